Context: an optimization exercise on an open-source flow, tuned for small area, a short achievable clock period and few clock cycles. The choices shown serve that exercise and are no tape-out recipe.
RTL that was checked went through simulation tests only; none was proved equivalent to the original.
Runs are listed by start time; runs that overlapped did not see each other's results, and the first one shown may already differ from the original design.
Not every run is shown, and edits may drop behaviour that the tests do not exercise.
Only the layout flow was run in runs 2 to 4, 11, 16 and 19; the RTL was not checked for function there.
Power figures rest on the tool's default switching activity, not on a simulated workload.

File: flow/config.mk
export PLATFORM = sky130hd
export DESIGN_NAME = top_module
export DESIGN_NICKNAME = top_module
export VERILOG_FILES = /design/flow/design.v
export SDC_FILE = /design/flow/constraint.sdc
export NUM_CORES = 4
export LEC_CHECK = 0
export CAP_MARGIN = 20
export CORE_MARGIN = 2
export CORE_UTILIZATION = 35
export PLACE_DENSITY = 0.55
export SLEW_MARGIN = 20
File: flow/constraint.sdc
create_clock -name core_clock -period 7.0 [get_ports {clock}]
set_input_delay 1.4000 -clock core_clock [delete_from_list [all_inputs] [get_ports {clock}]]
set_output_delay 1.4000 -clock core_clock [all_outputs]
set_load 0.01 [all_outputs]
File: flow/run.sh
#!/bin/bash
# synth_recipe.tcl (not shown) runs the flow's synth.tcl, then flattens the netlist and writes it again
# the make line also repeats each setting of config.mk as NAME=value (left out here)
make -C /OpenROAD-flow-scripts/flow DESIGN_CONFIG=/design/flow/config.mk WORK_HOME=/design/flow/orfs CLKGATE_MAP_FILE= SYNTH_SCRIPT=/design/flow/synth_recipe.tcl finish
File: flow/design.v
module processing_element (clock , r , s1 ,s2
   ,s1s2_mux , new_dist, accumulate, r_pipe);
  input clock;
  input [7:0] r;      
  input [7:0] s1;     
  input [7:0] s2;     
  input  s1s2_mux;    
  input  new_dist;    
  output [7:0] accumulate;     
  output [7:0] r_pipe;         
  reg [7:0]  r_pipe, accumulate, accumulate_in, difference;
  reg carry, borrow;
  always @(posedge clock) r_pipe <= r;
  always @(posedge clock) accumulate <=  accumulate_in;
  always @(*)
    begin
      if (s1s2_mux)
        {borrow, difference} = {1'b0, r} - {1'b0, s1};    
      else
        {borrow, difference} = {1'b0, r} - {1'b0, s2};    
      if (borrow) difference = 0 - difference;
        {carry, accumulate_in} = difference + accumulate;
        if (carry == 1) accumulate_in = 8'hFF;     
        if (new_dist == 1) accumulate_in = difference;
    end
endmodule
module controller (clock, reset, start, s1s2_mux, new_dist, comp_start,
   pe_ready, vector_x, vector_y, address_r, address_s1, address_s2, done);
input clock;
input reset;  
input start;  
output [15:0] s1s2_mux;
output [15:0] new_dist;
output comp_start;
output [15:0] pe_ready;
output [3:0] vector_x, vector_y;
output [7:0] address_r;
output [9:0] address_s1, address_s2;
output done;
reg [15:0] s1s2_mux;
reg [15:0] new_dist;
reg comp_start;
reg [15:0] pe_ready;
reg [3:0] vector_x, vector_y;
reg [7:0] address_r;
reg [9:0] address_s1, address_s2;
reg [12:0] count;
reg completed;
reg [11:0] temp;
integer i;
always @(posedge clock)
   if (reset) count <= 16 * 257;
   else if (completed == 0) count <= count + 1'b1;
   else if (start == 0 ) count <= 13'b0;
always @(*)
   begin
      for (i = 0; i < 16; i = i + 1)
         begin
            new_dist[i] = (count[7:0] == i );
            pe_ready[i] = (new_dist[i] && !(count < 256));
            s1s2_mux[i] = (count[3:0] >= i);
            comp_start = (!(count < 256));
         end
      temp = count[11:0] - 16;
      address_r = count[7:0];
      address_s1 = (count[11:8] + count[7:4]) * 31 + count[3:0];
      address_s2 = (temp[11:8] + temp[7:4]) * 31 + temp[3:0] + 16;
      vector_x = count[3:0] - 8;
      vector_y = count[11:8] - 9;
      completed = (count[12:0] == (16 * 257));
   end
assign done = completed;
endmodule
module comparator (clock, comp_start, pe_out, pe_ready, vector_x,
  vector_y, best_dist, motion_x, motion_y);
input clock;
input comp_start;
input [127:0] pe_out;             
input [15:0] pe_ready;            
input [3:0] vector_x, vector_y;   
output [7:0] best_dist;           
output [3:0] motion_x, motion_y;
reg [7:0] best_dist;
reg [7:0] new_dist;
reg [3:0] motion_x, motion_y;
reg new_best;
always@(posedge clock)
  if(comp_start == 0) best_dist <= 8'hFF;    
  else if (new_best == 1) 
    begin
      best_dist <= new_dist;
      motion_x <= vector_x;
      motion_y <= vector_y;
    end 
always @(*)
  begin
    case(pe_ready)
      16'b0000000000000001 :new_dist = pe_out[7:0];       
      16'b0000000000000010 :new_dist = pe_out[15:8];      
      16'b0000000000000100 :new_dist = pe_out[23:16];
      16'b0000000000001000 :new_dist = pe_out[31:24];
      16'b0000000000010000 :new_dist = pe_out[39:32];
      16'b0000000000100000 :new_dist = pe_out[47:40];
      16'b0000000001000000 :new_dist = pe_out[55:48];
      16'b0000000010000000 :new_dist = pe_out[63:56];
      16'b0000000100000000 :new_dist = pe_out[71:64];
      16'b0000001000000000 :new_dist = pe_out[79:72];
      16'b0000010000000000 :new_dist = pe_out[87:80];
      16'b0000100000000000 :new_dist = pe_out[95:88];
      16'b0001000000000000 :new_dist = pe_out[103:96];
      16'b0010000000000000 :new_dist = pe_out[111:104];
      16'b0100000000000000 :new_dist = pe_out[119:112];
      16'b1000000000000000 :new_dist = pe_out[127:120];
      default              :new_dist = 8'hFF;           
    endcase
    if ((|pe_ready == 0) || (comp_start == 0)) new_best = 0;
    else if (new_dist < best_dist)   
      new_best = 1;
    else 
      new_best = 0;
  end
endmodule
module top_module (clock, reset, start, r, s1, s2, address_r, address_s1, address_s2,
   best_dist, motion_x, motion_y, done);
input clock, reset, start;
input [7:0] r;
input [7:0] s1, s2;
output [7:0] best_dist, address_r;
output [3:0] motion_x, motion_y;
output [9:0] address_s1, address_s2;
output done;
wire comp_start;
wire [127:0] pe_out;
wire [15:0] s1s2_mux, new_dist, pe_ready;
wire [9:0] address_s1, address_s2;
wire [7:0] best_dist, address_r;
wire [3:0] vector_x, vector_y;
wire [7:0] r, r_pipe0, r_pipe1, r_pipe2, r_pipe3, r_pipe4, r_pipe5, r_pipe6, r_pipe7, r_pipe8, r_pipe9, r_pipe10, r_pipe11, r_pipe12;
wire [7:0] r_pipe13, r_pipe14, r_pipe15;   
comparator comparador(.clock(clock), .comp_start(comp_start), .pe_out(pe_out),
   .pe_ready(pe_ready), .vector_x(vector_x), .vector_y(vector_y),
   .best_dist(best_dist), .motion_x(motion_x), .motion_y(motion_y));
controller controlador(.clock(clock), .reset(reset), .start(start), .s1s2_mux(s1s2_mux),
   .new_dist(new_dist), .comp_start(comp_start), .pe_ready(pe_ready),
   .vector_x(vector_x), .vector_y(vector_y), .address_r(address_r),
   .address_s1(address_s1), .address_s2(address_s2), .done(done));   
processing_element pe0(.clock(clock), .r(r), .s1(s1), .s2(s2), .s1s2_mux(s1s2_mux[0]), .new_dist(new_dist[0]), .accumulate(pe_out [7 : 0]) , .r_pipe(r_pipe0));
processing_element pe1(.clock(clock), .r(r_pipe0), .s1(s1), .s2(s2), .s1s2_mux(s1s2_mux[1]), .new_dist(new_dist[1]), .accumulate(pe_out [15 : 8]) , .r_pipe(r_pipe1));  
processing_element pe2(.clock(clock), .r(r_pipe1), .s1(s1), .s2(s2), .s1s2_mux(s1s2_mux[2]), .new_dist(new_dist[2]), .accumulate(pe_out [23 : 16]) , .r_pipe(r_pipe2));  
processing_element pe3(.clock(clock), .r(r_pipe2), .s1(s1), .s2(s2), .s1s2_mux(s1s2_mux[3]), .new_dist(new_dist[3]), .accumulate(pe_out [31 : 24]) , .r_pipe(r_pipe3));    
processing_element pe4(.clock(clock), .r(r_pipe3), .s1(s1), .s2(s2), .s1s2_mux(s1s2_mux[4]), .new_dist(new_dist[4]), .accumulate(pe_out [39 : 32]) , .r_pipe(r_pipe4));  
processing_element pe5(.clock(clock), .r(r_pipe4), .s1(s1), .s2(s2), .s1s2_mux(s1s2_mux[5]), .new_dist(new_dist[5]), .accumulate(pe_out [47 : 40]) , .r_pipe(r_pipe5));  
processing_element pe6(.clock(clock), .r(r_pipe5), .s1(s1), .s2(s2), .s1s2_mux(s1s2_mux[6]), .new_dist(new_dist[6]), .accumulate(pe_out [55 : 48]) , .r_pipe(r_pipe6));       
processing_element pe7(.clock(clock), .r(r_pipe6), .s1(s1), .s2(s2), .s1s2_mux(s1s2_mux[7]), .new_dist(new_dist[7]), .accumulate(pe_out [63 : 56]) , .r_pipe(r_pipe7));  
processing_element pe8(.clock(clock), .r(r_pipe7), .s1(s1), .s2(s2), .s1s2_mux(s1s2_mux[8]), .new_dist(new_dist[8]), .accumulate(pe_out [71 : 64]) , .r_pipe(r_pipe8));  
processing_element pe9(.clock(clock), .r(r_pipe8), .s1(s1), .s2(s2), .s1s2_mux(s1s2_mux[9]), .new_dist(new_dist[9]), .accumulate(pe_out [79 : 72]) , .r_pipe(r_pipe9));    
processing_element pe10(.clock(clock), .r(r_pipe9), .s1(s1), .s2(s2), .s1s2_mux(s1s2_mux[10]), .new_dist(new_dist[10]), .accumulate(pe_out [87 : 80]) , .r_pipe(r_pipe10));  
processing_element pe11(.clock(clock), .r(r_pipe10), .s1(s1), .s2(s2), .s1s2_mux(s1s2_mux[11]), .new_dist(new_dist[11]), .accumulate(pe_out [95 : 88]) , .r_pipe(r_pipe11));  
processing_element pe12(.clock(clock), .r(r_pipe11), .s1(s1), .s2(s2), .s1s2_mux(s1s2_mux[12]), .new_dist(new_dist[12]), .accumulate(pe_out [103 : 96]) , .r_pipe(r_pipe12));        
processing_element pe13(.clock(clock), .r(r_pipe12), .s1(s1), .s2(s2), .s1s2_mux(s1s2_mux[13]), .new_dist(new_dist[13]), .accumulate(pe_out [111 : 104]) , .r_pipe(r_pipe13));  
processing_element pe14(.clock(clock), .r(r_pipe13), .s1(s1), .s2(s2), .s1s2_mux(s1s2_mux[14]), .new_dist(new_dist[14]), .accumulate(pe_out [119 : 112]) , .r_pipe(r_pipe14));  
processing_element pe15(.clock(clock), .r(r_pipe14), .s1(s1), .s2(s2), .s1s2_mux(s1s2_mux[15]), .new_dist(new_dist[15]), .accumulate(pe_out [127 : 120]) , .r_pipe(r_pipe15));  
endmodule
==> results.cfg, run 1 <==
[power]
powerDensity_nw_per_um2 = 470.7
ir_drop_mv = 0.5658
leakage_nw = 11.83

[sta]
worst_pin_slew_ns = 1.139
rsz0062_at_grt = false
clock_skew_ns = 0.01851
max_freq_mhz = 148.0
slew_violations = 0
period_needed_ns = 6.755
fin_tns_setup_ns = 0
relSlewSlack_pct = 23.46
hold_viol = 0
fin_crit_sh_pct = 96.50
setup_viol = 0

[setup_path]
crit_start = controlador.count[4]
path_class = reg2out
worst_ep_required_time_ns = 5.60
cp_max_fo = 6
start_kind = register
r2r_start = controlador.count[1]
rr_worst_depth = 15
end_kind = primary output
path_depth = 22
crit_path_top_delay_cell = fa_1
critPathArrivalTime_ns = 5.36
path_delay_family = adder cells
cp_cell_sequence = buf_4 > nor3_1 > nor3b_2 > xnor2_1 > inv_1 > fa_1 > nor2b_1 > o21ai_0 > nand2b_1 > inv_2 > fa_1 > ha_1 > inv_1 > fa_1 > inv_1 > ha_1 > a21oi_1 > o21bai_1 > a21o_1 > a21oi_1 > xnor2_1 > buf_2
max_stage_delay_ns = 0.53
critPathBufInv = 6

[finish]
final_cells = 3750
nets = 3294
drive_gt1_share_pct = 7.267
largest_reg_flops = 13
fillers = 6625
top_register = controlador.count
layout-area-overhead-vs-synth_pct = 14.36

[route]
drtIter0Drc = 1340
drc_errors = 0
routed_wl_um = 81350
antenna_left = 0
firstDrtPassIters = 7
wl_per_cell_um = 21.69
via_per_inst = 5.611
num_vias = 21040

[global_routing]
antenna_found_initial = 3
grt_max_degree = 24
grt_pass1_vias = 20796
grt_util_all_layers_pct = 22.95
overflow = 0
grt_pass1_wl_um = 123900

[clocking]
cts_tree = done
htree_levels = 2
postCtsHoldBufs = 0
clkSlewWorstSetupHoldPaths_ns = 0.06
clock-root-buffer = clkbuf_16
cts_buffer_depth = 3
cts_buffers = 36
clk-insertion-delay-late_ns = 0.58
cts_sinks = 277

[logic_synthesis]
yosysSeqAreaShare_pct = 23.49
synth_cells = 2719
ys_types = 76
synth.most_common_cell = ha_1
synth_edf_count = 8
synth_top_area_share_pct = 22.49
synth_common_cells = ha_1 (358), dfxtp_1 (269), nor2_1 (266), xnor2_1 (202), inv_1 (182)
ys_warn_count = 3
synthArstFlopShare_pct = 0
syn-num-nets = 3162
synth-main-ff-cell = dfxtp_1
yosysTopAreaCell = dfxtp_1
avgSynthCellArea_um2 = 8.806
synth-seq-cells = 277
synth_area_leaders = dfxtp_1 (22%), ha_1 (19%), xnor2_1 (7.4%)
syn_area_um2 = 23940

[worst_hold_path]
hold_path_class = reg2reg
min_path_cells = 0
hold_start = pe6.r_pipe[0]

[floorplanning]
die_h_um = 265.6
fp.coreArea_um2 = 67400
start_util_pct = 35.53
die_area_um2 = 70520
pin_count = 72
die_w_um = 265.6
fp-row-count = 95

[place]
portBuffers = 71
dpl.cell_count = 3679
place.gp.congestion = 0.9773
hpwl_um = 64540

[outcome]
status = timing/DRC/antenna clean

[run]
drv_cap = 0
-- stage by stage --
stage	hold WS, ns	instance area, µm²	total power, mW	worst slack, ns	utilization, %
6_report	0.3512	27380	12.89	0.2448	40.63
5_1_grt	0.3584	27380	14.01	0.003916	40.63
4_1_cts	0.3533	27300	12.90	0.009450	40.50
3_5_place_dp	0.3394	26060	10.94	0.03403	38.67
3_3_place_gp	0.3369	26060	10.69	0.2523	38.66
2_1_floorplan	0.3308	23940	8.564	0.3891	-
-- cell type report --
class                           count  area (µm²)  area share (%)
Clock inverter                     14       167.7          0.6123
Timing Repair Buffer              159        1371           5.008
Sequential cell                   277        5632           20.57
Tap cell                          873        1092           3.989
Antenna cell                        1       2.502        0.009138
Inverter                          188       708.2           2.586
Multi-Input combinational cell   2189       17370           63.43
Clock buffer                       49        1040           3.797
-- kinds of logic after synthesis --
family / after synthesis / synth area share (%)
xor gates and xnor gates: 265 / 9.693
AOI/OAI and AO/OA: 785 / 23.09
buffers and inverters: 253 / 4.274
muxes: 66 / 2.848
and+or+nand+nor: 657 / 13.05
adders and majority gates: 416 / 23.56
DFF: 277 / 23.49
-- placed cells by master (no fill, tap or decap), types with 11 or more instances in the layout --
cell | Yosys | layout
nand3b_1 | 12 | 12
o21a_1 | 83 | 83
o31ai_1 | 40 | 40
buf_4 | 9 | 87
nand2_1 | 116 | 116
mux2i_1 | 49 | 49
clkbuf_16 | 0 | 36
o21ai_1 | 11 | 11
o21ai_0 | 111 | 111
nor3_1 | 52 | 51
a21o_1 | 47 | 47
a32oi_1 | 14 | 14
o21bai_1 | 19 | 19
dfxtp_1 | 269 | 266
o31a_1 | 19 | 19
nand2b_1 | 42 | 42
a2bb2oi_1 | 17 | 17
o22a_1 | 108 | 108
a211oi_1 | 22 | 22
a22oi_1 | 24 | 24
nor2b_1 | 69 | 69
fa_1 | 58 | 57
a21oi_1 | 170 | 165
clkdlybuf4s50_1 | 0 | 67
mux2_2 | 17 | 17
a21boi_0 | 17 | 17
xnor2_1 | 202 | 200
inv_1 | 182 | 177
nand4_1 | 19 | 19
nand3_1 | 28 | 28
and2_1 | 11 | 11
xor2_1 | 63 | 62
o41ai_1 | 16 | 16
nor2_1 | 266 | 266
ha_1 | 358 | 357
-- what timing repair did --
action / in CTS / in global routing
endpoints found under the hold margin: 0 / 0
gates resized for setup: 14 / 16
pin swaps: 0 / 6
buffers inserted: 1 / 6
endpoints found under the setup margin: 8 / 9
-- worst register-to-register path, stage by stage, from the launching register on --
cell and delay, ns:
dfxtp_1 0.72, ha_1 0.85, nor3_1 0.17, o211ai_1 0.29, nor2b_1 0.26, a222oi_1 0.60, nand3_1 0.25, nor3_1 0.42
nand3_1 0.22, ha_1 0.35, a21oi_1 0.15, nor2_1 0.06, a2111oi_0 0.60, o41ai_1 0.31, or2_1 0.41, inv_1 0.31
-- where the power goes --
part           internal (mW)  leakage [nW]  switching, mW  total [mW]
registers               2.01          2.31          0.429        2.44
logic                   4.07          8.93           4.45        8.52
clock network           1.12         0.587          0.799        1.92
total                   7.21          11.8           5.68        12.9
-- worst paths after layout --
| path | slack, ns | to |
|---|---|---|
| max | 0.24 | address_s2[8] |
| min | 0.35 | pe7.r_pipe[0] |
| max reg2reg | 0.67 | comparador.motion_x[1] |
| min reg2reg | 0.35 | pe7.r_pipe[0] |
-- routing by layer --
layer	track usage, %	wire length [µm]	up-vias
li1	-	-	10085
met1	29.10	35830	10160
met2	38.25	37000	625
met3	2.999	4276	166
met4	11.51	4223	4
met5	0	23	-
Testbench counts, summed over its fixed seeds: cycles 131,616.
==> run 2: changes to the inputs <==
==> flow/design.v (replaced) <==
module processing_element (clock, r, s1, s2, s1s2_mux, new_dist, accumulate, ovf, r_pipe);
  input clock;
  input [7:0] r;          
  input [7:0] s1, s2;     
  input s1s2_mux;         
  input new_dist;         
  output reg [7:0] accumulate;
  output reg ovf;
  output reg [7:0] r_pipe;
  reg [8:0] d;
  always @(posedge clock) begin
    r_pipe <= r;
    d <= {1'b0, r_pipe} - {1'b0, s1s2_mux ? s1 : s2};
  end
  wire b = d[8];
  wire [7:0] x = d[7:0] ^ {8{b}};             
  wire [7:0] a = new_dist ? 8'd0 : accumulate;
  wire [8:0] sum = {1'b0, a} + {1'b0, x} + {8'd0, b};
  always @(posedge clock) begin
    accumulate <= sum[7:0];
    ovf <= (ovf & ~new_dist) | sum[8];
  end
endmodule
module controller (clock, reset, start, n, address_s1, address_s2, done);
  input clock, reset, start;
  output reg [12:0] n;
  output reg [9:0] address_s1, address_s2;
  output reg done;
  wire c15 = (n[3:0] == 4'd15);
  wire w1 = c15 & (n[7:4] == 4'd15);    
  wire w2 = c15 & (n[7:4] == 4'd0);     
  wire [9:0] k1 = {w1, 3'b000, w1, w1 | c15, w1, w1, w1, w1 | ~c15};
  wire [9:0] k2 = {w2, 3'b000, w2, w2 | c15, w2, w2, w2, w2 | ~c15};
  always @(posedge clock) begin
    if (reset) done <= 1'b1;
    else if (done) done <= start;
    else done <= (n == 13'd4114);
    if (done) begin
      n <= 13'd0;
      address_s1 <= 10'd0;
      address_s2 <= 10'd450;    
    end else begin
      n <= n + 1'b1;
      address_s1 <= address_s1 + k1;
      address_s2 <= address_s2 + k2;
    end
  end
endmodule
module comparator (clock, done, start, n, pick, pe_out, pe_ovf, best_dist, motion_x, motion_y);
  input clock, done, start;
  input [12:0] n;
  input [15:0] pick;         
  input [127:0] pe_out;
  input [15:0] pe_ovf;
  output reg [7:0] best_dist;
  output reg [3:0] motion_x, motion_y;
  reg [7:0] cv;
  reg cval;
  reg [7:0] v;
  reg o;
  integer k;
  always @(*) begin
    v = 8'd0;
    o = 1'b0;
    for (k = 0; k < 16; k = k + 1) begin
      v = v | (pe_out[k*8 +: 8] & {8{pick[k]}});
      o = o | (pe_ovf[k] & pick[k]);
    end
  end
  wire ready = (|pick) & (n[12:8] != 5'd0);
  always @(posedge clock) begin
    cv <= v;
    cval <= ready & ~o;
    if (done) begin
      if (!start) best_dist <= 8'hFF;
    end else if (cval && (cv < best_dist)) begin
      best_dist <= cv;
      motion_x <= n[3:0] + 4'd5;     
      motion_y <= n[11:8] + 4'd7;    
    end
  end
endmodule
module top_module (clock, reset, start, r, s1, s2, address_r, address_s1, address_s2,
   best_dist, motion_x, motion_y, done);
input clock, reset, start;
input [7:0] r;
input [7:0] s1, s2;
output [7:0] best_dist, address_r;
output [3:0] motion_x, motion_y;
output [9:0] address_s1, address_s2;
output done;
wire [12:0] n;
wire [127:0] pe_out;
wire [15:0] pe_ovf;
wire [135:0] rp;
reg [7:0] s1q, s2q;
reg [15:0] therm;      
wire [15:0] pick;
always @(posedge clock) begin
  s1q <= s1;
  s2q <= s2;
end
always @(*)
  case (n[3:0])
    4'd0:  therm = 16'hFFFF;
    4'd1:  therm = 16'h0001;
    4'd2:  therm = 16'h0003;
    4'd3:  therm = 16'h0007;
    4'd4:  therm = 16'h000F;
    4'd5:  therm = 16'h001F;
    4'd6:  therm = 16'h003F;
    4'd7:  therm = 16'h007F;
    4'd8:  therm = 16'h00FF;
    4'd9:  therm = 16'h01FF;
    4'd10: therm = 16'h03FF;
    4'd11: therm = 16'h07FF;
    4'd12: therm = 16'h0FFF;
    4'd13: therm = 16'h1FFF;
    4'd14: therm = 16'h3FFF;
    default: therm = 16'h7FFF;
  endcase
assign address_r = n[7:0];
assign rp[7:0] = r;
controller ctl (.clock(clock), .reset(reset), .start(start), .n(n),
  .address_s1(address_s1), .address_s2(address_s2), .done(done));
comparator cmp (.clock(clock), .done(done), .start(start), .n(n), .pick(pick),
  .pe_out(pe_out), .pe_ovf(pe_ovf), .best_dist(best_dist), .motion_x(motion_x),
  .motion_y(motion_y));
genvar g;
generate
  for (g = 0; g < 16; g = g + 1) begin : pe
    assign pick[g] = (n[7:0] == g + 2);
    processing_element u (.clock(clock), .r(rp[g*8 +: 8]), .s1(s1q), .s2(s2q),
      .s1s2_mux(therm[g]), .new_dist(pick[g]),
      .accumulate(pe_out[g*8 +: 8]), .ovf(pe_ovf[g]), .r_pipe(rp[g*8+8 +: 8]));
  end
endgenerate
endmodule
==> run 2 against run 1 <==
Sequential power rose by 81%. Die area rose by 9.9%. Largest power group unchanged. First-iteration DRC count fell by 2.6%. Register-to-register slack improved by 2.0 ns. Still clean on timing, DRC and antenna. Final cell count fell by 0.19%. Synthesized area rose by 10%. Fmax rose by 56%. Sequential share of layout area rose by 14 points.
==> results.cfg, run 2 <==
[setup_path]
max_stage_delay_ns = 0.73
critPathMostFrequentCell = nand2_1
end_kind = register
path_class = reg2reg
r2r_slack_ns = 2.68
rr_worst_depth = 12
r2r_start = ctl.n[0]
cp-endpoint = pe[3].u.ovf
critPathArrivalTime_ns = 4.83
crit_start = ctl.n[0]
crit_path_top_delay_cell = ha_1
cp_max_fo = 24
cp_cell_sequence = ha_1 > inv_1 > nor2_4 > nand2_1 > and2_1 > fa_1 > a21o_1 > a21oi_1 > nor2b_1 > o31a_1 > o21ai_0 > nand2_1
worst_ep_required_time_ns = 7.51
rr_endpoint = pe[3].u.ovf
start_kind = register

[route]
drtIter0Drc = 1305
antenna_left = 0
wl_per_cell_um = 19.96
num_vias = 19140
via_per_inst = 5.114
firstDrtPassIters = 8
drc_errors = 0
routed_wl_um = 74730

[sta]
slew_violations = 0
max_freq_mhz = 231.3
hold_viol = 0
fin_tns_setup_ns = 0
rsz0062_at_grt = false
worst_pin_slew_ns = 1.120
fin_crit_sh_pct = 61.76
relSlewSlack_pct = 25.22
clock_skew_ns = 0.03494
period_needed_ns = 4.323
setup_viol = 0

[floorplanning]
pin_count = 72
die_area_um2 = 77520
die_w_um = 278.4
die_h_um = 278.4
start_util_pct = 35.41
fp.coreArea_um2 = 74450
fp-row-count = 100

[finish]
multi_input_area_um2 = 15050
largestRegisters = pe.u.d: 144 flops, pe.u.accumulate: 128 flops, pe.u.r_pipe: 128 flops
layout_common_cells = dfxtp_1 (490), ha_1 (269), xor2_1 (185)
drive_gt1_share_pct = 6.022
largest_reg_flops = 144
layout-area-overhead-vs-synth_pct = 13.63
regArea_um2 = 10290
fillers = 7163
top_register = pe.u.d
nets = 3058
layout_commonest_cell = dfxtp_1

[global_routing]
antenna_found_initial = 0
grt_pass1_vias = 19285
overflow = 0
grt_pass1_wl_um = 115000
grt_util_all_layers_pct = 19.12
grt_max_degree = 41

[logic_synthesis]
avgSynthCellArea_um2 = 9.865
synth.most_common_cell = dfxtp_1
syn_area_um2 = 26360
synth-main-ff-cell = dfxtp_1
synth_top_area_share_pct = 37.21
synth_edf_count = 16
synth_cells = 2672
yosysTopAreaCell = dfxtp_1
synth-seq-cells = 506
synth_common_cells = dfxtp_1 (490), ha_1 (269), xor2_1 (185), inv_1 (151), nand2_1 (143)
synth_area_leaders = dfxtp_1 (37%), ha_1 (13%), xor2_1 (6.1%)
yosysSeqAreaShare_pct = 39.04
synthArstFlopShare_pct = 0
ys_warn_count = 4
ys_types = 71
syn-num-nets = 3002

[clocking]
cts_tree = done
clock-root-buffer = clkbuf_16
cts_buffers = 56
clk-insertion-delay-late_ns = 0.62
cts_buffer_depth = 3
postCtsHoldBufs = 0
post-cts-setup-buffers = 0
clkSlewWorstSetupHoldPaths_ns = 0.07
htree_levels = 2
cts_sinks = 506
cts_resized = 0

[power]
p_sw_mw = 4.987
p_int_mw = 8.309
ir_drop_mv = 0.2108
seqPwrFrac_pct = 33.1
p_total_mw = 13.30
leakage_nw = 13.37
clkPwrFrac_pct = 23.4
powerDensity_nw_per_um2 = 443.9
combPwrFrac_pct = 43.5
switching_share_pct = 37.51

[place]
portBuffers = 71
hpwl_um = 57860
place.gp.congestion = 0.9039

[worst_hold_path]
hold_path_class = reg2reg
min_path_cells = 0

[run]
drv_cap = 0

[outcome]
status = timing/DRC/antenna clean
==> run 2: cell types whose count changed after synthesis, moves of 38 or more <==
cell	change
nor2_1	-145
o31ai_1	-38
and2_1	+106
xnor2_1	-82
a21o_1	+40
xor2_1	+122
dfxtp_1	+221
o21a_1	-61
mux2i_1	+74
o22a_1	-108
ha_1	-89
==> run 2: worst min-delay path by stage <==
stage | from | end | slack (ns)
after global placement | pe[10].u.r_pipe[0] | pe[11].u.r_pipe[0] | 0.34
after global routing | pe[13].u.r_pipe[3] | pe[14].u.r_pipe[3] | 0.35
after CTS | pe[13].u.r_pipe[3] | pe[14].u.r_pipe[3] | 0.32
after floorplan | pe[9].u.r_pipe[0] | pe[10].u.r_pipe[0] | 0.33
after detailed placement | pe[5].u.r_pipe[0] | pe[6].u.r_pipe[0] | 0.34
final | pe[13].u.r_pipe[3] | pe[14].u.r_pipe[3] | 0.33
==> run 2: area by class of cell <==
class	count	share of cell area, %
Antenna cell	1	0.008355
Clock buffer	78	5.472
Clock inverter	25	1.061
Inverter	153	1.917
Multi-Input combinational cell	1920	50.26
Sequential cell	506	34.36
Tap cell	969	4.048
Timing Repair Buffer	91	2.874
==> run 2: power groups by stage <==
| stage | combinational [mW] | sequential (mW) | clock (mW) |
|---|---|---|---|
| 2_1_floorplan | 4.66 | 4.03 | 0 |
| 3_3_place_gp | 5.55 | 4.46 | 0 |
| 3_5_place_dp | 5.70 | 4.45 | 0 |
| 4_1_cts | 5.75 | 4.40 | 3.19 |
| 5_1_grt | 6.47 | 4.48 | 3.31 |
| 6_report | 5.78 | 4.41 | 3.11 |
==> run 2: logic make-up (layout without fill, tap and decap cells) <==
kind of cell | count (synthesis) | after routing | synth area share, %
AOI/OAI and AO/OA | 553 | 553 | 14.10
muxes | 140 | 140 | 5.440
and+or+nand+nor | 619 | 619 | 12.09
buffers and inverters | 246 | 347 | 3.850
other | 0 | 1 | 0
DFF | 506 | 506 | 39.04
xor gates and xnor gates | 305 | 305 | 10.13
adders and majority gates | 303 | 303 | 15.35
==> run 2: worst max-delay path: cells and delay by family, from the launching register on <==
kind                     cells  cell delay (ns)
AO/OA/AOI/OAI                4             0.86
adder cells (fa/ha/maj)      2             1.19
flip-flops                   1             0.48
AND/OR/NAND/NOR              5             1.42
buffers and inverters        1             0.26
==> run 2: metrics by stage <==
stage | worst slack [ns] | hold WS, ns | cell area, µm² | utilization (%) | instances
floorplan | 3.834 | 0.3308 | 26360 | - | 2672
global placement | 2.934 | 0.3412 | 27990 | 37.60 | 3639
detailed placement | 2.788 | 0.3373 | 27990 | 37.60 | 3639
CTS | 2.742 | 0.3231 | 29950 | 40.23 | 3742
global route | 2.383 | 0.3463 | 29950 | 40.23 | 3742
finish | 2.677 | 0.3272 | 29950 | 40.23 | 3743
==> run 2: metal layers <==
metal | track usage [%] | wire (µm) | up-vias
met5 | 0 | 0 | -
met4 | 5.184 | 1925 | 0
met3 | 2.569 | 3059 | 126
met2 | 30.81 | 33250 | 438
met1 | 26.76 | 36490 | 9198
li1 | - | - | 9378
==> run 3: changes to the inputs <==
--- a/flow/design.v
+++ b/flow/design.v
@@ -9,14 +9,28 @@
   output reg [7:0] r_pipe;
-  reg [8:0] d;
+  reg [7:0] d;
+  reg b;
+  wire [7:0] sn = s1s2_mux ? ~s1 : ~s2;
+  wire [8:0] c1;
+  wire [7:0] d1;
+  assign c1[0] = 1'b1;
+  wire [7:0] x = d ^ {8{b}};
+  wire [7:0] a = accumulate & {8{~new_dist}};
+  wire [8:0] c2;
+  wire [7:0] s;
+  assign c2[0] = b;
+  genvar k;
+  generate
+    for (k = 0; k < 8; k = k + 1) begin : fa
+      assign d1[k] = r_pipe[k] ^ sn[k] ^ c1[k];
+      assign c1[k+1] = (r_pipe[k] & sn[k]) | (r_pipe[k] & c1[k]) | (sn[k] & c1[k]);
+      assign s[k] = a[k] ^ x[k] ^ c2[k];
+      assign c2[k+1] = (a[k] & x[k]) | (a[k] & c2[k]) | (x[k] & c2[k]);
+    end
+  endgenerate
   always @(posedge clock) begin
     r_pipe <= r;
-    d <= {1'b0, r_pipe} - {1'b0, s1s2_mux ? s1 : s2};
-  end
-  wire b = d[8];
-  wire [7:0] x = d[7:0] ^ {8{b}};             
-  wire [7:0] a = new_dist ? 8'd0 : accumulate;
-  wire [8:0] sum = {1'b0, a} + {1'b0, x} + {8'd0, b};
-  always @(posedge clock) begin
-    accumulate <= sum[7:0];
-    ovf <= (ovf & ~new_dist) | sum[8];
+    d <= d1;
+    b <= ~c1[8];
+    accumulate <= s;
+    ovf <= (ovf & ~new_dist) | c2[8];
   end
==> run 3 against run 2 <==
Still clean. Worst setup slack lost 0.92 ns. Combinational power shrank 46%. First-iteration DRC count shrank 24%. Final area fell by 11%. Final cell count is 19% lower. Largest power group is now sequential cells. Clock power barely moved. Critical path type unchanged. Fmax decreased by 18%. Global-route usage fell by 0.61 points.
==> results.cfg, run 3 <==
[sta]
worst_pin_slew_ns = 1.218
setup_viol = 0
fin_tns_setup_ns = 0
slew_violations = 0
clock_skew_ns = 0.02274
rsz0062_at_grt = false
relSlewSlack_pct = 18.69
max_freq_mhz = 190.6
fin_crit_sh_pct = 74.96
period_needed_ns = 5.248
hold_viol = 0

[logic_synthesis]
synth_cells = 2082
synthArstFlopShare_pct = 0
synth_area_leaders = dfxtp_1 (42%), fa_1 (20%), inv_1 (6.5%)
synth_edf_count = 16
synth_common_cells = dfxtp_1 (490), inv_1 (400), fa_1 (226), nand2_1 (148), mux2_2 (124)
synth-main-ff-cell = dfxtp_1
synth_top_area_share_pct = 42.38
avgSynthCellArea_um2 = 11.12
ys_types = 70
synth.most_common_cell = dfxtp_1
synth-seq-cells = 506
yosysTopAreaCell = dfxtp_1
yosysSeqAreaShare_pct = 44.46
syn-num-nets = 2381
ys_warn_count = 4
syn_area_um2 = 23150

[global_routing]
grtUsageMet2_pct = 29.39
grt_pass1_vias = 14629
overflow = 0
grt_util_all_layers_pct = 18.51
grt_max_degree = 51
use_met1_pct = 25.64
grt_pass1_wl_um = 92670
antenna_found_initial = 1
grtUsageMet3_pct = 3.000
grt_busiest_layer = met2

[setup_path]
path_class = reg2reg
r2r_slack_ns = 1.75
critPathMostFrequentCell = fa_1
critPathArrivalTime_ns = 5.74
end_kind = register
r2r_start = ctl.n[0]
start_kind = register
path_delay_family = adder cells
cp_max_fo = 11
critPathBufInv = 3
rr_endpoint = pe[0].u.accumulate[7]
cp_cell_sequence = inv_1 > ha_1 > and2_1 > buf_4 > nand2_4 > a31oi_1 > fa_1 > fa_1 > fa_1 > fa_1 > fa_1 > fa_1 > inv_1 > fa_1
crit_path_top_delay_cell = dfxtp_1
max_stage_delay_ns = 0.55
path_depth = 14
rr_worst_depth = 14
worst_ep_required_time_ns = 7.49

[clocking]
post-cts-setup-buffers = 0
clk-insertion-delay-late_ns = 0.62
cts_tree = done
cts_buffers = 56
clock-root-buffer = clkbuf_16
postCtsHoldBufs = 0
cts_buffer_depth = 3
clkSlewWorstSetupHoldPaths_ns = 0.06
cts_resized = 0
cts_sinks = 506
htree_levels = 2

[finish]
largestRegisters = pe.u.accumulate: 128 flops, pe.u.d: 128 flops, pe.u.r_pipe: 128 flops
antenna_cells = 0
drive_gt1_share_pct = 11.95
nets = 2429
layout-area-overhead-vs-synth_pct = 14.74
layout_commonest_cell = dfxtp_1
layout_common_cells = dfxtp_1 (488), inv_1 (400), fa_1 (226)

[place]
hpwl_um = 47890
portBuffers = 71
place.gp.congestion = 0.9261

[worst_hold_path]
min_path_cells = 0
hold_start = pe[7].u.r_pipe[2]
hold_path_class = reg2reg
min_to = pe[8].u.r_pipe[2]

[floorplanning]
fp-row-count = 94
die_w_um = 261.2
pin_count = 72
die_h_um = 261.2
start_util_pct = 35.27
die_area_um2 = 68200
fp.coreArea_um2 = 65630

[power]
ir_drop_mv = 0.2132
powerDensity_nw_per_um2 = 400.1
leakage_nw = 11.92
p_total_mw = 10.62

[route]
firstDrtPassIters = 8
drc_errors = 0
routed_wl_um = 61930
num_vias = 13841
wl_per_cell_um = 20.37
drtIter0Drc = 993
antenna_left = 0
via_per_inst = 4.553

[run]
drv_cap = 0

[outcome]
status = timing/DRC/antenna clean
==> run 3: worst max path at each step <==
| stage | startpoint | end |
|---|---|---|
| after floorplan | ctl.n[0] | pe[10].u.accumulate[7] |
| after global placement | ctl.n[0] | pe[12].u.accumulate[7] |
| after detailed placement | ctl.n[0] | pe[0].u.accumulate[7] |
| after CTS | ctl.n[0] | pe[4].u.accumulate[7] |
| after global routing | ctl.n[0] | pe[4].u.accumulate[7] |
| final | ctl.n[0] | pe[0].u.accumulate[7] |
==> run 3: worst reg2reg max path: stages, from the launching register on <==
cell and delay, ns:
dfxtp_1 0.55, inv_1 0.14, ha_1 0.38, and2_1 0.32
buf_4 0.25, nand2_4 0.14, a31oi_1 0.13, fa_1 0.46
fa_1 0.46, fa_1 0.46, fa_1 0.47, fa_1 0.47
fa_1 0.42, inv_1 0.09, fa_1 0.39
==> run 3: through the flow <==
step / worst slack [ns] / instances / hold slack, ns / util [%] / cell area [µm²]
after floorplan: 2.172 / 2082 / 0.3308 / - / 23150
after global placement: 1.928 / 2935 / 0.3353 / 37.47 / 24590
after detailed placement: 1.733 / 2936 / 0.3350 / 37.50 / 24610
after CTS: 1.718 / 3040 / 0.3489 / 40.47 / 26560
after global routing: 1.466 / 3040 / 0.3537 / 40.47 / 26560
final: 1.752 / 3040 / 0.3464 / 40.47 / 26560
==> run 3: cell families after synthesis <==
logic type	synth area share [%]
flip-flops	44.46
buffers and inverters	8.411
AND/OR/NAND/NOR	7.709
adder cells (fa/ha/maj)	22.03
AO/OA/AOI/OAI	5.427
XOR/XNOR	5.714
multiplexers	6.249
==> run 3: power by group <==
part / switching (mW) / total [mW] / internal [mW]
Sequential: 0.704 / 4.41 / 3.71
Combinational: 1.70 / 3.13 / 1.43
Clock: 1.22 / 3.08 / 1.87
Total: 3.62 / 10.6 / 7.00
==> run 3: metal layers <==
layer  share of wire, %  vias up
met5              0.019        -
met4                3.0        2
met3                5.2      110
met2                 46      355
met1                 46     6818
li1                   -     6556
==> run 3: cell type report <==
type | count | area (µm²)
Clock buffer | 81 | 1617
Clock inverter | 23 | 332.8
Fill cell | 6290 | 39070
Inverter | 400 | 1501
Multi-Input combinational cell | 1082 | 10920
Sequential cell | 506 | 10290
Tap cell | 864 | 1081
Timing Repair Buffer | 84 | 815.8
==> run 4: changes to the inputs <==
--- a/flow/design.v
+++ b/flow/design.v
@@ -9,28 +9,15 @@
   output reg [7:0] r_pipe;
-  reg [7:0] d;
+  reg [7:0] x;
   reg b;
-  wire [7:0] sn = s1s2_mux ? ~s1 : ~s2;
-  wire [8:0] c1;
-  wire [7:0] d1;
-  assign c1[0] = 1'b1;
-  wire [7:0] x = d ^ {8{b}};
-  wire [7:0] a = accumulate & {8{~new_dist}};
-  wire [8:0] c2;
-  wire [7:0] s;
-  assign c2[0] = b;
-  genvar k;
-  generate
-    for (k = 0; k < 8; k = k + 1) begin : fa
-      assign d1[k] = r_pipe[k] ^ sn[k] ^ c1[k];
-      assign c1[k+1] = (r_pipe[k] & sn[k]) | (r_pipe[k] & c1[k]) | (sn[k] & c1[k]);
-      assign s[k] = a[k] ^ x[k] ^ c2[k];
-      assign c2[k+1] = (a[k] & x[k]) | (a[k] & c2[k]) | (x[k] & c2[k]);
-    end
-  endgenerate
+  wire [8:0] d = {1'b0, r_pipe} - {1'b0, s1s2_mux ? s1 : s2};
   always @(posedge clock) begin
     r_pipe <= r;
-    d <= d1;
-    b <= ~c1[8];
-    accumulate <= s;
-    ovf <= (ovf & ~new_dist) | c2[8];
+    x <= d[7:0] ^ {8{d[8]}};
+    b <= d[8];
+  end
+  wire [7:0] a = new_dist ? 8'd0 : accumulate;
+  wire [8:0] sum = {1'b0, a} + {1'b0, x} + {8'd0, b};
+  always @(posedge clock) begin
+    accumulate <= sum[7:0];
+    ovf <= (ovf & ~new_dist) | sum[8];
   end
@@ -111,3 +98,3 @@
 reg [15:0] therm;      
-wire [15:0] pick;
+reg [15:0] pick;       
 always @(posedge clock) begin
@@ -115,22 +102,7 @@
   s2q <= s2;
+  pick <= {pick[14:0], (n[7:0] == 8'd1)};
+  if (done) therm <= 16'hFFFF;
+  else if (therm[15]) therm <= 16'h0001;
+  else therm <= {therm[14:0], 1'b1};
 end
-always @(*)
-  case (n[3:0])
-    4'd0:  therm = 16'hFFFF;
-    4'd1:  therm = 16'h0001;
-    4'd2:  therm = 16'h0003;
-    4'd3:  therm = 16'h0007;
-    4'd4:  therm = 16'h000F;
-    4'd5:  therm = 16'h001F;
-    4'd6:  therm = 16'h003F;
-    4'd7:  therm = 16'h007F;
-    4'd8:  therm = 16'h00FF;
-    4'd9:  therm = 16'h01FF;
-    4'd10: therm = 16'h03FF;
-    4'd11: therm = 16'h07FF;
-    4'd12: therm = 16'h0FFF;
-    4'd13: therm = 16'h1FFF;
-    4'd14: therm = 16'h3FFF;
-    default: therm = 16'h7FFF;
-  endcase
 assign address_r = n[7:0];
@@ -145,3 +117,2 @@
   for (g = 0; g < 16; g = g + 1) begin : pe
-    assign pick[g] = (n[7:0] == g + 2);
     processing_element u (.clock(clock), .r(rp[g*8 +: 8]), .s1(s1q), .s2(s2q),
==> run 4 against run 3 <==
Worst setup slack better by 1.6 ns. Flip-flop and latch count up 16. Worst hold slack better by 0.0070 ns. Global-route usage up 0.34 points. Critical endpoint is now done.
==> results.cfg, run 4 <==
[outcome]
status = timing/DRC/antenna clean

[floorplanning]
die_area_um2 = 82860
start_util_pct = 35.18
die_h_um = 287.9
die_w_um = 287.9
fp-row-count = 104
pin_count = 72
fp.coreArea_um2 = 80160

[clocking]
cts_sinks = 522
cts_buffer_depth = 3
clock-root-buffer = clkbuf_16
postCtsHoldBufs = 0
cts_resized = 0
htree_levels = 2
post-cts-setup-buffers = 0
clkSlewWorstSetupHoldPaths_ns = 0.06
clk-insertion-delay-late_ns = 0.64
cts_tree = done
cts_buffers = 58

[route]
drc_errors = 0
wl_per_cell_um = 19.66
via_per_inst = 5.067
drtIter0Drc = 1465
firstDrtPassIters = 5
antenna_left = 0
routed_wl_um = 79030
num_vias = 20365

[power]
ir_drop_mv = 0.2156
leakage_nw = 14.04
powerDensity_nw_per_um2 = 413.8
p_total_mw = 13.15

[setup_path]
path_class = reg2out
critPathArrivalTime_ns = 2.21
crit_path_top_delay_cell = clkdlybuf4s50_1
cp_cell_sequence = buf_4 > clkdlybuf4s50_1
worst_ep_required_time_ns = 5.60
max_stage_delay_ns = 0.67
critPathBufInv = 2
path_delay_family = buffers and inverters
start_kind = register
end_kind = primary output
cp_max_fo = 62

[finish]
drive_gt1_share_pct = 5.542
nets = 3258
layout-area-overhead-vs-synth_pct = 12.64
layout_common_cells = dfxtp_1 (504), ha_1 (265), inv_1 (218)
finish.utilization_pct = 39.63
layout_commonest_cell = dfxtp_1
antenna_cells = 0
largestRegisters = pe.u.accumulate: 128 flops, pe.u.r_pipe: 128 flops, pe.u.x: 128 flops

[place]
hpwl_um = 59780
portBuffers = 71
place.gp.congestion = 0.9178

[logic_synthesis]
synth_edf_count = 16
synth_cells = 2881
synth-main-ff-cell = dfxtp_1
yosysSeqAreaShare_pct = 37.62
ys_warn_count = 4
synth_common_cells = dfxtp_1 (506), ha_1 (265), inv_1 (218), nor2_1 (185), nor2b_1 (182)
ys_types = 57
synth.most_common_cell = dfxtp_1
syn_area_um2 = 28200
synthArstFlopShare_pct = 0
syn-num-nets = 3223
synth_area_leaders = dfxtp_1 (36%), ha_1 (12%), xnor2_1 (4.9%)
synth_top_area_share_pct = 35.92
yosysTopAreaCell = dfxtp_1
synth-seq-cells = 522
avgSynthCellArea_um2 = 9.789

[sta]
relSlewSlack_pct = 24.71
max_freq_mhz = 276.9
hold_viol = 0
slew_violations = 0
period_needed_ns = 3.611
clock_skew_ns = 0.03000
rsz0062_at_grt = false
fin_crit_sh_pct = 51.59
fin_tns_setup_ns = 0
worst_pin_slew_ns = 1.128
setup_viol = 0

[global_routing]
grt_pass1_wl_um = 118700
antenna_found_initial = 2
grt_max_degree = 63
grt_pass1_vias = 19308
grt_util_all_layers_pct = 18.86
overflow = 0

[run]
drv_cap = 0

[worst_hold_path]
hold_path_class = reg2reg
run 4: cell types whose count changed in the layout (fill, tap and decap cells not counted), sizes merged, moves of 48 or more:
cell / before / now
fa: 226 / 50
nor2: 46 / 185
inv: 403 / 220
o21a: 4 / 52
nor2b: 32 / 182
a21o: 20 / 72
a21oi: 16 / 95
ha: 46 / 265
xor2: 30 / 113
nand2: 159 / 107
mux2: 124 / 15
nor3: 15 / 87
mux2i: 5 / 133
run 4: worst register-to-register path, stage by stage (launching register included):
cell	delay, ns
dfxtp_1	0.61
mux2_2	0.44
ha_1	0.22
fa_1	0.41
nand2b_1	0.17
a21oi_2	0.27
a31oi_1	0.23
a211oi_4	0.50
xor2_1	0.14
run 4: through the flow:
stage	worst slack [ns]	hold WS, ns	instances	cell area, µm²
3_3_place_gp	3.919	0.3338	3916	29900
5_1_grt	3.294	0.3575	4019	31770
3_5_place_dp	3.923	0.3450	3916	29900
4_1_cts	3.339	0.3543	4019	31770
2_1_floorplan	4.074	0.3290	2881	28200
6_report	3.389	0.3534	4019	31770
run 4: path summary, 6_finish.rpt:
check                      from  slack [ns]  depth (start not counted)            endpoint
min reg2reg  pe[11].u.r_pipe[0]        0.35                          0  pe[12].u.r_pipe[0]
max                    ctl.done        3.39                          2                done
min          pe[11].u.r_pipe[0]        0.35                          0  pe[12].u.r_pipe[0]
max reg2reg              s1q[0]        3.87                          8       pe[14].u.x[0]
run 4: area by class of cell:
cell class | count | area [µm²]
Fill cell | 7967 | 48390
Timing Repair Buffer | 85 | 815.8
Sequential cell | 522 | 10610
Multi-Input combinational cell | 2031 | 16330
Tap cell | 1060 | 1326
Clock buffer | 80 | 1615
Inverter | 218 | 818.3
Clock inverter | 23 | 246.5
run 4: per-layer routing:
metal / vias up / routed length [µm] / track usage [%]
met4: 0 / 2779 / 6.684
met3: 138 / 4072 / 2.591
li1: 10185 / - / -
met2: 506 / 34330 / 29.24
met1: 9536 / 37850 / 26.69
met5: - / 0 / 0
run 4: logic make-up after synthesis:
family	after synthesis	share of synthesized area (%)
AND/OR/NAND/NOR	753	13.70
buffers and inverters	328	4.472
AO/OA/AOI/OAI	535	14.45
adder cells (fa/ha/maj)	315	15.31
multiplexers	148	5.319
XOR/XNOR	280	9.135
flip-flops	522	37.62
run 4: power by group:
part	switching (mW)	leakage, nW	internal, mW	total, mW
clock network	1.27	0.918	1.76	3.03
logic	2.73	8.74	2.54	5.27
registers	0.897	4.38	3.95	4.85
total	4.90	14.0	8.25	13.1
==> run 5: changes to the inputs <==
--- a/flow/design.v
+++ b/flow/design.v
@@ -24,3 +24,3 @@
 endmodule
-module controller (clock, reset, start, n, address_s1, address_s2, done);
+module controller (clock, reset, start, n, address_s1, address_s2, done, idle);
   input clock, reset, start;
@@ -28,21 +28,68 @@
   output reg [9:0] address_s1, address_s2;
-  output reg done;
-  wire c15 = (n[3:0] == 4'd15);
-  wire w1 = c15 & (n[7:4] == 4'd15);    
-  wire w2 = c15 & (n[7:4] == 4'd0);     
-  wire [9:0] k1 = {w1, 3'b000, w1, w1 | c15, w1, w1, w1, w1 | ~c15};
-  wire [9:0] k2 = {w2, 3'b000, w2, w2 | c15, w2, w2, w2, w2 | ~c15};
+  output reg done;       
+  output reg idle;              
+  function [9:0] rowstart(input [3:0] k);
+    case (k)
+      4'd0: rowstart = 10'd31;
+      4'd1: rowstart = 10'd62;
+      4'd2: rowstart = 10'd93;
+      4'd3: rowstart = 10'd124;
+      4'd4: rowstart = 10'd155;
+      4'd5: rowstart = 10'd186;
+      4'd6: rowstart = 10'd217;
+      4'd7: rowstart = 10'd248;
+      4'd8: rowstart = 10'd279;
+      4'd9: rowstart = 10'd310;
+      4'd10: rowstart = 10'd341;
+      4'd11: rowstart = 10'd372;
+      4'd12: rowstart = 10'd403;
+      4'd13: rowstart = 10'd434;
+      4'd14: rowstart = 10'd465;
+      4'd15: rowstart = 10'd496;
+    endcase
+  endfunction
+  function [9:0] rowstart2(input [3:0] k);
+    case (k)
+      4'd0: rowstart2 = 10'd16;
+      4'd1: rowstart2 = 10'd47;
+      4'd2: rowstart2 = 10'd78;
+      4'd3: rowstart2 = 10'd109;
+      4'd4: rowstart2 = 10'd140;
+      4'd5: rowstart2 = 10'd171;
+      4'd6: rowstart2 = 10'd202;
+      4'd7: rowstart2 = 10'd233;
+      4'd8: rowstart2 = 10'd264;
+      4'd9: rowstart2 = 10'd295;
+      4'd10: rowstart2 = 10'd326;
+      4'd11: rowstart2 = 10'd357;
+      4'd12: rowstart2 = 10'd388;
+      4'd13: rowstart2 = 10'd419;
+      4'd14: rowstart2 = 10'd450;
+      4'd15: rowstart2 = 10'd481;
+    endcase
+  endfunction
+  wire last = n[12] & n[4] & n[1];     
+  wire c15 = &n[3:0];
+  wire w1 = c15 & (&n[7:4]);           
+  wire w2 = c15 & (n[7:4] == 4'd0);    
+  wire [9:0] step1 = {address_s1[9:4] + (c15 | (&address_s1[3:0])),
+                      (c15 ? address_s1[3:0] : address_s1[3:0] + 4'd1)};
+  wire [9:0] step2 = {address_s2[9:4] + (c15 | (&address_s2[3:0])),
+                      (c15 ? address_s2[3:0] : address_s2[3:0] + 4'd1)};
   always @(posedge clock) begin
-    if (reset) done <= 1'b1;
-    else if (done) done <= start;
-    else done <= (n == 13'd4114);
-    if (done) begin
+    if (reset) begin
+      done <= 1'b1;
+      idle <= 1'b1;
+    end else begin
+      done <= idle ? start : last;
+      idle <= done ? start : last;
+    end
+    if (idle) begin
       n <= 13'd0;
       address_s1 <= 10'd0;
-      address_s2 <= 10'd450;    
     end else begin
       n <= n + 1'b1;
-      address_s1 <= address_s1 + k1;
-      address_s2 <= address_s2 + k2;
+      address_s1 <= w1 ? rowstart(n[11:8]) : step1;
     end
+    address_s2 <= w2 ? rowstart2(n[11:8]) : step2;
   end
@@ -93,2 +140,3 @@
 wire [12:0] n;
+wire idle;
 wire [127:0] pe_out;
@@ -103,3 +151,3 @@
   pick <= {pick[14:0], (n[7:0] == 8'd1)};
-  if (done) therm <= 16'hFFFF;
+  if (idle) therm <= 16'hFFFF;
   else if (therm[15]) therm <= 16'h0001;
@@ -110,4 +158,4 @@
 controller ctl (.clock(clock), .reset(reset), .start(start), .n(n),
-  .address_s1(address_s1), .address_s2(address_s2), .done(done));
-comparator cmp (.clock(clock), .done(done), .start(start), .n(n), .pick(pick),
+  .address_s1(address_s1), .address_s2(address_s2), .done(done), .idle(idle));
+comparator cmp (.clock(clock), .done(idle), .start(start), .n(n), .pick(pick),
   .pe_out(pe_out), .pe_ovf(pe_ovf), .best_dist(best_dist), .motion_x(motion_x),
==> run 5 against run 4 <==
Core utilization up 0.53 points. Critical path depth up 7. Clock power up 5%. Via count down 4.1%. Final cell count down 2.1%. Clock skew down 0.010 ns. Total power down 1.8%. Global-route usage down 0.35 points. Sequential share of layout area up 1.8 points. Clock-buffer cell count up 7. Worst setup slack better by 0.42 ns. Largest cell class unchanged. Highest routed layer unchanged.
==> results.cfg, run 5 <==
[outcome]
status = timing/DRC/antenna clean

[logic_synthesis]
ys_types = 71
syn-num-nets = 3115
ys_warn_count = 4
synth-main-ff-cell = dfxtp_1
synth_cells = 2781
synth_common_cells = dfxtp_1 (515), ha_1 (259), nor2b_1 (209), inv_1 (198), nor2_1 (189)
synth_top_area_share_pct = 37.89
syn_area_um2 = 27210
synth.most_common_cell = dfxtp_1
yosysSeqAreaShare_pct = 40.10
synth-seq-cells = 535
synth_edf_count = 20
avgSynthCellArea_um2 = 9.784
synthArstFlopShare_pct = 0
yosysTopAreaCell = dfxtp_1
synth_area_leaders = dfxtp_1 (38%), ha_1 (12%), xnor2_1 (5.9%)

[clocking]
clkSlewWorstSetupHoldPaths_ns = 0.06
clk-insertion-delay-late_ns = 0.62
cts_resized = 0
cts_tree = done
postCtsHoldBufs = 0
cts_buffer_depth = 3
htree_levels = 2
post-cts-setup-buffers = 0
cts_buffers = 59
clock-root-buffer = clkbuf_16
cts_sinks = 535

[sta]
hold_ws_ns = 0.3493
period_needed_ns = 3.195
fin_crit_sh_pct = 45.64
relSlewSlack_pct = 36.38
worst_pin_slew_ns = 0.9530
hold_viol = 0
rsz0062_at_grt = false
fin_tns_setup_ns = 0
clock_skew_ns = 0.01960
max_freq_mhz = 313.0
setup_viol = 0
slew_violations = 0

[setup_path]
end_kind = register
path_class = reg2reg
max_stage_delay_ns = 0.84
cp_max_fo = 16
critPathArrivalTime_ns = 3.66
start_kind = register
crit_path_top_delay_cell = dfxtp_1
worst_ep_required_time_ns = 7.46
cp_cell_sequence = mux2_2 > ha_1 > fa_1 > nor2b_1 > o21a_1 > a31o_2 > or2_1 > a21boi_1 > xnor2_1

[floorplanning]
fp.coreArea_um2 = 77210
die_area_um2 = 79980
start_util_pct = 35.24
fp-row-count = 102
die_w_um = 282.8
pin_count = 72
die_h_um = 282.8

[finish]
fillers = 7506
regArea_um2 = 10910
largestRegisters = pe.u.accumulate: 128 flops, pe.u.r_pipe: 128 flops, pe.u.x: 128 flops
final_area_um2 = 31000
nets = 3178
layout_commonest_cell = dfxtp_1
layout-area-overhead-vs-synth_pct = 13.95
multi_input_area_um2 = 15170
drive_gt1_share_pct = 6.189
layout_common_cells = dfxtp_1 (514), ha_1 (259), nor2b_1 (209)

[route]
drc_errors = 0
antenna_left = 0
routed_wl_um = 74570
firstDrtPassIters = 5
wl_per_cell_um = 18.96
drtIter0Drc = 1183
via_per_inst = 4.964
num_vias = 19525

[power]
powerDensity_nw_per_um2 = 416.5
seqPwrFrac_pct = 37.7
leakage_nw = 13.54
clkPwrFrac_pct = 24.7
p_sw_mw = 4.641
ir_drop_mv = 0.2143
p_int_mw = 8.271
p_total_mw = 12.91
combPwrFrac_pct = 37.5
switching_share_pct = 35.94

[global_routing]
grt_util_all_layers_pct = 18.51
antenna_found_initial = 0
grt_pass1_vias = 19023
grt_pass1_wl_um = 112300
overflow = 0
grt_max_degree = 52

[place]
place.gp.congestion = 0.8845
portBuffers = 71
hpwl_um = 56650
placed_area_um2 = 28990

[worst_hold_path]
hold_path_class = reg2reg

[run]
drv_cap = 0
==> run 5: cell types whose count changed after synthesis, moves of 19 or more <==
cell | previous run | this run
a21o_1 | 72 | 31
a21oi_1 | 85 | 123
a31oi_1 | 19 | 0
clkbuf_1 | 96 | 64
inv_1 | 218 | 198
nand3_1 | 57 | 17
nor2b_1 | 182 | 209
nor3_1 | 87 | 51
o211ai_1 | 47 | 9
o21ai_0 | 31 | 157
o21bai_1 | 8 | 28
xnor2_1 | 158 | 184
xor2_1 | 113 | 91
==> run 5: critical path: cells and delay by family (launching register included) <==
kind,cells,cell delay [ns]
and+or+nand+nor,2,0.31
xor gates and xnor gates,1,0.15
adders and majority gates,2,0.43
DFF,1,0.84
muxes,1,0.29
AOI/OAI and AO/OA,3,1.00
==> run 5: cells by family (layout without fill, tap and decap cells) <==
group                      after synthesis  count (layout)  synth area share (%)
AOI/OAI and AO/OA                      582             582                 14.00
xor gates and xnor gates               275             275                 8.852
adders and majority gates              307             307                 15.44
buffers and inverters                  287             398                 4.129
DFF                                    535             535                 40.10
muxes                                  131             131                 4.888
other                                    0               1                     0
and+or+nand+nor                        664             664                 12.59
==> run 5: power groups by stage <==
stage	clock (mW)	sequential, mW	combinational, mW
after global placement	0	4.94	4.66
final	3.19	4.87	4.85
after detailed placement	0	4.93	4.81
after global routing	3.38	4.93	5.50
after CTS	3.27	4.87	4.85
after floorplan	0	4.37	3.92
==> run 5: worst paths after layout <==
kind | end | from | depth (start not counted) | slack [ns]
setup / recovery | pe[10].u.x[1] | s1q[0] | 9 | 3.81
setup reg to reg | pe[10].u.x[1] | s1q[0] | 9 | 3.81
hold / removal | pe[9].u.r_pipe[0] | pe[8].u.r_pipe[0] | 0 | 0.35
hold reg to reg | pe[9].u.r_pipe[0] | pe[8].u.r_pipe[0] | 0 | 0.35
==> run 5: cell type report <==
class	instances	share of cell area, %
multi-input cells	1959	48.94
flip-flops and latches	535	35.19
clock buffers	87	5.654
well taps	1040	4.197
repair buffers	91	2.776
inverters	198	2.397
clock inverters	22	0.8313
diodes	1	0.008071
==> run 5: per-layer routing <==
layer / part of all wire, % / vias to the layer above / global-route usage (%)
met5: 0 / - / 0
met4: 3.2 / 0 / 6.132
met3: 4.5 / 128 / 2.462
met2: 45 / 448 / 30.22
met1: 47 / 9242 / 25.19
li1: - / 9707 / -
==> run 5: stage by stage <==
step / cells / setup slack, ns / utilization [%]
after floorplan: 2781 / 4.232 / -
after global placement: 3823 / 3.842 / 37.55
after detailed placement: 3823 / 3.769 / 37.55
after CTS: 3932 / 3.756 / 40.15
after global routing: 3932 / 3.625 / 40.15
final: 3933 / 3.805 / 40.16
Testbench counts for the RTL of run 5, summed over its fixed seeds: cycles 131,712.
==> run 6: changes to the inputs <==
--- a/flow/config.mk
+++ b/flow/config.mk
@@ -9,4 +9,5 @@
 export CORE_MARGIN = 2
-export CORE_UTILIZATION = 35
-export PLACE_DENSITY = 0.55
+export CORE_UTILIZATION = 55
+export PLACE_DENSITY = 0.7
+export SETUP_SLACK_MARGIN = 4.6
 export SLEW_MARGIN = 20
==> run 6 against run 5 <==
Largest cell class unchanged. Critical endpoint is now address_s2[2]. Wire length rose by 1.6%. First-iteration DRC count rose by 14%. Clock power fell by 4%. Sequential power fell by 0.8%. Synthesized cell count did not move.
==> results.cfg, run 6 <==
[route]
antenna_left = 0
drc_errors = 0
routed_wl_um = 75750
drtIter0Drc = 1353
num_vias = 20732
firstDrtPassIters = 6
dr.max_layer_used = met4
met1_length_um = 33740
wl_met3_um = 4251
wl_met2_um = 35030
wl_per_cell_um = 20.40
via_per_inst = 5.584

[finish]
largestRegisters = pe.u.accumulate: 128 flops, pe.u.r_pipe: 128 flops, pe.u.x: 128 flops
antenna_cells = 0
layout-area-overhead-vs-synth_pct = 22.34
layout_commonest_cell = dfxtp_1
fillers = 3700
nets = 3337
drive_gt1_share_pct = 19.88
final_area_um2 = 33290
layout_common_cells = dfxtp_1 (454), ha_1 (242), nor2b_1 (199)

[sta]
setup_viol = 0
period_needed_ns = 2.576
hold_ws_ns = 0.3514
hold_viol = 0
relSlewSlack_pct = 27.07
max_freq_mhz = 388.3
slew_violations = 0
clock_skew_ns = 0.02841
worst_pin_slew_ns = 1.094
rsz0062_at_grt = true
fin_tns_setup_ns = 0
fin_crit_sh_pct = 36.79

[clocking]
cts_tree = done
cts_buffer_depth = 3
clkSlewWorstSetupHoldPaths_ns = 0.06
cts_sinks = 535
postCtsHoldBufs = 0
clock-root-buffer = clkbuf_16
htree_levels = 2
cts_buffers = 55
clk-insertion-delay-late_ns = 0.63

[power]
clkPwrFrac_pct = 22.9
p_total_mw = 13.42
p_int_mw = 8.511
seqPwrFrac_pct = 36.0
powerDensity_nw_per_um2 = 403.0
p_sw_mw = 4.904
combPwrFrac_pct = 41.1
switching_share_pct = 36.55
ir_drop_mv = 0.2149
leakage_nw = 14.81

[setup_path]
worst_ep_required_time_ns = 5.60
path_delay_family = flip-flops
rr_endpoint = pe[6].u.x[2]
cp_cell_sequence = buf_2
r2r_start = s1q[0]
end_kind = primary output
critPathArrivalTime_ns = 1.18
max_stage_delay_ns = 0.41
start_kind = register
critPathBufInv = 1
r2r_slack_ns = 4.48
rr_worst_depth = 12
path_class = reg2out
crit_path_top_delay_cell = edfxtp_1
cp_max_fo = 2

[logic_synthesis]
synth_top_family_by_area = adder cells
synth-compound-area-share_pct = 14.00
synth-xor-area-share_pct = 8.852
yosys.area_share.adder_pct = 15.44
yosysSeqAreaShare_pct = 40.10
yosysTopAreaCell = dfxtp_1
synth_area_leaders = dfxtp_1 (38%), ha_1 (12%), xnor2_1 (5.9%)
synthArstFlopShare_pct = 0
synth_edf_count = 20
synth_cells = 2781
synth_common_cells = dfxtp_1 (515), ha_1 (259), nor2b_1 (209), inv_1 (198), nor2_1 (189)
ys_warn_count = 4
synthSimpleGateAreaFrac_pct = 12.59
synth-seq-cells = 535
ys_types = 71
avgSynthCellArea_um2 = 9.784
syn_area_um2 = 27210
synth.most_common_cell = dfxtp_1
synth-main-ff-cell = dfxtp_1
muxShareOfSynthArea_pct = 4.888
synth_top_area_share_pct = 37.89
syn-num-nets = 3115

[global_routing]
overflow = 0
antenna_found_initial = 0
grt_max_degree = 52
grt_util_all_layers_pct = 28.82
grt_pass1_vias = 20166
grt_pass1_wl_um = 112400

[floorplanning]
fp.coreArea_um2 = 48850
die_area_um2 = 51270
die_h_um = 226.4
fp-row-count = 81
start_util_pct = 55.70
die_w_um = 226.4
pin_count = 72

[place]
portBuffers = 71
hpwl_um = 54420
place.gp.congestion = 0.9501
placed_area_um2 = 28520

[worst_hold_path]
min_path_cells = 0
hold_path_class = reg2reg
hold_start = pe[13].u.r_pipe[3]
min_to = pe[14].u.r_pipe[3]

[run]
drv_cap = 0

[outcome]
status = timing/DRC/antenna clean
[run 6: cell counts after synthesis]
Identical to the previous run, type by type.
[run 6: power groups by stage]
stage	registers [mW]	clock network, mW	logic, mW
floorplan	4.37	0	3.94
global placement	4.91	0	4.65
detailed placement	4.91	0	4.84
CTS	4.82	3.11	5.12
global route	4.86	3.23	6.12
finish	4.83	3.07	5.51
[run 6: layout make-up]
type | instances | area [µm²] | area share, %
clock buffer | 73 | 1598 | 4.800
clock inverter | 30 | 330.3 | 0.9924
inverter | 198 | 745.7 | 2.240
multi-input combinational | 1959 | 16390 | 49.25
sequential | 535 | 11090 | 33.32
tap | 664 | 830.8 | 2.496
timing repair buffer | 254 | 2296 | 6.898
[run 6: through the flow]
| step | util [%] | cells | setup slack [ns] |
|---|---|---|---|
| detailed placement | 58.39 | 3440 | 3.898 |
| floorplan | - | 2781 | 4.600 |
| CTS | 65.26 | 3637 | 4.385 |
| finish | 68.14 | 3713 | 4.424 |
| global placement | 58.39 | 3440 | 4.019 |
| global route | 68.14 | 3713 | 4.389 |
[run 6: logic make-up after synthesis]
| family | Yosys count |
|---|---|
| xor+xnor | 275 |
| flops | 535 |
| compound gates | 582 |
| fa+ha+maj | 307 |
| simple gates | 664 |
| buf+inv | 287 |
| mux | 131 |
[run 6: repair_timing]
| item | in CTS | in global routing |
|---|---|---|
| pin swaps | 66 | 111 |
| gates resized for setup | 421 | 155 |
| endpoints found under the setup margin | 230 | 197 |
| buffers inserted | 94 | 76 |
[run 6: worst max-delay path by stage]
stage	from	slack [ns]	end	depth (start not counted)
detailed placement	s1q[2]	3.90	pe[6].u.x[4]	8
global placement	s1q[2]	4.02	pe[6].u.x[2]	8
global route	ctl.address_s2[2]	4.39	address_s2[2]	1
CTS	ctl.address_s2[2]	4.39	address_s2[2]	1
floorplan	therm[4]	4.60	pe[4].u.x[3]	11
finish	ctl.address_s2[2]	4.42	address_s2[2]	1
[run 6: routing by layer]
metal / global-route usage (%) / vias up
met4: 10.82 / 0
li1: - / 10037
met2: 47.33 / 615
met3: 3.538 / 149
met1: 38.92 / 9931
met5: 0 / -
==> run 7: changes to the inputs <==
--- a/flow/config.mk
+++ b/flow/config.mk
@@ -9,5 +9,5 @@
 export CORE_MARGIN = 2
-export CORE_UTILIZATION = 55
-export PLACE_DENSITY = 0.7
-export SETUP_SLACK_MARGIN = 4.6
+export CORE_UTILIZATION = 35
+export PLACE_DENSITY = 0.55
+export SETUP_SLACK_MARGIN = 4.4
 export SLEW_MARGIN = 20
==> run 7 against run 6 <==
Critical path depth is the same. Clock skew decreased by 0.0051 ns. Critical path type unchanged. Combinational power fell by 7.4%. Still clean. Synthesized area stayed put. Non-clock buffer count is 81 lower.
==> results.cfg, run 7 <==
[clocking]
clock-root-buffer = clkbuf_16
cts_sinks = 535
htree_levels = 2
cts_tree = done
cts_buffer_depth = 3
clkSlewWorstSetupHoldPaths_ns = 0.06
clk-insertion-delay-late_ns = 0.64
cts_buffers = 59

[logic_synthesis]
synth-compound-area-share_pct = 14.00
synth_area_leaders = dfxtp_1 (38%), ha_1 (12%), xnor2_1 (5.9%)
syn-num-nets = 3115
synth_edf_count = 20
yosys.area_share.adder_pct = 15.44
yosysSeqAreaShare_pct = 40.10
synthArstFlopShare_pct = 0
synth-xor-area-share_pct = 8.852
synth-main-ff-cell = dfxtp_1
syn_area_um2 = 27210
ys_warn_count = 4
synth_common_cells = dfxtp_1 (515), ha_1 (259), nor2b_1 (209), inv_1 (198), nor2_1 (189)
synth_top_area_share_pct = 37.89
avgSynthCellArea_um2 = 9.784
synth.most_common_cell = dfxtp_1
yosysTopAreaCell = dfxtp_1
synth-seq-cells = 535
ys_types = 71
muxShareOfSynthArea_pct = 4.888
synth_cells = 2781
synth_top_family_by_area = adder cells
synthSimpleGateAreaFrac_pct = 12.59

[power]
clkPwrFrac_pct = 24.6
combPwrFrac_pct = 38.6
leakage_nw = 14.12
switching_share_pct = 36.26
p_int_mw = 8.421
ir_drop_mv = 0.2262
p_total_mw = 13.21
seqPwrFrac_pct = 36.8
powerDensity_nw_per_um2 = 412.6
p_sw_mw = 4.791

[global_routing]
grt_max_degree = 52
grt_util_all_layers_pct = 18.83
grt_pass1_wl_um = 113800
antenna_found_initial = 0
overflow = 0
grt_pass1_vias = 19370

[route]
routed_wl_um = 76800
firstDrtPassIters = 5
antenna_left = 0
wl_per_cell_um = 19.14
via_per_inst = 4.990
num_vias = 20021
drtIter0Drc = 1189
drc_errors = 0

[setup_path]
critPathBufInv = 1
critPathArrivalTime_ns = 1.24
cp_cell_sequence = buf_2
start_kind = register
cp_max_fo = 2
end_kind = primary output
path_class = reg2out
path_delay_family = flip-flops
max_stage_delay_ns = 0.43
crit_path_top_delay_cell = edfxtp_1
worst_ep_required_time_ns = 5.60

[sta]
clock_skew_ns = 0.02335
fin_crit_sh_pct = 37.75
worst_pin_slew_ns = 0.8748
slew_violations = 0
hold_viol = 0
setup_viol = 0
relSlewSlack_pct = 41.68
fin_tns_setup_ns = 0
period_needed_ns = 2.642
max_freq_mhz = 378.5
rsz0062_at_grt = true

[outcome]
status = timing/DRC/antenna clean

[floorplanning]
fp.coreArea_um2 = 77210
pin_count = 72
die_h_um = 282.8
die_w_um = 282.8
die_area_um2 = 79980
fp-row-count = 102
start_util_pct = 35.24

[finish]
largestRegisters = pe.u.accumulate: 128 flops, pe.u.r_pipe: 128 flops, pe.u.x: 128 flops
final_area_um2 = 32020
layout_common_cells = dfxtp_1 (457), ha_1 (259), nor2b_1 (204)
regArea_um2 = 11080
multi_input_area_um2 = 15470
layout_commonest_cell = dfxtp_1
layout-area-overhead-vs-synth_pct = 17.69
drive_gt1_share_pct = 13.53
fillers = 7486
antenna_cells = 0
nets = 3260

[place]
placed_area_um2 = 28970
hpwl_um = 58120
place.gp.congestion = 0.8815
portBuffers = 71

[worst_hold_path]
hold_path_class = reg2reg

[run]
drv_cap = 0
==> run 7: cell type report <==
type | instances | share of cell area (%)
inverter | 198 | 2.321
sequential | 535 | 34.61
multi-input combinational | 1959 | 48.31
timing repair buffer | 173 | 4.345
clock buffer | 83 | 5.302
clock inverter | 24 | 1.051
tap | 1040 | 4.064
==> run 7: final timing paths <==
| kind | startpoint | to | slack, ns | cells after the start |
|---|---|---|---|---|
| min reg2reg | pe[8].u.r_pipe[0] | pe[9].u.r_pipe[0] | 0.35 | 0 |
| min | pe[8].u.r_pipe[0] | pe[9].u.r_pipe[0] | 0.35 | 0 |
| max reg2reg | therm[6] | pe[6].u.x[7] | 4.47 | 9 |
| max | cmp.best_dist[1] | best_dist[1] | 4.36 | 1 |
==> run 7: kinds of logic after synthesis <==
kind of cell	after synthesis
buffers and inverters	287
adder cells (fa/ha/maj)	307
AO/OA/AOI/OAI	582
flip-flops	535
XOR/XNOR	275
multiplexers	131
AND/OR/NAND/NOR	664
==> run 7: timing repair <==
action                     in CTS  in global routing
setup endpoints to repair     209                148
hold buffers                    0                  0
gates resized for setup       293                 61
buffers inserted               39                 46
pin swaps                      12                 15
==> run 7: through the flow <==
step / cells / utilization [%] / setup slack, ns / hold slack [ns]
after floorplan: 2781 / - / 4.404 / 0.3290
after global placement: 3820 / 37.52 / 3.878 / 0.3375
after detailed placement: 3820 / 37.52 / 3.800 / 0.3364
after CTS: 3966 / 40.69 / 4.316 / 0.3498
after global routing: 4012 / 41.47 / 4.311 / 0.3558
final: 4012 / 41.47 / 4.358 / 0.3488
==> run 7: power by group through the flow <==
stage | Clock, mW | Sequential (mW) | Combinational [mW]
4_1_cts | 3.33 | 4.87 | 4.96
5_1_grt | 3.46 | 4.91 | 5.74
3_5_place_dp | 0 | 4.94 | 4.85
6_report | 3.25 | 4.86 | 5.10
2_1_floorplan | 0 | 4.37 | 3.92
3_3_place_gp | 0 | 4.95 | 4.67
==> run 7: metal layers <==
layer / part of all wire, % / GRT usage [%] / routed length (µm) / vias to the layer above
li1: - / - / - / 9883
met1: 47 / 25.59 / 36180 / 9548
met2: 44 / 29.64 / 33900 / 454
met3: 4.7 / 3.186 / 3621 / 136
met4: 4.0 / 7.638 / 3102 / 0
met5: 0 / 0 / 0 / -
==> run 7: worst register-to-register path: stages, from the launching register on <==
cell	delay, ns
dfxtp_4	0.41
mux2_2	0.36
ha_1	0.21
fa_1	0.40
nor2b_1	0.13
o21a_1	0.14
a31o_2	0.18
nor2_1	0.06
a2111oi_1	0.38
o22ai_1	0.13
==> run 8: changes to the inputs <==
--- a/flow/design.v
+++ b/flow/design.v
@@ -1,2 +1,2 @@
-module processing_element (clock, r, s1, s2, s1s2_mux, new_dist, accumulate, ovf, r_pipe);
+module processing_element (clock, r, s1, s2, s1s2_mux, new_dist, lo, hi, c, ovf, r_pipe);
   input clock;
@@ -6,4 +6,4 @@
   input new_dist;         
-  output reg [7:0] accumulate;
-  output reg ovf;
+  output reg [3:0] lo, hi;
+  output reg c, ovf;
   output reg [7:0] r_pipe;
@@ -17,7 +17,22 @@
   end
-  wire [7:0] a = new_dist ? 8'd0 : accumulate;
-  wire [8:0] sum = {1'b0, a} + {1'b0, x} + {8'd0, b};
+  wire [3:0] al = lo & {4{~new_dist}};
+  wire [3:0] ah = hi & {4{~new_dist}};
+  wire [4:0] cl, ch;
+  wire [3:0] sl, sh;
+  assign cl[0] = b;
+  assign ch[0] = c & ~new_dist;
+  genvar k;
+  generate
+    for (k = 0; k < 4; k = k + 1) begin : fa
+      assign sl[k] = al[k] ^ x[k] ^ cl[k];
+      assign cl[k+1] = (al[k] & x[k]) | (al[k] & cl[k]) | (x[k] & cl[k]);
+      assign sh[k] = ah[k] ^ x[k+4] ^ ch[k];
+      assign ch[k+1] = (ah[k] & x[k+4]) | (ah[k] & ch[k]) | (x[k+4] & ch[k]);
+    end
+  endgenerate
   always @(posedge clock) begin
-    accumulate <= sum[7:0];
-    ovf <= (ovf & ~new_dist) | sum[8];
+    lo <= sl;
+    hi <= sh;
+    c <= cl[4];
+    ovf <= (ovf & ~new_dist) | ch[4];
   end
@@ -96,3 +111,4 @@
 endmodule
-module comparator (clock, done, start, n, pick, pe_out, pe_ovf, best_dist, motion_x, motion_y);
+module comparator (clock, done, start, n, pick, pe_lo, pe_hi, pe_c, pe_ovf,
+  best_dist, motion_x, motion_y);
   input clock, done, start;
@@ -100,17 +116,21 @@
   input [15:0] pick;         
-  input [127:0] pe_out;
-  input [15:0] pe_ovf;
+  input [63:0] pe_lo, pe_hi;
+  input [15:0] pe_c, pe_ovf;
   output reg [7:0] best_dist;
   output reg [3:0] motion_x, motion_y;
-  reg [7:0] cv;
-  reg cval;
-  reg [7:0] v;
-  reg o;
+  reg [3:0] cl, ch;
+  reg cc, co, cval;
+  reg [3:0] vl, vh;
+  reg vc, vo;
   integer k;
   always @(*) begin
-    v = 8'd0;
-    o = 1'b0;
+    vl = 4'd0;
+    vh = 4'd0;
+    vc = 1'b0;
+    vo = 1'b0;
     for (k = 0; k < 16; k = k + 1) begin
-      v = v | (pe_out[k*8 +: 8] & {8{pick[k]}});
-      o = o | (pe_ovf[k] & pick[k]);
+      vl = vl | (pe_lo[k*4 +: 4] & {4{pick[k]}});
+      vh = vh | (pe_hi[k*4 +: 4] & {4{pick[k]}});
+      vc = vc | (pe_c[k] & pick[k]);
+      vo = vo | (pe_ovf[k] & pick[k]);
     end
@@ -118,9 +138,13 @@
   wire ready = (|pick) & (n[12:8] != 5'd0);
+  wire [4:0] h = {1'b0, ch} + {4'd0, cc};
+  wire [7:0] sad = {h[3:0], cl};
   always @(posedge clock) begin
-    cv <= v;
-    cval <= ready & ~o;
+    cl <= vl;
+    ch <= vh;
+    cc <= vc;
+    cval <= ready & ~vo;
     if (done) begin
       if (!start) best_dist <= 8'hFF;
-    end else if (cval && (cv < best_dist)) begin
-      best_dist <= cv;
+    end else if (cval && !h[4] && (sad < best_dist)) begin
+      best_dist <= sad;
       motion_x <= n[3:0] + 4'd5;     
@@ -141,4 +165,4 @@
 wire idle;
-wire [127:0] pe_out;
-wire [15:0] pe_ovf;
+wire [63:0] pe_lo, pe_hi;
+wire [15:0] pe_c, pe_ovf;
 wire [135:0] rp;
@@ -160,3 +184,3 @@
 comparator cmp (.clock(clock), .done(idle), .start(start), .n(n), .pick(pick),
-  .pe_out(pe_out), .pe_ovf(pe_ovf), .best_dist(best_dist), .motion_x(motion_x),
+  .pe_lo(pe_lo), .pe_hi(pe_hi), .pe_c(pe_c), .pe_ovf(pe_ovf), .best_dist(best_dist), .motion_x(motion_x),
   .motion_y(motion_y));
@@ -167,3 +191,3 @@
       .s1s2_mux(therm[g]), .new_dist(pick[g]),
-      .accumulate(pe_out[g*8 +: 8]), .ovf(pe_ovf[g]), .r_pipe(rp[g*8+8 +: 8]));
+      .lo(pe_lo[g*4 +: 4]), .hi(pe_hi[g*4 +: 4]), .c(pe_c[g]), .ovf(pe_ovf[g]), .r_pipe(rp[g*8+8 +: 8]));
   end
--- a/flow/config.mk
+++ b/flow/config.mk
@@ -10,2 +10,3 @@
 export CORE_UTILIZATION = 35
+export CTS_BUF_LIST = sky130_fd_sc_hd__clkbuf_8
 export PLACE_DENSITY = 0.55
==> run 8 against run 7 <==
Still clean. Die area is 5.3% lower. First-iteration DRC count is 8.4% higher. Clock skew is 0.0047 ns higher. Final cell count is 9.9% lower. Fmax is 0.35% lower. Non-clock buffer count is 15 lower. Worst hold slack better by 0.00063 ns. Worst setup slack worse by 0.0092 ns. Flip-flop and latch count is 17 higher. Register-to-register slack worse by 0.03 ns. Wire length is 7.1% lower. Critical path type unchanged. Largest cell class unchanged.
==> results.cfg, run 8 <==
[clocking]
cts_buffer_depth = 3
cts_sinks = 552
clkSlewWorstSetupHoldPaths_ns = 0.06
htree_levels = 3
clock-root-buffer = clkbuf_8
cts_tree = done
cts_buffers = 93
clk-insertion-delay-late_ns = 0.70

[logic_synthesis]
synth_area_leaders = dfxtp_1 (41%), fa_1 (11%), ha_1 (7.2%)
synthArstFlopShare_pct = 0
synth_top_area_share_pct = 41.35
synth_cells = 2413
synth_common_cells = dfxtp_1 (532), inv_1 (234), ha_1 (149), fa_1 (144), nor2b_1 (144)
ys_warn_count = 4
yosysSeqAreaShare_pct = 43.69
syn-num-nets = 2733
synth-seq-cells = 552
synth-main-ff-cell = dfxtp_1
synth.most_common_cell = dfxtp_1
avgSynthCellArea_um2 = 10.67
synth_edf_count = 20
yosysTopAreaCell = dfxtp_1
ys_types = 62
syn_area_um2 = 25750

[setup_path]
critPathArrivalTime_ns = 1.25
cp_cell_sequence = buf_2
start_kind = register
cp-endpoint = address_s2[2]
max_stage_delay_ns = 0.42
critPathBufInv = 1
r2r_start = s1q[0]
crit_start = ctl.address_s2[2]
end_kind = primary output
r2r_slack_ns = 4.44
rr_worst_depth = 10
cp_max_fo = 2
crit_path_top_delay_cell = edfxtp_1
rr_endpoint = pe[2].u.x[6]
path_depth = 1
path_delay_family = flip-flops
worst_ep_required_time_ns = 5.60
path_class = reg2out

[global_routing]
grt_pass1_wl_um = 106300
grt_util_all_layers_pct = 18.64
grt_pass1_vias = 17957
grt_max_degree = 54
overflow = 0
antenna_found_initial = 6

[place]
place.gp.congestion = 0.9331
placed_area_um2 = 27410
portBuffers = 71
hpwl_um = 51040

[power]
powerDensity_nw_per_um2 = 375.3
p_total_mw = 11.39
leakage_nw = 13.50
ir_drop_mv = 0.1879

[finish]
final_area_um2 = 30340
layout-area-overhead-vs-synth_pct = 17.80
layout_commonest_cell = dfxtp_1
drive_gt1_share_pct = 15.98
nets = 2899
layout_common_cells = dfxtp_1 (472), inv_1 (257), ha_1 (149)
largestRegisters = pe.u.r_pipe: 128 flops, pe.u.x: 128 flops
finish.utilization_pct = 41.58
fillers = 6935

[sta]
period_needed_ns = 2.651
slew_violations = 0
fin_tns_setup_ns = 0
setup_viol = 0
clock_skew_ns = 0.02804
relSlewSlack_pct = 37.81
hold_viol = 0
fin_crit_sh_pct = 37.88
rsz0062_at_grt = true
max_freq_mhz = 377.2
worst_pin_slew_ns = 0.9328
hold_ws_ns = 0.3495

[route]
firstDrtPassIters = 5
drc_errors = 0
via_per_inst = 4.962
num_vias = 17939
drtIter0Drc = 1289
wl_per_cell_um = 19.74
antenna_left = 0
routed_wl_um = 71360

[worst_hold_path]
hold_path_class = reg2reg

[floorplanning]
fp.coreArea_um2 = 72960
die_h_um = 275.3
fp-row-count = 99
pin_count = 72
die_area_um2 = 75770
die_w_um = 275.3
start_util_pct = 35.30

[outcome]
status = timing/DRC/antenna clean

[run]
drv_cap = 0
-- run 8: cell count changes in the layout (fill, tap and decap cells not counted), sizes merged, moves of 27 or more --
cell | before | now
nor3 | 52 | 7
fa | 48 | 144
xnor2 | 184 | 101
nor2b | 209 | 144
ha | 259 | 149
inv | 201 | 260
clkbuf | 83 | 110
o21ai | 165 | 126
a21oi | 127 | 100
nand2b | 17 | 53
nor2 | 191 | 129
o21a | 59 | 29
-- run 8: what timing repair did --
item / in CTS / in global routing
cloned: 0 / 0
endpoints found under the setup margin: 255 / 191
pin swaps: 4 / 24
resized for setup: 309 / 56
hold buffers: 0 / 0
buffers inserted: 34 / 39
-- run 8: where the power goes --
| group | switching [mW] | internal (mW) |
|---|---|---|
| clock | 1.35 | 1.70 |
| combinational | 1.77 | 1.57 |
| sequential | 0.839 | 4.16 |
| total | 3.96 | 7.42 |
-- run 8: how the worst min path moves through the flow --
stage                            start  depth (start not counted)                  to  slack, ns
finish              pe[14].u.r_pipe[0]                          0  pe[15].u.r_pipe[0]       0.35
floorplan            pe[9].u.r_pipe[0]                          0  pe[10].u.r_pipe[0]       0.33
detailed placement  pe[14].u.r_pipe[0]                          0  pe[15].u.r_pipe[0]       0.34
CTS                 pe[14].u.r_pipe[0]                          0  pe[15].u.r_pipe[0]       0.35
global route        pe[14].u.r_pipe[0]                          0  pe[15].u.r_pipe[0]       0.36
global placement    pe[14].u.r_pipe[0]                          0  pe[15].u.r_pipe[0]       0.34
-- run 8: layout make-up --
type                    instances  area, µm²  area share [%]
multi-input cells            1538      13460           44.36
flip-flops and latches        552      11440           37.72
clock buffers                 110       1514           4.991
repair buffers                158       1363           4.491
well taps                     959       1200           3.955
inverters                     236      885.9           2.920
clock inverters                59      466.7           1.538
diodes                          3      7.507         0.02475
-- run 8: layer usage --
layer  vias up  global-route usage, %  wire length (µm)
li1       8502                      -                 -
met4         0                  5.349              1793
met2       539                  29.82             32420
met3       116                  3.776              4414
met5         -                      0                 0
met1      8782                  25.48             32730
-- run 8: metrics by stage --
stage	worst slack [ns]	std cells
global route	4.273	3613
detailed placement	3.738	3370
global placement	3.777	3370
floorplan	4.401	2413
CTS	4.275	3573
finish	4.349	3615
-- run 8: cells by family (layout without fill, tap and decap cells) --
logic type | count (synthesis) | count (layout) | synth area share, %
flops | 552 | 552 | 43.69
simple gates | 491 | 491 | 10.21
compound gates | 442 | 442 | 11.44
buf+inv | 323 | 563 | 4.858
fa+ha+maj | 293 | 293 | 18.43
xor+xnor | 173 | 173 | 5.883
mux | 139 | 139 | 5.495
other cells | 0 | 3 | 0
Testbench counts for the RTL of run 8, summed over its fixed seeds: cycles 131,712.
==> run 9: changes to the inputs <==
--- a/flow/config.mk
+++ b/flow/config.mk
@@ -10,3 +10,2 @@
 export CORE_UTILIZATION = 35
-export CTS_BUF_LIST = sky130_fd_sc_hd__clkbuf_8
 export PLACE_DENSITY = 0.55
==> run 9 against run 8 <==
Still clean. Clock-buffer cell count down 34. Clock skew down 0.0079 ns. Critical path depth unchanged. Non-clock buffer count down 6. Critical endpoint unchanged. Largest cell class unchanged.
==> results.cfg, run 9 <==
[sta]
clock_skew_ns = 0.02014
max_freq_mhz = 385.1
worst_pin_slew_ns = 0.9921
hold_viol = 0
fin_tns_setup_ns = 0
setup_viol = 0
relSlewSlack_pct = 33.86
rsz0062_at_grt = true
hold_ws_ns = 0.3523
slew_violations = 0
fin_crit_sh_pct = 37.10
period_needed_ns = 2.597

[run]
drv_cap = 0

[setup_path]
path_class = reg2out
path_delay_family = flip-flops
critPathArrivalTime_ns = 1.20
cp_cell_sequence = buf_2
end_kind = primary output
crit_path_top_delay_cell = edfxtp_1
max_stage_delay_ns = 0.41
cp_max_fo = 2
start_kind = register
critPathBufInv = 1
worst_ep_required_time_ns = 5.60

[route]
drtIter0Drc = 1185
routed_wl_um = 70550
via_per_inst = 4.957
num_vias = 17591
firstDrtPassIters = 5
wl_per_cell_um = 19.88
antenna_left = 0
drc_errors = 0

[logic_synthesis]
yosysSeqAreaShare_pct = 43.69
synthArstFlopShare_pct = 0
syn_area_um2 = 25750
synth_common_cells = dfxtp_1 (532), inv_1 (234), ha_1 (149), fa_1 (144), nor2b_1 (144)
synth_cells = 2413
ys_warn_count = 4
syn-num-nets = 2733
synth-seq-cells = 552
yosysTopAreaCell = dfxtp_1
synth_area_leaders = dfxtp_1 (41%), fa_1 (11%), ha_1 (7.2%)
synth_edf_count = 20
synth-main-ff-cell = dfxtp_1
ys_types = 62
avgSynthCellArea_um2 = 10.67
synth.most_common_cell = dfxtp_1
synth_top_area_share_pct = 41.35

[finish]
layout_common_cells = dfxtp_1 (473), inv_1 (234), ha_1 (149)
regArea_um2 = 11440
largestRegisters = pe.u.r_pipe: 128 flops, pe.u.x: 128 flops
fillers = 6933
layout_commonest_cell = dfxtp_1
layout-area-overhead-vs-synth_pct = 17.51
drive_gt1_share_pct = 14.26
multi_input_area_um2 = 13440
nets = 2858

[place]
place.gp.congestion = 0.9331
portBuffers = 71
hpwl_um = 51040

[global_routing]
grt_pass1_vias = 17727
grt_util_all_layers_pct = 18.35
grt_pass1_wl_um = 104700
grt_max_degree = 54
antenna_found_initial = 7
overflow = 0

[floorplanning]
die_h_um = 275.3
fp.coreArea_um2 = 72960
start_util_pct = 35.30
die_area_um2 = 75770
fp-row-count = 99
die_w_um = 275.3
pin_count = 72

[power]
leakage_nw = 13.37
powerDensity_nw_per_um2 = 385.0
ir_drop_mv = 0.2253

[clocking]
clock-root-buffer = clkbuf_16
postCtsHoldBufs = 0
cts_buffer_depth = 3
cts_tree = done
clk-insertion-delay-late_ns = 0.62
cts_sinks = 552
clkSlewWorstSetupHoldPaths_ns = 0.06
cts_buffers = 58
htree_levels = 2

[outcome]
status = timing/DRC/antenna clean

[worst_hold_path]
hold_path_class = reg2reg
run 9: cell counts after synthesis:
No cell type changed its count.
run 9: through the flow:
stage | power, mW | cell area [µm²] | worst slack, ns | utilization, % | cells
finish | 11.65 | 30260 | 4.403 | 41.48 | 3549
global route | 12.48 | 30260 | 4.332 | 41.47 | 3547
CTS | 11.69 | 29780 | 4.361 | 40.82 | 3511
detailed placement | 8.252 | 27410 | 3.738 | 37.57 | 3370
global placement | 8.105 | 27410 | 3.777 | 37.57 | 3370
floorplan | 7.002 | 25830 | 4.401 | - | 2413
run 9: cell type report:
class	instances	area share (%)
clock inverters	34	1.583
inverters	236	2.927
clock buffers	76	5.424
multi-input cells	1538	44.41
repair buffers	152	3.866
flip-flops and latches	552	37.81
diodes	2	0.01654
well taps	959	3.965
run 9: worst paths after layout:
check | start | endpoint | slack, ns | cells after the start
setup reg to reg | s1q[0] | pe[2].u.x[6] | 4.42 | 10
hold / removal | pe[14].u.r_pipe[0] | pe[15].u.r_pipe[0] | 0.35 | 0
setup / recovery | ctl.address_s2[2] | address_s2[2] | 4.40 | 1
hold reg to reg | pe[14].u.r_pipe[0] | pe[15].u.r_pipe[0] | 0.35 | 0
run 9: where the power goes:
part / internal [mW] / switching [mW] / total [mW]
combinational: 1.54 / 1.76 / 3.30
sequential: 4.16 / 0.836 / 4.99
clock: 2.03 / 1.33 / 3.36
run 9: cell families (layout without fill, tap and decap cells):
logic type / after synthesis / in the layout / share of synthesized area, %
buffers and inverters: 323 / 498 / 4.858
and+or+nand+nor: 491 / 491 / 10.21
xor gates and xnor gates: 173 / 173 / 5.883
other: 0 / 2 / 0
DFF: 552 / 552 / 43.69
AOI/OAI and AO/OA: 442 / 442 / 11.44
muxes: 139 / 139 / 5.495
adders and majority gates: 293 / 293 / 18.43
run 9: metal layers:
layer  vias up  share of wire, %  global-route usage, %
li1       8402                 -                      -
met1      8572                45                  24.51
met2       502                45                  29.33
met3       113               6.9                  4.080
met4         2               3.3                  6.017
met5         -              0.15                  1.003
run 9: timing repair:
item,4_1_cts,5_1_grt
setup endpoints to repair,255,170
gates resized for setup,286,51
pin swaps,5,26
buffers inserted,31,36
==> run 10: changes to the inputs <==
--- a/flow/config.mk
+++ b/flow/config.mk
@@ -11,3 +11,3 @@
 export PLACE_DENSITY = 0.55
-export SETUP_SLACK_MARGIN = 4.4
+export SETUP_SLACK_MARGIN = 4.7
 export SLEW_MARGIN = 20
==> run 10 against run 9 <==
Worst setup slack better by 0.024 ns. Combinational power is 18% higher. Fmax rose by 0.92%. Non-clock buffer count up 130. Clock power decreased by 9.8%. Register-to-register slack improved by 0.09 ns. Synthesized cell count unchanged. Worst hold slack got worse by 0.0017 ns. Still clean on timing, DRC and antenna.
==> results.cfg, run 10 <==
[route]
drtIter0Drc = 1254
via_per_inst = 5.025
drc_errors = 0
routed_wl_um = 75620
wl_per_cell_um = 20.58
firstDrtPassIters = 5
antenna_left = 0
num_vias = 18462

[logic_synthesis]
yosysTopAreaCell = dfxtp_1
synth_common_cells = dfxtp_1 (532), inv_1 (234), ha_1 (149), fa_1 (144), nor2b_1 (144)
syn_area_um2 = 25750
syn-num-nets = 2733
avgSynthCellArea_um2 = 10.67
synthArstFlopShare_pct = 0
synth_cells = 2413
ys_warn_count = 4
synth-main-ff-cell = dfxtp_1
ys_types = 62
synth_top_area_share_pct = 41.35
yosysSeqAreaShare_pct = 43.69
synth.most_common_cell = dfxtp_1
synth_area_leaders = dfxtp_1 (41%), fa_1 (11%), ha_1 (7.2%)
synth-seq-cells = 552
synth_edf_count = 20

[finish]
finish.utilization_pct = 45.28
layout_common_cells = dfxtp_1 (463), inv_1 (226), buf_4 (171)
drive_gt1_share_pct = 27.68
largestRegisters = pe.u.r_pipe: 128 flops, pe.u.x: 128 flops
nets = 2989
layout_commonest_cell = dfxtp_1
layout-area-overhead-vs-synth_pct = 28.28

[worst_hold_path]
hold_path_class = reg2reg
min_to = pe[10].u.r_pipe[0]
min_path_cells = 0
hold_start = pe[9].u.r_pipe[0]

[setup_path]
path_delay_family = flip-flops
r2r_start = s2q[0]
rr_worst_depth = 11
cp_cell_sequence = buf_6
crit_path_top_delay_cell = edfxtp_1
start_kind = register
rr_endpoint = pe[2].u.x[1]
critPathBufInv = 1
worst_ep_required_time_ns = 5.60
crit_start = ctl.address_s2[3]
critPathArrivalTime_ns = 1.17
end_kind = primary output
cp_max_fo = 2
r2r_slack_ns = 4.51
path_class = reg2out
max_stage_delay_ns = 0.41

[clocking]
clkSlewWorstSetupHoldPaths_ns = 0.06
cts_sinks = 552
clock-root-buffer = clkbuf_16
htree_levels = 2
cts_buffer_depth = 3
cts_tree = done
postCtsHoldBufs = 0
cts_buffers = 59
clk-insertion-delay-late_ns = 0.62

[floorplanning]
fp.coreArea_um2 = 72960
pin_count = 72
fp-row-count = 99
start_util_pct = 35.30
die_h_um = 275.3
die_area_um2 = 75770
die_w_um = 275.3

[sta]
fin_crit_sh_pct = 36.76
max_freq_mhz = 388.6
rsz0062_at_grt = true
clock_skew_ns = 0.01677
period_needed_ns = 2.573
hold_viol = 0
layout_setup_ws_ns = 4.427
slew_violations = 0
fin_tns_setup_ns = 0
relSlewSlack_pct = 28.96
setup_viol = 0
worst_pin_slew_ns = 1.064

[run]
drv_cap = 0

[place]
place.gp.congestion = 0.9563
portBuffers = 71
dpl_worst_slack_ns = 3.884
hpwl_um = 50790

[global_routing]
antenna_found_initial = 3
grt_pass1_vias = 18818
grt_pass1_wl_um = 112000
overflow = 0
grt_util_all_layers_pct = 19.63
grt_max_degree = 54

[outcome]
status = timing/DRC/antenna clean

[power]
powerDensity_nw_per_um2 = 360.6
p_total_mw = 11.91
leakage_nw = 14.41
ir_drop_mv = 0.1906
-- run 10: cell types whose count changed in the layout (fill, tap and decap cells not counted), sizes merged --
cell / delta
buf: +128
bufbuf: +1
clkbuf: +14
clkinv: -3
bufinv: -8
clkinvlp: -7
-- run 10: what timing repair did --
| action | CTS | global route |
|---|---|---|
| cloned | 2 | 0 |
| setup endpoints to repair | 257 | 231 |
| resized for setup | 494 | 152 |
| pin swaps | 128 | 138 |
| setup buffers | 133 | 64 |
| hold endpoints to repair | 0 | 0 |
-- run 10: through the flow --
step                area (µm²)  hold slack (ns)  cells
floorplan                26550           0.3308   2413
global placement         27700           0.3406   3368
detailed placement       27700           0.3430   3368
CTS                      31730           0.3523   3608
global route             33030           0.3562   3672
finish                   33040           0.3506   3674
-- run 10: power by group --
| group | internal [mW] | switching, mW |
|---|---|---|
| clock network | 1.75 | 1.27 |
| registers | 4.16 | 0.826 |
| logic | 1.90 | 2.00 |
-- run 10: how the worst max path moves through the flow --
stage | to | slack (ns) | cells after the start
3_3_place_gp | pe[2].u.x[0] | 3.94 | 9
4_1_cts | best_dist[7] | 4.39 | 1
3_5_place_dp | pe[2].u.x[1] | 3.88 | 9
6_report | address_s2[3] | 4.43 | 1
5_1_grt | best_dist[7] | 4.38 | 1
2_1_floorplan | pe[2].u.x[0] | 4.67 | 10
-- run 10: cells by family (layout without fill, tap and decap cells) --
kind of cell | count (synthesis) | count (layout) | share of synthesized area, %
buffers and inverters | 323 | 623 | 4.858
xor gates and xnor gates | 173 | 173 | 5.883
adders and majority gates | 293 | 293 | 18.43
and+or+nand+nor | 491 | 491 | 10.21
AOI/OAI and AO/OA | 442 | 442 | 11.44
muxes | 139 | 139 | 5.495
other | 0 | 2 | 0
DFF | 552 | 552 | 43.69
-- run 10: final cells by class --
| class | instances | area, µm² |
|---|---|---|
| sequential | 552 | 11450 |
| antenna | 2 | 5.005 |
| tap | 959 | 1200 |
| fill | 6632 | 39920 |
| timing repair buffer | 282 | 2542 |
| clock buffer | 89 | 1709 |
| clock inverter | 16 | 167.7 |
| multi-input combinational | 1538 | 15070 |
| inverter | 236 | 885.9 |
-- run 10: layer usage --
metal	up-vias	wire [µm]	GRT usage, %	part of all wire, %
met5	-	0	0	0
met3	134	4615	3.132	6.1
met2	486	34430	31.88	46
met1	9151	33920	26.68	45
met4	0	2654	6.401	3.5
li1	8691	-	-	-
==> run 11: changes to the inputs <==
--- a/flow/design.v
+++ b/flow/design.v
@@ -90,5 +90,5 @@
   wire [9:0] step1 = {address_s1[9:4] + (c15 | (&address_s1[3:0])),
-                      (c15 ? address_s1[3:0] : address_s1[3:0] + 4'd1)};
+                      address_s1[3:0] + {3'd0, ~c15}};
   wire [9:0] step2 = {address_s2[9:4] + (c15 | (&address_s2[3:0])),
-                      (c15 ? address_s2[3:0] : address_s2[3:0] + 4'd1)};
+                      address_s2[3:0] + {3'd0, ~c15}};
   always @(posedge clock) begin
@@ -140,2 +140,7 @@
   wire [7:0] sad = {h[3:0], cl};
+  reg [7:0] bd;
+  reg [3:0] mx, my;
+  wire upd = ~done & cval & ~h[4] & (sad < bd);
+  wire [3:0] mxn = n[3:0] + 4'd5;     
+  wire [3:0] myn = n[11:8] + 4'd7;    
   always @(posedge clock) begin
@@ -145,9 +150,8 @@
     cval <= ready & ~vo;
-    if (done) begin
-      if (!start) best_dist <= 8'hFF;
-    end else if (cval && !h[4] && (sad < best_dist)) begin
-      best_dist <= sad;
-      motion_x <= n[3:0] + 4'd5;     
-      motion_y <= n[11:8] + 4'd7;    
-    end
+    best_dist <= done ? (start ? bd : 8'hFF) : (upd ? sad : bd);
+    bd <= done ? (start ? best_dist : 8'hFF) : (upd ? sad : best_dist);
+    motion_x <= upd ? mxn : mx;
+    mx <= upd ? mxn : motion_x;
+    motion_y <= upd ? myn : my;
+    my <= upd ? myn : motion_y;
   end
--- a/flow/config.mk
+++ b/flow/config.mk
@@ -11,3 +11,3 @@
 export PLACE_DENSITY = 0.55
-export SETUP_SLACK_MARGIN = 4.7
+export SETUP_SLACK_MARGIN = 4.45
 export SLEW_MARGIN = 20
==> run 11 against run 10 <==
Fmax grew 1.0%. Clock power is 11% higher. Via count shrank 1.7%. First-iteration DRC count shrank 5.3%. Critical path type is now reg2reg. Critical endpoint is now pe[12].u.x[7]. Largest cell class unchanged. Largest power group unchanged. Highest routed layer unchanged.
==> results.cfg, run 11 <==
[outcome]
status = timing/DRC/antenna clean

[global_routing]
grt_pass1_wl_um = 111800
grt_max_degree = 46
grt_util_all_layers_pct = 19.13
antenna_found_initial = 1
overflow = 0
grt_pass1_vias = 18161

[route]
dr.max_layer_used = met4
firstDrtPassIters = 5
via_per_inst = 4.976
wl_per_cell_um = 20.37
drtIter0Drc = 1188
drc_errors = 0
num_vias = 18148
antenna_left = 0
wl_met3_um = 4182
met1_length_um = 34590
routed_wl_um = 74300
wl_met2_um = 33380

[place]
placed_area_um2 = 27880
place.gp.congestion = 0.9159
hpwl_um = 53360
portBuffers = 71
dpl_worst_slack_ns = 3.812

[sta]
rsz0062_at_grt = true
fin_tns_setup_ns = 0
worst_pin_slew_ns = 0.9545
hold_viol = 0
setup_viol = 0
max_freq_mhz = 392.6
layout_setup_ws_ns = 4.453
fin_crit_sh_pct = 36.39
clock_skew_ns = 0.02824
period_needed_ns = 2.547
slew_violations = 0
relSlewSlack_pct = 36.30

[setup_path]
crit_path_top_delay_cell = dfxtp_4
max_stage_delay_ns = 0.55
worst_ep_required_time_ns = 7.52
cp_max_fo = 15
path_depth = 8
path_class = reg2reg
rr_worst_depth = 8
path_delay_family = compound AO/OA/AOI/OAI gates
start_kind = register
cp_cell_sequence = mux2i_1 > ha_1 > nor2b_1 > o31a_1 > o21ai_1 > a21oi_1 > or4b_1 > o2111a_1
critPathArrivalTime_ns = 3.07
critPathBufInv = 0
end_kind = register

[logic_synthesis]
synthArstFlopShare_pct = 0
avgSynthCellArea_um2 = 10.48
ys_types = 59
synth_top_area_share_pct = 43.54
synth_edf_count = 0
synth_common_cells = dfxtp_1 (568), inv_1 (241), ha_1 (151), nor2_1 (145), nor2b_1 (145)
synth.most_common_cell = dfxtp_1
synth_area_leaders = dfxtp_1 (44%), fa_1 (11%), ha_1 (7.2%)
syn-num-nets = 2815
synth-seq-cells = 568
muxShareOfSynthArea_pct = 5.327
synth_top_family_by_area = adder cells
synth-compound-area-share_pct = 11.67
synthSimpleGateAreaFrac_pct = 10.48
yosysSeqAreaShare_pct = 43.54
syn_area_um2 = 26120
synth-xor-area-share_pct = 5.835
yosysTopAreaCell = dfxtp_1
yosys.area_share.adder_pct = 18.27
ys_warn_count = 4
synth-main-ff-cell = dfxtp_1
synth_cells = 2493

[floorplanning]
fp-row-count = 100
die_w_um = 277.2
fp.coreArea_um2 = 74200
pin_count = 72
start_util_pct = 35.20
die_h_um = 277.2
die_area_um2 = 76820

[finish]
nets = 2954
fillers = 7018
layout-area-overhead-vs-synth_pct = 19.22
regArea_um2 = 11550
final_area_um2 = 31140
layout_commonest_cell = dfxtp_1
multi_input_area_um2 = 13890
finish.utilization_pct = 41.97
drive_gt1_share_pct = 16.84
antenna_cells = 0
largestRegisters = pe.u.r_pipe: 128 flops, pe.u.x: 128 flops
layout_common_cells = dfxtp_1 (497), inv_1 (241), ha_1 (147)

[power]
leakage_nw = 13.81
powerDensity_nw_per_um2 = 380.3
p_total_mw = 11.84
ir_drop_mv = 0.2141

[run]
drv_cap = 0

[clocking]
clk-insertion-delay-late_ns = 0.64
cts_tree = done
cts_sinks = 568
cts_buffer_depth = 3
cts_buffers = 61
clkSlewWorstSetupHoldPaths_ns = 0.07
clock-root-buffer = clkbuf_16
htree_levels = 2

[worst_hold_path]
hold_path_class = reg2reg
min_path_cells = 0
## run 11: changes by cell type in the layout (fill, tap and decap cells not counted), moves of 34 or more
cell,change
fa_1,+56
fa_2,-56
o21ai_0,+40
xnor2_1,+44
nand2_1,+36
dfxtp_1,+34
buf_4,-101
xnor2_2,-47
buf_6,-36
a21oi_1,+42
## run 11: kinds of logic after synthesis
group                      Yosys count
DFF                                568
and+or+nand+nor                    527
AOI/OAI and AO/OA                  464
buffers and inverters              328
adders and majority gates          295
xor gates and xnor gates           174
muxes                              137
## run 11: worst paths after layout
| check | startpoint | end | slack [ns] |
|---|---|---|---|
| max | s2q[1] | pe[12].u.x[7] | 4.45 |
| min | pe[14].u.r_pipe[0] | pe[15].u.r_pipe[0] | 0.35 |
| max reg2reg | s2q[1] | pe[12].u.x[7] | 4.45 |
| min reg2reg | pe[14].u.r_pipe[0] | pe[15].u.r_pipe[0] | 0.35 |
## run 11: area by class of cell
class | instances | share of cell area [%]
timing repair buffer | 163 | 4.726
multi-input combinational | 1597 | 44.60
inverter | 241 | 2.905
clock buffer | 82 | 5.606
sequential | 568 | 37.11
clock inverter | 27 | 1.157
tap | 969 | 3.894
## run 11: stage by stage
stage | std cells | hold WS [ns]
3_3_place_gp | 3469 | 0.3395
2_1_floorplan | 2493 | 0.3308
3_5_place_dp | 3469 | 0.3367
6_report | 3647 | 0.3502
5_1_grt | 3647 | 0.3570
4_1_cts | 3615 | 0.3510
## run 11: power breakdown
| part | internal, mW | switching (mW) |
|---|---|---|
| sequential | 4.22 | 0.843 |
| combinational | 1.58 | 1.83 |
| clock | 2.00 | 1.36 |
## run 11: metal layers
| layer | vias up | global-route usage (%) |
|---|---|---|
| met4 | 0 | 5.895 |
| li1 | 8659 | - |
| met5 | - | 0 |
| met2 | 478 | 30.60 |
| met3 | 102 | 3.037 |
| met1 | 8909 | 26.50 |
## run 11: timing repair
| action | in CTS | in global routing |
|---|---|---|
| setup buffers | 37 | 30 |
| gates cloned | 0 | 2 |
| setup endpoints to repair | 238 | 189 |
| hold buffers | 0 | 0 |
| endpoints found under the hold margin | 0 | 0 |
| resized for setup | 339 | 101 |
| pin swaps | 20 | 42 |
==> run 12: changes to the inputs <==
--- a/flow/design.v
+++ b/flow/design.v
@@ -90,5 +90,5 @@
   wire [9:0] step1 = {address_s1[9:4] + (c15 | (&address_s1[3:0])),
-                      address_s1[3:0] + {3'd0, ~c15}};
+                      (c15 ? address_s1[3:0] : address_s1[3:0] + 4'd1)};
   wire [9:0] step2 = {address_s2[9:4] + (c15 | (&address_s2[3:0])),
-                      address_s2[3:0] + {3'd0, ~c15}};
+                      (c15 ? address_s2[3:0] : address_s2[3:0] + 4'd1)};
   always @(posedge clock) begin
@@ -140,7 +140,2 @@
   wire [7:0] sad = {h[3:0], cl};
-  reg [7:0] bd;
-  reg [3:0] mx, my;
-  wire upd = ~done & cval & ~h[4] & (sad < bd);
-  wire [3:0] mxn = n[3:0] + 4'd5;     
-  wire [3:0] myn = n[11:8] + 4'd7;    
   always @(posedge clock) begin
@@ -150,8 +145,9 @@
     cval <= ready & ~vo;
-    best_dist <= done ? (start ? bd : 8'hFF) : (upd ? sad : bd);
-    bd <= done ? (start ? best_dist : 8'hFF) : (upd ? sad : best_dist);
-    motion_x <= upd ? mxn : mx;
-    mx <= upd ? mxn : motion_x;
-    motion_y <= upd ? myn : my;
-    my <= upd ? myn : motion_y;
+    if (done) begin
+      if (!start) best_dist <= 8'hFF;
+    end else if (cval && !h[4] && (sad < best_dist)) begin
+      best_dist <= sad;
+      motion_x <= n[3:0] + 4'd5;     
+      motion_y <= n[11:8] + 4'd7;    
+    end
   end
--- a/flow/config.mk
+++ b/flow/config.mk
@@ -10,4 +10,6 @@
 export CORE_UTILIZATION = 35
+export CTS_BUF_LIST = sky130_fd_sc_hd__clkbuf_16
+export CTS_CLUSTER_SIZE = 24
 export PLACE_DENSITY = 0.55
-export SETUP_SLACK_MARGIN = 4.45
+export SETUP_SLACK_MARGIN = 4.4
 export SLEW_MARGIN = 20
==> run 12 against run 11 <==
Flip-flop and latch count is 16 lower. Sequential power fell by 2%. Critical path depth is 7 lower. Largest cell class unchanged. Still clean.
==> results.cfg, run 12 <==
[logic_synthesis]
synth-seq-cells = 552
ys_types = 62
synth-main-ff-cell = dfxtp_1
ys_warn_count = 4
syn-num-nets = 2733
synth_cells = 2413
yosysTopAreaCell = dfxtp_1
synthArstFlopShare_pct = 0
syn_area_um2 = 25750
avgSynthCellArea_um2 = 10.67
synth_common_cells = dfxtp_1 (532), inv_1 (234), ha_1 (149), fa_1 (144), nor2b_1 (144)
synth_edf_count = 20
synth_top_area_share_pct = 41.35
synth.most_common_cell = dfxtp_1
synth_area_leaders = dfxtp_1 (41%), fa_1 (11%), ha_1 (7.2%)
yosysSeqAreaShare_pct = 43.69

[setup_path]
path_delay_family = flip-flops
critPathArrivalTime_ns = 1.19
cp_max_fo = 2
cp_cell_sequence = buf_2
path_class = reg2out
end_kind = primary output
worst_ep_required_time_ns = 5.60
critPathBufInv = 1
start_kind = register
crit_path_top_delay_cell = edfxtp_1
max_stage_delay_ns = 0.41

[sta]
setup_viol = 0
max_freq_mhz = 385.7
rsz0062_at_grt = true
clock_skew_ns = 0.01925
hold_ws_ns = 0.3537
fin_tns_setup_ns = 0
worst_pin_slew_ns = 0.9788
hold_viol = 0
relSlewSlack_pct = 34.75
fin_crit_sh_pct = 37.04
period_needed_ns = 2.593
slew_violations = 0

[power]
leakage_nw = 13.36
powerDensity_nw_per_um2 = 382.6
ir_drop_mv = 0.2241

[route]
antenna_left = 0
drc_errors = 0
via_per_inst = 4.978
num_vias = 17656
routed_wl_um = 70610
wl_per_cell_um = 19.91
firstDrtPassIters = 5
drtIter0Drc = 1155

[clocking]
cts_tree = done
htree_levels = 2
clkSlewWorstSetupHoldPaths_ns = 0.06
cts_sinks = 552
cts_buffers = 58
clk-insertion-delay-late_ns = 0.62
clock-root-buffer = clkbuf_16
cts_buffer_depth = 3

[place]
dpl.cell_count = 3370
place.gp.congestion = 0.9331
portBuffers = 71
hpwl_um = 51040

[worst_hold_path]
hold_path_class = reg2reg

[floorplanning]
die_h_um = 275.3
fp.coreArea_um2 = 72960
pin_count = 72
die_area_um2 = 75770
die_w_um = 275.3
start_util_pct = 35.30
fp-row-count = 99

[finish]
final_cells = 3547
largestRegisters = pe.u.r_pipe: 128 flops, pe.u.x: 128 flops
layout_common_cells = dfxtp_1 (473), inv_1 (242), ha_1 (149)
drive_gt1_share_pct = 13.99
layout_commonest_cell = dfxtp_1
nets = 2858
finish.utilization_pct = 41.36
antenna_cells = 0
layout-area-overhead-vs-synth_pct = 17.18

[run]
drv_cap = 0

[global_routing]
grt_pass1_wl_um = 104600
overflow = 0
grt_pass1_vias = 17708
grt_util_all_layers_pct = 18.34
antenna_found_initial = 7
grt_max_degree = 54

[outcome]
status = timing/DRC/antenna clean
==> run 12: changes by cell type after synthesis, moves of 4 or more <==
cell and delta:
or2_2 +6, nand2_1 -37, dfxtp_1 -36, xor2_1 -4
nand3_1 +5, a21o_1 +5, edfxtp_1 +20, inv_1 -7
mux2_1 +4, a21oi_1 -19, o21ai_0 -38, nor2_1 -16
o21ai_1 +31
==> run 12: kinds of logic after synthesis <==
family,after synthesis,share of synthesized area (%)
AOI/OAI and AO/OA,442,11.44
and+or+nand+nor,491,10.21
buffers and inverters,323,4.858
xor gates and xnor gates,173,5.883
adders and majority gates,293,18.43
muxes,139,5.495
DFF,552,43.69
==> run 12: final cells by class <==
class                   instances  area (µm²)
clock buffers                  60        1501
well taps                     959        1200
clock inverters                50       539.3
fillers                      6941       42780
multi-input cells            1538       13440
flip-flops and latches        552       11440
repair buffers                152        1170
inverters                     236       885.9
==> run 12: path summary, 6_finish.rpt <==
kind	from	to	slack [ns]	cells after the start
worst min register to register	pe[14].u.r_pipe[0]	pe[15].u.r_pipe[0]	0.35	0
worst max register to register	s1q[0]	pe[2].u.x[6]	4.43	10
worst max-delay path	ctl.address_s2[2]	address_s2[2]	4.41	1
worst min-delay path	pe[14].u.r_pipe[0]	pe[15].u.r_pipe[0]	0.35	0
==> run 12: report_power, final <==
part	switching, mW	internal, mW	total [mW]
clock network	1.33	1.93	3.26
logic	1.76	1.54	3.30
registers	0.835	4.16	4.99
==> run 12: per-stage QoR <==
stage	setup slack [ns]	cell area, µm²	power, mW
after floorplan	4.401	25830	7.002
after global placement	3.777	27410	8.105
after detailed placement	3.738	27410	8.252
after CTS	4.363	29700	11.59
after global routing	4.332	30180	12.38
final	4.407	30180	11.55
==> run 12: per-layer routing <==
metal | routed length, µm | global-route usage [%] | part of all wire, %
met5 | 105 | 1.003 | 0.15
met1 | 31640 | 24.49 | 45
met2 | 31450 | 29.32 | 45
met4 | 2394 | 6.017 | 3.4
met3 | 5019 | 4.080 | 7.1
==> run 12: what timing repair did <==
| action | in CTS | in global routing |
|---|---|---|
| buffers inserted | 31 | 36 |
| pin swaps | 5 | 26 |
| setup endpoints to repair | 255 | 170 |
| hold buffers | 0 | 0 |
| gates resized for setup | 286 | 51 |
Testbench counts for the RTL of run 12, summed over its fixed seeds: cycles 131,712.
==> run 13: changes to the inputs <==
--- a/flow/design.v
+++ b/flow/design.v
@@ -9,3 +9,3 @@
   output reg [7:0] r_pipe;
-  reg [7:0] x;
+  reg [7:0] dq;
   reg b;
@@ -14,5 +14,6 @@
     r_pipe <= r;
-    x <= d[7:0] ^ {8{d[8]}};
+    dq <= d[7:0];
     b <= d[8];
   end
+  wire [7:0] x = dq ^ {8{b}};
   wire [3:0] al = lo & {4{~new_dist}};
@@ -90,5 +91,5 @@
   wire [9:0] step1 = {address_s1[9:4] + (c15 | (&address_s1[3:0])),
-                      (c15 ? address_s1[3:0] : address_s1[3:0] + 4'd1)};
+                      address_s1[3:0] + {3'd0, ~c15}};
   wire [9:0] step2 = {address_s2[9:4] + (c15 | (&address_s2[3:0])),
-                      (c15 ? address_s2[3:0] : address_s2[3:0] + 4'd1)};
+                      address_s2[3:0] + {3'd0, ~c15}};
   always @(posedge clock) begin
@@ -140,2 +141,7 @@
   wire [7:0] sad = {h[3:0], cl};
+  reg [7:0] bd;
+  reg [3:0] mx, my;
+  wire upd = ~done & cval & ~h[4] & (sad < bd);
+  wire [3:0] mxn = n[3:0] + 4'd5;     
+  wire [3:0] myn = n[11:8] + 4'd7;    
   always @(posedge clock) begin
@@ -145,9 +151,8 @@
     cval <= ready & ~vo;
-    if (done) begin
-      if (!start) best_dist <= 8'hFF;
-    end else if (cval && !h[4] && (sad < best_dist)) begin
-      best_dist <= sad;
-      motion_x <= n[3:0] + 4'd5;     
-      motion_y <= n[11:8] + 4'd7;    
-    end
+    best_dist <= done ? (start ? bd : 8'hFF) : (upd ? sad : bd);
+    bd <= done ? (start ? best_dist : 8'hFF) : (upd ? sad : best_dist);
+    motion_x <= upd ? mxn : mx;
+    mx <= upd ? mxn : motion_x;
+    motion_y <= upd ? myn : my;
+    my <= upd ? myn : motion_y;
   end
--- a/flow/config.mk
+++ b/flow/config.mk
@@ -10,6 +10,4 @@
 export CORE_UTILIZATION = 35
-export CTS_BUF_LIST = sky130_fd_sc_hd__clkbuf_16
-export CTS_CLUSTER_SIZE = 24
 export PLACE_DENSITY = 0.55
-export SETUP_SLACK_MARGIN = 4.4
+export SETUP_SLACK_MARGIN = 4.55
 export SLEW_MARGIN = 20
==> run 13 against run 12 <==
Largest power group unchanged. Core utilization rose by 0.59 points. Fmax increased by 4.0%. Sequential power shrank 1%. Flip-flop and latch count increased by 16. Largest cell class unchanged. Register-to-register slack better by 0.12 ns. Global-route usage up 0.34 points. Worst setup slack better by 0.099 ns. Final cell count decreased by 1.3%. Clock power grew 2%. Synthesized cell count is 0.79% lower. Synthesized area decreased by 1.0%. Wire length shrank 1.1%.
==> results.cfg, run 13 <==
[route]
drtIter0Drc = 1156
antenna_left = 0
num_vias = 16988
drc_errors = 0
wl_per_cell_um = 19.95
firstDrtPassIters = 5
routed_wl_um = 69840
via_per_inst = 4.852

[clocking]
cts_tree = done
htree_levels = 2
postCtsHoldBufs = 0
cts_buffers = 60
cts_sinks = 568
clock-root-buffer = clkbuf_16
clkSlewWorstSetupHoldPaths_ns = 0.06
clk-insertion-delay-late_ns = 0.63
cts_buffer_depth = 3

[global_routing]
grt_util_all_layers_pct = 18.69
grt_pass1_wl_um = 105300
antenna_found_initial = 1
overflow = 0
grt_pass1_vias = 17466
grt_max_degree = 44

[setup_path]
path_class = reg2out
worst_ep_required_time_ns = 5.60
path_delay_family = flip-flops
start_kind = register
critPathArrivalTime_ns = 1.09
rr_worst_depth = 8
crit_path_top_delay_cell = dfxtp_2
end_kind = primary output
cp_cell_sequence = buf_6
critPathBufInv = 1
max_stage_delay_ns = 0.36
path_depth = 1
cp_max_fo = 2

[logic_synthesis]
avgSynthCellArea_um2 = 10.65
synth_area_leaders = dfxtp_1 (45%), fa_1 (10%), ha_1 (7.4%)
synth.most_common_cell = dfxtp_1
synth_edf_count = 0
synthArstFlopShare_pct = 0
synth_top_area_share_pct = 44.61
syn_area_um2 = 25490
synth-seq-cells = 568
ys_types = 56
synth-main-ff-cell = dfxtp_1
syn-num-nets = 2700
yosysTopAreaCell = dfxtp_1
synth_common_cells = dfxtp_1 (568), inv_1 (239), ha_1 (151), nor2_1 (137), xnor2_1 (134)
synth_cells = 2394
yosysSeqAreaShare_pct = 44.61
ys_warn_count = 4

[finish]
layout_commonest_cell = dfxtp_1
drive_gt1_share_pct = 15.05
nets = 2811
layout-area-overhead-vs-synth_pct = 18.28
antenna_cells = 0
multi_input_area_um2 = 13040
layout_common_cells = dfxtp_1 (472), inv_1 (239), ha_1 (146)
fillers = 6866
regArea_um2 = 11560
largestRegisters = pe.u.dq: 128 flops, pe.u.r_pipe: 128 flops

[sta]
rsz0062_at_grt = true
setup_viol = 0
relSlewSlack_pct = 30.98
fin_tns_setup_ns = 0
hold_viol = 0
period_needed_ns = 2.494
clock_skew_ns = 0.02533
slew_violations = 0
hold_ws_ns = 0.3531
fin_crit_sh_pct = 35.63
max_freq_mhz = 401.0
worst_pin_slew_ns = 1.034

[power]
leakage_nw = 13.54
powerDensity_nw_per_um2 = 387.4
ir_drop_mv = 0.1873

[place]
portBuffers = 71
hpwl_um = 51140
place.gp.congestion = 0.8792

[floorplanning]
die_area_um2 = 75000
fp-row-count = 98
die_w_um = 273.9
die_h_um = 273.9
start_util_pct = 35.47
fp.coreArea_um2 = 71850
pin_count = 72

[worst_hold_path]
hold_path_class = reg2reg
min_path_cells = 0

[outcome]
status = timing/DRC/antenna clean

[run]
drv_cap = 0
==> run 13: changes by cell type in the layout (fill, tap and decap cells not counted), moves of 35 or more <==
cell | before | now
o21ai_0 | 81 | 33
nand2b_1 | 53 | 2
nand2_1 | 57 | 129
dfxtp_2 | 12 | 69
o21ai_1 | 44 | 7
buf_2 | 43 | 0
nor3_1 | 6 | 71
nor2b_1 | 140 | 105
a21oi_1 | 87 | 16
buf_6 | 5 | 45
==> run 13: worst reg2reg max path: cells and delay by family, from the launching register on <==
kind | cells | cell delay (ns)
muxes | 1 | 0.30
adders and majority gates | 2 | 0.66
DFF | 1 | 0.43
and+or+nand+nor | 1 | 0.13
AOI/OAI and AO/OA | 4 | 0.77
==> run 13: worst paths after layout <==
| check | startpoint | to | slack (ns) |
|---|---|---|---|
| setup / recovery | cmp.motion_y[1] | motion_y[1] | 4.51 |
| hold reg to reg | pe[2].u.r_pipe[3] | pe[3].u.r_pipe[3] | 0.35 |
| hold / removal | pe[2].u.r_pipe[3] | pe[3].u.r_pipe[3] | 0.35 |
| setup reg to reg | s2q[0] | pe[1].u.b | 4.55 |
==> run 13: per-layer routing <==
metal	up-vias	routed length (µm)	global-route usage (%)
li1	8193	-	-
met1	8253	31540	24.82
met2	425	31640	29.98
met3	117	4094	3.739
met4	0	2560	7.080
met5	-	0	0
==> run 13: cell type report <==
cell class / count / share of cell area (%)
timing repair buffer: 146 / 4.578
tap: 950 / 3.943
inverter: 241 / 3.009
clock buffer: 87 / 5.781
multi-input combinational: 1488 / 43.24
clock inverter: 21 / 1.108
sequential: 568 / 38.34
==> run 13: stage by stage <==
step / instance area [µm²] / cells / total power [mW] / utilization, % / setup slack, ns
after floorplan: 25510 / 2394 / 7.048 / - / 4.473
after global placement: 27080 / 3329 / 8.127 / 37.68 / 3.907
after detailed placement: 27080 / 3329 / 8.279 / 37.68 / 3.776
after CTS: 29770 / 3478 / 11.71 / 41.43 / 4.460
after global routing: 30150 / 3501 / 12.52 / 41.96 / 4.433
final: 30150 / 3501 / 11.68 / 41.96 / 4.506
==> run 13: kinds of logic (layout without fill, tap and decap cells) <==
kind of cell | after synthesis | after routing | synth area share, %
buffers and inverters | 341 | 495 | 5.194
muxes | 137 | 137 | 5.503
xor gates and xnor gates | 228 | 228 | 7.835
AOI/OAI and AO/OA | 304 | 307 | 9.298
adders and majority gates | 279 | 279 | 17.47
and+or+nand+nor | 537 | 537 | 10.09
DFF | 568 | 568 | 44.61
==> run 13: power breakdown <==
part           switching [mW]  internal [mW]
sequential              0.801           4.14
clock                    1.32           2.01
combinational            1.85           1.56
==> run 13: repair_timing <==
item / 4_1_cts / 5_1_grt
setup endpoints to repair: 148 / 115
gates cloned: 3 / 0
pin swaps: 2 / 19
resized for setup: 349 / 58
setup buffers: 38 / 23
Testbench counts for the RTL of run 13, summed over its fixed seeds: cycles 131,712.
==> run 14: changes to the inputs <==
--- a/flow/config.mk
+++ b/flow/config.mk
@@ -11,3 +11,3 @@
 export PLACE_DENSITY = 0.55
-export SETUP_SLACK_MARGIN = 4.55
+export SETUP_SLACK_MARGIN = 4.45
 export SLEW_MARGIN = 20
==> run 14 against run 13 <==
Worst setup slack worse by 0.011 ns. Synthesized cell count did not move. Largest power group unchanged. Clock power down 4%. First-iteration DRC count fell by 0.35%. Critical path depth did not move. Core utilization decreased by 1.0 points.
==> results.cfg, run 14 <==
[place]
dpl_worst_slack_ns = 3.873
hpwl_um = 50790
place.gp.congestion = 0.8817
placed_area_um2 = 27080
dpl.cell_count = 3330
portBuffers = 71

[floorplanning]
die_w_um = 273.9
fp-row-count = 98
die_h_um = 273.9
start_util_pct = 35.47
pin_count = 72
die_area_um2 = 75000
fp.coreArea_um2 = 71850

[sta]
setup_viol = 0
worst_pin_slew_ns = 0.8884
max_freq_mhz = 399.3
layout_setup_ws_ns = 4.495
fin_crit_sh_pct = 35.78
slew_violations = 0
fin_tns_setup_ns = 0
period_needed_ns = 2.505
relSlewSlack_pct = 40.78
hold_viol = 0
rsz0062_at_grt = true
clock_skew_ns = 0.01474

[setup_path]
path_delay_family = flip-flops
max_stage_delay_ns = 0.34
cp_max_fo = 2
critPathArrivalTime_ns = 1.10
end_kind = primary output
crit_path_top_delay_cell = dfxtp_4
path_class = reg2out
worst_ep_required_time_ns = 5.60
start_kind = register
critPathBufInv = 1
cp_cell_sequence = buf_2

[logic_synthesis]
syn-num-nets = 2700
avgSynthCellArea_um2 = 10.65
synth_edf_count = 0
synthArstFlopShare_pct = 0
synth_cells = 2394
syn_area_um2 = 25490
yosysSeqAreaShare_pct = 44.61
synth_common_cells = dfxtp_1 (568), inv_1 (239), ha_1 (151), nor2_1 (137), xnor2_1 (134)
ys_warn_count = 4
yosysTopAreaCell = dfxtp_1
synth-seq-cells = 568
synth.most_common_cell = dfxtp_1
synth_area_leaders = dfxtp_1 (45%), fa_1 (10%), ha_1 (7.4%)
synth-main-ff-cell = dfxtp_1
ys_types = 56
synth_top_area_share_pct = 44.61

[global_routing]
antenna_found_initial = 1
grt_util_all_layers_pct = 18.40
grt_pass1_wl_um = 104600
overflow = 0
grt_pass1_vias = 17297
grt_max_degree = 44

[power]
powerDensity_nw_per_um2 = 388.5
leakage_nw = 13.29
ir_drop_mv = 0.1717

[clocking]
clock-root-buffer = clkbuf_16
cts_buffers = 61
clkSlewWorstSetupHoldPaths_ns = 0.06
cts_sinks = 568
cts_buffer_depth = 3
htree_levels = 2
cts_tree = done
postCtsHoldBufs = 0
clk-insertion-delay-late_ns = 0.63

[finish]
regArea_um2 = 11540
largestRegisters = pe.u.dq: 128 flops, pe.u.r_pipe: 128 flops
multi_input_area_um2 = 12880
fillers = 6959
final_cells = 3475
drive_gt1_share_pct = 12.40
nets = 2782
layout_common_cells = dfxtp_1 (485), inv_1 (239), ha_1 (151)
layout_commonest_cell = dfxtp_1
final_area_um2 = 29420
layout-area-overhead-vs-synth_pct = 15.42

[route]
via_per_inst = 4.897
routed_wl_um = 68890
drc_errors = 0
firstDrtPassIters = 5
drtIter0Drc = 1152
wl_per_cell_um = 19.83
antenna_left = 0
num_vias = 17018

[outcome]
status = timing/DRC/antenna clean

[run]
drv_cap = 0

[worst_hold_path]
hold_path_class = reg2reg
[run 14: cell counts after synthesis]
Identical to the previous run, type by type.
[run 14: cell type report]
type / count / area share (%)
multi-input cells: 1487 / 43.79
clock inverters: 16 / 0.4721
inverters: 241 / 3.083
well taps: 950 / 4.040
repair buffers: 117 / 3.054
flip-flops and latches: 568 / 39.22
clock buffers: 95 / 6.337
diodes: 1 / 0.008506
[run 14: routing by layer]
| metal | part of all wire, % | track usage (%) | vias to the layer above |
|---|---|---|---|
| met5 | 0 | 0 | - |
| met4 | 2.6 | 5.635 | 0 |
| met3 | 4.8 | 2.750 | 99 |
| met2 | 46 | 30.24 | 396 |
| met1 | 46 | 24.94 | 8374 |
| li1 | - | - | 8149 |
[run 14: where the power goes]
part           total [mW]  switching, mW  internal [mW]  leakage (nW)
Combinational        3.32           1.81           1.50          7.53
Clock                3.19           1.33           1.86         0.987
Sequential           4.92          0.784           4.14          4.78
[run 14: metrics by stage]
| step | hold slack, ns | total power [mW] | utilization (%) |
|---|---|---|---|
| 5_1_grt | 0.3593 | 12.22 | 40.94 |
| 3_5_place_dp | 0.3426 | 8.269 | 37.69 |
| 4_1_cts | 0.3525 | 11.51 | 40.66 |
| 2_1_floorplan | 0.3290 | 7.047 | - |
| 6_report | 0.3534 | 11.43 | 40.94 |
| 3_3_place_gp | 0.3386 | 8.121 | 37.69 |
[run 14: cells by family after synthesis]
| group | Yosys count | share of synthesized area, % |
|---|---|---|
| adders and majority gates | 279 | 17.47 |
| buffers and inverters | 341 | 5.194 |
| xor gates and xnor gates | 228 | 7.835 |
| DFF | 568 | 44.61 |
| muxes | 137 | 5.503 |
| and+or+nand+nor | 537 | 10.09 |
| AOI/OAI and AO/OA | 304 | 9.298 |
[run 14: final timing paths]
| kind | start | endpoint | slack [ns] | cells after the start |
|---|---|---|---|---|
| min | pe[6].u.r_pipe[0] | pe[7].u.r_pipe[0] | 0.35 | 0 |
| min reg2reg | pe[6].u.r_pipe[0] | pe[7].u.r_pipe[0] | 0.35 | 0 |
| max reg2reg | s1q[0] | pe[15].u.b | 4.53 | 9 |
| max | ctl.address_s1[2] | address_s1[2] | 4.50 | 1 |
[run 14: timing repair]
item,4_1_cts,5_1_grt
endpoints found under the setup margin,124,68
cloned,1,1
endpoints found under the hold margin,0,0
pin swaps,2,3
resized for setup,270,41
setup buffers,20,11
==> run 15: changes to the inputs <==
--- a/flow/config.mk
+++ b/flow/config.mk
@@ -10,2 +10,5 @@
 export CORE_UTILIZATION = 35
+export CTS_BUF_LIST = sky130_fd_sc_hd__clkbuf_16
+export CTS_CLUSTER_DIAMETER = 120
+export CTS_CLUSTER_SIZE = 30
 export PLACE_DENSITY = 0.55
==> run 15 against run 14 <==
Flip-flop and latch count did not move. Non-clock buffer count rose by 19. Still clean on timing, DRC and antenna. Via count fell by 2.1%. Largest power group unchanged. Worst setup slack improved by 0.0027 ns.
==> results.cfg, run 15 <==
[outcome]
status = timing/DRC/antenna clean

[power]
powerDensity_nw_per_um2 = 350.0
p_total_mw = 9.836
ir_drop_mv = 0.1911
leakage_nw = 12.69

[route]
wl_per_cell_um = 19.88
drtIter0Drc = 1201
antenna_left = 0
drc_errors = 0
firstDrtPassIters = 5
via_per_inst = 4.889
routed_wl_um = 67740
num_vias = 16662

[finish]
layout_commonest_cell = dfxtp_1
finish.utilization_pct = 39.11
layout_common_cells = dfxtp_1 (477), inv_1 (241), ha_1 (151)
drive_gt1_share_pct = 10.70
nets = 2762
largestRegisters = pe.u.dq: 128 flops, pe.u.r_pipe: 128 flops
layout-area-overhead-vs-synth_pct = 10.25
final_cells = 3408

[clocking]
clock-root-buffer = clkbuf_16
cts_buffer_depth = 3
cts_tree = done
cts_sinks = 568
clk-insertion-delay-late_ns = 0.59
clkSlewWorstSetupHoldPaths_ns = 0.11
postCtsHoldBufs = 0
cts_buffers = 22
htree_levels = 1

[logic_synthesis]
synthSimpleGateAreaFrac_pct = 10.09
syn-num-nets = 2700
avgSynthCellArea_um2 = 10.65
yosys.area_share.adder_pct = 17.47
yosysTopAreaCell = dfxtp_1
ys_types = 56
synth-xor-area-share_pct = 7.835
synth.most_common_cell = dfxtp_1
syn_area_um2 = 25490
synth_edf_count = 0
synth-seq-cells = 568
yosysSeqAreaShare_pct = 44.61
synth_top_area_share_pct = 44.61
synth-main-ff-cell = dfxtp_1
synth-compound-area-share_pct = 9.298
muxShareOfSynthArea_pct = 5.503
synth_top_family_by_area = adder cells
synth_cells = 2394
synth_area_leaders = dfxtp_1 (45%), fa_1 (10%), ha_1 (7.4%)
synthArstFlopShare_pct = 0
ys_warn_count = 4
synth_common_cells = dfxtp_1 (568), inv_1 (239), ha_1 (151), nor2_1 (137), xnor2_1 (134)

[place]
hpwl_um = 50790
dpl_worst_slack_ns = 3.873
place.gp.congestion = 0.8817
dpl.cell_count = 3330
portBuffers = 71

[global_routing]
grt_util_all_layers_pct = 17.96
overflow = 0
grt_pass1_wl_um = 102400
grt_pass1_vias = 16835
grt_max_degree = 44
antenna_found_initial = 2

[floorplanning]
die_w_um = 273.9
fp-row-count = 98
pin_count = 72
die_area_um2 = 75000
die_h_um = 273.9
start_util_pct = 35.47
fp.coreArea_um2 = 71850

[setup_path]
rr_endpoint = pe[15].u.b
path_class = reg2reg
start_kind = register
critPathArrivalTime_ns = 2.98
r2r_start = s1q[0]
cp_max_fo = 13
r2r_slack_ns = 4.50
worst_ep_required_time_ns = 7.48
end_kind = register
rr_worst_depth = 9

[sta]
layout_setup_ws_ns = 4.498
setup_viol = 0
rsz0062_at_grt = true
fin_tns_setup_ns = 0
relSlewSlack_pct = 39.53
clock_skew_ns = 0.01728
period_needed_ns = 2.502
worst_pin_slew_ns = 0.9071
hold_viol = 0
fin_crit_sh_pct = 35.74
slew_violations = 0
max_freq_mhz = 399.7

[run]
drv_cap = 0

[worst_hold_path]
min_path_cells = 0
hold_start = pe[6].u.r_pipe[0]
min_to = pe[7].u.r_pipe[0]
hold_path_class = reg2reg
run 15: timing repair:
item,CTS,global route
resized for setup,267,39
pin swaps,2,2
gates cloned,1,1
buffers inserted,33,17
endpoints found under the setup margin,126,67
run 15: worst max-delay path: stages (launching register included):
cell and delay [ns]:
dfxtp_4 0.45, buf_12 0.16, mux2_2 0.27, ha_1 0.22, fa_1 0.44, nor2b_1 0.13, o21a_1 0.14, o211a_1 0.16
a211oi_1 0.05, or3_1 0.36
run 15: final cells by class:
class | count | area (µm²)
Antenna cell | 1 | 2.502
Clock inverter | 2 | 7.507
Clock buffer | 23 | 575.6
Sequential cell | 568 | 11540
Timing Repair Buffer | 136 | 998.5
Fill cell | 7054 | 43750
Multi-Input combinational cell | 1487 | 12880
Inverter | 241 | 907.1
Tap cell | 950 | 1189
run 15: power breakdown:
| part | internal [mW] | leakage [nW] | total, mW | switching [mW] |
|---|---|---|---|---|
| logic | 1.51 | 7.61 | 3.33 | 1.82 |
| clock network | 0.596 | 0.294 | 1.60 | 1.00 |
| registers | 4.13 | 4.78 | 4.91 | 0.779 |
run 15: cell families after synthesis:
| logic type | Yosys count |
|---|---|
| DFF | 568 |
| buffers and inverters | 341 |
| xor gates and xnor gates | 228 |
| and+or+nand+nor | 537 |
| adders and majority gates | 279 |
| AOI/OAI and AO/OA | 304 |
| muxes | 137 |
run 15: worst max path at each step:
| stage | start | endpoint | depth (start not counted) |
|---|---|---|---|
| global route | pe[7].u.b | pe[7].u.hi[3] | 7 |
| floorplan | therm[4] | pe[4].u.b | 9 |
| detailed placement | cmp.cc | cmp.best_dist[2] | 10 |
| CTS | ctl.n[0] | address_r[0] | 1 |
| finish | s1q[0] | pe[15].u.b | 9 |
| global placement | cmp.cc | cmp.bd[6] | 10 |
run 15: metal layers:
| layer | track usage [%] | wire length, µm | vias to the layer above |
|---|---|---|---|
| li1 | - | - | 8046 |
| met1 | 24.88 | 32000 | 8221 |
| met2 | 29.98 | 31300 | 333 |
| met3 | 2.329 | 3090 | 62 |
| met4 | 3.676 | 1350 | 0 |
| met5 | 0 | 0 | - |
run 15: metrics by stage:
stage | hold WS (ns) | cell area, µm²
global route | 0.3693 | 28100
global placement | 0.3386 | 27080
CTS | 0.3613 | 27850
floorplan | 0.3290 | 25490
detailed placement | 0.3426 | 27080
finish | 0.3623 | 28100
==> run 16: changes to the inputs <==
--- a/flow/design.v
+++ b/flow/design.v
@@ -175,2 +175,6 @@
 reg [15:0] therm;      
+integer j;
+always @(*)
+  for (j = 0; j < 16; j = j + 1)
+    therm[j] = (n[3:0] == 4'd0) || (n[3:0] > j);
 reg [15:0] pick;       
@@ -180,5 +184,2 @@
   pick <= {pick[14:0], (n[7:0] == 8'd1)};
-  if (idle) therm <= 16'hFFFF;
-  else if (therm[15]) therm <= 16'h0001;
-  else therm <= {therm[14:0], 1'b1};
 end
--- a/flow/config.mk
+++ b/flow/config.mk
@@ -11,4 +11,4 @@
 export CTS_BUF_LIST = sky130_fd_sc_hd__clkbuf_16
-export CTS_CLUSTER_DIAMETER = 120
-export CTS_CLUSTER_SIZE = 30
+export CTS_CLUSTER_DIAMETER = 100
+export CTS_CLUSTER_SIZE = 24
 export PLACE_DENSITY = 0.55
==> run 16 against run 15 <==
Via count up 3.6%. Wire length up 9.9%. Critical path type unchanged. First-iteration DRC count down 5.2%. Still clean. Critical endpoint is now pe[1].u.b. Worst hold slack worse by 0.0020 ns. Core utilization up 4.3 points. Flip-flop and latch count down 15. Largest cell class unchanged. Worst setup slack worse by 0.44 ns.
==> results.cfg, run 16 <==
[outcome]
status = timing/DRC/antenna clean

[place]
portBuffers = 71
dpl_worst_slack_ns = 3.362
place.gp.congestion = 0.8803
dpl.cell_count = 3273
hpwl_um = 53780
placed_area_um2 = 26690

[sta]
hold_viol = 0
period_needed_ns = 2.942
worst_pin_slew_ns = 1.134
setup_viol = 0
rsz0062_at_grt = true
relSlewSlack_pct = 24.31
layout_setup_ws_ns = 4.058
max_freq_mhz = 339.9
fin_tns_setup_ns = 0
slew_violations = 0
fin_crit_sh_pct = 42.02
clock_skew_ns = 0.04727
hold_ws_ns = 0.3603

[clocking]
clock-root-buffer = clkbuf_16
cts_tree = done
clk-insertion-delay-late_ns = 0.62
clkSlewWorstSetupHoldPaths_ns = 0.10
cts_sinks = 553
cts_buffer_depth = 3
cts_buffers = 27
htree_levels = 1
postCtsHoldBufs = 0

[global_routing]
overflow = 0
antenna_found_initial = 1
grt_pass1_vias = 17464
grt_util_all_layers_pct = 19.71
grt_max_degree = 31
grt_pass1_wl_um = 110100

[logic_synthesis]
synth.most_common_cell = dfxtp_1
syn-num-nets = 2648
yosysTopAreaCell = dfxtp_1
synth-main-ff-cell = dfxtp_1
synth_top_area_share_pct = 44.44
avgSynthCellArea_um2 = 10.65
synth_area_leaders = dfxtp_1 (44%), fa_1 (10%), ha_1 (7.7%)
synth-seq-cells = 553
synth_edf_count = 0
yosysSeqAreaShare_pct = 44.44
synth_common_cells = dfxtp_1 (553), inv_1 (206), nor2_1 (164), ha_1 (153), nand2_1 (147)
ys_warn_count = 4
ys_types = 55
syn_area_um2 = 24910
synth_cells = 2340
synthArstFlopShare_pct = 0

[floorplanning]
fp-row-count = 97
die_h_um = 270.8
die_area_um2 = 73330
start_util_pct = 35.45
pin_count = 72
fp.coreArea_um2 = 70270
die_w_um = 270.8

[setup_path]
r2r_slack_ns = 4.06
critPathArrivalTime_ns = 3.42
rr_worst_depth = 13
cp_cell_sequence = inv_4 > ha_4 > nor3_4 > buf_6 > and2_4 > mux2_4 > ha_4 > fa_2 > nand2b_4 > a21boi_2 > o211a_1 > a211oi_1 > or3_1
path_class = reg2reg
cp_max_fo = 5
r2r_start = ctl.n[1]
rr_endpoint = pe[1].u.b
crit_start = ctl.n[1]
crit_path_top_delay_cell = dfxtp_4
start_kind = register
critPathMostFrequentCell = ha_4
worst_ep_required_time_ns = 7.48
end_kind = register
max_stage_delay_ns = 0.38

[route]
wl_per_cell_um = 21.27
antenna_left = 0
drc_errors = 0
firstDrtPassIters = 6
num_vias = 17266
drtIter0Drc = 1139
routed_wl_um = 74450
via_per_inst = 4.933

[finish]
layout-area-overhead-vs-synth_pct = 22.36
final_area_um2 = 30490
layout_commonest_cell = dfxtp_1
drive_gt1_share_pct = 24.35
final_cells = 3500
finish.utilization_pct = 43.38
largestRegisters = pe.u.dq: 128 flops, pe.u.r_pipe: 128 flops
layout_common_cells = dfxtp_1 (476), inv_1 (193), buf_4 (146)
nets = 2862

[power]
powerDensity_nw_per_um2 = 352.1
p_total_mw = 10.73
ir_drop_mv = 0.2069
leakage_nw = 13.23

[worst_hold_path]
min_path_cells = 0
min_to = pe[1].u.r_pipe[0]
hold_path_class = reg2reg
hold_start = pe[0].u.r_pipe[0]

[run]
drv_cap = 0
-- run 16: changes by cell type after synthesis, moves of 15 or more --
cell,delta
a21oi_1,+38
dfxtp_1,-15
inv_1,-33
mux2i_1,-21
nand2_1,+17
nor2_1,+27
nor3_1,-37
o21a_1,-23
o21ai_0,-16
xor2_1,+15
-- run 16: timing repair --
item | 4_1_cts | 5_1_grt
setup buffers | 137 | 54
pin swaps | 101 | 147
resized for setup | 436 | 191
setup endpoints to repair | 190 | 136
gates cloned | 0 | 1
-- run 16: cell families (layout without fill, tap and decap cells) --
group	count (synthesis)	after routing	share of synthesized area, %
muxes	120	120	4.922
AOI/OAI and AO/OA	298	299	9.080
DFF	553	553	44.44
and+or+nand+nor	534	534	9.989
xor gates and xnor gates	252	252	8.859
adders and majority gates	281	281	17.97
buffers and inverters	302	520	4.746
other	0	1	0
-- run 16: where the power goes --
group	switching (mW)	internal, mW
Sequential	0.783	4.09
Combinational	2.14	1.91
Clock	1.04	0.774
Total	3.96	6.77
-- run 16: final cells by class --
type                       count  area, µm²
fill                        6506      39790
multi-input combinational   1486      14180
sequential                   553      11190
timing repair buffer         279       2379
tap                          940       1176
inverter                     207      788.3
clock buffer                  27      675.6
clock inverter                 7      93.84
antenna                        1      2.502
-- run 16: routing by layer --
metal	routed length (µm)	up-vias	share of wire, %	track usage, %
met2	35140	456	47	33.13
met4	2583	0	3.5	5.568
met1	32750	8520	44	26.60
li1	-	8176	-	-
met3	3984	114	5.4	2.388
met5	0	-	0	0
-- run 16: worst max path at each step --
stage            endpoint  slack [ns]
6_report        pe[1].u.b        4.06
5_1_grt         pe[1].u.b        4.00
4_1_cts        pe[11].u.b        4.13
3_5_place_dp   pe[10].u.b        3.36
3_3_place_gp   pe[10].u.b        3.55
2_1_floorplan   pe[1].u.b        4.12
-- run 16: critical path: cells and delay by family, from the launching register on --
| family | cells | cell delay [ns] |
|---|---|---|
| fa+ha+maj | 3 | 0.71 |
| simple gates | 4 | 0.78 |
| mux | 1 | 0.31 |
| compound gates | 3 | 0.41 |
| flops | 1 | 0.38 |
| buf+inv | 2 | 0.20 |
==> run 17: changes to the inputs <==
--- a/flow/design.v
+++ b/flow/design.v
@@ -175,6 +175,2 @@
 reg [15:0] therm;      
-integer j;
-always @(*)
-  for (j = 0; j < 16; j = j + 1)
-    therm[j] = (n[3:0] == 4'd0) || (n[3:0] > j);
 reg [15:0] pick;       
@@ -184,2 +180,5 @@
   pick <= {pick[14:0], (n[7:0] == 8'd1)};
+  if (idle) therm <= 16'hFFFF;
+  else if (therm[15]) therm <= 16'h0001;
+  else therm <= {therm[14:0], 1'b1};
 end
--- a/flow/config.mk
+++ b/flow/config.mk
@@ -11,4 +11,4 @@
 export CTS_BUF_LIST = sky130_fd_sc_hd__clkbuf_16
-export CTS_CLUSTER_DIAMETER = 100
-export CTS_CLUSTER_SIZE = 24
+export CTS_CLUSTER_DIAMETER = 90
+export CTS_CLUSTER_SIZE = 30
 export PLACE_DENSITY = 0.55
==> run 17 against run 16 <==
Via count fell by 2.7%. First-iteration DRC count fell by 6.3%. Still clean. Worst setup slack improved by 0.43 ns. Clock skew fell by 0.015 ns. Critical path depth fell by 5. Final cell count fell by 2.0%. Final area fell by 6.4%. Flip-flop and latch count rose by 15. Highest routed layer unchanged. Synthesized cell count rose by 2.3%. Sequential power rose by 0.8%. Clock-buffer cell count rose by 2.
==> results.cfg, run 17 <==
[finish]
drive_gt1_share_pct = 11.46
final_area_um2 = 28530
layout_commonest_cell = dfxtp_1
nets = 2765
layout-area-overhead-vs-synth_pct = 11.93
final_cells = 3429
layout_common_cells = dfxtp_1 (477), inv_1 (239), ha_1 (151)
finish.utilization_pct = 39.71
largestRegisters = pe.u.dq: 128 flops, pe.u.r_pipe: 128 flops

[clocking]
clkSlewWorstSetupHoldPaths_ns = 0.11
cts_tree = done
cts_sinks = 568
cts_buffer_depth = 3
clk-insertion-delay-late_ns = 0.62
postCtsHoldBufs = 0
cts_buffers = 29
clock-root-buffer = clkbuf_16
htree_levels = 1

[place]
hpwl_um = 50790
dpl_worst_slack_ns = 3.873
placed_area_um2 = 27080
dpl.cell_count = 3330
portBuffers = 71
place.gp.congestion = 0.8817

[floorplanning]
die_area_um2 = 75000
start_util_pct = 35.47
die_w_um = 273.9
die_h_um = 273.9
pin_count = 72
fp-row-count = 98
fp.coreArea_um2 = 71850

[logic_synthesis]
yosysTopAreaCell = dfxtp_1
synth-seq-cells = 568
synth_edf_count = 0
synth-xor-area-share_pct = 7.835
yosys.area_share.adder_pct = 17.47
ys_types = 56
synthArstFlopShare_pct = 0
syn_area_um2 = 25490
yosysSeqAreaShare_pct = 44.61
ys_warn_count = 4
synth.most_common_cell = dfxtp_1
synth_top_area_share_pct = 44.61
synth_area_leaders = dfxtp_1 (45%), fa_1 (10%), ha_1 (7.4%)
synthSimpleGateAreaFrac_pct = 10.09
avgSynthCellArea_um2 = 10.65
synth_common_cells = dfxtp_1 (568), inv_1 (239), ha_1 (151), nor2_1 (137), xnor2_1 (134)
synth_cells = 2394
synth_top_family_by_area = adder cells
synth-compound-area-share_pct = 9.298
synth-main-ff-cell = dfxtp_1
syn-num-nets = 2700
muxShareOfSynthArea_pct = 5.503

[setup_path]
rr_worst_depth = 8
r2r_start = s1q[0]
critPathArrivalTime_ns = 3.00
worst_ep_required_time_ns = 7.48
end_kind = register
rr_endpoint = pe[1].u.b
path_class = reg2reg
r2r_slack_ns = 4.48
start_kind = register
cp_max_fo = 16

[global_routing]
overflow = 0
grt_pass1_vias = 16938
antenna_found_initial = 1
grt_max_degree = 44
grt_pass1_wl_um = 102800
grt_util_all_layers_pct = 18.01

[outcome]
status = timing/DRC/antenna clean

[route]
via_per_inst = 4.900
firstDrtPassIters = 5
antenna_left = 0
num_vias = 16802
routed_wl_um = 67890
drc_errors = 0
wl_per_cell_um = 19.80
drtIter0Drc = 1067

[run]
drv_cap = 0

[sta]
setup_viol = 0
max_freq_mhz = 397.5
period_needed_ns = 2.516
fin_crit_sh_pct = 35.94
hold_ws_ns = 0.3414
hold_viol = 0
layout_setup_ws_ns = 4.484
fin_tns_setup_ns = 0
worst_pin_slew_ns = 0.9124
clock_skew_ns = 0.03192
slew_violations = 0
rsz0062_at_grt = true
relSlewSlack_pct = 39.18

[power]
powerDensity_nw_per_um2 = 361.6
leakage_nw = 12.87
p_total_mw = 10.32
ir_drop_mv = 0.2005

[worst_hold_path]
hold_start = pe[6].u.r_pipe[0]
hold_path_class = reg2reg
min_path_cells = 0
min_to = pe[7].u.r_pipe[0]
## run 17: cell count changes after synthesis, moves of 12 or more
| cell | before | now |
|---|---|---|
| a21oi_1 | 56 | 18 |
| nor2_1 | 164 | 137 |
| xor2_1 | 109 | 94 |
| mux2i_1 | 100 | 121 |
| inv_1 | 206 | 239 |
| o21ai_0 | 24 | 40 |
| o21a_1 | 18 | 41 |
| o41ai_1 | 14 | 0 |
| nor3_1 | 35 | 72 |
| nand2_1 | 147 | 130 |
| nor2b_1 | 97 | 110 |
| a211o_1 | 3 | 15 |
| dfxtp_1 | 553 | 568 |
## run 17: worst max path at each step
stage | slack, ns | cells past startpoint | startpoint | end
floorplan | 4.47 | 9 | therm[4] | pe[4].u.b
global placement | 3.92 | 10 | cmp.cc | cmp.bd[6]
detailed placement | 3.87 | 10 | cmp.cc | cmp.best_dist[2]
CTS | 4.32 | 1 | ctl.n[0] | address_r[0]
global route | 4.37 | 8 | s1q[0] | pe[1].u.b
finish | 4.48 | 8 | s1q[0] | pe[1].u.b
## run 17: critical path, cell delays in order, from the launching register on
cell,delay [ns]
dfxtp_4,0.46
mux2_2,0.30
ha_1,0.22
fa_1,0.43
nor2b_1,0.15
o21a_1,0.14
o21a_1,0.17
o21ai_0,0.14
a211o_1,0.36
## run 17: cell families (layout without fill, tap and decap cells)
| kind of cell | count (synthesis) | after routing |
|---|---|---|
| AO/OA/AOI/OAI | 304 | 306 |
| XOR/XNOR | 228 | 228 |
| adder cells (fa/ha/maj) | 279 | 279 |
| buffers and inverters | 341 | 423 |
| flip-flops | 568 | 568 |
| multiplexers | 137 | 137 |
| other | 0 | 1 |
| AND/OR/NAND/NOR | 537 | 537 |
## run 17: layout make-up
| type | count | area, µm² |
|---|---|---|
| antenna | 1 | 2.502 |
| clock buffer | 29 | 725.7 |
| clock inverter | 21 | 296.5 |
| fill | 7001 | 43320 |
| inverter | 241 | 907.1 |
| multi-input combinational | 1487 | 12880 |
| sequential | 568 | 11540 |
| tap | 950 | 1189 |
| timing repair buffer | 132 | 987.2 |
## run 17: routing by layer
layer,vias to the layer above,wire length [µm],track usage (%)
met5,-,0,0
met2,383,31410,29.94
met4,0,1615,4.205
met3,76,3302,2.111
met1,8272,31560,24.99
li1,8071,-,-
## run 17: report_power, final
group | switching [mW] | internal [mW] | total [mW]
Combinational | 1.82 | 1.51 | 3.33
Clock | 1.21 | 0.865 | 2.07
Sequential | 0.781 | 4.13 | 4.91
## run 17: what timing repair did
item                       CTS  global route
resized for setup          270            41
pin swaps                    2             3
gates cloned                 1             1
setup endpoints to repair  125            72
buffers inserted            29            17
Testbench counts for the RTL of run 17, summed over its fixed seeds: cycles 131,712.
==> run 18: changes to the inputs <==
--- a/flow/config.mk
+++ b/flow/config.mk
@@ -11,4 +11,4 @@
 export CTS_BUF_LIST = sky130_fd_sc_hd__clkbuf_16
-export CTS_CLUSTER_DIAMETER = 90
-export CTS_CLUSTER_SIZE = 30
+export CTS_CLUSTER_DIAMETER = 100
+export CTS_CLUSTER_SIZE = 24
 export PLACE_DENSITY = 0.55
==> run 18 against run 17 <==
Global-route usage barely moved. Clock power fell by 8%. Combinational power barely moved. Sequential share of layout area rose by 0.32 points. Synthesized cell count did not move. Flip-flop and latch count did not move. Die area did not move. Still clean. Non-clock buffer count fell by 3. Total power fell by 1.6%. First-iteration DRC count rose by 11%.
==> results.cfg, run 18 <==
[logic_synthesis]
synthArstFlopShare_pct = 0
synth.most_common_cell = dfxtp_1
syn_area_um2 = 25490
yosysSeqAreaShare_pct = 44.61
synth_top_area_share_pct = 44.61
synth-main-ff-cell = dfxtp_1
synth-seq-cells = 568
synth_edf_count = 0
ys_types = 56
synth_area_leaders = dfxtp_1 (45%), fa_1 (10%), ha_1 (7.4%)
syn-num-nets = 2700
avgSynthCellArea_um2 = 10.65
yosysTopAreaCell = dfxtp_1
ys_warn_count = 4
synth_common_cells = dfxtp_1 (568), inv_1 (239), ha_1 (151), nor2_1 (137), xnor2_1 (134)
synth_cells = 2394

[route]
num_vias = 16764
wl_per_cell_um = 19.90
routed_wl_um = 67930
antenna_left = 0
firstDrtPassIters = 5
drc_errors = 0
drtIter0Drc = 1188
via_per_inst = 4.910

[floorplanning]
die_w_um = 273.9
fp-row-count = 98
die_h_um = 273.9
start_util_pct = 35.47
die_area_um2 = 75000
fp.coreArea_um2 = 71850
pin_count = 72

[setup_path]
critPathBufInv = 0
max_stage_delay_ns = 0.46
worst_ep_required_time_ns = 7.47
path_class = reg2reg
start_kind = register
rr_endpoint = pe[1].u.b
r2r_slack_ns = 4.49
cp_max_fo = 16
end_kind = register
cp_cell_sequence = mux2_2 > ha_1 > fa_1 > nor2b_1 > o21a_1 > o21a_1 > o21ai_0 > a211o_1
r2r_start = s1q[0]
rr_worst_depth = 8
path_delay_family = compound AO/OA/AOI/OAI gates
critPathMostFrequentCell = o21a_1
critPathArrivalTime_ns = 2.97
crit_path_top_delay_cell = dfxtp_4

[global_routing]
grt_max_degree = 44
antenna_found_initial = 1
grt_util_all_layers_pct = 18.02
grt_pass1_vias = 16927
overflow = 0
grt_pass1_wl_um = 102800

[clocking]
clock-root-buffer = clkbuf_16
clkSlewWorstSetupHoldPaths_ns = 0.10
postCtsHoldBufs = 0
cts_buffer_depth = 3
cts_buffers = 29
cts_tree = done
clk-insertion-delay-late_ns = 0.61
htree_levels = 1
cts_sinks = 568

[worst_hold_path]
min_path_cells = 0
hold_path_class = reg2reg
min_to = pe[8].u.r_pipe[0]
hold_start = pe[7].u.r_pipe[0]

[sta]
fin_crit_sh_pct = 35.84
clock_skew_ns = 0.02072
fin_tns_setup_ns = 0
slew_violations = 0
hold_ws_ns = 0.3527
rsz0062_at_grt = true
period_needed_ns = 2.509
worst_pin_slew_ns = 0.9052
hold_viol = 0
max_freq_mhz = 398.6
setup_viol = 0
relSlewSlack_pct = 39.66

[power]
ir_drop_mv = 0.2122
leakage_nw = 12.78
p_total_mw = 10.16
powerDensity_nw_per_um2 = 358.8

[finish]
nets = 2762
layout_common_cells = dfxtp_1 (477), inv_1 (241), ha_1 (151)
final_cells = 3414
fillers = 7036
layout_commonest_cell = dfxtp_1
layout-area-overhead-vs-synth_pct = 11.05
multi_input_area_um2 = 12880
regArea_um2 = 11540
drive_gt1_share_pct = 10.92
largestRegisters = pe.u.dq: 128 flops, pe.u.r_pipe: 128 flops

[place]
dpl.cell_count = 3330
place.gp.congestion = 0.8817
hpwl_um = 50790
portBuffers = 71

[outcome]
status = timing/DRC/antenna clean

[run]
drv_cap = 0
-- run 18: power breakdown --
part | total, mW | internal [mW] | switching [mW]
logic | 3.33 | 1.51 | 1.82
clock network | 1.91 | 0.835 | 1.08
registers | 4.92 | 4.13 | 0.782
-- run 18: logic make-up (layout without fill, tap and decap cells) --
logic type / after synthesis / after routing / share of synthesized area, %
xor+xnor: 228 / 228 / 7.835
fa+ha+maj: 279 / 279 / 17.47
simple gates: 537 / 537 / 10.09
compound gates: 304 / 306 / 9.298
mux: 137 / 137 / 5.503
flops: 568 / 568 / 44.61
buf+inv: 341 / 408 / 5.194
other cells: 0 / 1 / 0
-- run 18: stage by stage --
step / area [µm²] / setup slack, ns / utilization (%)
2_1_floorplan: 25490 / 4.473 / -
3_3_place_gp: 27080 / 3.916 / 37.69
3_5_place_dp: 27080 / 3.873 / 37.69
4_1_cts: 28090 / 4.369 / 39.10
5_1_grt: 28300 / 4.378 / 39.39
6_report: 28310 / 4.491 / 39.39
-- run 18: worst max path at each step --
stage | startpoint | endpoint | slack [ns] | depth (start not counted)
2_1_floorplan | therm[4] | pe[4].u.b | 4.47 | 9
3_3_place_gp | cmp.cc | cmp.bd[6] | 3.92 | 10
3_5_place_dp | cmp.cc | cmp.best_dist[2] | 3.87 | 10
4_1_cts | ctl.n[0] | address_r[0] | 4.37 | 1
5_1_grt | s1q[0] | pe[1].u.b | 4.38 | 8
6_report | s1q[0] | pe[1].u.b | 4.49 | 8
-- run 18: final cells by class --
cell class | count | share of cell area [%]
multi-input combinational | 1487 | 45.49
sequential | 568 | 40.79
tap | 950 | 4.199
timing repair buffer | 129 | 3.298
inverter | 241 | 3.205
clock buffer | 29 | 2.564
clock inverter | 9 | 0.4464
antenna | 1 | 0.008841
-- run 18: what timing repair did --
action	4_1_cts	5_1_grt
buffers inserted	29	14
cloned	1	1
endpoints found under the setup margin	124	68
resized for setup	268	38
pin swaps	2	3
-- run 18: layer usage --
layer / vias up / track usage (%) / wire length [µm]
met3: 65 / 2.154 / 3235
met4: 0 / 3.676 / 1379
met1: 8258 / 25.14 / 31860
met5: - / 0 / 0
met2: 386 / 30.01 / 31460
li1: 8055 / - / -
==> run 19: changes to the inputs <==
--- a/flow/design.v
+++ b/flow/design.v
@@ -141,7 +141,2 @@
   wire [7:0] sad = {h[3:0], cl};
-  reg [7:0] bd;
-  reg [3:0] mx, my;
-  wire upd = ~done & cval & ~h[4] & (sad < bd);
-  wire [3:0] mxn = n[3:0] + 4'd5;     
-  wire [3:0] myn = n[11:8] + 4'd7;    
   always @(posedge clock) begin
@@ -151,8 +146,9 @@
     cval <= ready & ~vo;
-    best_dist <= done ? (start ? bd : 8'hFF) : (upd ? sad : bd);
-    bd <= done ? (start ? best_dist : 8'hFF) : (upd ? sad : best_dist);
-    motion_x <= upd ? mxn : mx;
-    mx <= upd ? mxn : motion_x;
-    motion_y <= upd ? myn : my;
-    my <= upd ? myn : motion_y;
+    if (done) begin
+      if (!start) best_dist <= 8'hFF;
+    end else if (cval && !h[4] && (sad < best_dist)) begin
+      best_dist <= sad;
+      motion_x <= n[3:0] + 4'd5;     
+      motion_y <= n[11:8] + 4'd7;    
+    end
   end
==> run 19 against run 18 <==
Clock-buffer cell count stayed put. Core utilization is 0.25 points lower. Wire length is 0.19% higher. Worst setup slack worse by 0.11 ns. Clock skew fell by 0.0031 ns. Combinational power is 3% higher. Critical path depth down 7. Fmax decreased by 4.3%. Register-to-register slack better by 0.05 ns. Flip-flop and latch count is 16 lower. Global-route usage increased by 0.44 points. Largest cell class unchanged.
==> results.cfg, run 19 <==
[outcome]
status = timing/DRC/antenna clean

[logic_synthesis]
syn-num-nets = 2637
ys_types = 56
syn_area_um2 = 25090
synth_cells = 2331
synth_area_leaders = dfxtp_1 (43%), fa_1 (10%), ha_1 (7.5%)
synth_common_cells = dfxtp_1 (536), inv_1 (241), ha_1 (151), xnor2_1 (133)
ys_warn_count = 4
synth-main-ff-cell = dfxtp_1
synth-seq-cells = 552
yosysSeqAreaShare_pct = 44.69
synth_edf_count = 16
yosysTopAreaCell = dfxtp_1
synthArstFlopShare_pct = 0
synth.most_common_cell = dfxtp_1
synth_top_area_share_pct = 42.78
avgSynthCellArea_um2 = 10.76

[clocking]
cts_tree = done
clkSlewWorstSetupHoldPaths_ns = 0.10
cts_sinks = 552
htree_levels = 1
cts_buffers = 28
postCtsHoldBufs = 0
clk-insertion-delay-late_ns = 0.62
clock-root-buffer = clkbuf_16
cts_buffer_depth = 3

[global_routing]
overflow = 0
antenna_found_initial = 1
grt_max_degree = 55
grt_pass1_vias = 16406
grt_pass1_wl_um = 103500
grt_util_all_layers_pct = 18.46

[sta]
period_needed_ns = 2.622
max_freq_mhz = 381.4
setup_viol = 0
hold_ws_ns = 0.3507
worst_pin_slew_ns = 0.8712
slew_violations = 0
hold_viol = 0
rsz0062_at_grt = true
fin_tns_setup_ns = 0
relSlewSlack_pct = 41.50
layout_setup_ws_ns = 4.378
clock_skew_ns = 0.01762
fin_crit_sh_pct = 37.46

[finish]
regArea_um2 = 11360
nets = 2703
fillers = 6855
largestRegisters = pe.u.dq: 128 flops, pe.u.r_pipe: 128 flops
final_area_um2 = 27880
layout_commonest_cell = dfxtp_1
final_cells = 3358
finish.utilization_pct = 39.14
layout_common_cells = dfxtp_1 (464), inv_1 (245), ha_1 (151)
layout-area-overhead-vs-synth_pct = 11.16
multi_input_area_um2 = 12590
drive_gt1_share_pct = 10.72

[setup_path]
end_kind = primary output
start_kind = register
crit_start = cmp.best_dist[4]
cp_cell_sequence = buf_2
crit_path_top_delay_cell = edfxtp_1
worst_ep_required_time_ns = 5.60
r2r_start = pe[2].u.b
path_class = reg2out
path_delay_family = flip-flops
max_stage_delay_ns = 0.44
critPathArrivalTime_ns = 1.22
cp_max_fo = 2
critPathBufInv = 1

[floorplanning]
die_h_um = 271.7
fp.coreArea_um2 = 71240
fp-row-count = 98
start_util_pct = 35.21
die_w_um = 271.7
pin_count = 72
die_area_um2 = 73830

[place]
place.gp.congestion = 0.8758
dpl.cell_count = 3273
placed_area_um2 = 26720
dpl_worst_slack_ns = 4.251
hpwl_um = 51960
portBuffers = 71

[worst_hold_path]
hold_start = pe[2].u.r_pipe[5]
hold_path_class = reg2reg

[route]
routed_wl_um = 68060
num_vias = 16038
antenna_left = 0
wl_per_cell_um = 20.27
firstDrtPassIters = 7
via_per_inst = 4.776
drc_errors = 0
drtIter0Drc = 827

[power]
ir_drop_mv = 0.1851
powerDensity_nw_per_um2 = 362.3
leakage_nw = 12.57
p_total_mw = 10.10

[run]
drv_cap = 0
[run 19: cell count changes in the layout (fill, tap and decap cells not counted), moves of 6 or more]
cell      change
nand2_1      -14
buf_6         +9
nor2_1        -7
buf_2         -6
dfxtp_2      -18
edfxtp_1     +16
a21oi_1       -7
o21ai_0      -10
o22a_1       -12
dfxtp_1      -13
[run 19: logic make-up after synthesis]
group                      share of synthesized area (%)
DFF                                                44.69
and+or+nand+nor                                    10.14
buffers and inverters                              5.217
adders and majority gates                          17.75
AOI/OAI and AO/OA                                  8.674
xor gates and xnor gates                           7.995
muxes                                              5.541
[run 19: layout make-up]
class                   count  area share, %
well taps                 950          4.263
multi-input cells        1440          45.17
clock buffers              29          2.603
clock inverters            11         0.3590
diodes                      1       0.008974
repair buffers            134          3.621
flip-flops and latches    552          40.73
inverters                 241          3.244
[run 19: power breakdown]
group          switching (mW)  internal (mW)
clock                    1.07          0.795
combinational            1.88           1.55
sequential              0.740           4.07
[run 19: worst paths after layout]
kind / cells past startpoint / endpoint / slack (ns)
min: 0 / pe[3].u.r_pipe[5] / 0.35
min reg2reg: 0 / pe[3].u.r_pipe[5] / 0.35
max reg2reg: 7 / pe[2].u.hi[3] / 4.54
max: 1 / best_dist[4] / 4.38
[run 19: layer usage]
metal | GRT usage (%) | wire length [µm] | up-vias | share of wire (%)
li1 | - | - | 7858 | -
met1 | 25.91 | 32420 | 7774 | 48
met3 | 2.141 | 2546 | 82 | 3.7
met4 | 5.061 | 2034 | 0 | 3.0
met5 | 0 | 0 | - | 0
met2 | 30.00 | 31070 | 324 | 46
[run 19: repair_timing]
item                                    4_1_cts  5_1_grt
buffers inserted                             32       12
endpoints found under the hold margin         0        0
endpoints found under the setup margin       89       80
gates resized for setup                     250       50
pin swaps                                     0        3
==> run 20: changes to the inputs <==
--- a/flow/design.v
+++ b/flow/design.v
@@ -141,2 +141,7 @@
   wire [7:0] sad = {h[3:0], cl};
+  reg [7:0] bd;
+  reg [3:0] mx, my;
+  wire upd = ~done & cval & ~h[4] & (sad < bd);
+  wire [3:0] mxn = n[3:0] + 4'd5;     
+  wire [3:0] myn = n[11:8] + 4'd7;    
   always @(posedge clock) begin
@@ -146,9 +151,8 @@
     cval <= ready & ~vo;
-    if (done) begin
-      if (!start) best_dist <= 8'hFF;
-    end else if (cval && !h[4] && (sad < best_dist)) begin
-      best_dist <= sad;
-      motion_x <= n[3:0] + 4'd5;     
-      motion_y <= n[11:8] + 4'd7;    
-    end
+    best_dist <= done ? (start ? bd : 8'hFF) : (upd ? sad : bd);
+    bd <= done ? (start ? best_dist : 8'hFF) : (upd ? sad : best_dist);
+    motion_x <= upd ? mxn : mx;
+    mx <= upd ? mxn : motion_x;
+    motion_y <= upd ? myn : my;
+    my <= upd ? myn : motion_y;
   end
--- a/flow/config.mk
+++ b/flow/config.mk
@@ -14,3 +14,3 @@
 export PLACE_DENSITY = 0.55
-export SETUP_SLACK_MARGIN = 4.45
+export SETUP_SLACK_MARGIN = 4.52
 export SLEW_MARGIN = 20
==> run 20 against run 19 <==
Clock power is essentially flat. Flip-flop and latch count grew 16. Sequential share of layout area shrank 0.73 points. First-iteration DRC count grew 33%. Critical endpoint is now motion_y[1]. Synthesized cell count grew 2.7%. Via count grew 4.1%. Final area grew 3.6%. Sequential power grew 2%. Critical path depth is the same. Still clean. Global-route usage shrank 0.22 points. Largest power group unchanged.
==> results.cfg, run 20 <==
[outcome]
status = timing/DRC/antenna clean

[floorplanning]
fp.coreArea_um2 = 71850
fp-row-count = 98
die_area_um2 = 75000
start_util_pct = 35.47
die_w_um = 273.9
die_h_um = 273.9
pin_count = 72

[sta]
max_freq_mhz = 401.8
fin_crit_sh_pct = 35.56
worst_pin_slew_ns = 1.004
fin_tns_setup_ns = 0
relSlewSlack_pct = 33.02
slew_violations = 0
hold_viol = 0
rsz0062_at_grt = true
clock_skew_ns = 0.01708
period_needed_ns = 2.489
setup_viol = 0

[clocking]
clkSlewWorstSetupHoldPaths_ns = 0.10
cts_buffer_depth = 3
htree_levels = 1
cts_buffers = 29
cts_sinks = 568
cts_tree = done
clk-insertion-delay-late_ns = 0.62
clock-root-buffer = clkbuf_16

[place]
dpl.cell_count = 3329
place.gp.congestion = 0.8792
hpwl_um = 51140
portBuffers = 71

[route]
wl_per_cell_um = 20.06
via_per_inst = 4.862
drtIter0Drc = 1101
antenna_left = 0
num_vias = 16701
routed_wl_um = 68920
drc_errors = 0
firstDrtPassIters = 5

[logic_synthesis]
synth.most_common_cell = dfxtp_1
syn_area_um2 = 25490
yosys.area_share.adder_pct = 17.47
synth_top_area_share_pct = 44.61
synthSimpleGateAreaFrac_pct = 10.09
synth_top_family_by_area = adder cells
yosysTopAreaCell = dfxtp_1
synth-main-ff-cell = dfxtp_1
syn-num-nets = 2700
ys_warn_count = 4
synth_edf_count = 0
synth-xor-area-share_pct = 7.835
yosysSeqAreaShare_pct = 44.61
synth_area_leaders = dfxtp_1 (45%), fa_1 (10%), ha_1 (7.4%)
synthArstFlopShare_pct = 0
synth-seq-cells = 568
synth_common_cells = dfxtp_1 (568), inv_1 (239), ha_1 (151), nor2_1 (137), xnor2_1 (134)
synth-compound-area-share_pct = 9.298
avgSynthCellArea_um2 = 10.65
synth_cells = 2394
ys_types = 56
muxShareOfSynthArea_pct = 5.503

[setup_path]
start_kind = register
critPathArrivalTime_ns = 1.09
cp_max_fo = 2
path_class = reg2out
path_depth = 1
worst_ep_required_time_ns = 5.60
path_delay_family = flip-flops
critPathBufInv = 1
end_kind = primary output
max_stage_delay_ns = 0.37
rr_worst_depth = 9
crit_path_top_delay_cell = dfxtp_2
cp_cell_sequence = buf_6

[finish]
layout_commonest_cell = dfxtp_1
fillers = 6987
drive_gt1_share_pct = 12.84
nets = 2783
layout_common_cells = dfxtp_1 (472), inv_1 (239), ha_1 (149)
final_cells = 3435
layout-area-overhead-vs-synth_pct = 13.33
largestRegisters = pe.u.dq: 128 flops, pe.u.r_pipe: 128 flops

[power]
ir_drop_mv = 0.2358
powerDensity_nw_per_um2 = 352.9
leakage_nw = 12.94

[global_routing]
grt_pass1_vias = 17100
overflow = 0
grt_pass1_wl_um = 103300
antenna_found_initial = 2
grt_util_all_layers_pct = 18.23
grt_max_degree = 44

[worst_hold_path]
hold_path_class = reg2reg
min_path_cells = 0

[run]
drv_cap = 0
## run 20: timing repair
item	4_1_cts	5_1_grt
gates cloned	2	0
endpoints found under the setup margin	145	104
resized for setup	343	48
pin swaps	3	13
buffers inserted	42	23
hold buffers	0	0
## run 20: path summary, 6_finish.rpt
| kind | from | end | slack (ns) |
|---|---|---|---|
| hold reg to reg | pe[6].u.r_pipe[0] | pe[7].u.r_pipe[0] | 0.35 |
| hold / removal | pe[6].u.r_pipe[0] | pe[7].u.r_pipe[0] | 0.35 |
| setup / recovery | cmp.motion_y[1] | motion_y[1] | 4.51 |
| setup reg to reg | s2q[0] | pe[13].u.b | 4.57 |
## run 20: metal layers
| metal | global-route usage, % | vias to the layer above | routed length (µm) |
|---|---|---|---|
| li1 | - | 8083 | - |
| met1 | 24.45 | 8137 | 31200 |
| met2 | 29.76 | 385 | 31290 |
| met3 | 3.240 | 96 | 3858 |
| met4 | 5.850 | 0 | 2570 |
| met5 | 0 | - | 0 |
## run 20: layout make-up
| type | count | area [µm²] | area share [%] |
|---|---|---|---|
| well taps | 950 | 1189 | 4.115 |
| repair buffers | 150 | 1414 | 4.895 |
| clock buffers | 29 | 725.7 | 2.512 |
| clock inverters | 9 | 107.6 | 0.3725 |
| multi-input cells | 1487 | 12980 | 44.95 |
| flip-flops and latches | 568 | 11560 | 40.01 |
| inverters | 241 | 907.1 | 3.140 |
| diodes | 1 | 2.502 | 0.008663 |
## run 20: kinds of logic after synthesis
family,count (synthesis)
AO/OA/AOI/OAI,304
multiplexers,137
buffers and inverters,341
XOR/XNOR,228
flip-flops,568
AND/OR/NAND/NOR,537
adder cells (fa/ha/maj),279
## run 20: metrics by stage
stage,instance area (µm²),power [mW],setup WS (ns),hold slack (ns),utilization [%]
after detailed placement,27080,8.279,3.776,0.3421,37.68
final,28890,10.19,4.511,0.3510,40.20
after CTS,28540,10.22,4.485,0.3528,39.72
after floorplan,25510,7.048,4.473,0.3290,-
after global placement,27080,8.127,3.907,0.3390,37.68
after global routing,28880,10.99,4.409,0.3652,40.20
## run 20: worst reg2reg max path: stages, from the launching register on
cell and delay (ns):
dfxtp_4 0.42, buf_6 0.18, mux2_2 0.29, ha_1 0.23, fa_2 0.39, nor2b_1 0.13, o21a_1 0.14, o21a_1 0.16
o21ai_0 0.13, a211o_1 0.28
## run 20: report_power, final
part	switching, mW	internal (mW)	total, mW
Sequential	0.792	4.14	4.93
Combinational	1.84	1.55	3.39
Clock	1.08	0.801	1.88
Total	3.71	6.48	10.2
Testbench counts for the RTL of run 20, summed over its fixed seeds: cycles 131,712.
==> run 21: changes to the inputs <==
--- a/flow/config.mk
+++ b/flow/config.mk
@@ -9,3 +9,3 @@
 export CORE_MARGIN = 2
-export CORE_UTILIZATION = 35
+export CORE_UTILIZATION = 45
 export CTS_BUF_LIST = sky130_fd_sc_hd__clkbuf_16
@@ -13,4 +13,4 @@
 export CTS_CLUSTER_SIZE = 24
-export PLACE_DENSITY = 0.55
-export SETUP_SLACK_MARGIN = 4.52
+export PLACE_DENSITY = 0.65
+export SETUP_SLACK_MARGIN = 4.45
 export SLEW_MARGIN = 20
==> run 21 against run 20 <==
Sequential power is essentially flat. Final cell count decreased by 6.6%. Clock power shrank 6%. Clock skew increased by 0.0013 ns. Non-clock buffer count decreased by 21. Fmax is 2.0% lower. Clock-buffer cell count decreased by 2. Combinational power fell by 2%. Worst setup slack worse by 0.052 ns. Die area down 22%. Core utilization rose by 9.5 points. Global-route usage is 3.5 points higher. Critical endpoint is now pe[14].u.b. Largest power group unchanged. Highest routed layer unchanged.
==> results.cfg, run 21 <==
[logic_synthesis]
synth_edf_count = 0
yosys.area_share.adder_pct = 17.47
ys_types = 56
ys_warn_count = 4
synth_top_family_by_area = adder cells
yosysSeqAreaShare_pct = 44.61
synth_area_leaders = dfxtp_1 (45%), fa_1 (10%), ha_1 (7.4%)
avgSynthCellArea_um2 = 10.65
syn_area_um2 = 25490
syn-num-nets = 2700
synth_cells = 2394
yosysTopAreaCell = dfxtp_1
synth-xor-area-share_pct = 7.835
synth.most_common_cell = dfxtp_1
synth-main-ff-cell = dfxtp_1
synthArstFlopShare_pct = 0
synth-seq-cells = 568
synth_common_cells = dfxtp_1 (568), inv_1 (239), ha_1 (151), nor2_1 (137), xnor2_1 (134)
synth_top_area_share_pct = 44.61
synth-compound-area-share_pct = 9.298
muxShareOfSynthArea_pct = 5.503
synthSimpleGateAreaFrac_pct = 10.09

[finish]
largestRegisters = pe.u.dq: 128 flops, pe.u.r_pipe: 128 flops
layout_common_cells = dfxtp_1 (474), inv_1 (239), ha_1 (151)
antenna_cells = 0
layout_commonest_cell = dfxtp_1
fillers = 5155
drive_gt1_share_pct = 10.72
layout-area-overhead-vs-synth_pct = 9.597
nets = 2760

[floorplanning]
die_area_um2 = 58560
fp.coreArea_um2 = 56170
die_w_um = 242.0
start_util_pct = 45.38
pin_count = 72
die_h_um = 242.0
fp-row-count = 87

[power]
ir_drop_mv = 0.1941
powerDensity_nw_per_um2 = 357.4
leakage_nw = 12.72

[global_routing]
grt_max_degree = 44
overflow = 0
grt_pass1_wl_um = 98680
grt_pass1_vias = 16766
grt_util_all_layers_pct = 21.73
antenna_found_initial = 2

[route]
firstDrtPassIters = 5
wl_per_cell_um = 20.21
drtIter0Drc = 1155
num_vias = 16843
via_per_inst = 5.247
antenna_left = 0
drc_errors = 0
routed_wl_um = 64880

[sta]
max_freq_mhz = 393.6
fin_tns_setup_ns = 0
setup_viol = 0
hold_ws_ns = 0.3592
worst_pin_slew_ns = 0.9589
relSlewSlack_pct = 36.00
clock_skew_ns = 0.01836
slew_violations = 0
period_needed_ns = 2.541
rsz0062_at_grt = true
fin_crit_sh_pct = 36.30
hold_viol = 0

[clocking]
cts_buffers = 27
cts_sinks = 568
clk-insertion-delay-late_ns = 0.60
clkSlewWorstSetupHoldPaths_ns = 0.10
cts_tree = done
cts_buffer_depth = 3
clock-root-buffer = clkbuf_16
htree_levels = 1
postCtsHoldBufs = 0

[setup_path]
cp_cell_sequence = buf_6 > mux2_2 > ha_1 > fa_1 > nor2b_1 > o21a_1 > o21a_1 > o21ai_0 > a211o_1
path_class = reg2reg
end_kind = register
path_delay_family = compound AO/OA/AOI/OAI gates
crit_path_top_delay_cell = fa_1
start_kind = register
critPathBufInv = 1
critPathArrivalTime_ns = 3.02
cp_max_fo = 9
max_stage_delay_ns = 0.44
critPathMostFrequentCell = o21a_1
worst_ep_required_time_ns = 7.48

[place]
hpwl_um = 48180
portBuffers = 71
place.gp.congestion = 0.9055

[run]
drv_cap = 0

[worst_hold_path]
hold_path_class = reg2reg

[outcome]
status = timing/DRC/antenna clean
==> run 21: power breakdown <==
| group | switching, mW | internal (mW) | total [mW] |
|---|---|---|---|
| clock | 1.00 | 0.765 | 1.77 |
| sequential | 0.762 | 4.13 | 4.90 |
| combinational | 1.80 | 1.52 | 3.32 |
==> run 21: cell type report <==
cell class                 instances  area, µm²  area share [%]
multi-input combinational       1487      12870           46.07
tap                              756      945.9           3.386
sequential                       568      11540           41.30
clock inverter                     2      60.06          0.2150
inverter                         241      907.1           3.247
clock buffer                      27      675.6           2.419
timing repair buffer             129      940.9           3.368
==> run 21: worst register-to-register path, cell delays in order, from the launching register on <==
cell     delay, ns
dfxtp_4       0.42
buf_6         0.19
mux2_2        0.29
ha_1          0.21
fa_1          0.44
nor2b_1       0.15
o21a_1        0.16
o21a_1        0.16
o21ai_0       0.12
a211o_1       0.27
==> run 21: cells by family (layout without fill, tap and decap cells) <==
kind of cell | Yosys count | count (layout)
compound gates | 304 | 306
xor+xnor | 228 | 228
fa+ha+maj | 279 | 279
buf+inv | 341 | 399
flops | 568 | 568
mux | 137 | 137
simple gates | 537 | 537
==> run 21: path summary, 6_finish.rpt <==
kind	depth (start not counted)	start	to	slack [ns]
setup / recovery	9	s1q[0]	pe[14].u.b	4.46
hold / removal	0	pe[9].u.r_pipe[0]	pe[10].u.r_pipe[0]	0.36
setup reg to reg	9	s1q[0]	pe[14].u.b	4.46
hold reg to reg	0	pe[9].u.r_pipe[0]	pe[10].u.r_pipe[0]	0.36
==> run 21: layer usage <==
metal | up-vias | part of all wire (%) | track usage, %
met5 | - | 0 | 0
met4 | 0 | 2.4 | 5.047
met3 | 78 | 5.2 | 2.448
met2 | 422 | 47 | 36.50
met1 | 8312 | 45 | 30.05
li1 | 8031 | - | -
==> run 21: timing repair <==
item,CTS,global route
endpoints found under the hold margin,0,0
resized for setup,261,41
endpoints found under the setup margin,121,71
pin swaps,2,2
gates cloned,1,1
buffers inserted,32,15
==> run 21: stage by stage <==
step / std cells / util, % / setup WS (ns) / total power, mW / cell area [µm²]
after global routing: 3210 / 49.73 / 4.387 / 10.70 / 27930
after CTS: 3194 / 49.39 / 4.450 / 9.992 / 27740
after floorplan: 2394 / - / 4.473 / 7.047 / 25490
after global placement: 3132 / 47.73 / 3.964 / 8.042 / 26810
final: 3210 / 49.73 / 4.459 / 9.984 / 27930
after detailed placement: 3132 / 47.74 / 3.874 / 8.228 / 26810
==> run 22: changes to the inputs <==
--- a/flow/config.mk
+++ b/flow/config.mk
@@ -7,5 +7,6 @@
 export LEC_CHECK = 0
+export ABC_CLOCK_PERIOD_IN_PS = 2500
 export CAP_MARGIN = 20
 export CORE_MARGIN = 2
-export CORE_UTILIZATION = 45
+export CORE_UTILIZATION = 35
 export CTS_BUF_LIST = sky130_fd_sc_hd__clkbuf_16
@@ -13,3 +14,3 @@
 export CTS_CLUSTER_SIZE = 24
-export PLACE_DENSITY = 0.65
+export PLACE_DENSITY = 0.55
 export SETUP_SLACK_MARGIN = 4.45
==> run 22 against run 21 <==
Still clean. Worst setup slack gained 0.032 ns. First-iteration DRC count increased by 2.9%. Final area is 1.3% higher. Synthesized cell count unchanged. Clock skew up 0.0024 ns. Critical endpoint is now pe[1].u.b. Largest power group unchanged. Highest routed layer unchanged.
==> results.cfg, run 22 <==
[power]
ir_drop_mv = 0.2122
seqPwrFrac_pct = 48.4
leakage_nw = 12.78
p_int_mw = 6.475
switching_share_pct = 36.24
p_sw_mw = 3.681
combPwrFrac_pct = 32.8
clkPwrFrac_pct = 18.8
powerDensity_nw_per_um2 = 358.8

[logic_synthesis]
syn_area_um2 = 25490
synth.most_common_cell = dfxtp_1
syn-num-nets = 2700
synth-compound-area-share_pct = 9.298
synth_top_family_by_area = adder cells
ys_warn_count = 4
synth_cells = 2394
ys_types = 56
synth_common_cells = dfxtp_1 (568), inv_1 (239), ha_1 (151), nor2_1 (137), xnor2_1 (134)
synth-seq-cells = 568
synthArstFlopShare_pct = 0
synth-xor-area-share_pct = 7.835
muxShareOfSynthArea_pct = 5.503
synthSimpleGateAreaFrac_pct = 10.09
synth_edf_count = 0
avgSynthCellArea_um2 = 10.65
synth_area_leaders = dfxtp_1 (45%), fa_1 (10%), ha_1 (7.4%)
yosys.area_share.adder_pct = 17.47
synth-main-ff-cell = dfxtp_1
yosysSeqAreaShare_pct = 44.61
synth_top_area_share_pct = 44.61
yosysTopAreaCell = dfxtp_1

[outcome]
status = timing/DRC/antenna clean

[setup_path]
max_stage_delay_ns = 0.46
critPathMostFrequentCell = o21a_1
path_delay_family = compound AO/OA/AOI/OAI gates
worst_ep_required_time_ns = 7.47
path_class = reg2reg
critPathBufInv = 0
end_kind = register
start_kind = register
cp_max_fo = 16
crit_path_top_delay_cell = dfxtp_4
cp_cell_sequence = mux2_2 > ha_1 > fa_1 > nor2b_1 > o21a_1 > o21a_1 > o21ai_0 > a211o_1
critPathArrivalTime_ns = 2.97

[sta]
max_freq_mhz = 398.6
period_needed_ns = 2.509
slew_violations = 0
worst_pin_slew_ns = 0.9052
setup_viol = 0
fin_crit_sh_pct = 35.84
fin_tns_setup_ns = 0
rsz0062_at_grt = true
relSlewSlack_pct = 39.66
hold_viol = 0
clock_skew_ns = 0.02072

[finish]
drive_gt1_share_pct = 10.92
largestRegisters = pe.u.dq: 128 flops, pe.u.r_pipe: 128 flops
finish.utilization_pct = 39.39
layout-area-overhead-vs-synth_pct = 11.05
regArea_um2 = 11540
fillers = 7036
layout_commonest_cell = dfxtp_1
final_area_um2 = 28310
final_cells = 3414
multi_input_area_um2 = 12880
layout_common_cells = dfxtp_1 (477), inv_1 (241), ha_1 (151)
nets = 2762

[clocking]
clkSlewWorstSetupHoldPaths_ns = 0.10
postCtsHoldBufs = 0
cts_sinks = 568
clock-root-buffer = clkbuf_16
cts_buffer_depth = 3
cts_tree = done
htree_levels = 1
cts_buffers = 29
clk-insertion-delay-late_ns = 0.61

[global_routing]
antenna_found_initial = 1
grt_util_all_layers_pct = 18.02
grt_max_degree = 44
grt_pass1_wl_um = 102800
grt_pass1_vias = 16927
overflow = 0

[floorplanning]
die_w_um = 273.9
die_area_um2 = 75000
start_util_pct = 35.47
die_h_um = 273.9
pin_count = 72
fp-row-count = 98
fp.coreArea_um2 = 71850

[place]
place.gp.congestion = 0.8817
placed_area_um2 = 27080
portBuffers = 71
dpl.cell_count = 3330
hpwl_um = 50790

[route]
antenna_left = 0
routed_wl_um = 67930
drtIter0Drc = 1188
via_per_inst = 4.910
firstDrtPassIters = 5
num_vias = 16764
wl_per_cell_um = 19.90
drc_errors = 0

[run]
drv_cap = 0

[worst_hold_path]
hold_path_class = reg2reg
## run 22: power groups by stage
stage | Combinational, mW | Clock, mW | Sequential (mW)
global route | 3.85 | 2.08 | 4.98
global placement | 3.14 | 0 | 4.99
detailed placement | 3.28 | 0 | 4.99
CTS | 3.31 | 1.97 | 4.92
floorplan | 2.55 | 0 | 4.49
finish | 3.33 | 1.91 | 4.92
## run 22: cells by family (layout without fill, tap and decap cells)
family / after synthesis / in the layout
muxes: 137 / 137
adders and majority gates: 279 / 279
and+or+nand+nor: 537 / 537
buffers and inverters: 341 / 408
DFF: 568 / 568
other: 0 / 1
AOI/OAI and AO/OA: 304 / 306
xor gates and xnor gates: 228 / 228
## run 22: through the flow
stage	total power [mW]	worst slack [ns]	hold WS, ns
floorplan	7.047	4.473	0.3290
global placement	8.121	3.916	0.3386
detailed placement	8.269	3.873	0.3426
CTS	10.21	4.369	0.3482
global route	10.91	4.378	0.3612
finish	10.16	4.491	0.3527
## run 22: what timing repair did
action                     in CTS  in global routing
setup buffers                  29                 14
setup endpoints to repair     124                 68
cloned                          1                  1
hold endpoints to repair        0                  0
pin swaps                       2                  3
resized for setup             268                 38
## run 22: final timing paths
check	startpoint	end	slack [ns]	cells after the start
setup / recovery	s1q[0]	pe[1].u.b	4.49	8
hold / removal	pe[7].u.r_pipe[0]	pe[8].u.r_pipe[0]	0.35	0
setup reg to reg	s1q[0]	pe[1].u.b	4.49	8
hold reg to reg	pe[7].u.r_pipe[0]	pe[8].u.r_pipe[0]	0.35	0
## run 22: layout make-up
class                   instances  area share (%)
clock buffers                  29           2.564
flip-flops and latches        568           40.79
inverters                     241           3.205
multi-input cells            1487           45.49
clock inverters                 9          0.4464
repair buffers                129           3.298
well taps                     950           4.199
diodes                          1        0.008841
## run 22: routing by layer
| layer | global-route usage (%) | wire [µm] |
|---|---|---|
| met5 | 0 | 0 |
| met4 | 3.676 | 1379 |
| met3 | 2.154 | 3235 |
| met2 | 30.01 | 31460 |
| met1 | 25.14 | 31860 |
## run 22: worst register-to-register path: stages (launching register included)
cell and delay (ns):
dfxtp_4 0.46, mux2_2 0.31, ha_1 0.22, fa_1 0.43
nor2b_1 0.15, o21a_1 0.15, o21a_1 0.17, o21ai_0 0.14
a211o_1 0.36
==> run 23: changes to the inputs <==
--- a/flow/config.mk
+++ b/flow/config.mk
@@ -7,3 +7,3 @@
 export LEC_CHECK = 0
-export ABC_CLOCK_PERIOD_IN_PS = 2500
+export ABC_AREA = 1
 export CAP_MARGIN = 20
@@ -15,3 +15,3 @@
 export PLACE_DENSITY = 0.55
-export SETUP_SLACK_MARGIN = 4.45
+export SETUP_SLACK_MARGIN = 4.35
 export SLEW_MARGIN = 20
==> run 23 against run 22 <==
Synthesized cell count rose by 20%. Clock power fell by 3%. Worst hold slack got worse by 0.0022 ns. Via count rose by 5.1%. Core utilization fell by 0.48 points. Fmax fell by 3.5%. Die area rose by 0.92%. Worst setup slack got worse by 0.092 ns. Final cell count rose by 13%. Sequential share of layout area fell by 0.36 points. Still clean on timing, DRC and antenna. Highest routed layer unchanged.
==> results.cfg, run 23 <==
[route]
via_per_inst = 4.565
num_vias = 17612
antenna_left = 0
firstDrtPassIters = 6
drtIter0Drc = 1206
wl_per_cell_um = 16.63
routed_wl_um = 64160
drc_errors = 0

[logic_synthesis]
synthArstFlopShare_pct = 0
syn_area_um2 = 25730
yosysSeqAreaShare_pct = 44.20
synth-main-ff-cell = dfxtp_1
yosysTopAreaCell = dfxtp_1
synth_cells = 2863
synth-seq-cells = 568
synth.most_common_cell = nand2_1
syn-num-nets = 3169
avgSynthCellArea_um2 = 8.986
synth_top_area_share_pct = 44.20
synth_area_leaders = dfxtp_1 (44%), fa_1 (10%), nand2_1 (8.6%)
synth_edf_count = 0
synth_common_cells = nand2_1 (587), dfxtp_1 (568), inv_1 (375), o21ai_0 (212), ha_1 (151)
ys_types = 42
ys_warn_count = 4

[setup_path]
rr_worst_depth = 8
r2r_slack_ns = 4.46
cp-endpoint = address_r[7]
cp_cell_sequence = clkdlybuf4s15_2
rr_endpoint = pe[9].u.lo[3]
critPathArrivalTime_ns = 1.20
path_depth = 1
start_kind = register
max_stage_delay_ns = 0.38
crit_start = ctl.n[7]
end_kind = primary output
path_class = reg2out
cp_max_fo = 4
crit_path_top_delay_cell = dfxtp_4
worst_ep_required_time_ns = 5.60
critPathBufInv = 1
r2r_start = pick[9]
path_delay_family = flip-flops

[sta]
hold_ws_ns = 0.3505
relSlewSlack_pct = 40.07
max_freq_mhz = 384.5
period_needed_ns = 2.601
fin_tns_setup_ns = 0
clock_skew_ns = 0.02690
setup_viol = 0
rsz0062_at_grt = true
fin_crit_sh_pct = 37.15
hold_viol = 0
worst_pin_slew_ns = 0.8980
slew_violations = 0

[power]
leakage_nw = 13.26
seqPwrFrac_pct = 47.4
ir_drop_mv = 0.2124
switching_share_pct = 36.90
powerDensity_nw_per_um2 = 350.2
clkPwrFrac_pct = 18.7
p_int_mw = 6.264
combPwrFrac_pct = 33.9
p_sw_mw = 3.663

[global_routing]
grt_pass1_vias = 17112
overflow = 0
grt_util_all_layers_pct = 17.17
grt_max_degree = 42
antenna_found_initial = 1
grt_pass1_wl_um = 100500

[place]
place.gp.congestion = 0.8755
dpl.cell_count = 3807
portBuffers = 71
hpwl_um = 49180
placed_area_um2 = 27290

[finish]
drive_gt1_share_pct = 6.554
layout-area-overhead-vs-synth_pct = 10.17
final_area_um2 = 28340
nets = 3200
regArea_um2 = 11460
largestRegisters = pe.u.dq: 128 flops, pe.u.r_pipe: 128 flops
fillers = 7318
antenna_cells = 0
layout_common_cells = nand2_1 (587), dfxtp_1 (522), inv_1 (362)
layout_commonest_cell = nand2_1
final_cells = 3858
multi_input_area_um2 = 12560

[clocking]
clkSlewWorstSetupHoldPaths_ns = 0.09
cts_buffer_depth = 3
cts_sinks = 568
cts_tree = done
clk-insertion-delay-late_ns = 0.63
cts_buffers = 29
clock-root-buffer = clkbuf_16
htree_levels = 1

[run]
drv_cap = 0

[floorplanning]
fp-row-count = 99
start_util_pct = 35.32
die_h_um = 275.1
die_area_um2 = 75690
die_w_um = 275.1
fp.coreArea_um2 = 72830
pin_count = 72

[outcome]
status = timing/DRC/antenna clean

[worst_hold_path]
hold_path_class = reg2reg
## run 23: cell count changes after synthesis, moves of 33 or more
cell | before | now
mux2i_1 | 121 | 0
o21ai_0 | 40 | 212
nor2b_1 | 110 | 0
inv_1 | 239 | 375
o21a_1 | 41 | 1
nand2_1 | 130 | 587
xor2_1 | 94 | 132
a21oi_1 | 18 | 129
a22o_1 | 38 | 5
## run 23: area by class of cell
type | instances | area share [%]
Inverter | 383 | 5.178
Sequential cell | 568 | 40.43
Clock buffer | 29 | 2.560
Clock inverter | 7 | 0.2914
Multi-Input combinational cell | 1823 | 44.33
Tap cell | 959 | 4.233
Timing Repair Buffer | 89 | 2.980
## run 23: how the worst min path moves through the flow
stage,startpoint,to,depth (start not counted)
2_1_floorplan,pick[0],pick[1],0
3_3_place_gp,pe[2].u.r_pipe[0],pe[3].u.r_pipe[0],0
3_5_place_dp,pe[10].u.r_pipe[0],pe[11].u.r_pipe[0],0
4_1_cts,pe[11].u.r_pipe[7],pe[12].u.r_pipe[7],0
5_1_grt,pe[11].u.r_pipe[4],pe[12].u.r_pipe[4],0
6_report,pe[11].u.r_pipe[7],pe[12].u.r_pipe[7],0
## run 23: what timing repair did
| action | in CTS | in global routing |
|---|---|---|
| gates resized for setup | 158 | 50 |
| pin swaps | 0 | 1 |
| hold buffers | 0 | 0 |
| cloned | 0 | 1 |
| setup buffers | 7 | 7 |
| endpoints found under the setup margin | 86 | 88 |
## run 23: routing by layer
metal,vias to the layer above,GRT usage [%],wire length (µm)
met4,0,4.196,1602
li1,9092,-,-
met3,69,1.484,2491
met5,-,0,0
met2,373,26.96,27700
met1,8078,25.39,32370
## run 23: logic make-up after synthesis
| group | Yosys count | synth area share [%] |
|---|---|---|
| and+or+nand+nor | 872 | 14.03 |
| DFF | 568 | 44.20 |
| adders and majority gates | 279 | 17.30 |
| buffers and inverters | 473 | 7.066 |
| AOI/OAI and AO/OA | 428 | 9.133 |
| xor gates and xnor gates | 243 | 8.273 |
## run 23: power groups by stage
stage | clock network, mW | logic (mW) | registers (mW)
3_5_place_dp | 0 | 3.38 | 4.78
2_1_floorplan | 0 | 2.57 | 4.49
6_report | 1.85 | 3.36 | 4.71
3_3_place_gp | 0 | 3.24 | 4.78
4_1_cts | 1.92 | 3.38 | 4.71
5_1_grt | 2.02 | 3.95 | 4.81
## run 23: metrics by stage
step                worst slack (ns)  power (mW)  util, %
finish                         4.399       9.927    38.91
global route                   4.246       10.78    38.91
CTS                            4.278       10.02    38.78
detailed placement             4.094       8.167    37.46
global placement               4.127       8.023    37.46
floorplan                      4.629       7.057        -
==> run 24: changes to the inputs <==
--- a/flow/config.mk
+++ b/flow/config.mk
@@ -15,3 +15,3 @@
 export PLACE_DENSITY = 0.55
-export SETUP_SLACK_MARGIN = 4.35
+export SETUP_SLACK_MARGIN = 4.55
 export SLEW_MARGIN = 20
==> run 24 against run 23 <==
Global-route usage rose by 0.14 points. Synthesized area is the same. Combinational power increased by 1%. First-iteration DRC count fell by 1.0%. Final area up 2.3%. Sequential power is essentially flat. Non-clock buffer count is 40 higher. Fmax is 4.3% higher. Flip-flop and latch count stayed put. Critical path type unchanged.
==> results.cfg, run 24 <==
[setup_path]
max_stage_delay_ns = 0.37
path_delay_family = flip-flops
cp_cell_sequence = buf_6
worst_ep_required_time_ns = 5.60
start_kind = register
cp_max_fo = 4
crit_path_top_delay_cell = dfxtp_4
critPathBufInv = 1
end_kind = primary output
critPathArrivalTime_ns = 1.09
path_class = reg2out

[sta]
max_freq_mhz = 400.9
period_needed_ns = 2.494
hold_viol = 0
rsz0062_at_grt = true
relSlewSlack_pct = 40.33
setup_viol = 0
slew_violations = 0
fin_crit_sh_pct = 35.63
clock_skew_ns = 0.02519
worst_pin_slew_ns = 0.8940
fin_tns_setup_ns = 0
hold_ws_ns = 0.3513

[floorplanning]
die_h_um = 275.1
die_area_um2 = 75690
die_w_um = 275.1
start_util_pct = 35.32
pin_count = 72
fp-row-count = 99
fp.coreArea_um2 = 72830

[place]
place.gp.congestion = 0.8755
portBuffers = 71
hpwl_um = 49180

[outcome]
status = timing/DRC/antenna clean

[route]
num_vias = 17761
drc_errors = 0
routed_wl_um = 64890
firstDrtPassIters = 5
via_per_inst = 4.555
antenna_left = 0
drtIter0Drc = 1194
wl_per_cell_um = 16.64

[finish]
layout_commonest_cell = nand2_1
finish.utilization_pct = 39.82
drive_gt1_share_pct = 10.44
antenna_cells = 0
nets = 3241
layout-area-overhead-vs-synth_pct = 12.73
layout_common_cells = nand2_1 (587), dfxtp_1 (473), inv_1 (354)
largestRegisters = pe.u.dq: 128 flops, pe.u.r_pipe: 128 flops

[power]
ir_drop_mv = 0.2118
leakage_nw = 13.57
powerDensity_nw_per_um2 = 344.3

[logic_synthesis]
syn-num-nets = 3169
synth_cells = 2863
synth-main-ff-cell = dfxtp_1
ys_warn_count = 4
synth.most_common_cell = nand2_1
syn_area_um2 = 25730
yosysTopAreaCell = dfxtp_1
yosys.area_share.adder_pct = 17.30
synth_area_leaders = dfxtp_1 (44%), fa_1 (10%), nand2_1 (8.6%)
avgSynthCellArea_um2 = 8.986
synthSimpleGateAreaFrac_pct = 14.03
yosysSeqAreaShare_pct = 44.20
synthArstFlopShare_pct = 0
synth_common_cells = nand2_1 (587), dfxtp_1 (568), inv_1 (375), o21ai_0 (212), ha_1 (151)
synth-seq-cells = 568
synth_top_area_share_pct = 44.20
synth-compound-area-share_pct = 9.133
synth-xor-area-share_pct = 8.273
ys_types = 42
muxShareOfSynthArea_pct = 0
synth_edf_count = 0
synth_top_family_by_area = adder cells

[global_routing]
grt_pass1_vias = 17293
grt_max_degree = 40
antenna_found_initial = 1
grt_pass1_wl_um = 101300
grt_util_all_layers_pct = 17.30
overflow = 0

[clocking]
clkSlewWorstSetupHoldPaths_ns = 0.09
postCtsHoldBufs = 0
cts_tree = done
clk-insertion-delay-late_ns = 0.63
htree_levels = 1
cts_sinks = 568
cts_buffers = 29
clock-root-buffer = clkbuf_16
cts_buffer_depth = 3

[worst_hold_path]
hold_path_class = reg2reg

[run]
drv_cap = 0
-- run 24: cell counts after synthesis --
Identical to the previous run, type by type.
-- run 24: routing by layer --
layer / GRT usage, % / wire (µm)
met5: 0 / 0
met4: 4.196 / 1625
met3: 1.501 / 2337
met2: 27.32 / 28200
met1: 25.47 / 32730
-- run 24: metrics by stage --
stage               power [mW]  instances  instance area, µm²  setup slack (ns)
floorplan                7.057       2863               25730             4.629
detailed placement       8.167       3807               27290             4.094
global route             10.84       3899               29000             4.455
CTS                      10.04       3883               28650             4.463
global placement         8.023       3807               27290             4.127
finish                   9.985       3899               29000             4.506
-- run 24: cell type report --
class                           count  area (µm²)
Tap cell                          959        1200
Clock inverter                      7       82.58
Sequential cell                   568       11520
Fill cell                        7279       43830
Timing Repair Buffer              129        1315
Clock buffer                       29       725.7
Inverter                          383        1481
Multi-Input combinational cell   1824       12670
-- run 24: logic make-up after synthesis --
family	Yosys count
compound gates	428
xor+xnor	243
fa+ha+maj	279
buf+inv	473
flops	568
simple gates	872
-- run 24: worst paths after layout --
check / startpoint / endpoint / slack, ns / cells after the start
min: pe[11].u.r_pipe[6] / pe[12].u.r_pipe[6] / 0.35 / 0
min reg2reg: pe[11].u.r_pipe[6] / pe[12].u.r_pipe[6] / 0.35 / 0
max reg2reg: pe[1].u.b / pe[1].u.hi[3] / 4.62 / 7
max: ctl.address_s1[6] / address_s1[6] / 4.51 / 1
-- run 24: what timing repair did --
item                       4_1_cts  5_1_grt
setup endpoints to repair      161      123
cloned                           1        1
pin swaps                        1        0
setup buffers                   39       15
gates resized for setup        323       58
-- run 24: power breakdown --
group	switching (mW)	internal, mW
clock	1.09	0.763
combinational	2.00	1.40
sequential	0.595	4.14
total	3.68	6.30
==> run 25: changes to the inputs <==
--- a/flow/config.mk
+++ b/flow/config.mk
@@ -15,3 +15,3 @@
 export PLACE_DENSITY = 0.55
-export SETUP_SLACK_MARGIN = 4.55
+export SETUP_SLACK_MARGIN = 4.45
 export SLEW_MARGIN = 20
==> run 25 against run 24 <==
Total power decreased by 0.45%. Die area unchanged. Clock skew is 0.00057 ns higher. Final cell count fell by 0.51%. Non-clock buffer count shrank 19. Flip-flop and latch count unchanged. Synthesized cell count unchanged. Critical path depth unchanged.
==> results.cfg, run 25 <==
[route]
drc_errors = 0
antenna_left = 0
firstDrtPassIters = 5
drtIter0Drc = 1223
routed_wl_um = 64420
wl_per_cell_um = 16.61
num_vias = 17663
via_per_inst = 4.553

[sta]
setup_viol = 0
fin_crit_sh_pct = 35.73
clock_skew_ns = 0.02576
worst_pin_slew_ns = 0.8948
fin_tns_setup_ns = 0
relSlewSlack_pct = 40.28
max_freq_mhz = 399.9
slew_violations = 0
period_needed_ns = 2.501
rsz0062_at_grt = true
hold_viol = 0

[clocking]
cts_sinks = 568
cts_tree = done
clk-insertion-delay-late_ns = 0.63
postCtsHoldBufs = 0
htree_levels = 1
cts_buffers = 29
clkSlewWorstSetupHoldPaths_ns = 0.10
clock-root-buffer = clkbuf_16
cts_buffer_depth = 3

[outcome]
status = timing/DRC/antenna clean

[setup_path]
critPathBufInv = 1
cp_max_fo = 2
crit_path_top_delay_cell = dfxtp_2
path_class = reg2out
max_stage_delay_ns = 0.36
worst_ep_required_time_ns = 5.60
critPathArrivalTime_ns = 1.10
end_kind = primary output
cp_cell_sequence = buf_2
path_delay_family = flip-flops
start_kind = register

[logic_synthesis]
synth_area_leaders = dfxtp_1 (44%), fa_1 (10%), nand2_1 (8.6%)
synth_top_area_share_pct = 44.20
synth_common_cells = nand2_1 (587), dfxtp_1 (568), inv_1 (375), o21ai_0 (212), ha_1 (151)
synth_top_family_by_area = adder cells
synth-xor-area-share_pct = 8.273
synth_edf_count = 0
ys_warn_count = 4
syn-num-nets = 3169
yosysSeqAreaShare_pct = 44.20
ys_types = 42
avgSynthCellArea_um2 = 8.986
synth_cells = 2863
synth.most_common_cell = nand2_1
yosys.area_share.adder_pct = 17.30
syn_area_um2 = 25730
synthArstFlopShare_pct = 0
synth-seq-cells = 568
synthSimpleGateAreaFrac_pct = 14.03
synth-main-ff-cell = dfxtp_1
muxShareOfSynthArea_pct = 0
yosysTopAreaCell = dfxtp_1
synth-compound-area-share_pct = 9.133

[floorplanning]
fp-row-count = 99
start_util_pct = 35.32
fp.coreArea_um2 = 72830
die_area_um2 = 75690
die_h_um = 275.1
pin_count = 72
die_w_um = 275.1

[power]
powerDensity_nw_per_um2 = 349.8
ir_drop_mv = 0.2125
leakage_nw = 13.38
p_total_mw = 9.940

[global_routing]
grt_max_degree = 40
grt_util_all_layers_pct = 17.26
grt_pass1_vias = 17253
antenna_found_initial = 1
overflow = 0
grt_pass1_wl_um = 101100

[finish]
antenna_cells = 0
drive_gt1_share_pct = 9.041
layout_common_cells = nand2_1 (587), dfxtp_1 (482), inv_1 (357)
layout-area-overhead-vs-synth_pct = 10.46
nets = 3221
layout_commonest_cell = nand2_1
largestRegisters = pe.u.dq: 128 flops, pe.u.r_pipe: 128 flops

[place]
portBuffers = 71
place.gp.congestion = 0.8755
hpwl_um = 49180

[worst_hold_path]
hold_path_class = reg2reg

[run]
drv_cap = 0
[run 25: path summary, 6_finish.rpt]
kind | start | end | slack [ns] | cells past startpoint
min reg2reg | pe[11].u.r_pipe[7] | pe[12].u.r_pipe[7] | 0.35 | 0
min | pe[11].u.r_pipe[7] | pe[12].u.r_pipe[7] | 0.35 | 0
max | cmp.motion_y[0] | motion_y[0] | 4.50 | 1
max reg2reg | pick[5] | pe[5].u.lo[3] | 4.55 | 9
[run 25: layout make-up]
class / count / area (µm²)
inverter: 383 / 1476
timing repair buffer: 110 / 847.1
fill: 7343 / 44420
multi-input combinational: 1823 / 12590
sequential: 568 / 11500
tap: 959 / 1200
clock buffer: 29 / 725.7
clock inverter: 7 / 82.58
[run 25: logic make-up after synthesis]
kind of cell | Yosys count
AND/OR/NAND/NOR | 872
XOR/XNOR | 243
AO/OA/AOI/OAI | 428
flip-flops | 568
adder cells (fa/ha/maj) | 279
buffers and inverters | 473
[run 25: power breakdown]
| group | switching [mW] | internal [mW] |
|---|---|---|
| Clock | 1.09 | 0.763 |
| Combinational | 1.99 | 1.38 |
| Sequential | 0.586 | 4.13 |
[run 25: repair_timing]
action | in CTS | in global routing
pin swaps | 1 | 0
gates cloned | 1 | 0
buffers inserted | 29 | 6
endpoints found under the setup margin | 113 | 92
resized for setup | 247 | 59
[run 25: metrics by stage]
stage          instance area, µm²  hold WS (ns)  setup WS [ns]  util, %  instances
2_1_floorplan               25730        0.3290          4.629        -       2863
3_3_place_gp                27290        0.3391          4.127    37.46       3807
3_5_place_dp                27290        0.3371          4.094    37.46       3807
4_1_cts                     28230        0.3471          4.376    38.75       3873
5_1_grt                     28420        0.3480          4.332    39.02       3879
6_report                    28420        0.3484          4.499    39.02       3879
[run 25: per-layer routing]
metal,global-route usage [%],part of all wire [%],vias to the layer above
met5,0,0,-
met1,25.47,50,8095
met3,1.501,4.0,69
met2,27.18,43,372
met4,4.196,2.5,0
li1,-,-,9127
==> run 26: changes to the inputs <==
--- a/flow/config.mk
+++ b/flow/config.mk
@@ -17 +17,2 @@
 export SLEW_MARGIN = 20
+export TNS_END_PERCENT = 10
==> run 26 against run 25 <==
Worst setup slack worse by 0.13 ns. Final cell count is 0.57% lower. Combinational power hardly changed. Critical endpoint is now pe[1].u.hi[3]. First-iteration DRC count is 5.1% lower. Critical path depth is 6 higher. Clock power hardly changed.
==> results.cfg, run 26 <==
[worst_hold_path]
hold_path_class = reg2reg

[clocking]
cts_sinks = 568
cts_buffer_depth = 3
cts_buffers = 29
clkSlewWorstSetupHoldPaths_ns = 0.10
htree_levels = 1
clk-insertion-delay-late_ns = 0.63
clock-root-buffer = clkbuf_16
cts_tree = done

[logic_synthesis]
synthArstFlopShare_pct = 0
synth_common_cells = nand2_1 (587), dfxtp_1 (568), inv_1 (375), o21ai_0 (212), ha_1 (151)
ys_warn_count = 4
yosysSeqAreaShare_pct = 44.20
synth-seq-cells = 568
synthSimpleGateAreaFrac_pct = 14.03
syn-num-nets = 3169
syn_area_um2 = 25730
synth_top_family_by_area = adder cells
yosys.area_share.adder_pct = 17.30
ys_types = 42
muxShareOfSynthArea_pct = 0
avgSynthCellArea_um2 = 8.986
synth_area_leaders = dfxtp_1 (44%), fa_1 (10%), nand2_1 (8.6%)
synth-xor-area-share_pct = 8.273
yosysTopAreaCell = dfxtp_1
synth_top_area_share_pct = 44.20
synth-compound-area-share_pct = 9.133
synth-main-ff-cell = dfxtp_1
synth_cells = 2863
synth.most_common_cell = nand2_1
synth_edf_count = 0

[place]
dpl.cell_count = 3807
placed_area_um2 = 27290
place.gp.congestion = 0.8755
dpl_worst_slack_ns = 4.094
portBuffers = 71
hpwl_um = 49180

[global_routing]
grt_max_degree = 42
grt_pass1_vias = 17150
grt_pass1_wl_um = 100600
overflow = 0
grtUsageMet2_pct = 26.99
grt_busiest_layer = met2
antenna_found_initial = 1
use_met1_pct = 25.39
grtUsageMet3_pct = 1.493
grt_util_all_layers_pct = 17.18

[route]
via_per_inst = 4.562
num_vias = 17594
firstDrtPassIters = 5
wl_per_cell_um = 16.66
antenna_left = 0
drc_errors = 0
routed_wl_um = 64260
drtIter0Drc = 1161

[sta]
period_needed_ns = 2.635
relSlewSlack_pct = 38.91
setup_viol = 0
worst_pin_slew_ns = 0.9153
rsz0062_at_grt = true
max_freq_mhz = 379.5
slew_violations = 0
fin_tns_setup_ns = 0
layout_setup_ws_ns = 4.365
hold_viol = 0
clock_skew_ns = 0.03115
fin_crit_sh_pct = 37.65

[setup_path]
start_kind = register
path_class = reg2reg
end_kind = register
cp_max_fo = 8
worst_ep_required_time_ns = 7.49
critPathArrivalTime_ns = 3.13

[finish]
drive_gt1_share_pct = 6.108
final_area_um2 = 28310
nets = 3199
layout-area-overhead-vs-synth_pct = 10.05
antenna_cells = 0
largestRegisters = pe.u.dq: 128 flops, pe.u.r_pipe: 128 flops
layout_common_cells = nand2_1 (587), dfxtp_1 (526), inv_1 (367)
layout_commonest_cell = nand2_1
final_cells = 3857

[power]
seqPwrFrac_pct = 47.4
p_int_mw = 6.264
p_sw_mw = 3.664
leakage_nw = 13.27
powerDensity_nw_per_um2 = 350.7
combPwrFrac_pct = 33.9
clkPwrFrac_pct = 18.7
ir_drop_mv = 0.2126
switching_share_pct = 36.90

[floorplanning]
start_util_pct = 35.32
fp-row-count = 99
die_w_um = 275.1
fp.coreArea_um2 = 72830
pin_count = 72
die_area_um2 = 75690
die_h_um = 275.1

[run]
drv_cap = 0

[outcome]
status = timing/DRC/antenna clean
run 26: layout make-up:
cell class                      instances  area [µm²]
Clock buffer                           29       725.7
Inverter                              383        1460
Multi-Input combinational cell       1823       12560
Fill cell                            7330       44520
Sequential cell                       568       11440
Clock inverter                          7       82.58
Timing Repair Buffer                   88       838.3
Tap cell                              959        1200
run 26: timing repair:
action	CTS	global route
pin swaps	0	1
buffers inserted	12	1
hold buffers	0	0
resized for setup	179	22
gates cloned	0	1
endpoints found under the setup margin	113	163
run 26: cells by family (layout without fill, tap and decap cells):
kind of cell               Yosys count  in the layout
AOI/OAI and AO/OA                  428            428
xor gates and xnor gates           243            243
adders and majority gates          279            279
buffers and inverters              473            507
DFF                                568            568
and+or+nand+nor                    872            873
run 26: final timing paths:
| path | slack, ns | cells past startpoint | from | end |
|---|---|---|---|---|
| max | 4.36 | 7 | pe[1].u.b | pe[1].u.hi[3] |
| min | 0.35 | 0 | pe[11].u.r_pipe[7] | pe[12].u.r_pipe[7] |
| max reg2reg | 4.36 | 7 | pe[1].u.b | pe[1].u.hi[3] |
| min reg2reg | 0.35 | 0 | pe[11].u.r_pipe[7] | pe[12].u.r_pipe[7] |
run 26: power by group through the flow:
| stage | Sequential, mW | Clock [mW] | Combinational, mW |
|---|---|---|---|
| after floorplan | 4.49 | 0 | 2.57 |
| after global placement | 4.78 | 0 | 3.24 |
| after detailed placement | 4.78 | 0 | 3.38 |
| after CTS | 4.71 | 1.92 | 3.39 |
| after global routing | 4.81 | 2.02 | 3.95 |
| final | 4.71 | 1.85 | 3.36 |
run 26: critical path: stages, from the launching register on:
cell and delay [ns]:
dfxtp_1 0.58, xor2_1 0.40, fa_1 0.24, inv_1 0.05, fa_1 0.37, fa_1 0.37, inv_1 0.07, fa_1 0.40
run 26: metrics by stage:
stage                     hold slack (ns)  utilization, %  power, mW
after floorplan                    0.3290               -      7.057
after detailed placement           0.3371           37.46      8.167
after global placement             0.3391           37.46      8.023
after CTS                          0.3471           38.77      10.02
after global routing               0.3480           38.87      10.78
final                              0.3498           38.87      9.928
run 26: per-layer routing:
metal	wire (µm)	vias up
li1	-	9087
met1	32500	8072
met2	27700	366
met3	2443	69
met4	1615	0
met5	0	-

what the ideal ports hide:
How much do the figures lean on ideal ports? The routed layouts below were timed once more, with nothing changed but the port constraints.
Step 1, drivers: a clkbuf_16 drives clock and a buf_2 each remaining input, both assumed.
Step 2 moves the port delays by t, midway between the first and last clock arrival at a register: inputs arrive t later, outputs are due t later. That takes back most of the time a late clock gives input paths.
Slacks: no drivers / after step 1 / after step 2; pairs: no drivers / after step 1.
run | shift t [ns] | setup slack, ns | cell pins on the clock port's net
run 1 | 0.631 | 0.245 / 0.184 / 0.401 | 1
run 2 | 0.671 | 2.677 / 2.677 / 2.677 | 1
run 3 | 0.665 | 1.752 / 1.752 / 1.752 | 1
run 4 | 0.689 | 3.389 / 3.325 / 3.867 | 1
run 5 | 0.683 | 3.805 / 3.799 / 3.805 | 1
run 6 | 0.677 | 4.424 / 4.361 / 4.360 | 1
run 7 | 0.693 | 4.358 / 4.294 / 4.057 | 1
run 8 | 0.736 | 4.349 / 4.292 / 4.438 | 1
run 9 | 0.667 | 4.403 / 4.348 / 4.421 | 1
run 10 | 0.675 | 4.427 / 4.365 / 4.502 | 1
run 11 | 0.686 | 4.453 / 4.436 / 4.453 | 1
run 12 | 0.666 | 4.407 / 4.353 / 4.425 | 1
run 13 | 0.675 | 4.506 / 4.445 / 4.412 | 1
run 14 | 0.682 | 4.495 / 4.432 / 4.352 | 1
run 15 | 0.645 | 4.498 / 4.460 / 4.339 | 1
run 16 | 0.657 | 4.058 / 4.058 / 4.058 | 1
run 17 | 0.671 | 4.484 / 4.425 / 4.368 | 1
run 18 | 0.661 | 4.491 / 4.442 / 4.342 | 1
run 19 | 0.671 | 4.378 / 4.317 / 4.382 | 1
run 20 | 0.664 | 4.511 / 4.453 / 4.418 | 1
run 21 | 0.645 | 4.459 / 4.448 / 4.387 | 1
run 22 | 0.661 | 4.491 / 4.442 / 4.342 | 1
run 23 | 0.669 | 4.399 / 4.341 / 4.249 | 1
run 24 | 0.668 | 4.506 / 4.449 / 4.232 | 1
run 25 | 0.668 | 4.499 / 4.441 / 4.235 | 1
run 26 | 0.668 | 4.365 / 4.330 / 4.236 | 1
After both steps setup and hold are still met in every run listed. For run 7, which loses most, drivers alone change the setup slack by -0.064 ns; drivers and shift together by -0.301 ns.
